From an optimization exercise on the open Yosys and OpenROAD flow, aimed at small area; shortcuts taken in it are not production practice. RTL that was checked went through simulation tests only; none was proved equivalent to the original. Runs are listed by start time; runs that overlapped did not see each other's results, and the first one shown may already differ from the original design. Not every run is shown, and edits may drop behaviour that the tests do not exercise. The RTL of runs 1, 3, 4, 9, 10 and 12 was laid out without a check of its function. The clock port is modelled as an ideal driver; clocking choices that lean on that would not hold on a real chip.

==> design.v <==
module newpiece(input clk, input rst, output[2:0] piece, output[2:0] next);
logic[2:0] number, nextpiece;
always_ff @(posedge clk) begin
    if(~rst) begin
        number <= 0;
    end else begin
        if(number == 3'd6) begin
            number <= 0;
        end else begin
        number <= number + 1;
        end
    end
end
always_comb begin
    if(number == 3'd5) begin
        nextpiece = 3'd0;
    end else begin
        nextpiece = number + 2;
    end
end
assign piece = number;
assign next = nextpiece;
endmodule
module piece_rom(input[2:0] piece_id, input[1:0] rotation, input[1:0] row_index, output[0:3] piece_row, output[2:0] piece_rgb);
    logic[0:3] row;
    logic[2:0] piece_rgb_inner;
    always_comb begin
        case(piece_id)
            3'b000: begin
                piece_rgb_inner = 3'b011;
                if(rotation == 2'b01 || rotation == 2'b11) begin
                    case(row_index)
                        2'b00: row = 4'b0010;
                        2'b01: row = 4'b0010;
                        2'b10: row = 4'b0010;
                        2'b11: row = 4'b0010;
                    endcase
                end else begin
                    case(row_index)
                        2'b00: row = 4'b1111;
                        2'b01: row = 4'b0000;
                        2'b10: row = 4'b0000;
                        2'b11: row = 4'b0000;
                    endcase
                end
            end
            3'b001: begin
                piece_rgb_inner = 3'b001;
                case(rotation)
                    2'b00: begin
                        case(row_index)
                            2'b00: row = 4'b0100;
                            2'b01: row = 4'b0111;
                            2'b10: row = 4'b0000;
                            2'b11: row = 4'b0000;
                        endcase
                    end
                    2'b01: begin
                        case(row_index)
                            2'b00: row = 4'b0010;
                            2'b01: row = 4'b0010;
                            2'b10: row = 4'b0110;
                            2'b11: row = 4'b0000;
                        endcase
                    end
                    2'b10: begin
                        case(row_index)
                            2'b00: row = 4'b0000;
                            2'b01: row = 4'b0111;
                            2'b10: row = 4'b0001;
                            2'b11: row = 4'b0000;
                        endcase
                    end
                    2'b11: begin
                        case(row_index)
                            2'b00: row = 4'b0011;
                            2'b01: row = 4'b0010;
                            2'b10: row = 4'b0010;
                            2'b11: row = 4'b0000;
                        endcase
                    end
                endcase
            end
            3'b010: begin
                piece_rgb_inner = 3'b111;
                case(rotation)
                    2'b00: begin
                        case(row_index)
                            2'b00: row = 4'b0001;
                            2'b01: row = 4'b0111;
                            2'b10: row = 4'b0000;
                            2'b11: row = 4'b0000;
                        endcase
                    end
                    2'b01: begin
                        case(row_index)
                            2'b00: row = 4'b0110;
                            2'b01: row = 4'b0010;
                            2'b10: row = 4'b0010;
                            2'b11: row = 4'b0000;
                        endcase
                    end
                    2'b10: begin
                        case(row_index)
                            2'b00: row = 4'b0000;
                            2'b01: row = 4'b0111;
                            2'b10: row = 4'b0100;
                            2'b11: row = 4'b0000;
                        endcase
                    end
                    2'b11: begin
                        case(row_index)
                            2'b00: row = 4'b0010;
                            2'b01: row = 4'b0010;
                            2'b10: row = 4'b0011;
                            2'b11: row = 4'b0000;
                        endcase
                    end
                endcase
            end
            3'b011: begin
                piece_rgb_inner = 3'b110;
                case(row_index)
                    2'b00: row = 4'b0110;
                    2'b01: row = 4'b0110;
                    2'b10: row = 4'b0000;
                    2'b11: row = 4'b0000;
                endcase
            end
            3'b100: begin
                piece_rgb_inner = 3'b010;
                if(rotation == 2'b00 || rotation == 2'b10) begin
                    case(row_index)
                        2'b00: row = 4'b0011;
                        2'b01: row = 4'b0110;
                        2'b10: row = 4'b0000;
                        2'b11: row = 4'b0000;
                    endcase
                end else begin
                    case(row_index)
                        2'b00: row = 4'b0100;
                        2'b01: row = 4'b0110;
                        2'b10: row = 4'b0010;
                        2'b11: row = 4'b0000;
                    endcase
                end
            end
            3'b101: begin
                piece_rgb_inner = 3'b101;
                case(rotation)
                    2'b00: begin
                        case(row_index)
                            2'b00: row = 4'b0010;
                            2'b01: row = 4'b0111;
                            2'b10: row = 4'b0000;
                            2'b11: row = 4'b0000;
                        endcase
                    end
                    2'b01: begin
                        case(row_index)
                            2'b00: row = 4'b0010;
                            2'b01: row = 4'b0110;
                            2'b10: row = 4'b0010;
                            2'b11: row = 4'b0000;
                        endcase
                    end
                    2'b10: begin
                        case(row_index)
                            2'b00: row = 4'b0000;
                            2'b01: row = 4'b0111;
                            2'b10: row = 4'b0010;
                            2'b11: row = 4'b0000;
                        endcase
                    end
                    2'b11: begin
                        case(row_index)
                            2'b00: row = 4'b0010;
                            2'b01: row = 4'b0011;
                            2'b10: row = 4'b0010;
                            2'b11: row = 4'b0000;
                        endcase
                    end
                endcase
            end
            3'b110: begin
                piece_rgb_inner = 3'b100;
                if(rotation == 2'b00 || rotation == 2'b10) begin
                    case(row_index)
                        2'b00: row = 4'b0110;
                        2'b01: row = 4'b0011;
                        2'b10: row = 4'b0000;
                        2'b11: row = 4'b0000;
                    endcase
                end else begin
                    case(row_index)
                        2'b00: row = 4'b0001;
                        2'b01: row = 4'b0011;
                        2'b10: row = 4'b0010;
                        2'b11: row = 4'b0000;
                    endcase
                end
            end
            default: begin
                row = 4'b0000;
                piece_rgb_inner = 3'b000;
            end
        endcase
    end
    assign piece_row = row;
    assign piece_rgb = piece_rgb_inner;
endmodule
module tick_gen(input clk, input rst, input ticking, output vertical_flag, output horizontal_flag);
    logic[8:0] vertical_tick;    
    logic[6:0] horizontal_tick;  
    logic vertical_flag_inner;
    logic horizontal_flag_inner;
    always_ff @(posedge clk) begin
        if(~rst) begin
            vertical_tick <= '0;
            horizontal_tick <= '0;
            vertical_flag_inner <= 0;
            horizontal_flag_inner <= 0;
        end else if(ticking == 1)begin
            if(vertical_tick == 9'd358 && horizontal_tick != 7'd100) begin    
                vertical_tick <= '0;
                vertical_flag_inner <= 1;
            end else vertical_tick <= vertical_tick + 1;
            if(horizontal_tick == 7'd100 && vertical_tick != 9'd358) begin  
                horizontal_tick <= '0;
                horizontal_flag_inner <= 1;
            end else horizontal_tick <= horizontal_tick + 1;
            if(horizontal_tick == 7'd100 && vertical_tick == 9'd358) begin  
                vertical_tick <= '0;
                vertical_flag_inner <= 1;
                horizontal_tick <= '0;
                horizontal_flag_inner <= 1;
            end
            if(vertical_flag_inner == 1) vertical_flag_inner <= 0;
            if(horizontal_flag_inner == 1) horizontal_flag_inner <= 0;
        end
    end
    assign vertical_flag = vertical_flag_inner;
    assign horizontal_flag = horizontal_flag_inner;
endmodule
module board(input rst, input clk, input[3:0] board_x, input[4:0] board_y, input[3:0] vga_board_x, input[4:0] vga_board_y,
input[2:0] write_colour, input validate_start, output vga_occupied,
input write_done, input[5:0] x0, input[5:0] x1, input[5:0] x2, input[5:0] x3, input[5:0] y0, input[5:0] y1, 
input[5:0] y2, input[5:0] y3, input[5:0] future_x0, input[5:0] future_x1, input[5:0] future_x2, input[5:0] future_x3,
input[5:0] future_y0, input[5:0] future_y1, input[5:0] future_y2, input[5:0] future_y3,output occupied, output[1:0] lines_cleared, 
output[2:0] output_colour, output validate_done_flag, output left_allowed, output right_allowed, output crash, output board_rdy,
output rotation_allowed);
    logic[2:0] board[0:19][0:9];  
    logic[4:0] x, y;     
    logic board_rdy_inner, occupied_inner, validate_done_inner, crash_inner, left_allowed_inner, right_allowed_inner, vga_occupied_inner;
    logic rotation_allowed_inner;
    logic[2:0] colour_inner;
    logic[1:0] lines_cleared_inner;
    logic[2:0] count;
    logic signed[5:0] write_row, read_row;  
    logic[2:0] output_colour_inner;
    logic full;  
enum{RESET, WAIT, WRITE, CHECKLINE, FILLZERO, COPYLINE} state;
    always_ff @(posedge clk) begin
        if(~rst) begin
            validate_done_inner <= 0;
            x <= 5'd0;
            y <= 5'd0;
            board_rdy_inner <= 0;
            state <= RESET;
        end else begin
            case(state)
                RESET: begin
                    board[y][x] <= 24'd0;
                    x <= x + 1;
                    if(x == 5'd9) begin
                        x <= 5'd0;
                        y <= y + 1;
                        if(y == 5'd19) begin
                            state <= WAIT;
                            board_rdy_inner <= 1;
                        end
                    end
                end
                WAIT: begin
                    validate_done_inner <= 0;
                    if(validate_start) begin
                        state <= WRITE;
                        count <= 3'd0;
                    end
                    else state <= WAIT;
                end
                WRITE: begin
                    count <= count + 1;
                    if(count == 3'd4) begin
                        state <= CHECKLINE;
                        lines_cleared_inner <= 2'b00;
                        write_row <= 6'd19;
                        read_row <= 6'd19;
                        x <= 5'd0;
                        full <= 1;
                    end
                    if(count == 3'd0) board[y0][x0] <= write_colour;
                    if(count == 3'd1) board[y1][x1] <= write_colour;
                    if(count == 3'd2) board[y2][x2] <= write_colour;
                    if(count == 3'd3) board[y3][x3] <= write_colour;
                end
                CHECKLINE: begin
                    if(read_row == -6'd1) begin
                        state <= FILLZERO;
                        x <= 6'd0;
                    end else begin
                        x <= x + 1;
                        if(x == 6'd0) full <= 1;
                        if(board[read_row][x] == 0) begin
                            full <= 0;
                        end
                        if(x == 6'd10 && full == 1) begin
                            read_row <= read_row - 1;
                        end
                        if(x == 6'd10 && full == 0) begin
                            state <= COPYLINE;
                            x <= 6'd0;
                        end
                    end
                end
                COPYLINE: begin
                    if(x == 6'd10) begin
                        state <= CHECKLINE;
                        write_row <= write_row - 1;
                        read_row <= read_row - 1;
                        x <= 6'd0;
                        full <= 1;
                    end else begin
                        x <= x + 1;
                        board[write_row][x] <= board[read_row][x];
                    end
                end
                FILLZERO: begin
                    if(write_row == -6'd1) begin
                        state <= WAIT;
                        validate_done_inner <= 1;
                    end else begin
                        x <= x + 1;
                        if(x != 10) board[write_row][x] <= 24'd0;  
                        if(x == 10) begin
                            write_row <= write_row - 1;
                            x <= 6'd0;
                        end
                    end
                end
            endcase
        end
    end
    always_comb begin
        if(board[board_y][board_x] != 24'd0) begin
            occupied_inner = 1;
        end else begin
            occupied_inner = 0;
        end
        if(board[vga_board_y][vga_board_x] != 24'd0) begin
            vga_occupied_inner = 1;
            output_colour_inner = board[vga_board_y][vga_board_x];
        end else begin
            vga_occupied_inner = 0;
            output_colour_inner = 3'd0;
        end
    if ((board[y0+1][x0] != 24'd0) || (board[y1+1][x1] != 24'd0) || (board[y2+1][x2] != 24'd0) || (board[y3+1][x3] != 24'd0) ||
        (y0+1 == 6'd20) || (y1+1 == 6'd20) || (y2+1 == 6'd20) || (y3+1 == 6'd20)) begin
            crash_inner = 1;
        end else begin
            crash_inner = 0;
        end
        if((board[y0][x0+1] == 24'd0) && (board[y1][x1+1] == 24'd0) && (board[y2][x2+1] == 24'd0) && (board[y3][x3+1] == 24'd0) &&
            (x0+1 != 6'd10) && (x1+1 != 6'd10) && (x2+1 != 6'd10) && (x3+1 != 6'd10)) begin
                right_allowed_inner = 1;
            end else begin
                right_allowed_inner = 0;
            end
        if((board[y0][x0-1] == 24'd0) && (board[y1][x1-1] == 24'd0) && (board[y2][x2-1] == 24'd0) && (board[y3][x3-1] == 24'd0) &&
            (x0-1 <= 6'd9) && (x0-1 >= 6'd0) && (x1-1 <= 6'd9) && (x1-1 >= 6'd0) && (x2-1 <= 6'd9) && (x2-1 >= 6'd0) && 
            (x3-1 <= 6'd9) && (x3-1 >= 6'd0)) begin
                left_allowed_inner = 1;
            end else begin
                left_allowed_inner = 0;
            end
        if((board[future_y0][future_x0] == 24'd0) && (board[future_y1][future_x1] == 24'd0) && (board[future_y2][future_x2] == 24'd0) &&
           (board[future_y3][future_x3] == 24'd0) && (future_x0 <= 6'd9) && (future_x0 >= 6'd0) && (future_x1 <= 6'd9) && 
           (future_x1 >= 6'd0) && (future_x2 <= 6'd9) && (future_x2 >= 6'd0) && (future_x3 <= 6'd9) && (future_x3 >= 6'd0) && 
           (future_y0 >= 6'd0) && (future_y0 <= 6'd19) && (future_y1 >= 6'd0) && (future_y1 <= 6'd19) && 
           (future_y2 >= 6'd0) && (future_y2 <= 6'd19) && (future_y3 >= 6'd0) && (future_y3 <= 6'd19)) begin
            rotation_allowed_inner = 1;
           end else begin
            rotation_allowed_inner = 0;
           end
    end
    assign validate_done_flag = validate_done_inner;
    assign occupied = occupied_inner;
    assign output_colour = output_colour_inner;
    assign crash = crash_inner;
    assign left_allowed = left_allowed_inner;
    assign right_allowed = right_allowed_inner;
    assign rotation_allowed = rotation_allowed_inner;
    assign board_rdy = board_rdy_inner;
    assign vga_occupied = vga_occupied_inner;
endmodule
module game(input clk, input rst, input notstart, input pause, input notleft, input notright, input notrotate, input notfastdrop,
            input[3:0] vga_board_x, input[4:0] vga_board_y, output vga_occupied,
            output logic gameover, output logic[2:0] board_colour, output [2:0] current_colour, output[5:0] vga_x0, output[5:0] vga_x1,
            output[5:0] vga_x2, output[5:0] vga_x3, output[5:0] vga_y0, output[5:0] vga_y1, output[5:0] vga_y2, output[5:0] vga_y3);
    logic[2:0] piece, nextpiece;
    logic[23:0] score;
    logic vertical_flag, horizontal_flag;
    logic[2:0] current_piece_id, next_piece_id, count;
    logic[1:0] rotation, row_index;
    logic[3:0] piece_row, board_x, x_fetch, check_x;
    logic[4:0] board_y, y_fetch, check_y;
    logic[5:0] current_x[3:0], current_y[3:0];  
    logic signed[5:0] relative_x, relative_y;   
    logic[5:0] future_x[3:0], future_y[3:0];    
    logic board_rdy, validate_start, validate_done_flag, write_done, occupied, rotation_allowed, movement_allowed; 
    logic left_allowed, right_allowed, crash, fastdrop_allowed;
    logic[2:0] current_piece_rgb;
enum{WAIT, ACTIVE_PIECE, VALIDATE, GAMEOVER, PAUSE} state;
enum{AP_INIT, AP_FETCH, AP_SPAWN, AP_MOVE_ALLOWED, AP_MOVE_NOT_ALLOWED, AP_ROTATION, AP_ROTATE_FETCH, AP_FASTDROP} ap_state; 
    always_ff @(posedge clk) begin
        if(~rst) begin
            gameover <= 0;
            state <= WAIT;
            ap_state <= AP_INIT;
            validate_start <= 0;
            fastdrop_allowed <= 0;
            count <= 3'b000;
            x_fetch <= 4'b0000;
            y_fetch <= 5'b00000;
            current_piece_id <= 3'b000;
            rotation <= 2'b00;
            row_index <= 2'b00;
            relative_x <= 6'd0;
            relative_y <= 6'd0;
            for(int i = 0; i < 4; i++) begin
                current_x[i] <= 6'd0;
                current_y[i] <= 6'd0;
                future_x[i] <= 6'd0;
                future_y[i] <= 6'd0;
            end
        end else begin
            case(state)
                WAIT: begin
                    if(~notstart && board_rdy && notfastdrop) begin
                        state <= ACTIVE_PIECE;
                        ap_state <= AP_INIT;
                    end else state <= WAIT;
                end
                ACTIVE_PIECE: begin
                    if(notfastdrop) begin
                        fastdrop_allowed <= 1;
                    end
                    case(ap_state)
                        AP_INIT: begin
                                count <= 3'b000;
                                x_fetch <= 4'b000;
                                y_fetch <= 5'b000;
                                current_piece_id <= piece;
                                rotation <= 2'b00;
                                row_index <= 2'b00;
                                fastdrop_allowed <= 1;
                                relative_x <= 3;
                                relative_y <= 0;
                                ap_state <= AP_FETCH;
                        end
                        AP_FETCH: begin
                            if(count == 3'd4) begin
                                count <= 3'd0;
                                ap_state <= AP_MOVE_ALLOWED;
                            end else begin
                                if(x_fetch == 4'd4) begin
                                    row_index <= row_index + 1;
                                    x_fetch <= 4'd0;
                                end 
                                else begin 
                                    x_fetch <= x_fetch + 1;
                                    if(piece_row[x_fetch] == 1) begin
                                        current_x[count] <= x_fetch + 3;
                                        current_y[count] <= row_index + 0;
                                        count <= count + 1;
                                        if(occupied) begin
                                            state <= GAMEOVER;
                                            gameover <= 1;
                                        end
                                    end
                                end
                            end
                        end
                        AP_MOVE_ALLOWED: begin
                            if(vertical_flag) begin
                                if(crash) begin
                                    state <= VALIDATE;
                                    validate_start <= 1;
                                end 
                                else begin
                                    current_y[0] <= current_y[0] + 1;
                                    current_y[1] <= current_y[1] + 1;
                                    current_y[2] <= current_y[2] + 1;
                                    current_y[3] <= current_y[3] + 1;
                                    relative_y <= relative_y + 1;
                                end
                            end 
                            else begin
                                if(horizontal_flag) begin
                                    if(!notleft && left_allowed) begin
                                        current_x[0] <= current_x[0] - 1;
                                        current_x[1] <= current_x[1] - 1;
                                        current_x[2] <= current_x[2] - 1;
                                        current_x[3] <= current_x[3] - 1;
                                        relative_x <= relative_x - 1;
                                        ap_state <= AP_MOVE_NOT_ALLOWED;
                                    end
                                    if(!notright && right_allowed) begin
                                        current_x[0] <= current_x[0] + 1;
                                        current_x[1] <= current_x[1] + 1;
                                        current_x[2] <= current_x[2] + 1;
                                        current_x[3] <= current_x[3] + 1;
                                        relative_x <= relative_x + 1;
                                        ap_state <= AP_MOVE_NOT_ALLOWED;
                                    end
                                end
                                else begin
                                    if(!notrotate) begin
                                        rotation <= (rotation + 1) % 4;
                                        count <= 2'd0;
                                        x_fetch <= 4'b000;
                                        y_fetch <= 5'b000;
                                        ap_state <= AP_ROTATE_FETCH;
                                    end else begin
                                        if(!notfastdrop && !crash && fastdrop_allowed) begin
                                            fastdrop_allowed <= 0;
                                            ap_state <= AP_FASTDROP;
                                        end
                                    end
                                end
                            end     
                        end
                        AP_MOVE_NOT_ALLOWED: begin
                            if(vertical_flag) begin
                                if(crash) begin
                                    state <= VALIDATE;
                                    validate_start <= 1;
                                end 
                                else begin
                                    current_y[0] <= current_y[0] + 1;
                                    current_y[1] <= current_y[1] + 1;
                                    current_y[2] <= current_y[2] + 1;
                                    current_y[3] <= current_y[3] + 1;
                                    relative_y <= relative_y + 1;
                                end
                            end
                            if(notright && notleft && notrotate && notfastdrop) begin
                                ap_state <= AP_MOVE_ALLOWED;
                            end
                        end
                        AP_ROTATE_FETCH: begin
                            if(count == 3'd4) begin
                                count <= 3'd0;
                                ap_state <= AP_ROTATION;
                            end else begin
                                if(x_fetch == 4'd4) begin
                                    row_index <= row_index + 1;
                                    x_fetch <= 4'd0;
                                end 
                                else begin 
                                    x_fetch <= x_fetch + 1;
                                    if(piece_row[x_fetch] == 1) begin
                                        future_x[count] <= x_fetch + relative_x;
                                        future_y[count] <= row_index + relative_y;
                                        count <= count + 1; 
                                    end
                                end
                            end
                        end
                        AP_ROTATION: begin
                            ap_state <= AP_MOVE_NOT_ALLOWED;
                            if(rotation_allowed) begin
                                current_x[0] <= future_x[0];
                                current_x[1] <= future_x[1];
                                current_x[2] <= future_x[2];
                                current_x[3] <= future_x[3];
                                current_y[0] <= future_y[0];
                                current_y[1] <= future_y[1];
                                current_y[2] <= future_y[2];
                                current_y[3] <= future_y[3];
                            end else begin
                                rotation <= (rotation - 1) % 4;
                            end
                        end
                        AP_FASTDROP: begin
                            if(crash) begin
                                state <= VALIDATE;
                                validate_start <= 1;
                            end else begin
                                current_y[0] <= current_y[0] + 1;
                                current_y[1] <= current_y[1] + 1;
                                current_y[2] <= current_y[2] + 1;
                                current_y[3] <= current_y[3] + 1;
                            end
                        end
                    endcase
                end
                VALIDATE: begin
                    validate_start <= 0;
                    if(validate_done_flag) begin
                        state <= WAIT;
                    end          
                end
            endcase
        end
    end
    always_comb begin
        case(state)
            WAIT: begin
            end
            ACTIVE_PIECE: begin
            end
            VALIDATE: begin
            end
            GAMEOVER: begin
            end
            PAUSE: begin
            end
        endcase
    end
    assign check_x = 4'd0;
    assign check_y = 5'd0;
    assign board_x = (ap_state == AP_FETCH) ? (x_fetch + 3) : check_x;
    assign board_y = (ap_state == AP_FETCH) ? (row_index + 0) : check_y;
    assign current_colour = current_piece_rgb;
    assign vga_x0 = current_x[0];
    assign vga_x1 = current_x[1];
    assign vga_x2 = current_x[2];
    assign vga_x3 = current_x[3];
    assign vga_y0 = current_y[0];
    assign vga_y1 = current_y[1];
    assign vga_y2 = current_y[2];
    assign vga_y3 = current_y[3];
newpiece np(
    .clk(clk),
    .rst(rst),
    .piece(piece),
    .next(nextpiece)
);
piece_rom pr(
    .piece_id(current_piece_id),
    .rotation(rotation),
    .row_index(row_index),
    .piece_row(piece_row),
    .piece_rgb(current_piece_rgb)
);
tick_gen tg(
    .clk(clk),
    .rst(rst),
    .ticking(((state == ACTIVE_PIECE) && (ap_state != AP_ROTATE_FETCH) && (ap_state != AP_FASTDROP))),
    .vertical_flag(vertical_flag),
    .horizontal_flag(horizontal_flag)
);
board b(
    .clk(clk),
    .rst(rst),
    .board_rdy(board_rdy),
    .board_x(board_x),
    .board_y(board_y),
    .vga_board_x(vga_board_x),
    .vga_board_y(vga_board_y),
    .vga_occupied(vga_occupied),
    .x0(current_x[0]),
    .x1(current_x[1]),
    .x2(current_x[2]),
    .x3(current_x[3]),
    .y0(current_y[0]),
    .y1(current_y[1]),
    .y2(current_y[2]),
    .y3(current_y[3]),
    .future_x0(future_x[0]),
    .future_x1(future_x[1]),
    .future_x2(future_x[2]),
    .future_x3(future_x[3]),
    .future_y0(future_y[0]),
    .future_y1(future_y[1]),
    .future_y2(future_y[2]),
    .future_y3(future_y[3]),
    .left_allowed(left_allowed),
    .right_allowed(right_allowed),
    .rotation_allowed(rotation_allowed),
    .write_colour(current_piece_rgb),
    .validate_start(validate_start),
    .write_done(write_done),
    .validate_done_flag(validate_done_flag),
    .crash(crash),
    .occupied(occupied),
    .lines_cleared(),
    .output_colour(board_colour)
);
endmodule
module tetris(input logic CLOCK_50, input logic[3:0] KEY, input logic RESET_N, input logic START_N, output logic[6:0] HEX5,
              output logic [7:0] VGA_X, output logic [6:0] VGA_Y,
              output logic [2:0] VGA_COLOUR, output logic VGA_PLOT);
    logic[9:0] SW;
    assign SW = {RESET_N, START_N, 8'b1111_1111};
    logic[2:0] board_colour, current_colour;
    logic[7:0] x;
    logic[6:0] y;
    logic[4:0] vga_board_y;
    logic[3:0] vga_board_x;
    logic vga_occupied;
    logic[5:0] current_x0, current_x1, current_x2, current_x3, current_y0, current_y1, current_y2, current_y3;
    logic gameover;
    enum{RESET, WAITTOSTART, SCANDRAW, GAMEOVER} state;
    always_ff @(posedge CLOCK_50) begin
        if(~SW[9]) begin
            state <= RESET;
            x <= 8'd0;
            y <= 7'd0;
            HEX5 <= 7'b0001001;
            VGA_PLOT <= 1;
        end else begin
            case(state)
                RESET: begin
                    y <= y + 1;
                    if(y == 7'd119) begin
                        x <= x + 1;
                        y <= 7'd0;
                        if(x == 8'd159) begin
                            x <= 8'd3;
                            y <= 7'd0;
                            state <= WAITTOSTART;
                        end
                    end 
                end
                WAITTOSTART: begin
                    if(~SW[8]) begin
                        state <= SCANDRAW;
                    end
                end
                SCANDRAW: begin
                    if(gameover) begin
                        state <= GAMEOVER;
                    end else begin
                        x <= x + 1;
                        if(x == 8'd62) begin
                            x <= 8'd3;
                            y <= y + 1;
                            if(y == 7'd119) begin
                                y <= 7'd0;
                                x <= 8'd3;
                            end
                        end
                    end
                end
                GAMEOVER: begin 
                end
            endcase
        end
    end
    always_comb begin
        vga_board_x = (x - 3) / 6;
        vga_board_y = y / 6;
        VGA_COLOUR = 3'b000;
        case(state)
            RESET: begin
                if((x <= 8'd2) || (x >= 8'd63 && x <= 8'd65)) begin
                    VGA_COLOUR = 3'b111;
                end else begin
                    VGA_COLOUR = 3'b000;
                end
            end
            WAITTOSTART: begin
            end
            SCANDRAW: begin
                if(vga_occupied) begin
                    VGA_COLOUR = board_colour;
                end else if((vga_board_x == current_x0 && vga_board_y == current_y0) || 
                            (vga_board_x == current_x1 && vga_board_y == current_y1) ||
                            (vga_board_x == current_x2 && vga_board_y == current_y2) || 
                            (vga_board_x == current_x3 && vga_board_y == current_y3)) begin
                                VGA_COLOUR = current_colour;
                            end
                        else begin
                            VGA_COLOUR = 3'b000;
                        end
            end
            GAMEOVER: begin
            end
        endcase
    end
    assign VGA_X = x;
    assign VGA_Y = y;
    game g(
        .clk(CLOCK_50),
        .rst(SW[9]),
        .notstart(SW[8]),
        .pause(SW[7]),
        .notleft(KEY[3]),
        .notright(KEY[2]),
        .notrotate(KEY[1]),
        .notfastdrop(KEY[0]),
        .gameover(gameover),
        .vga_board_x(vga_board_x),
        .vga_board_y(vga_board_y),
        .vga_occupied(vga_occupied),
        .board_colour(board_colour),
        .current_colour(current_colour),
        .vga_x0(current_x0),
        .vga_x1(current_x1),
        .vga_x2(current_x2),
        .vga_x3(current_x3),
        .vga_y0(current_y0),
        .vga_y1(current_y1),
        .vga_y2(current_y2),
        .vga_y3(current_y3)
    );
endmodule
==> run.sh <==
#!/bin/bash
# synth_recipe.tcl (not shown) runs the flow's synth.tcl, then flattens the netlist and writes it again
# the make line also repeats each setting of config.mk as NAME=value (left out here)
make -C /OpenROAD-flow-scripts/flow DESIGN_CONFIG=/design/flow/config.mk WORK_HOME=/design/flow/orfs CLKGATE_MAP_FILE= SYNTH_SCRIPT=/design/flow/synth_recipe.tcl finish
==> config.mk <==
export PLATFORM = sky130hd
export DESIGN_NAME = tetris
export DESIGN_NICKNAME = tetris
export VERILOG_FILES = /design/flow/design.v
export SDC_FILE = /design/flow/constraint.sdc
export NUM_CORES = 8
export LEC_CHECK = 0
export CAP_MARGIN = 20
export CORE_MARGIN = 2
export CORE_UTILIZATION = 30
export SLEW_MARGIN = 20
==> constraint.sdc <==
create_clock -name core_clock -period 20.0 [get_ports {CLOCK_50}]
set_input_delay 4.0000 -clock core_clock [delete_from_list [all_inputs] [get_ports {CLOCK_50}]]
set_output_delay 4.0000 -clock core_clock [all_outputs]
set_load 0.01 [all_outputs]
==> out/results.tsv, run 1 <==
metric	value	unit
deepest clock path buffer count	3	
CP max stage delay	0.97	ns
CP max-delay cell	o31ai_2	
clock-pin transition on the worst setup and hold timing paths	0.06	ns
fraction of layout cells with a size suffix above 1	29.0	%
Mapped Cells	8067	
Placer Congestion	1.09	
area of the die	304000	um^2
mean post-synth cell area	11.1	um^2
CTS tree	built	
PortBufs	24	
setup tns final	0	ns
period utilization	76.4	%
die width	551	um
gr busiest metal	met2	
fin. max-slew vios	0	
top_reg_cell synth	edfxtp_1	
CP Class	flip-flop to primary output	
via/cell ratio	7.44	
Critical path buffers and inverters	7	
Die Span Y	551	um
FF+latch count, synth	799	
worst-margin pin slew	1.40	ns
Synth Area in XOR/XNOR	3.09	%
H-tree depth	3	
Clock Latency Late Sink	0.81	ns
Non-Filler Instances	12048	
EDFF count, synth	712	
adder and majority cell fraction of the synthesized area	5.42	%
Tmin final	15.29	ns
Top Ports	33	
CTS root buffer	clkbuf_16	
Hold Crit Class	flip-flop to flip-flop	
Syn-to-layout area delta	11.4	%
largest area contributor in the netlist	mux4_2	
ys async rst share	0	%
vias in the first global route	81581	
hpwl dp	412000	um
Worst setup EP type	primary output	
area share of the largest cell type after synthesis	33.2	%
GR Util met2	48.2	%
main combinational cell family by area after synthesis	multiplexers	
top cells by area, synth	mux4_2 33%, edfxtp_1 24%, ha_1 4.4%, nor2_1 3.8%, mux2i_1 3.5%	
Seq/Total Area, Yosys	25.7	%
core utilization of the finished layout	33.7	%
core area	298000	um^2
ANT nets after route	0	
1st-pass router iterations	10	
mux cell area share after synthesis	37.9	%
fmax	65.4	MHz
normalized max-slew margin	6.11	%
Final Hold Vio Count	0	
post-route DRC violation count	0	
met1 GRT Util	44.0	%
largest net degree at the start of global routing	101	
initial antenna violation count	83	
Critical Path RT	16.00	ns
clock skew	0.0803	ns
setup violators final	0	
Arr. time, crit path	11.29	ns
setup bufs post-CTS	0	
placed insts	11776	
Final Worst Setup Slack	4.71	ns
compound-cell area share of the yosys netlist	11.3	%
DR WL/cell	47.5	um
RSZ-0062 raised after global routing	no	
Synth Warn #	6	
simple-gate share of the synthesized area	12.1	%
Cell Rows	200	
first-pass GRT wire length	755000	um
Worst path top cell family by delay	compound AO/OA/AOI/OAI gates	
# hold bufs at CTS	0	
worst slack, placed	5.84	ns
status	timing/DRC/antenna clean	
DRT Wirelength	572000	um
Setup crit start kind	flip-flop	
Yosys cell types	102	
Tot GR Track Use	36.7	%
crit-path max FO	39	
Crit path top cell by count	buf_4	
nets	8305	
number of buffers created by CTS	95	
synthesized area	89900	um^2
Vias	89577	
initial DRC count	16085	
grt total ovfl	0	
Initial Util	30.2	%
CTS sink cnt	799	
Max Cap Viol	0	
quantity of gates resized following cts	0	
grt met3 use	20.9	%
[stage by stage]
stage / area, um^2 / hold slack (ns)
floorplan: 89900 / 0.416
finish: 100000 / 0.488
global route: 99900 / 0.510
detailed placement: 96800 / 0.485
global placement: 96700 / 0.445
CTS: 99800 / 0.493
[Yosys cell counts (188+ instances only)]
cell,instances
a21oi_1,427
clkbuf_1,504
edfxtp_1,712
ha_1,318
inv_1,188
mux2i_1,318
mux4_2,1325
nand2_1,466
nor2_1,898
nor3_1,448
o21ai_0,247
xnor2_1,189
[cell usage in the layout (no fill, tap or decap), types with 116 or more instances in the layout]
| cell | n |
|---|---|
| nand2_1 | 449 |
| xnor2_1 | 166 |
| inv_1 | 180 |
| mux4_2 | 1325 |
| edfxtp_1 | 712 |
| nor3_1 | 429 |
| o21ai_0 | 244 |
| a21oi_1 | 425 |
| a211oi_1 | 174 |
| nor2_1 | 888 |
| mux2i_1 | 318 |
| buf_4 | 510 |
| nand3_1 | 116 |
| ha_1 | 302 |
[tightest hold or removal path: stages (launching register included)]
cell and delay (ns):
dfxtp_1 0.33, nand2_1 0.06, a21oi_1 0.05
[kinds of logic after synthesis]
family | Yosys count
compound gates | 1520
xor+xnor | 317
fa+ha+maj | 363
buf+inv | 975
flops | 799
mux | 1727
other cells | 2
simple gates | 2364
[worst paths after layout]
path,slack [ns],start,depth (start not counted),end
worst max-delay path,4.71,x[0],27,VGA_COLOUR[0]
worst min-delay path,0.49,g.tg.horizontal_tick[1],2,g.tg.horizontal_tick[1]
worst max register to register,10.07,g.current_x[0][0],21,g.current_x[2][3]
worst min register to register,0.49,g.tg.horizontal_tick[1],2,g.tg.horizontal_tick[1]
[cell type report]
type,count,area [um^2]
clock buffers,108,2470
diodes,97,243
repair buffers,542,4230
flip-flops and latches,799,23100
clock inverters,65,594
fillers,29477,197000
multi-input cells,6299,63800
well taps,3939,4930
inverters,199,761
[state kept, by name, indices dropped and copies added, names as in the netlist, 5 cells and up]
signal / count
g.b.board: 600
g.b.read_row: 6
g.b.write_row: 6
g.b.x: 5
g.b.y: 5
g.current_x: 24
g.current_y: 24
g.future_x: 24
g.future_y: 24
g.relative_x: 6
g.relative_y: 6
g.tg.horizontal_tick: 7
g.tg.vertical_tick: 9
x: 8
y: 7
[metal layers]
metal  vias up  part of all wire (%)  wire length, um
met1     45238                    35           199000
met5         -                  0.25             1450
li1      32213                     -                -
met2      9631                    38           220000
met4        46                   9.0            51600
met3      2449                    17           100000
Power of run 1 is not shown: the default activity estimate is doubtful for this run.
==> inputs of run 2 (changes only) <==
==> design.v (replaced) <==
module piece_hit(input logic [3:0] vx, input logic [4:0] vy, input logic [15:0] M, input logic [15:0] MF,
                 input logic init, input logic fetching, input logic [2:0] count, input logic [1:0] ri,
                 input logic [2:0] xf, input logic [1:0] r0, input logic signed [4:0] rx,
                 input logic [4:0] ry, output logic hit);
    function automatic logic keep_old(input logic [15:0] m, input logic [1:0] q0, input logic [1:0] dr,
                                      input logic [1:0] dc, input logic [2:0] cnt);
        logic [2:0] rank;
        logic [1:0] pd, pq;
        rank = 3'd0;
        pd = dr - q0;
        for (int q = 0; q < 4; q++) begin
            pq = 2'(q) - q0;
            if (pq < pd)
                for (int c = 0; c < 4; c++) rank = rank + {2'b00, m[q * 4 + c]};
        end
        for (int c = 0; c < 4; c++)
            if (2'(c) < dc) rank = rank + {2'b00, m[{dr, 2'(c)}]};
        keep_old = rank >= cnt;
    endfunction
    always_comb begin
        logic signed [5:0] dr6, dc6;
        logic inbox, on_old, keep, on_new;
        logic [1:0] nc;
        keep = 1'b0;
        on_new = 1'b0;
        nc = 2'd0;
        dr6 = 6'({1'b0, vy}) - 6'({1'b0, ry});
        dc6 = 6'({2'b00, vx}) - 6'(signed'(rx));
        inbox = (dr6 >= 0) && (dr6 <= 3) && (dc6 >= 0) && (dc6 <= 3);
        on_old = init ? (vx == 4'd0 && vy == 5'd0) : (inbox && M[{dr6[1:0], dc6[1:0]}]);
        if (fetching) begin
            keep = init ? (count != 3'd4) : keep_old(M, r0, dr6[1:0], dc6[1:0], count);
            nc = 2'(vx - 4'd3);
            on_new = (vy < 5'd4) && (vx >= 4'd3) && (vx <= 4'd6) && MF[{vy[1:0], nc}] &&
                     ((vy[1:0] < ri) || (vy[1:0] == ri && {1'b0, nc} < xf));
            hit = (on_old && keep) || on_new;
        end else hit = on_old;
    end
endmodule
module tetris(input logic CLOCK_50, input logic[3:0] KEY, input logic RESET_N, input logic START_N,
              output logic[6:0] HEX5,
              output logic [7:0] VGA_X, output logic [6:0] VGA_Y,
              output logic [2:0] VGA_COLOUR, output logic VGA_PLOT);
    function automatic logic [15:0] shape(input logic [2:0] p, input logic [1:0] rot);
        logic [15:0] t, m;
        case ({p, rot})
            5'b000_00, 5'b000_10: t = 16'hf000;
            5'b000_01, 5'b000_11: t = 16'h2222;
            5'b001_00: t = 16'h4700;
            5'b001_01: t = 16'h2260;
            5'b001_10: t = 16'h0710;
            5'b001_11: t = 16'h3220;
            5'b010_00: t = 16'h1700;
            5'b010_01: t = 16'h6220;
            5'b010_10: t = 16'h0740;
            5'b010_11: t = 16'h2230;
            5'b011_00, 5'b011_01, 5'b011_10, 5'b011_11: t = 16'h6600;
            5'b100_00, 5'b100_10: t = 16'h3600;
            5'b100_01, 5'b100_11: t = 16'h4620;
            5'b101_00: t = 16'h2700;
            5'b101_01: t = 16'h2620;
            5'b101_10: t = 16'h0720;
            5'b101_11: t = 16'h2320;
            5'b110_00, 5'b110_10: t = 16'h6300;
            5'b110_01, 5'b110_11: t = 16'h1320;
            default: t = 16'h0000;
        endcase
        for (int r = 0; r < 4; r++)
            for (int c = 0; c < 4; c++)
                m[r * 4 + c] = t[12 - 4 * r + c];
        shape = m;
    endfunction
    function automatic logic [2:0] colour_of(input logic [2:0] p);
        case (p)
            3'd0: colour_of = 3'b011;
            3'd1: colour_of = 3'b001;
            3'd2: colour_of = 3'b111;
            3'd3: colour_of = 3'b110;
            3'd4: colour_of = 3'b010;
            3'd5: colour_of = 3'b101;
            3'd6: colour_of = 3'b100;
            default: colour_of = 3'b000;
        endcase
    endfunction
    assign HEX5 = 7'b0001001;
    assign VGA_PLOT = 1'b1;
    localparam logic [1:0] T_RESET = 2'd0, T_WAIT = 2'd1, T_SCAN = 2'd2, T_OVER = 2'd3;
    logic [1:0] tstate;
    logic [7:0] x;
    logic [6:0] y;
    logic gameover;
    always_ff @(posedge CLOCK_50) begin
        if (!RESET_N) begin
            tstate <= T_RESET;
            x <= 8'd0;
            y <= 7'd0;
        end else begin
            case (tstate)
                T_RESET: begin
                    y <= y + 7'd1;
                    if (y == 7'd119) begin
                        x <= x + 8'd1;
                        y <= 7'd0;
                        if (x == 8'd159) begin
                            x <= 8'd3;
                            tstate <= T_WAIT;
                        end
                    end
                end
                T_WAIT: if (!START_N) tstate <= T_SCAN;
                T_SCAN: begin
                    if (gameover) tstate <= T_OVER;
                    else begin
                        x <= x + 8'd1;
                        if (x == 8'd62) begin
                            x <= 8'd3;
                            y <= (y == 7'd119) ? 7'd0 : y + 7'd1;
                        end
                    end
                end
                default: ;
            endcase
        end
    end
    assign VGA_X = x;
    assign VGA_Y = y;
    logic [3:0] vx;
    logic [4:0] vy;
    always_comb begin
        logic [5:0] xm;
        xm = x[5:0] - 6'd3;
        vx = 4'(xm / 6'd6);
        vy = 5'(y / 7'd6);
    end
    logic board_rdy, board_clr;
    assign board_rdy = !(tstate == T_RESET && (x == 8'd0 || (x == 8'd1 && y < 7'd80)));
    assign board_clr = (tstate == T_RESET) && (x == 8'd0);
    logic [2:0] num;
    always_ff @(posedge CLOCK_50) begin
        if (!RESET_N) num <= 3'd0;
        else num <= (num == 3'd6) ? 3'd0 : num + 3'd1;
    end
    logic ticking;
    logic [8:0] vt;
    logic [6:0] ht;
    logic vflag, hflag;
    always_ff @(posedge CLOCK_50) begin
        if (!RESET_N) begin
            vt <= 9'd0;
            ht <= 7'd0;
            vflag <= 1'b0;
            hflag <= 1'b0;
        end else if (ticking) begin
            vt <= (vt == 9'd358) ? 9'd0 : vt + 9'd1;
            ht <= (ht == 7'd100) ? 7'd0 : ht + 7'd1;
            vflag <= !vflag && (vt == 9'd358);
            hflag <= !hflag && (ht == 7'd100);
        end
    end
    logic [2:0] brd [0:19][0:9];
    logic [4:0] ra;
    logic [2:0] rowc [0:9];
    logic [9:0] rowocc;
    always_comb begin
        logic [19:0] ra_oh;
        for (int r = 0; r < 20; r++) ra_oh[r] = (ra == 5'(r));
        for (int c = 0; c < 10; c++) begin
            rowc[c] = 3'd0;
            for (int r = 0; r < 20; r++) rowc[c] = rowc[c] | ({3{ra_oh[r]}} & brd[r][c]);
            rowocc[c] = (ra >= 5'd20) ? 1'b1 : (rowc[c] != 3'd0);
        end
    end
    logic [2:0] vcol;
    always_comb begin
        logic [19:0] vy_oh;
        logic [9:0] vx_oh;
        logic [2:0] rv;
        for (int r = 0; r < 20; r++) vy_oh[r] = (vy == 5'(r));
        for (int c = 0; c < 10; c++) vx_oh[c] = (vx == 4'(c));
        vcol = 3'd0;
        for (int r = 0; r < 20; r++) begin
            rv = 3'd0;
            for (int c = 0; c < 10; c++) rv = rv | ({3{vx_oh[c]}} & brd[r][c]);
            vcol = vcol | ({3{vy_oh[r]}} & rv);
        end
    end
    localparam logic [1:0] G_WAIT = 2'd0, G_ACTIVE = 2'd1, G_VALID = 2'd2, G_OVER = 2'd3;
    localparam logic [2:0] AP_INIT = 3'd0, AP_FETCH = 3'd1, AP_MA = 3'd2, AP_MNA = 3'd3,
                           AP_ROT = 3'd4, AP_RFETCH = 3'd5, AP_FD = 3'd6;
    localparam logic [2:0] B_IDLE = 3'd0, B_START = 3'd1, B_WRITE = 3'd2, B_CHECK = 3'd3,
                           B_COPY = 3'd4, B_FILL = 3'd5, B_DONE = 3'd6;
    logic [1:0] gstate;
    logic [2:0] ap;
    logic [2:0] count;         
    logic [2:0] xf;            
    logic [1:0] ri;            
    logic [2:0] cid;           
    logic [2:0] id;            
    logic [1:0] rot;           
    logic signed [4:0] rx;     
    logic [4:0] ry;            
    logic [1:0] r0;            
    logic init;                
    logic rok;                 
    logic [9:0] W [0:4];       
    logic [2:0] bstate;
    logic [4:0] bx;
    logic [4:0] wr, rr;        
    assign gameover = (gstate == G_OVER);
    assign ticking = (gstate == G_ACTIVE) && (ap != AP_RFETCH) && (ap != AP_FD);
    logic [15:0] M, MF;
    assign M = shape(id, rot);
    assign MF = (ap == AP_FETCH) ? shape(cid, 2'd0) : shape(id, rot + 2'd1);
    logic [9:0] P [0:3];
    always_comb begin
        for (int r = 0; r < 4; r++)
            for (int col = 0; col < 10; col++) begin
                P[r][col] = 1'b0;
                for (int c = 0; c < 4; c++)
                    if (M[r * 4 + c] && (6'(signed'(rx)) + 6'(c) == 6'(col))) P[r][col] = 1'b1;
            end
    end
    logic crash, left_ok, right_ok;
    always_comb begin
        crash = 1'b0;
        left_ok = 1'b1;
        right_ok = 1'b1;
        for (int r = 0; r < 4; r++) begin
            crash = crash | (|(P[r] & W[r + 1]));
            left_ok = left_ok & !P[r][0] & !(|(P[r][9:1] & W[r][8:0]));
            right_ok = right_ok & !P[r][9] & !(|(P[r][8:0] & W[r][9:1]));
        end
    end
    logic fbit;
    assign fbit = (xf[2] == 1'b0) && MF[{ri, xf[1:0]}];
    logic spawn_occ;
    always_comb begin
        spawn_occ = 1'b0;
        for (int r = 0; r < 4; r++)
            for (int c = 0; c < 4; c++)
                if (ri == 2'(r) && xf[1:0] == 2'(c)) spawn_occ = (brd[r][c + 3] != 3'd0);
    end
    logic rot_blocked;
    always_comb begin
        logic signed [5:0] col;
        col = 6'(signed'(rx)) + 6'(xf[1:0]);
        rot_blocked = 1'b1;
        for (int c = 0; c < 10; c++)
            if (col == 6'(c)) rot_blocked = W[ri][c];
    end
    logic vmove, wshift;
    assign vmove = (((ap == AP_MA) || (ap == AP_MNA)) && vflag && !crash) || ((ap == AP_FD) && !crash);
    assign wshift = (gstate == G_ACTIVE) &&
                    ((ap == AP_INIT) || ((ap == AP_FETCH) && (ri == 2'd0) && !xf[2]) || vmove);
    always_comb begin
        if (bstate == B_CHECK || bstate == B_COPY) ra = rr;
        else if (ap == AP_INIT) ra = 5'd0;
        else if (ap == AP_FETCH) ra = {2'b00, xf} + 5'd1;
        else ra = ry + 5'd5;
    end
    always_ff @(posedge CLOCK_50) begin
        if (wshift) begin
            for (int i = 0; i < 4; i++) W[i] <= W[i + 1];
            W[4] <= rowocc;
        end
    end
    always_ff @(posedge CLOCK_50) begin
        if (!RESET_N) begin
            gstate <= G_WAIT;
            ap <= AP_INIT;
            count <= 3'd0;
            xf <= 3'd0;
            ri <= 2'd0;
            cid <= 3'd0;
            id <= 3'd0;
            rot <= 2'd0;
            rx <= 5'sd0;
            ry <= 5'd0;
            r0 <= 2'd0;
            init <= 1'b1;
            rok <= 1'b0;
        end else begin
            case (gstate)
                G_WAIT: begin
                    if (!START_N && board_rdy && KEY[0]) begin
                        gstate <= G_ACTIVE;
                        ap <= AP_INIT;
                    end
                end
                G_ACTIVE: begin
                    case (ap)
                        AP_INIT: begin
                            count <= 3'd0;
                            xf <= 3'd0;
                            ri <= 2'd0;
                            cid <= num;
                            ap <= AP_FETCH;
                        end
                        AP_FETCH, AP_RFETCH: begin
                            if (count == 3'd4) begin
                                count <= 3'd0;
                                if (ap == AP_FETCH) begin
                                    ap <= AP_MA;
                                    id <= cid;
                                    rot <= 2'd0;
                                    rx <= 5'sd3;
                                    ry <= 5'd0;
                                    r0 <= ri + 2'd1;
                                    init <= 1'b0;
                                end else ap <= AP_ROT;
                            end else if (xf == 3'd4) begin
                                ri <= ri + 2'd1;
                                xf <= 3'd0;
                            end else begin
                                xf <= xf + 3'd1;
                                if (fbit) begin
                                    count <= count + 3'd1;
                                    if (ap == AP_FETCH) begin
                                        if (spawn_occ) gstate <= G_OVER;
                                    end else if (rot_blocked) rok <= 1'b0;
                                end
                            end
                        end
                        AP_MA: begin
                            if (vflag) begin
                                if (crash) gstate <= G_VALID;
                                else ry <= ry + 5'd1;
                            end else if (hflag) begin
                                if (!KEY[2] && right_ok) begin
                                    rx <= rx + 5'sd1;
                                    ap <= AP_MNA;
                                end else if (!KEY[3] && left_ok) begin
                                    rx <= rx - 5'sd1;
                                    ap <= AP_MNA;
                                end
                            end else if (!KEY[1]) begin
                                count <= 3'd0;
                                xf <= 3'd0;
                                rok <= 1'b1;
                                ap <= AP_RFETCH;
                            end else if (!KEY[0] && !crash) ap <= AP_FD;
                        end
                        AP_MNA: begin
                            if (vflag) begin
                                if (crash) gstate <= G_VALID;
                                else ry <= ry + 5'd1;
                            end
                            if (KEY == 4'b1111) ap <= AP_MA;
                        end
                        AP_ROT: begin
                            ap <= AP_MNA;
                            if (rok) begin
                                rot <= rot + 2'd1;
                                r0 <= ri + 2'd1;
                            end
                        end
                        AP_FD: begin
                            if (crash) gstate <= G_VALID;
                            else ry <= ry + 5'd1;
                        end
                        default: ;
                    endcase
                end
                G_VALID: if (bstate == B_DONE) gstate <= G_WAIT;
                default: ;
            endcase
        end
    end
    logic rowfull;
    assign rowfull = &rowocc;
    always_ff @(posedge CLOCK_50) begin
        if (!RESET_N) begin
            bstate <= B_IDLE;
            bx <= 5'd0;
            wr <= 5'd0;
            rr <= 5'd0;
        end else begin
            case (bstate)
                B_IDLE: if (gstate == G_ACTIVE && (ap == AP_MA || ap == AP_MNA || ap == AP_FD) &&
                            crash && (vflag || ap == AP_FD)) bstate <= B_START;
                B_START: begin
                    bstate <= B_WRITE;
                    bx <= 5'd0;
                end
                B_WRITE: begin
                    bx <= bx + 5'd1;
                    if (bx == 5'd4) begin
                        bstate <= B_CHECK;
                        wr <= 5'd19;
                        rr <= 5'd19;
                        bx <= 5'd0;
                    end
                end
                B_CHECK: begin
                    if (rr == 5'd31) begin
                        bstate <= B_FILL;
                        bx <= 5'd0;
                    end else begin
                        bx <= bx + 5'd1;
                        if (bx == 5'd10) begin
                            if (rowfull) rr <= rr - 5'd1;
                            else begin
                                bstate <= B_COPY;
                                bx <= 5'd0;
                            end
                        end
                    end
                end
                B_COPY: begin
                    if (bx == 5'd10) begin
                        bstate <= B_CHECK;
                        wr <= wr - 5'd1;
                        rr <= rr - 5'd1;
                        bx <= 5'd0;
                    end else bx <= bx + 5'd1;
                end
                B_FILL: begin
                    if (wr == 5'd31) bstate <= B_DONE;
                    else begin
                        bx <= bx + 5'd1;
                        if (bx == 5'd10) begin
                            wr <= wr - 5'd1;
                            bx <= 5'd0;
                        end
                    end
                end
                B_DONE: bstate <= B_IDLE;
                default: bstate <= B_IDLE;
            endcase
        end
    end
    logic [19:0] rowsel;
    logic [9:0] colsel;
    logic [2:0] wdata;
    always_comb begin
        logic [4:0] wrow;
        logic wen;
        logic [9:0] onehot;
        onehot = 10'd0;
        for (int c = 0; c < 10; c++) if (bx == 5'(c)) onehot[c] = 1'b1;
        wrow = (bstate == B_WRITE) ? (ry + {3'b000, bx[1:0]}) : wr;
        wen = ((bstate == B_WRITE) && !bx[2]) || (bstate == B_COPY) || ((bstate == B_FILL) && (wr != 5'd31));
        for (int r = 0; r < 20; r++) rowsel[r] = board_clr || (wen && wrow == 5'(r));
        if (board_clr) colsel = 10'h3ff;
        else if (bstate == B_WRITE) colsel = P[bx[1:0]];
        else colsel = onehot;
        if (board_clr) wdata = 3'd0;
        else if (bstate == B_WRITE) wdata = colour_of(cid);
        else if (bstate == B_COPY) wdata = rowc[bx[3:0]];
        else wdata = 3'd0;
    end
    always_ff @(posedge CLOCK_50) begin
        for (int r = 0; r < 20; r++)
            for (int c = 0; c < 10; c++)
                if (rowsel[r] && colsel[c]) brd[r][c] <= wdata;
    end
    logic hit;
    piece_hit ph(.vx(vx), .vy(vy), .M(M), .MF(MF), .init(init), .fetching(ap == AP_FETCH), .count(count),
                 .ri(ri), .xf(xf), .r0(r0), .rx(rx), .ry(ry), .hit(hit));
    always_comb begin
        VGA_COLOUR = 3'b000;
        case (tstate)
            T_RESET: if ((x <= 8'd2) || (x >= 8'd63 && x <= 8'd65)) VGA_COLOUR = 3'b111;
            T_SCAN: begin
                if (vcol != 3'd0) VGA_COLOUR = vcol;
                else if (hit) VGA_COLOUR = colour_of(cid);
            end
            default: ;
        endcase
    end
endmodule
==> out/results.tsv, run 2 <==
metric	value	unit	change
Placer Congestion	1.07		-1.4%
Top Ports	33		unchanged
core utilization of the finished layout	34.2	%	+0.59 points
worst-margin pin slew	1.24	ns	-0.163 ns
Crit path top cell by count	ha_1		
hold path endpoint	W[3][1]		
Syn-to-layout area delta	13.6	%	
PortBufs	24		unchanged
via/cell ratio	6.60		-11%
Top Registers	brd: 600 flops, W: 50 flops, vt: 9 flops		
normalized max-slew margin	17.2	%	+11 points
most common cell after layout, fill and taps aside	edfxtp_1		
DRT Wirelength	222000	um	-61%
Worst path top cell family by delay	adder cells		
synthesized area	41300	um^2	-54%
initial antenna violation count	21		-75%
Die Span Y	375	um	-32%
FF-to-FF path depth	17		-19%
CP max stage delay	0.77	ns	-0.20 ns
Mapped Cells	3925		-51%
Worst setup EP type	primary output		
initial DRC count	7503		-53%
most frequent cell after synthesis	edfxtp_1		
reg-to-reg startpoint	ap[0]		
DR WL/cell	38.5	um	-19%
hold_sp	W[4][1]		
crit-path max FO	11		-72%
deepest clock path buffer count	3		unchanged
Seq/Total Area, Yosys	51.7	%	+26 points
first-pass GRT wire length	301000	um	-60%
# hold bufs at CTS	0		unchanged
WP depth	47		+74%
Yosys cell types	107		+4.9%
period utilization	83.4	%	+7.0 points
hpwl dp	166000	um	-60%
number of buffers created by CTS	86		-9.5%
clock-pin transition on the worst setup and hold timing paths	0.06	ns	about the same
CTS sink cnt	741		-7.3%
Arr. time, crit path	12.68	ns	+1.39 ns
quantity of gates resized following cts	0		unchanged
post-route DRC violation count	0		unchanged
Clock Latency Late Sink	0.76	ns	-0.05 ns
worst slack, placed	3.77	ns	-2.07 ns
FF+latch count, synth	741		-7.3%
Final Hold Vio Count	0		unchanged
Largest register FFs	600		unchanged
Hold Slack	0.429	ns	-0.0591 ns
grt total ovfl	0		unchanged
setup violators final	0		unchanged
Cell Rows	136		-32%
H-tree depth	3		unchanged
setup tns final	0	ns	unchanged
Final Worst Setup Slack	3.32	ns	-1.40 ns
clock skew	0.0771	ns	-0.00328 ns
area share of the largest cell type after synthesis	47.3	%	+14 points
Vias	38039		-58%
vias in the first global route	35538		-56%
EDFF count, synth	650		-8.7%
mean post-synth cell area	10.5	um^2	-5.5%
Synth Warn #	6		unchanged
largest net degree at the start of global routing	201		+99%
status	timing/DRC/antenna clean		
Tmin final	16.68	ns	+1.40 ns
fraction of layout cells with a size suffix above 1	10.6	%	-18 points
Hold Crit Class	flip-flop to flip-flop		
area of the die	141000	um^2	-54%
Tot GR Track Use	30.6	%	-6.1 points
CP Class	flip-flop to primary output		
die width	375	um	-32%
reg2reg setup slack	11.64	ns	+1.57 ns
ys async rst share	0	%	unchanged
CTS tree	built		
core area	137000	um^2	-54%
top cells by area, synth	edfxtp_1 47%, dfxtp_1 4.4%, nor2_1 3.7%, a222oi_1 3.5%, a22oi_1 3.2%		
Commonest cells post-synth	650 x edfxtp_1, 402 x nor2_1, 291 x nand2_1		
ANT nets after route	0		unchanged
CTS root buffer	clkbuf_16		
top_reg_cell synth	edfxtp_1		
fin. max-slew vios	0		unchanged
Initial Util	30.2	%	-0.050 points
Setup crit start kind	flip-flop		
Biggest register	brd		
fmax	59.9	MHz	-8.4%
CP max-delay cell	fa_1		
largest area contributor in the netlist	edfxtp_1		
1st-pass router iterations	13		+3
Critical path buffers and inverters	5		-2
commonest non-fill, non-tap cells in the layout	650 x edfxtp_1, 400 x nor2_1, 291 x nand2_1		
setup bufs post-CTS	0		unchanged
hold depth	0		-2
Max Cap Viol	0		unchanged
Critical Path RT	16.00	ns	about the same
endpoint of the worst-slack reg-to-reg timing path	brd[52][2]		
RSZ-0062 raised after global routing	no		
nets	4005		-52%
-- run 2: changes by cell type in the layout (fill, tap and decap cells not counted), sizes merged, moves of 101 or more --
cell    before  now
a22oi       28  175
a211oi     175   52
a21oi      427  217
mux2i      318   79
buf        519  139
nor2       900  405
ha         318   94
nand2      469  292
xnor2      189   33
a222oi       1  144
xor2       128   27
nor3       448   65
mux4      1333    7
-- run 2: area by class of cell --
class	instances	area, um^2
Clock inverter	59	687
Timing Repair Buffer	163	1320
Antenna cell	4	10.0
Fill cell	13678	90100
Multi-Input combinational cell	2749	18500
Sequential cell	741	21300
Tap cell	1794	2240
Inverter	152	571
Clock buffer	100	2200
-- run 2: cell families after synthesis --
kind of cell               after synthesis  synth area share [%]
buffers and inverters                  441                  4.51
other                                    2                0.0182
xor gates and xnor gates                60                  1.27
and+or+nand+nor                       1231                  14.2
muxes                                  109                  2.93
adders and majority gates              105                  3.38
DFF                                    741                  51.7
AOI/OAI and AO/OA                     1236                  22.0
-- run 2: worst max-delay path by stage --
stage	startpoint	to	slack (ns)
final	y[6]	VGA_COLOUR[2]	3.32
after global routing	y[6]	VGA_COLOUR[2]	2.45
after CTS	y[6]	VGA_COLOUR[2]	3.01
after detailed placement	y[6]	VGA_COLOUR[2]	3.77
after global placement	y[6]	VGA_COLOUR[2]	3.93
after floorplan	y[6]	VGA_COLOUR[2]	5.87
-- run 2: worst register-to-register path: stages, from the launching register on --
cell and delay, ns:
dfxtp_1 0.64, nor3b_2 0.25, buf_4 0.24, nand4_2 0.34
a31oi_4 0.82, buf_4 0.45, buf_4 0.62, nand2_1 0.51
o22ai_1 0.40, a221o_1 0.30, a21oi_1 0.13, nand3_1 0.53
a222oi_1 0.23, a211oi_1 0.34, a211oi_1 0.14, o32ai_4 0.43
buf_4 0.75, buf_4 0.82
-- run 2: stage by stage --
stage          instances  cell area (um^2)
4_1_cts             5758             46900
2_1_floorplan       3931             41300
3_3_place_gp        5599             44000
6_report            5762             46900
5_1_grt             5758             46900
3_5_place_dp        5599             44000
-- run 2: metal layers --
| layer | track usage (%) | vias up | routed length (um) |
|---|---|---|---|
| met5 | 0 | - | 184 |
| met4 | 18.6 | 26 | 16800 |
| met3 | 9.73 | 697 | 28500 |
| met2 | 44.3 | 3182 | 91900 |
| met1 | 39.5 | 18758 | 84300 |
| li1 | - | 15376 | - |
Power of run 2 is not shown: the default activity estimate is doubtful for this run.
==> inputs of run 3 (changes only) <==
--- a/design.v
+++ b/design.v
@@ -1,26 +1,11 @@
 module piece_hit(input logic [3:0] vx, input logic [4:0] vy, input logic [15:0] M, input logic [15:0] MF,
                  input logic init, input logic fetching, input logic [2:0] count, input logic [1:0] ri,
-                 input logic [2:0] xf, input logic [1:0] r0, input logic signed [4:0] rx,
+                 input logic [2:0] xf, input logic [1:0] rofs, input logic signed [4:0] rx,
                  input logic [4:0] ry, output logic hit);
-    function automatic logic keep_old(input logic [15:0] m, input logic [1:0] q0, input logic [1:0] dr,
-                                      input logic [1:0] dc, input logic [2:0] cnt);
-        logic [2:0] rank;
-        logic [1:0] pd, pq;
-        rank = 3'd0;
-        pd = dr - q0;
-        for (int q = 0; q < 4; q++) begin
-            pq = 2'(q) - q0;
-            if (pq < pd)
-                for (int c = 0; c < 4; c++) rank = rank + {2'b00, m[q * 4 + c]};
-        end
-        for (int c = 0; c < 4; c++)
-            if (2'(c) < dc) rank = rank + {2'b00, m[{dr, 2'(c)}]};
-        keep_old = rank >= cnt;
-    endfunction
     always_comb begin
         logic signed [5:0] dr6, dc6;
         logic inbox, on_old, keep, on_new;
-        logic [1:0] nc;
+        logic [1:0] nc, rank0, rank;
         keep = 1'b0;
         on_new = 1'b0;
         nc = 2'd0;
@@ -28,8 +13,12 @@
         dc6 = 6'({2'b00, vx}) - 6'(signed'(rx));
         inbox = (dr6 >= 0) && (dr6 <= 3) && (dc6 >= 0) && (dc6 <= 3);
         on_old = init ? (vx == 4'd0 && vy == 5'd0) : (inbox && M[{dr6[1:0], dc6[1:0]}]);
+        rank0 = 2'd0;
+        for (int q = 0; q < 16; q++)
+            if (4'(q) < {dr6[1:0], dc6[1:0]}) rank0 = rank0 + {1'b0, M[q]};
+        rank = rank0 - rofs;
         if (fetching) begin
-            keep = init ? (count != 3'd4) : keep_old(M, r0, dr6[1:0], dc6[1:0], count);
+            keep = init ? (count != 3'd4) : ({1'b0, rank} >= count);
             nc = 2'(vx - 4'd3);
             on_new = (vy < 5'd4) && (vx >= 4'd3) && (vx <= 4'd6) && MF[{vy[1:0], nc}] &&
                      ((vy[1:0] < ri) || (vy[1:0] == ri && {1'b0, nc} < xf));
@@ -170,20 +159,6 @@
             rowocc[c] = (ra >= 5'd20) ? 1'b1 : (rowc[c] != 3'd0);
         end
     end
-    logic [2:0] vcol;
-    always_comb begin
-        logic [19:0] vy_oh;
-        logic [9:0] vx_oh;
-        logic [2:0] rv;
-        for (int r = 0; r < 20; r++) vy_oh[r] = (vy == 5'(r));
-        for (int c = 0; c < 10; c++) vx_oh[c] = (vx == 4'(c));
-        vcol = 3'd0;
-        for (int r = 0; r < 20; r++) begin
-            rv = 3'd0;
-            for (int c = 0; c < 10; c++) rv = rv | ({3{vx_oh[c]}} & brd[r][c]);
-            vcol = vcol | ({3{vy_oh[r]}} & rv);
-        end
-    end
     localparam logic [1:0] G_WAIT = 2'd0, G_ACTIVE = 2'd1, G_VALID = 2'd2, G_OVER = 2'd3;
     localparam logic [2:0] AP_INIT = 3'd0, AP_FETCH = 3'd1, AP_MA = 3'd2, AP_MNA = 3'd3,
                            AP_ROT = 3'd4, AP_RFETCH = 3'd5, AP_FD = 3'd6;
@@ -199,7 +174,7 @@
     logic [1:0] rot;           
     logic signed [4:0] rx;     
     logic [4:0] ry;            
-    logic [1:0] r0;            
+    logic [1:0] rofs;          
     logic init;                
     logic rok;                 
     logic [9:0] W [0:4];       
@@ -231,14 +206,20 @@
             right_ok = right_ok & !P[r][9] & !(|(P[r][8:0] & W[r][9:1]));
         end
     end
+    logic [1:0] pc_le;
+    always_comb begin
+        pc_le = 2'd0;
+        for (int q = 0; q < 4; q++)
+            if (2'(q) <= ri)
+                for (int c = 0; c < 4; c++) pc_le = pc_le + {1'b0, MF[q * 4 + c]};
+    end
     logic fbit;
     assign fbit = (xf[2] == 1'b0) && MF[{ri, xf[1:0]}];
     logic spawn_occ;
     always_comb begin
         spawn_occ = 1'b0;
-        for (int r = 0; r < 4; r++)
-            for (int c = 0; c < 4; c++)
-                if (ri == 2'(r) && xf[1:0] == 2'(c)) spawn_occ = (brd[r][c + 3] != 3'd0);
+        for (int c = 0; c < 4; c++)
+            if (xf[1:0] == 2'(c)) spawn_occ = (ri == 2'd0) ? W[4 - c][c + 3] : W[ri][c + 3];
     end
     logic rot_blocked;
     always_comb begin
@@ -252,8 +233,15 @@
     assign vmove = (((ap == AP_MA) || (ap == AP_MNA)) && vflag && !crash) || ((ap == AP_FD) && !crash);
     assign wshift = (gstate == G_ACTIVE) &&
                     ((ap == AP_INIT) || ((ap == AP_FETCH) && (ri == 2'd0) && !xf[2]) || vmove);
+    logic board_use, game_use;
+    logic [4:0] vb_row;
+    assign board_use = ((bstate == B_CHECK) && (bx == 5'd10)) || ((bstate == B_COPY) && (bx != 5'd10));
+    assign game_use = (gstate == G_ACTIVE) &&
+                      ((ap == AP_INIT) || ((ap == AP_FETCH) && (ri == 2'd0) && !xf[2]) ||
+                       (((ap == AP_MA) || (ap == AP_MNA)) && vflag) || (ap == AP_FD));
     always_comb begin
-        if (bstate == B_CHECK || bstate == B_COPY) ra = rr;
+        if (board_use) ra = rr;
+        else if (!game_use) ra = vb_row;
         else if (ap == AP_INIT) ra = 5'd0;
         else if (ap == AP_FETCH) ra = {2'b00, xf} + 5'd1;
         else ra = ry + 5'd5;
@@ -276,7 +264,7 @@
             rot <= 2'd0;
             rx <= 5'sd0;
             ry <= 5'd0;
-            r0 <= 2'd0;
+            rofs <= 2'd0;
             init <= 1'b1;
             rok <= 1'b0;
         end else begin
@@ -305,7 +293,7 @@
                                     rot <= 2'd0;
                                     rx <= 5'sd3;
                                     ry <= 5'd0;
-                                    r0 <= ri + 2'd1;
+                                    rofs <= 2'd0;
                                     init <= 1'b0;
                                 end else ap <= AP_ROT;
                             end else if (xf == 3'd4) begin
@@ -351,7 +339,7 @@
                             ap <= AP_MNA;
                             if (rok) begin
                                 rot <= rot + 2'd1;
-                                r0 <= ri + 2'd1;
+                                rofs <= pc_le;
                             end
                         end
                         AP_FD: begin
@@ -432,9 +420,9 @@
     logic [19:0] rowsel;
     logic [9:0] colsel;
     logic [2:0] wdata;
+    logic [4:0] wrow;
+    logic wen;
     always_comb begin
-        logic [4:0] wrow;
-        logic wen;
         logic [9:0] onehot;
         onehot = 10'd0;
         for (int c = 0; c < 10; c++) if (bx == 5'(c)) onehot[c] = 1'b1;
@@ -454,9 +442,31 @@
             for (int c = 0; c < 10; c++)
                 if (rowsel[r] && colsel[c]) brd[r][c] <= wdata;
     end
+    logic [2:0] VB [0:9];
+    logic [2:0] ymod;
+    logic lastrow;
+    logic [4:0] vyr, vyn;
+    assign ymod = 3'(y - 7'(vy) * 7'd6);
+    assign lastrow = (tstate == T_SCAN) && (ymod == 3'd5);
+    assign vyr = (tstate == T_SCAN || tstate == T_OVER) ? vy : 5'd0;
+    assign vyn = (vy == 5'd19) ? 5'd0 : vy + 5'd1;
+    assign vb_row = lastrow ? vyn : vyr;
+    always_ff @(posedge CLOCK_50) begin
+        for (int c = 0; c < 10; c++) begin
+            logic passed;
+            passed = lastrow && (4'(c) < vx);
+            if (colsel[c] && (board_clr || (wen && wrow == (passed ? vyn : vyr)))) VB[c] <= wdata;
+            else if (!board_use && !game_use && (!lastrow || passed)) VB[c] <= rowc[c];
+        end
+    end
+    logic [2:0] vcol;
+    always_comb begin
+        vcol = 3'd0;
+        for (int c = 0; c < 10; c++) if (vx == 4'(c)) vcol = VB[c];
+    end
     logic hit;
     piece_hit ph(.vx(vx), .vy(vy), .M(M), .MF(MF), .init(init), .fetching(ap == AP_FETCH), .count(count),
-                 .ri(ri), .xf(xf), .r0(r0), .rx(rx), .ry(ry), .hit(hit));
+                 .ri(ri), .xf(xf), .rofs(rofs), .rx(rx), .ry(ry), .hit(hit));
     always_comb begin
         VGA_COLOUR = 3'b000;
         case (tstate)
--- a/config.mk
+++ b/config.mk
@@ -7,5 +7,7 @@
 export LEC_CHECK = 0
 export CAP_MARGIN = 20
 export CORE_MARGIN = 2
-export CORE_UTILIZATION = 30
+export CORE_UTILIZATION = 50
+export CTS_BUF_LIST = sky130_fd_sc_hd__clkbuf_4
+export GPL_TIMING_DRIVEN = 0
 export SLEW_MARGIN = 20
==> out/results.tsv, run 3 <==
metric	value	unit	change
via/cell ratio	6.90		+4.6%
mean post-synth cell area	10.9	um^2	+3.3%
FF-to-FF path depth	27		+10
hold_sp	W[4][5]		
reg2reg setup slack	9.81	ns	-1.83 ns
synthesized area	40600	um^2	-1.6%
Clock Latency Late Sink	1.15	ns	+0.39 ns
fmax	52.6	MHz	-12%
area of the die	83600	um^2	-41%
Tot GR Track Use	40.7	%	+10 points
CTS sink cnt	771		+4.0%
area share of the largest cell type after synthesis	50.3	%	+3.0 points
Syn-to-layout area delta	13.4	%	
Largest register FFs	600		unchanged
1st-pass router iterations	10		-3
PortBufs	23		-4.2%
Die Span Y	289	um	-23%
Max Cap Viol	0		unchanged
Critical Path RT	16.00	ns	about the same
Arr. time, crit path	15.00	ns	+2.32 ns
post-route DRC violation count	0		unchanged
fin. max-slew vios	0		unchanged
CP max-delay cell	clkdlybuf4s50_1		
largest area contributor in the netlist	edfxtp_1		
DR WL/cell	32.9	um	-15%
commonest non-fill, non-tap cells in the layout	680 x edfxtp_1, 422 x nor2_1, 327 x nand2_1		
Crit path top cell by count	ha_1		
Tmin final	19.00	ns	+2.32 ns
clock-pin transition on the worst setup and hold timing paths	0.07	ns	about the same
reg-to-reg startpoint	y[6]		
fraction of layout cells with a size suffix above 1	14.0	%	+3.4 points
clock skew	0.0981	ns	+0.0210 ns
Initial Util	50.4	%	+20 points
RSZ-0062 raised after global routing	no		
Placer Congestion	1.05		-2.2%
register area	22200	um^2	+4.2%
EDFF count, synth	680		+4.6%
grt total ovfl	0		unchanged
endpoint of the worst-slack reg-to-reg timing path	brd[194][0]		
Mapped Cells	3739		-4.7%
CP Class	flip-flop to primary output		
design area	46100	um^2	-1.8%
most frequent cell after synthesis	edfxtp_1		
normalized max-slew margin	9.91	%	-7.3 points
H-tree depth	4		+1
Setup crit start kind	flip-flop		
Synth Warn #	7		+1
Vias	36150		-5.0%
setup violators final	0		unchanged
multi-input logic area	17500	um^2	-5.8%
first-pass GRT wire length	241000	um	-20%
top_reg_cell synth	edfxtp_1		
largest net degree at the start of global routing	114		-43%
initial antenna violation count	10		-52%
FF+latch count, synth	771		+4.0%
hold path endpoint	W[3][5]		
CTS tree	built		
Non-Filler Instances	5236		-9.1%
vias in the first global route	33594		-5.5%
CTS root buffer	clkbuf_4		
number of buffers created by CTS	199		+130%
Seq/Total Area, Yosys	54.7	%	+3.1 points
period utilization	95.0	%	+12 points
hold depth	0		unchanged
ys async rst share	0	%	unchanged
Final Hold Vio Count	0		unchanged
crit-path max FO	11		unchanged
CP max stage delay	0.59	ns	-0.18 ns
FILL cells	6990		-49%
Top Ports	33		unchanged
setup bufs post-CTS	0		unchanged
Top Registers	brd: 600 flops, W: 50 flops, VB: 30 flops		
Worst setup EP type	primary output		
Cell Rows	104		-24%
die width	289	um	-23%
Yosys cell types	103		-3.7%
status	timing/DRC/antenna clean		
Biggest register	brd		
deepest clock path buffer count	3		unchanged
worst-margin pin slew	1.34	ns	+0.104 ns
setup tns final	0	ns	unchanged
initial DRC count	6110		-19%
Commonest cells post-synth	680 x edfxtp_1, 430 x nor2_1, 327 x nand2_1		
top cells by area, synth	edfxtp_1 50%, dfxtp_1 4.5%, nor2_1 4.0%, nand2_1 3.0%, ha_1 2.9%		
ANT nets after route	0		unchanged
placed insts	4878		-13%
Hold Crit Class	flip-flop to flip-flop		
most common cell after layout, fill and taps aside	edfxtp_1		
core area	80500	um^2	-41%
hpwl dp	121000	um	-27%
Area after DPL	43600	um^2	-0.98%
nets	4128		+3.1%
DRT Wirelength	172000	um	-22%
-- run 3: worst max path at each step --
stage          cells after the start            end  from
3_3_place_gp                      52  VGA_COLOUR[2]  x[0]
5_1_grt                           52  VGA_COLOUR[2]  x[0]
4_1_cts                           52  VGA_COLOUR[2]  x[1]
6_report                          52  VGA_COLOUR[2]  x[1]
3_5_place_dp                      52  VGA_COLOUR[2]  x[0]
2_1_floorplan                     51  VGA_COLOUR[2]  x[0]
-- run 3: worst max-delay path, delay by kind of cell, from the launching register on --
family	cells	cell delay, ns
mux	11	2.91
flops	1	0.40
simple gates	5	1.32
fa+ha+maj	15	4.35
xor+xnor	6	1.40
buf+inv	6	2.04
compound gates	9	1.44
-- run 3: cells by family after synthesis --
| group | synth area share [%] |
|---|---|
| xor+xnor | 2.73 |
| flops | 54.7 |
| simple gates | 14.4 |
| other cells | 0.0185 |
| mux | 3.89 |
| compound gates | 17.3 |
| buf+inv | 3.58 |
| fa+ha+maj | 3.27 |
-- run 3: per-stage QoR --
| step | setup WS, ns | utilization [%] | hold WS, ns |
|---|---|---|---|
| after floorplan | 5.10 | - | 0.425 |
| after global placement | 1.97 | 52.4 | 0.433 |
| after detailed placement | 1.96 | 54.1 | 0.434 |
| after CTS | 0.738 | 57.1 | 0.428 |
| after global routing | 0.244 | 57.2 | 0.461 |
| final | 1.00 | 57.2 | 0.445 |
-- run 3: cell type report --
| type | instances | share of cell area (%) |
|---|---|---|
| flip-flops and latches | 771 | 48.3 |
| multi-input cells | 2623 | 37.9 |
| clock buffers | 280 | 4.56 |
| well taps | 1060 | 2.88 |
| repair buffers | 73 | 2.40 |
| plain buffers | 249 | 2.35 |
| inverters | 102 | 0.863 |
| clock inverters | 67 | 0.766 |
| diodes | 11 | 0.0597 |
-- run 3: metal layers --
metal | up-vias | global-route usage [%] | part of all wire (%)
met3 | 835 | 13.3 | 13
met4 | 6 | 32.2 | 9.6
met1 | 17265 | 49.2 | 35
met5 | - | 0.341 | 0.039
met2 | 2999 | 60.2 | 42
li1 | 15045 | - | -
-- run 3: timing repair --
item	in CTS	in global routing
endpoints found under the hold margin	0	0
setup endpoints to repair	0	1
gates resized for setup	0	2
hold buffers	0	0
Power of run 3 is not shown: the default activity estimate is doubtful for this run.
==> inputs of run 4 (changes only) <==
--- a/design.v
+++ b/design.v
@@ -1,29 +1,55 @@
-module piece_hit(input logic [3:0] vx, input logic [4:0] vy, input logic [15:0] M, input logic [15:0] MF,
-                 input logic init, input logic fetching, input logic [2:0] count, input logic [1:0] ri,
-                 input logic [2:0] xf, input logic [1:0] rofs, input logic signed [4:0] rx,
-                 input logic [4:0] ry, output logic hit);
+module piece_hit(input logic [3:0] vx, input logic [4:0] vy, input logic [2:0] id, input logic [1:0] rot,
+                 input logic [15:0] MF, input logic init, input logic fetching, input logic [2:0] count,
+                 input logic [1:0] ri, input logic [2:0] xf, input logic [1:0] rofs,
+                 input logic signed [4:0] rx, input logic [4:0] ry, output logic hit);
+    function automatic logic [15:0] cells_of(input logic [2:0] p, input logic [1:0] rot);
+        case ({p, rot})
+            5'b000_00, 5'b000_10: cells_of = 16'h3210;
+            5'b000_01, 5'b000_11: cells_of = 16'hd951;
+            5'b001_00: cells_of = 16'h6542;
+            5'b001_01: cells_of = 16'ha951;
+            5'b001_10: cells_of = 16'h8654;
+            5'b001_11: cells_of = 16'h9510;
+            5'b010_00: cells_of = 16'h6540;
+            5'b010_01: cells_of = 16'h9521;
+            5'b010_10: cells_of = 16'ha654;
+            5'b010_11: cells_of = 16'h9851;
+            5'b011_00, 5'b011_01, 5'b011_10, 5'b011_11: cells_of = 16'h6521;
+            5'b100_00, 5'b100_10: cells_of = 16'h6510;
+            5'b100_01, 5'b100_11: cells_of = 16'h9652;
+            5'b101_00: cells_of = 16'h6541;
+            5'b101_01: cells_of = 16'h9651;
+            5'b101_10: cells_of = 16'h9654;
+            5'b101_11: cells_of = 16'h9541;
+            5'b110_00, 5'b110_10: cells_of = 16'h5421;
+            5'b110_01, 5'b110_11: cells_of = 16'h9540;
+            default: cells_of = 16'h0000;
+        endcase
+    endfunction
     always_comb begin
         logic signed [5:0] dr6, dc6;
-        logic inbox, on_old, keep, on_new;
-        logic [1:0] nc, rank0, rank;
-        keep = 1'b0;
+        logic inbox, on_old, on_new;
+        logic [15:0] cl;
+        logic [1:0] nc;
         on_new = 1'b0;
         nc = 2'd0;
+        cl = cells_of(id, rot);
         dr6 = 6'({1'b0, vy}) - 6'({1'b0, ry});
         dc6 = 6'({2'b00, vx}) - 6'(signed'(rx));
         inbox = (dr6 >= 0) && (dr6 <= 3) && (dc6 >= 0) && (dc6 <= 3);
-        on_old = init ? (vx == 4'd0 && vy == 5'd0) : (inbox && M[{dr6[1:0], dc6[1:0]}]);
-        rank0 = 2'd0;
-        for (int q = 0; q < 16; q++)
-            if (4'(q) < {dr6[1:0], dc6[1:0]}) rank0 = rank0 + {1'b0, M[q]};
-        rank = rank0 - rofs;
+        on_old = 1'b0;
+        for (int j = 0; j < 4; j++) begin
+            logic [1:0] rk;
+            rk = 2'(j) - rofs;
+            if (cl[4 * j +: 4] == {dr6[1:0], dc6[1:0]} && (!fetching || {1'b0, rk} >= count)) on_old = inbox;
+        end
+        if (init) on_old = (vx == 4'd0) && (vy == 5'd0) && (!fetching || count != 3'd4);
         if (fetching) begin
-            keep = init ? (count != 3'd4) : ({1'b0, rank} >= count);
             nc = 2'(vx - 4'd3);
             on_new = (vy < 5'd4) && (vx >= 4'd3) && (vx <= 4'd6) && MF[{vy[1:0], nc}] &&
                      ((vy[1:0] < ri) || (vy[1:0] == ri && {1'b0, nc} < xf));
-            hit = (on_old && keep) || on_new;
-        end else hit = on_old;
+        end
+        hit = on_old || on_new;
     end
 endmodule
 module tetris(input logic CLOCK_50, input logic[3:0] KEY, input logic RESET_N, input logic START_N,
@@ -465,7 +491,7 @@
         for (int c = 0; c < 10; c++) if (vx == 4'(c)) vcol = VB[c];
     end
     logic hit;
-    piece_hit ph(.vx(vx), .vy(vy), .M(M), .MF(MF), .init(init), .fetching(ap == AP_FETCH), .count(count),
+    piece_hit ph(.vx(vx), .vy(vy), .id(id), .rot(rot), .MF(MF), .init(init), .fetching(ap == AP_FETCH), .count(count),
                  .ri(ri), .xf(xf), .rofs(rofs), .rx(rx), .ry(ry), .hit(hit));
     always_comb begin
         VGA_COLOUR = 3'b000;
==> flow/run.sh (new file) <==
#!/bin/bash
# Layout flow: the standard ORFS flow (standard.sh), with two changes:
#  - synthesis maps the logic with the ABC script in flow/abc_speed.script (area-oriented &nf mapping)
#    instead of ORFS's default; registers, their names and their cells are unchanged;
#  - clock tree synthesis runs with the settings in CTS_ARGS below.
# Every tool's output goes to ORFS's own logs under orfs/logs; standard.sh's output to standard.log.
set -euo pipefail
here=$(pwd)
rm -rf "$here/scripts_custom"
cp -r "$FLOW_HOME/scripts" "$here/scripts_custom"
cp "$here/flow/abc_speed.script" "$here/scripts_custom/abc_speed.script"
export SCRIPTS_DIR="$here/scripts_custom"
export CTS_ARGS="-sink_clustering_enable -repair_clock_nets -buf_list sky130_fd_sc_hd__clkbuf_4"
bash standard.sh > "$here/standard.log" 2>&1
==> flow/abc_speed.script (new file) <==
strash
&get -n
&fraig -x
&put
scorr
dc2
dretime
strash
&get -n
&dch -f
&nf -R 1000
&put
==> standard.sh (new file) <==
#!/bin/bash
# synth_recipe.tcl (not shown) runs the flow's synth.tcl, then flattens the netlist and writes it again
# the make line also repeats each setting of config.mk as NAME=value (left out here)
make -C /OpenROAD-flow-scripts/flow DESIGN_CONFIG=/design/flow/config.mk WORK_HOME=/design/flow/orfs CLKGATE_MAP_FILE= SYNTH_SCRIPT=/design/flow/synth_recipe.tcl "${@:-finish}"
--- a/config.mk
+++ b/config.mk
@@ -8,6 +8,5 @@
 export CAP_MARGIN = 20
 export CORE_MARGIN = 2
 export CORE_UTILIZATION = 50
-export CTS_BUF_LIST = sky130_fd_sc_hd__clkbuf_4
 export GPL_TIMING_DRIVEN = 0
 export SLEW_MARGIN = 20
removed: run.sh
==> out/results.tsv, run 4 <==
metric	value	unit	change
CTS root buffer	clkbuf_4		
Top Ports	33		unchanged
Mapped Cells	3084		-18%
fraction of layout cells with a size suffix above 1	12.5	%	-1.5 points
fmax	75.7	MHz	+44%
hpwl dp	86100	um	-29%
Clock Latency Late Sink	1.09	ns	-0.06 ns
core area	71700	um^2	-11%
CP Class	flip-flop to primary output		
via/cell ratio	6.64		-3.9%
main combinational cell family by area after synthesis	compound AO/OA/AOI/OAI gates		
Tmin final	13.21	ns	-5.79 ns
setup violators final	0		unchanged
Vias	29725		-18%
CTS tree	built		
Hold Crit Class	flip-flop to flip-flop		
CP max-delay cell	a21oi_1		
worst-margin pin slew	1.18	ns	-0.159 ns
EDFF count, synth	680		unchanged
top cells by area, synth	edfxtp_1 56%, dfxtp_1 5.0%, nor2_1 4.6%, a222oi_1 3.9%, ha_1 3.1%		
CP max stage delay	0.60	ns	about the same
simple-gate share of the synthesized area	13.3	%	-1.2 points
largest net degree at the start of global routing	88		-23%
register area	22200	um^2	about the same
gr busiest metal	met2		
1st-pass router iterations	7		-3
Placer Congestion	0.959		-8.6%
PortBufs	24		+4.3%
FILL cells	6009		-14%
multi-input logic area	14200	um^2	-18%
setup bufs post-CTS	0		unchanged
quantity of gates resized following cts	0		unchanged
area of the die	74800	um^2	-11%
vias in the first global route	29092		-13%
mux cell area share after synthesis	1.08	%	-2.8 points
fin. max-slew vios	0		unchanged
Syn-to-layout area delta	15.9	%	
ys async rst share	0	%	unchanged
Arr. time, crit path	9.21	ns	-5.79 ns
Final Hold Vio Count	0		unchanged
Tot GR Track Use	33.2	%	-7.5 points
Critical Path RT	16.00	ns	about the same
crit-path max FO	9		-2
area share of the largest cell type after synthesis	56.3	%	+6.0 points
FF+latch count, synth	771		unchanged
reg2reg setup slack	7.61	ns	-2.20 ns
H-tree depth	4		unchanged
initial antenna violation count	2		-8
first-pass GRT wire length	185000	um	-23%
adder and majority cell fraction of the synthesized area	3.49	%	+0.22 points
Synth Area in XOR/XNOR	2.53	%	-0.20 points
post-route DRC violation count	0		unchanged
period utilization	66.1	%	-29 points
Setup crit start kind	flip-flop		
top_reg_cell synth	edfxtp_1		
synthesized area	36300	um^2	-11%
commonest non-fill, non-tap cells in the layout	680 x edfxtp_1, 424 x nor2_1, 269 x clkbuf_4		
largest area contributor in the netlist	edfxtp_1		
Biggest register	brd		
die width	273	um	-5.4%
most frequent cell after synthesis	edfxtp_1		
grt met3 use	6.66	%	-6.6 points
GR Util met2	54.9	%	-5.3 points
Worst setup EP type	primary output		
nets	3474		-16%
Max Cap Viol	0		unchanged
clock skew	0.125	ns	+0.0272 ns
grt total ovfl	0		unchanged
Largest register FFs	600		unchanged
DRT Wirelength	125000	um	-27%
setup tns final	0	ns	unchanged
normalized max-slew margin	20.5	%	+11 points
compound-cell area share of the yosys netlist	17.3	%	-0.039 points
Critical path buffers and inverters	4		-2
Worst path top cell family by delay	simple AND/OR/NAND/NOR gates		
number of buffers created by CTS	192		-3.5%
initial DRC count	3998		-35%
Seq/Total Area, Yosys	61.3	%	+6.5 points
deepest clock path buffer count	3		unchanged
CTS sink cnt	771		unchanged
Cell Rows	98		-5.8%
# hold bufs at CTS	0		unchanged
Top Registers	brd: 600 flops, W: 50 flops, VB: 30 flops		
DR WL/cell	27.9	um	-15%
Initial Util	50.6	%	+0.15 points
status	timing/DRC/antenna clean		
Yosys cell types	64		-38%
clock-pin transition on the worst setup and hold timing paths	0.07	ns	about the same
ANT nets after route	0		unchanged
most common cell after layout, fill and taps aside	edfxtp_1		
Crit path top cell by count	nand2_1		
Commonest cells post-synth	680 x edfxtp_1, 446 x nor2_1, 260 x nand2_1		
Die Span Y	273	um	-5.4%
mean post-synth cell area	11.8	um^2	+8.3%
Synth Warn #	7		unchanged
RSZ-0062 raised after global routing	no		
met1 GRT Util	41.9	%	-7.3 points
==> run 4: final cells by class <==
class / count / area share [%]
Inverter: 85 / 0.794
Sequential cell: 771 / 52.9
Clock buffer: 269 / 4.80
Clock inverter: 80 / 1.16
Tap cell: 950 / 2.83
Antenna cell: 5 / 0.0298
Buffer: 8 / 0.143
Multi-Input combinational cell: 2226 / 33.8
Timing Repair Buffer: 86 / 3.51
==> run 4: kinds of logic after synthesis <==
group | after synthesis
adders and majority gates | 97
muxes | 37
AOI/OAI and AO/OA | 900
and+or+nand+nor | 1079
buffers and inverters | 93
xor gates and xnor gates | 105
DFF | 771
other | 2
==> run 4: path summary, 6_finish.rpt <==
kind / from / to / cells past startpoint
worst min-delay path: num[0] / num[0] / 1
worst max-delay path: y[4] / VGA_COLOUR[0] / 29
worst max register to register: y[4] / brd[89][1] / 36
worst min register to register: num[0] / num[0] / 1
==> run 4: metal layers <==
layer  share of wire [%]  routed length, um
met5                   0                  0
met4                 5.0               6240
met3                 9.0              11300
met2                  48              60100
met1                  38              47500
==> run 4: metrics by stage <==
step / util [%] / setup WS, ns / instance area [um^2] / instances / hold slack (ns)
3_3_place_gp: 52.6 / 1.39 / 37700 / 4064 / 0.428
3_5_place_dp: 55.1 / 7.88 / 39500 / 4126 / 0.444
4_1_cts: 58.6 / 6.73 / 42000 / 4475 / 0.461
6_report: 58.6 / 6.79 / 42100 / 4480 / 0.467
2_1_floorplan: - / 9.39 / 36300 / 3090 / 0.421
5_1_grt: 58.6 / 6.13 / 42100 / 4480 / 0.473
Power of run 4 is not shown: the default activity estimate is doubtful for this run.
==> inputs of run 5 (changes only) <==
--- a/design.v
+++ b/design.v
@@ -1,5 +1,5 @@
 module piece_hit(input logic [3:0] vx, input logic [4:0] vy, input logic [2:0] id, input logic [1:0] rot,
-                 input logic [15:0] MF, input logic init, input logic fetching, input logic [2:0] count,
+                 input logic [15:0] MF, input logic fetching, input logic [2:0] count,
                  input logic [1:0] ri, input logic [2:0] xf, input logic [1:0] rofs,
                  input logic signed [4:0] rx, input logic [4:0] ry, output logic hit);
     function automatic logic [15:0] cells_of(input logic [2:0] p, input logic [1:0] rot);
@@ -43,7 +43,6 @@
             rk = 2'(j) - rofs;
             if (cl[4 * j +: 4] == {dr6[1:0], dc6[1:0]} && (!fetching || {1'b0, rk} >= count)) on_old = inbox;
         end
-        if (init) on_old = (vx == 4'd0) && (vy == 5'd0) && (!fetching || count != 3'd4);
         if (fetching) begin
             nc = 2'(vx - 4'd3);
             on_new = (vy < 5'd4) && (vx >= 4'd3) && (vx <= 4'd6) && MF[{vy[1:0], nc}] &&
@@ -97,6 +96,14 @@
             default: colour_of = 3'b000;
         endcase
     endfunction
+    function automatic logic [8:0] lfsr9(input logic [8:0] s);
+        lfsr9 = {s[7:0], ~(s[8] ^ s[4])};
+    endfunction
+    function automatic logic [6:0] lfsr7(input logic [6:0] s);
+        lfsr7 = {s[5:0], ~(s[6] ^ s[5])};
+    endfunction
+    localparam logic [8:0] VT_END = 9'd275;    
+    localparam logic [6:0] HT_END = 7'd22;     
     assign HEX5 = 7'b0001001;
     assign VGA_PLOT = 1'b1;
     localparam logic [1:0] T_RESET = 2'd0, T_WAIT = 2'd1, T_SCAN = 2'd2, T_OVER = 2'd3;
@@ -166,10 +173,10 @@
             vflag <= 1'b0;
             hflag <= 1'b0;
         end else if (ticking) begin
-            vt <= (vt == 9'd358) ? 9'd0 : vt + 9'd1;
-            ht <= (ht == 7'd100) ? 7'd0 : ht + 7'd1;
-            vflag <= !vflag && (vt == 9'd358);
-            hflag <= !hflag && (ht == 7'd100);
+            vt <= (vt == VT_END) ? 9'd0 : lfsr9(vt);
+            ht <= (ht == HT_END) ? 7'd0 : lfsr7(ht);
+            vflag <= !vflag && (vt == VT_END);
+            hflag <= !hflag && (ht == HT_END);
         end
     end
     logic [2:0] brd [0:19][0:9];
@@ -192,8 +199,9 @@
                            B_COPY = 3'd4, B_FILL = 3'd5, B_DONE = 3'd6;
     logic [1:0] gstate;
     logic [2:0] ap;
-    logic [2:0] count;         
-    logic [2:0] xf;            
+    logic [5:0] k;             
+    logic [2:0] count, xf;
+    logic [4:0] bx;
     logic [1:0] ri;            
     logic [2:0] cid;           
     logic [2:0] id;            
@@ -201,12 +209,13 @@
     logic signed [4:0] rx;     
     logic [4:0] ry;            
     logic [1:0] rofs;          
-    logic init;                
     logic rok;                 
-    logic [9:0] W [0:4];       
+    logic [9:0] W [0:3];       
     logic [2:0] bstate;
-    logic [4:0] bx;
     logic [4:0] wr, rr;        
+    assign count = k[5:3];
+    assign xf = k[2:0];
+    assign bx = k[4:0];
     assign gameover = (gstate == G_OVER);
     assign ticking = (gstate == G_ACTIVE) && (ap != AP_RFETCH) && (ap != AP_FD);
     logic [15:0] M, MF;
@@ -223,13 +232,15 @@
     end
     logic crash, left_ok, right_ok;
     always_comb begin
+        logic [9:0] wrow;
         crash = 1'b0;
         left_ok = 1'b1;
         right_ok = 1'b1;
         for (int r = 0; r < 4; r++) begin
-            crash = crash | (|(P[r] & W[r + 1]));
-            left_ok = left_ok & !P[r][0] & !(|(P[r][9:1] & W[r][8:0]));
-            right_ok = right_ok & !P[r][9] & !(|(P[r][8:0] & W[r][9:1]));
+            wrow = (r == 0) ? rowocc : W[r - 1];
+            crash = crash | (|(P[r] & W[r]));
+            left_ok = left_ok & !P[r][0] & !(|(P[r][9:1] & wrow[8:0]));
+            right_ok = right_ok & !P[r][9] & !(|(P[r][8:0] & wrow[9:1]));
         end
     end
     logic [1:0] pc_le;
@@ -245,53 +256,57 @@
     always_comb begin
         spawn_occ = 1'b0;
         for (int c = 0; c < 4; c++)
-            if (xf[1:0] == 2'(c)) spawn_occ = (ri == 2'd0) ? W[4 - c][c + 3] : W[ri][c + 3];
+            if (xf[1:0] == 2'(c)) spawn_occ = (ri == 2'd0) ? (brd[0][c + 3] != 3'd0) : W[ri - 2'd1][c + 3];
     end
     logic rot_blocked;
     always_comb begin
         logic signed [5:0] col;
+        logic [9:0] wrow;
         col = 6'(signed'(rx)) + 6'(xf[1:0]);
+        wrow = (ri == 2'd0) ? rowocc : W[ri - 2'd1];
         rot_blocked = 1'b1;
         for (int c = 0; c < 10; c++)
-            if (col == 6'(c)) rot_blocked = W[ri][c];
+            if (col == 6'(c)) rot_blocked = wrow[c];
     end
-    logic vmove, wshift;
+    logic vmove, wload, wshift;
     assign vmove = (((ap == AP_MA) || (ap == AP_MNA)) && vflag && !crash) || ((ap == AP_FD) && !crash);
-    assign wshift = (gstate == G_ACTIVE) &&
-                    ((ap == AP_INIT) || ((ap == AP_FETCH) && (ri == 2'd0) && !xf[2]) || vmove);
-    logic board_use, game_use;
+    assign wload = (ap == AP_INIT) || ((ap == AP_FETCH) && (ri == 2'd0) && (xf < 3'd3));
+    assign wshift = (gstate == G_ACTIVE) && (wload || vmove);
+    logic board_use, game_use, game_top;
     logic [4:0] vb_row;
     assign board_use = ((bstate == B_CHECK) && (bx == 5'd10)) || ((bstate == B_COPY) && (bx != 5'd10));
+    assign game_top = (ap == AP_RFETCH) || ((ap == AP_MA) && hflag && !vflag);
     assign game_use = (gstate == G_ACTIVE) &&
-                      ((ap == AP_INIT) || ((ap == AP_FETCH) && (ri == 2'd0) && !xf[2]) ||
-                       (((ap == AP_MA) || (ap == AP_MNA)) && vflag) || (ap == AP_FD));
+                      (wload || game_top || (((ap == AP_MA) || (ap == AP_MNA)) && vflag) || (ap == AP_FD));
     always_comb begin
         if (board_use) ra = rr;
         else if (!game_use) ra = vb_row;
-        else if (ap == AP_INIT) ra = 5'd0;
-        else if (ap == AP_FETCH) ra = {2'b00, xf} + 5'd1;
+        else if (ap == AP_INIT) ra = 5'd1;
+        else if (ap == AP_FETCH) ra = {2'b00, xf} + 5'd2;
+        else if (game_top) ra = ry;
         else ra = ry + 5'd5;
     end
     always_ff @(posedge CLOCK_50) begin
         if (wshift) begin
-            for (int i = 0; i < 4; i++) W[i] <= W[i + 1];
-            W[4] <= rowocc;
+            for (int i = 0; i < 3; i++) W[i] <= W[i + 1];
+            W[3] <= rowocc;
         end
     end
+    logic bstart;
+    assign bstart = (gstate == G_ACTIVE) && (ap == AP_MA || ap == AP_MNA || ap == AP_FD) &&
+                    crash && (vflag || ap == AP_FD);
     always_ff @(posedge CLOCK_50) begin
         if (!RESET_N) begin
             gstate <= G_WAIT;
             ap <= AP_INIT;
-            count <= 3'd0;
-            xf <= 3'd0;
+            k <= 6'd0;
             ri <= 2'd0;
             cid <= 3'd0;
-            id <= 3'd0;
+            id <= 3'd7;
             rot <= 2'd0;
             rx <= 5'sd0;
             ry <= 5'd0;
             rofs <= 2'd0;
-            init <= 1'b1;
             rok <= 1'b0;
         end else begin
             case (gstate)
@@ -304,15 +319,14 @@
                 G_ACTIVE: begin
                     case (ap)
                         AP_INIT: begin
-                            count <= 3'd0;
-                            xf <= 3'd0;
+                            k <= 6'd0;
                             ri <= 2'd0;
                             cid <= num;
                             ap <= AP_FETCH;
                         end
                         AP_FETCH, AP_RFETCH: begin
                             if (count == 3'd4) begin
-                                count <= 3'd0;
+                                k[5:3] <= 3'd0;
                                 if (ap == AP_FETCH) begin
                                     ap <= AP_MA;
                                     id <= cid;
@@ -320,15 +334,14 @@
                                     rx <= 5'sd3;
                                     ry <= 5'd0;
                                     rofs <= 2'd0;
-                                    init <= 1'b0;
                                 end else ap <= AP_ROT;
                             end else if (xf == 3'd4) begin
                                 ri <= ri + 2'd1;
-                                xf <= 3'd0;
+                                k[2:0] <= 3'd0;
                             end else begin
-                                xf <= xf + 3'd1;
+                                k[2:0] <= xf + 3'd1;
                                 if (fbit) begin
-                                    count <= count + 3'd1;
+                                    k[5:3] <= count + 3'd1;
                                     if (ap == AP_FETCH) begin
                                         if (spawn_occ) gstate <= G_OVER;
                                     end else if (rot_blocked) rok <= 1'b0;
@@ -348,8 +361,7 @@
                                     ap <= AP_MNA;
                                 end
                             end else if (!KEY[1]) begin
-                                count <= 3'd0;
-                                xf <= 3'd0;
+                                k <= 6'd0;
                                 rok <= 1'b1;
                                 ap <= AP_RFETCH;
                             end else if (!KEY[0] && !crash) ap <= AP_FD;
@@ -375,7 +387,21 @@
                         default: ;
                     endcase
                 end
-                G_VALID: if (bstate == B_DONE) gstate <= G_WAIT;
+                G_VALID: begin
+                    if (bstate == B_DONE) gstate <= G_WAIT;
+                    case (bstate)
+                        B_START: k[4:0] <= 5'd0;
+                        B_WRITE: k[4:0] <= (bx == 5'd4) ? 5'd0 : bx + 5'd1;
+                        B_CHECK: begin
+                            if (rr == 5'd31) k[4:0] <= 5'd0;
+                            else if (bx == 5'd10 && !rowfull) k[4:0] <= 5'd0;
+                            else k[4:0] <= bx + 5'd1;
+                        end
+                        B_COPY: k[4:0] <= (bx == 5'd10) ? 5'd0 : bx + 5'd1;
+                        B_FILL: if (wr != 5'd31) k[4:0] <= (bx == 5'd10) ? 5'd0 : bx + 5'd1;
+                        default: ;
+                    endcase
+                end
                 default: ;
             endcase
         end
@@ -385,39 +411,24 @@
     always_ff @(posedge CLOCK_50) begin
         if (!RESET_N) begin
             bstate <= B_IDLE;
-            bx <= 5'd0;
             wr <= 5'd0;
             rr <= 5'd0;
         end else begin
             case (bstate)
-                B_IDLE: if (gstate == G_ACTIVE && (ap == AP_MA || ap == AP_MNA || ap == AP_FD) &&
-                            crash && (vflag || ap == AP_FD)) bstate <= B_START;
-                B_START: begin
-                    bstate <= B_WRITE;
-                    bx <= 5'd0;
-                end
+                B_IDLE: if (bstart) bstate <= B_START;
+                B_START: bstate <= B_WRITE;
                 B_WRITE: begin
-                    bx <= bx + 5'd1;
                     if (bx == 5'd4) begin
                         bstate <= B_CHECK;
                         wr <= 5'd19;
                         rr <= 5'd19;
-                        bx <= 5'd0;
                     end
                 end
                 B_CHECK: begin
-                    if (rr == 5'd31) begin
-                        bstate <= B_FILL;
-                        bx <= 5'd0;
-                    end else begin
-                        bx <= bx + 5'd1;
-                        if (bx == 5'd10) begin
-                            if (rowfull) rr <= rr - 5'd1;
-                            else begin
-                                bstate <= B_COPY;
-                                bx <= 5'd0;
-                            end
-                        end
+                    if (rr == 5'd31) bstate <= B_FILL;
+                    else if (bx == 5'd10) begin
+                        if (rowfull) rr <= rr - 5'd1;
+                        else bstate <= B_COPY;
                     end
                 end
                 B_COPY: begin
@@ -425,18 +436,11 @@
                         bstate <= B_CHECK;
                         wr <= wr - 5'd1;
                         rr <= rr - 5'd1;
-                        bx <= 5'd0;
-                    end else bx <= bx + 5'd1;
+                    end
                 end
                 B_FILL: begin
                     if (wr == 5'd31) bstate <= B_DONE;
-                    else begin
-                        bx <= bx + 5'd1;
-                        if (bx == 5'd10) begin
-                            wr <= wr - 5'd1;
-                            bx <= 5'd0;
-                        end
-                    end
+                    else if (bx == 5'd10) wr <= wr - 5'd1;
                 end
                 B_DONE: bstate <= B_IDLE;
                 default: bstate <= B_IDLE;
@@ -477,11 +481,14 @@
     assign vyr = (tstate == T_SCAN || tstate == T_OVER) ? vy : 5'd0;
     assign vyn = (vy == 5'd19) ? 5'd0 : vy + 5'd1;
     assign vb_row = lastrow ? vyn : vyr;
+    logic wr_vyn, wr_vyr;
+    assign wr_vyn = wen && (wrow == vyn);
+    assign wr_vyr = wen && (wrow == vyr);
     always_ff @(posedge CLOCK_50) begin
         for (int c = 0; c < 10; c++) begin
             logic passed;
             passed = lastrow && (4'(c) < vx);
-            if (colsel[c] && (board_clr || (wen && wrow == (passed ? vyn : vyr)))) VB[c] <= wdata;
+            if (colsel[c] && (board_clr || (passed ? wr_vyn : wr_vyr))) VB[c] <= wdata;
             else if (!board_use && !game_use && (!lastrow || passed)) VB[c] <= rowc[c];
         end
     end
@@ -491,7 +498,7 @@
         for (int c = 0; c < 10; c++) if (vx == 4'(c)) vcol = VB[c];
     end
     logic hit;
-    piece_hit ph(.vx(vx), .vy(vy), .id(id), .rot(rot), .MF(MF), .init(init), .fetching(ap == AP_FETCH), .count(count),
+    piece_hit ph(.vx(vx), .vy(vy), .id(id), .rot(rot), .MF(MF), .fetching(ap == AP_FETCH), .count(count),
                  .ri(ri), .xf(xf), .rofs(rofs), .rx(rx), .ry(ry), .hit(hit));
     always_comb begin
         VGA_COLOUR = 3'b000;
==> flow/run.sh (replaced) <==
#!/bin/bash
# Layout flow: the standard ORFS flow (standard.sh), with two changes:
#  - synthesis maps the logic with the ABC script in flow/abc_speed.script (area-oriented mapping)
#    instead of ORFS's default; registers, their names and their cells are unchanged;
#  - clock tree synthesis runs with the settings in CTS_ARGS below (no dummy loads, small clkbuf_4 clusters).
# Every tool's output goes to ORFS's own logs under orfs/logs; standard.sh's output to standard.log.
set -euo pipefail
here=$(pwd)
rm -rf "$here/scripts_custom"
cp -r "$FLOW_HOME/scripts" "$here/scripts_custom"
cp "$here/flow/abc_speed.script" "$here/scripts_custom/abc_speed.script"
export SCRIPTS_DIR="$here/scripts_custom"
export CTS_ARGS="-sink_clustering_enable -repair_clock_nets -dont_use_dummy_load -buf_list sky130_fd_sc_hd__clkbuf_4 -sink_clustering_size 8 -sink_clustering_max_diameter 30"
bash standard.sh > "$here/standard.log" 2>&1
==> flow/abc_speed.script (replaced) <==
strash
&get -n
&deepsyn -T 30
&put
strash
&get -n
&dch -f
&nf -R 1000
&put
==> out/results.tsv, run 5 <==
metric	value	unit	change
synthesized area	35000	um^2	-3.6%
PortBufs	24		unchanged
mean post-synth cell area	12.0	um^2	+1.6%
placed insts	3957		-4.1%
Critical Path RT	16.00	ns	about the same
worst slack, placed	8.50	ns	+0.622 ns
Final Worst Setup Slack	7.50	ns	+0.716 ns
largest area contributor in the netlist	edfxtp_1		
Cell Rows	96		-2.0%
ys async rst share	0	%	unchanged
initial antenna violation count	2		unchanged
largest net degree at the start of global routing	108		+23%
FILL cells	5846		-2.7%
Top Ports	33		unchanged
fmax	80.0	MHz	+5.7%
hpwl dp	83900	um	-2.6%
worst setup path start	x[0]		
Placer Congestion	0.963		+0.34%
Tot GR Track Use	33.3	%	+0.084 points
vias in the first global route	26921		-7.5%
normalized max-slew margin	19.4	%	-1.1 points
Top Registers	brd: 600 flops, W: 40 flops, VB: 30 flops		
post-route DRC violation count	0		unchanged
hold_sp	num[0]		
RSZ-0062 raised after global routing	no		
FF+latch count, synth	755		-2.1%
reg2reg setup slack	9.03	ns	+1.42 ns
Seq/Total Area, Yosys	62.4	%	+1.1 points
Setup crit start kind	flip-flop		
Biggest register	brd		
Hold Crit Class	flip-flop to flip-flop		
Mapped Cells	2927		-5.1%
deepest clock path buffer count	3		unchanged
setup tns final	0	ns	unchanged
die width	269	um	-1.8%
EDFF count, synth	670		-1.5%
grt total ovfl	0		unchanged
DRT Wirelength	120000	um	-4.2%
DR WL/cell	29.2	um	+4.5%
fraction of layout cells with a size suffix above 1	9.02	%	-3.5 points
Clock Latency Late Sink	1.06	ns	-0.03 ns
number of buffers created by CTS	146		-24%
Die Span Y	269	um	-1.8%
Tmin final	12.50	ns	-0.716 ns
Initial Util	50.7	%	+0.15 points
quantity of gates resized following cts	0		unchanged
# hold bufs at CTS	0		unchanged
top_reg_cell synth	edfxtp_1		
setup violators final	0		unchanged
Largest register FFs	600		unchanged
setup bufs post-CTS	0		unchanged
1st-pass router iterations	9		+2
Non-Filler Instances	4107		-8.3%
most common cell after layout, fill and taps aside	edfxtp_1		
via/cell ratio	6.78		+2.2%
nets	3277		-5.7%
Yosys cell types	67		+4.7%
initial DRC count	4075		+1.9%
Hold Slack	0.471	ns	+0.00415 ns
worst-margin pin slew	1.20	ns	+0.0141 ns
Worst setup EP type	primary output		
CTS tree	built		
core area	68900	um^2	-3.9%
first-pass GRT wire length	176000	um	-5.0%
fin. max-slew vios	0		unchanged
crit-path max FO	11		+2
top cells by area, synth	edfxtp_1 58%, dfxtp_1 4.9%, nor2_1 4.5%, a22oi_1 3.9%, ha_1 3.2%		
area share of the largest cell type after synthesis	57.5	%	+1.2 points
Max Cap Viol	0		unchanged
reg-to-reg startpoint	y[3]		
CP Class	flip-flop to primary output		
status	timing/DRC/antenna clean		
H-tree depth	4		unchanged
area of the die	72100	um^2	-3.5%
Vias	27856		-6.3%
most frequent cell after synthesis	edfxtp_1		
Syn-to-layout area delta	12.1	%	
clock-pin transition on the worst setup and hold timing paths	0.07	ns	about the same
ANT nets after route	0		unchanged
Arr. time, crit path	8.50	ns	-0.71 ns
Commonest cells post-synth	670 x edfxtp_1, 422 x nor2_1, 256 x nand2_1		
clock skew	0.181	ns	+0.0553 ns
CTS root buffer	clkbuf_4		
period utilization	62.5	%	-3.6 points
CTS sink cnt	755		-2.1%
commonest non-fill, non-tap cells in the layout	670 x edfxtp_1, 401 x nor2_1, 256 x nand2_1		
Synth Warn #	7		unchanged
Final Hold Vio Count	0		unchanged
run 5: per-layer routing:
metal  vias up  track usage, %  share of wire, %
met3       351            6.37               9.0
met2      1576            52.8                46
met1     13791            44.2                39
met4         0            16.5               5.3
li1      12138               -                 -
met5         -               0                 0
run 5: layout make-up:
| class | instances | area [um^2] | area share (%) |
|---|---|---|---|
| Buffer | 8 | 60.1 | 0.153 |
| Timing Repair Buffer | 93 | 1470 | 3.75 |
| Tap cell | 931 | 1160 | 2.97 |
| Clock buffer | 146 | 1100 | 2.79 |
| Sequential cell | 755 | 21800 | 55.6 |
| Antenna cell | 4 | 10.0 | 0.0255 |
| Multi-Input combinational cell | 2078 | 13200 | 33.8 |
| Inverter | 92 | 355 | 0.906 |
run 5: critical path, stage by stage, from the launching register on:
cell	delay, ns
dfxtp_1	0.53
ha_1	0.37
nor3_1	0.13
nor2_1	0.16
nor3b_1	0.09
a221o_1	0.59
nor2_1	0.77
xor2_1	0.27
nand2b_1	0.15
and2_0	0.55
clkinv_1	0.42
ha_1	0.32
fa_1	0.45
a22o_1	0.24
nor3_1	0.16
nand2_1	0.07
or4_1	0.54
a21oi_1	0.26
a31oi_1	0.11
nor3_1	0.29
nand2_1	0.09
nor2_1	0.10
o21ai_0	0.08
nand2b_1	0.19
clkdlybuf4s50_1	0.57
run 5: final timing paths:
check,to,cells after the start
worst max-delay path,VGA_COLOUR[1],24
worst min-delay path,num[0],1
worst max register to register,rx[2],33
worst min register to register,num[0],1
run 5: metrics by stage:
stage / area, um^2 / util (%)
floorplan: 35000 / -
global placement: 36400 / 52.8
detailed placement: 38100 / 55.2
CTS: 39200 / 56.8
global route: 39200 / 56.9
finish: 39200 / 56.9
run 5: kinds of logic after synthesis:
family | Yosys count | synth area share [%]
AND/OR/NAND/NOR | 1072 | 13.8
AO/OA/AOI/OAI | 832 | 17.1
flip-flops | 755 | 62.4
buffers and inverters | 100 | 1.16
adder cells (fa/ha/maj) | 96 | 3.58
XOR/XNOR | 50 | 1.25
multiplexers | 20 | 0.662
other | 2 | 0.0215
Power of run 5 is not shown: the default activity estimate is doubtful for this run.
==> inputs of run 6 (changes only) <==
--- a/flow/run.sh
+++ b/flow/run.sh
@@ -10,5 +10,5 @@
 cp -r "$FLOW_HOME/scripts" "$here/scripts_custom"
 cp "$here/flow/abc_speed.script" "$here/scripts_custom/abc_speed.script"
 export SCRIPTS_DIR="$here/scripts_custom"
-export CTS_ARGS="-sink_clustering_enable -repair_clock_nets -dont_use_dummy_load -buf_list sky130_fd_sc_hd__clkbuf_4 -sink_clustering_size 8 -sink_clustering_max_diameter 30"
+export CTS_ARGS="-sink_clustering_enable -repair_clock_nets -dont_use_dummy_load -buf_list sky130_fd_sc_hd__clkbuf_4 -sink_clustering_size 10 -sink_clustering_max_diameter 40"
 bash standard.sh > "$here/standard.log" 2>&1
==> out/results.tsv, run 6 <==
metric	value	unit	change
clock-pin transition on the worst setup and hold timing paths	0.08	ns	about the same
Arr. time, crit path	8.51	ns	about the same
via/cell ratio	6.77		-0.23%
Yosys cell types	67		unchanged
commonest non-fill, non-tap cells in the layout	670 x edfxtp_1, 401 x nor2_1, 256 x nand2_1		
Final Hold Vio Count	0		unchanged
Die Span Y	269	um	unchanged
Seq/Total Area, Yosys	62.4	%	unchanged
most common cell after layout, fill and taps aside	edfxtp_1		
worst-margin pin slew	1.22	ns	+0.0190 ns
top_reg_cell synth	edfxtp_1		
H-tree depth	3		-1
1st-pass router iterations	7		-2
fraction of layout cells with a size suffix above 1	7.88	%	-1.1 points
Max Cap Viol	0		unchanged
Hold Crit Class	flip-flop to flip-flop		
fmax	79.9	MHz	-0.11%
core area	68900	um^2	unchanged
PortBufs	24		unchanged
Vias	27529		-1.2%
CTS sink cnt	755		unchanged
clock skew	0.165	ns	-0.0155 ns
Biggest register	brd		
CTS root buffer	clkbuf_4		
Commonest cells post-synth	670 x edfxtp_1, 422 x nor2_1, 256 x nand2_1		
quantity of gates resized following cts	0		unchanged
deepest clock path buffer count	3		unchanged
Critical Path RT	16.00	ns	about the same
Area after DPL	38100	um^2	unchanged
EDFF count, synth	670		unchanged
grt total ovfl	0		unchanged
area of the die	72100	um^2	unchanged
top cells by area, synth	edfxtp_1 58%, dfxtp_1 4.9%, nor2_1 4.5%, a22oi_1 3.9%, ha_1 3.2%		
register area	21800	um^2	unchanged
ys async rst share	0	%	unchanged
setup bufs post-CTS	0		unchanged
Mapped Cells	2927		unchanged
mean post-synth cell area	12.0	um^2	unchanged
Clock Latency Late Sink	0.98	ns	-0.08 ns
ANT nets after route	0		unchanged
number of buffers created by CTS	107		-27%
initial antenna violation count	4		+2
normalized max-slew margin	18.4	%	-1.0 points
crit-path max FO	11		unchanged
vias in the first global route	26614		-1.1%
period utilization	62.6	%	+0.070 points
die width	269	um	unchanged
largest net degree at the start of global routing	108		unchanged
setup tns final	0	ns	unchanged
RSZ-0062 raised after global routing	no		
Syn-to-layout area delta	11.3	%	
Initial Util	50.7	%	unchanged
synthesized area	35000	um^2	unchanged
design area	38900	um^2	-0.75%
# hold bufs at CTS	0		unchanged
status	timing/DRC/antenna clean		
FF+latch count, synth	755		unchanged
CTS tree	built		
most frequent cell after synthesis	edfxtp_1		
post-route DRC violation count	0		unchanged
core utilization of the finished layout	56.5	%	-0.42 points
largest area contributor in the netlist	edfxtp_1		
Largest register FFs	600		unchanged
Top Registers	brd: 600 flops, W: 40 flops, VB: 30 flops		
FILL cells	5867		+0.36%
DRT Wirelength	120000	um	-0.33%
fin. max-slew vios	0		unchanged
multi-input logic area	13200	um^2	unchanged
CP Class	flip-flop to primary output		
Cell Rows	96		unchanged
Top Ports	33		unchanged
hpwl dp	83900	um	unchanged
initial DRC count	4016		-1.4%
first-pass GRT wire length	175000	um	-0.44%
Setup crit start kind	flip-flop		
Placer Congestion	0.963		unchanged
Tmin final	12.51	ns	+0.0139 ns
nets	3238		-1.2%
area share of the largest cell type after synthesis	57.5	%	unchanged
Tot GR Track Use	33.0	%	-0.29 points
Synth Warn #	7		unchanged
setup violators final	0		unchanged
Worst setup EP type	primary output		
DR WL/cell	29.4	um	+0.63%
-- run 6: cell counts after synthesis --
Identical to the previous run, type by type.
-- run 6: cells by family (layout without fill, tap and decap cells) --
| logic type | count (synthesis) | count (layout) | synth area share (%) |
|---|---|---|---|
| muxes | 20 | 20 | 0.662 |
| adders and majority gates | 96 | 96 | 3.58 |
| AOI/OAI and AO/OA | 832 | 832 | 17.1 |
| and+or+nand+nor | 1072 | 1072 | 13.8 |
| DFF | 755 | 755 | 62.4 |
| other | 2 | 12 | 0.0215 |
| xor gates and xnor gates | 50 | 50 | 1.25 |
| buffers and inverters | 100 | 300 | 1.16 |
-- run 6: final timing paths --
check,startpoint,to,slack (ns),cells past startpoint
setup reg to reg,y[3],rx[2],9.01,33
hold reg to reg,num[0],num[0],0.47,1
hold / removal,num[0],num[0],0.47,1
setup / recovery,x[0],VGA_COLOUR[1],7.49,24
-- run 6: critical path: stages (launching register included) --
cell and delay (ns):
dfxtp_1 0.53, ha_1 0.37, nor3_1 0.13, nor2_1 0.16, nor3b_1 0.09, a221o_1 0.59, nor2_1 0.78, xor2_1 0.27
nand2b_1 0.15, and2_0 0.57, clkinv_1 0.43, ha_1 0.33, fa_1 0.45, a22o_1 0.24, nor3_1 0.17, nand2_1 0.07
or4_1 0.54, a21oi_1 0.27, a31oi_1 0.11, nor3_1 0.29, nand2_1 0.09, nor2_1 0.11, o21ai_0 0.08, nand2b_1 0.20
clkdlybuf4s50_1 0.57
-- run 6: per-layer routing --
layer  GRT usage (%)  vias up  share of wire, %
met5               0        -                 0
met2            52.1     1485                46
met3            6.37      354               9.1
li1                -    12058                 -
met4            16.4        0               5.7
met1            43.9    13632                39
-- run 6: layout make-up --
type / count / share of cell area, %
diodes: 4 / 0.0257
repair buffers: 93 / 3.78
clock buffers: 107 / 2.06
flip-flops and latches: 755 / 56.1
multi-input cells: 2078 / 34.0
inverters: 92 / 0.913
plain buffers: 8 / 0.154
well taps: 931 / 2.99
-- run 6: through the flow --
stage                     hold WS [ns]  instances  worst slack [ns]
after floorplan                  0.433       2933              7.82
after global placement           0.451       3888             -3.66
after detailed placement         0.459       3957              8.50
after CTS                        0.478       4064              7.49
after global routing             0.502       4068              7.12
final                            0.472       4068              7.49
Power of run 6 is not shown: the default activity estimate is doubtful for this run.
==> inputs of run 7 (changes only) <==
==> flow/run.sh (replaced) <==
#!/bin/bash
# Layout flow: the standard ORFS flow (standard.sh), with these changes:
#  - synthesis maps the logic with the ABC script in flow/abc_speed.script (area-oriented mapping)
#    instead of ORFS's default, and leaves adders to ABC (no ADDER_MAP_FILE); registers, their names
#    and their cells are unchanged;
#  - the larger buffers (buf_6/8/12/16, bufbuf_8/16) are added to the platform's don't-use list, so repair_design
#    fixes slew with smaller ones;
#  - clock tree synthesis runs with the settings in CTS_ARGS below (no dummy loads, clkbuf_8
#    clusters).
# Every tool's output goes to ORFS's own logs under orfs/logs; standard.sh's output to standard.log.
set -euo pipefail
here=$(pwd)
rm -rf "$here/scripts_custom"
cp -r "$FLOW_HOME/scripts" "$here/scripts_custom"
cp "$here/flow/abc_speed.script" "$here/scripts_custom/abc_speed.script"
export SCRIPTS_DIR="$here/scripts_custom"
export CTS_ARGS="-sink_clustering_enable -repair_clock_nets -dont_use_dummy_load -buf_list sky130_fd_sc_hd__clkbuf_8 -sink_clustering_size 15 -sink_clustering_max_diameter 50"
platform_du=$(make -s -C "$FLOW_HOME" DESIGN_CONFIG="$FLOW_CONFIG" WORK_HOME="$here/orfs" print-DONT_USE_CELLS 2> "$here/print_dont_use.log" | sed -n 's/^DONT_USE_CELLS: //p')
du="$platform_du sky130_fd_sc_hd__buf_6 sky130_fd_sc_hd__buf_8 sky130_fd_sc_hd__buf_12 sky130_fd_sc_hd__buf_16 sky130_fd_sc_hd__bufbuf_8 sky130_fd_sc_hd__bufbuf_16"
echo "$du" > "$here/dont_use_cells.log"
bash standard.sh "DONT_USE_CELLS=$du" "ADDER_MAP_FILE=" finish > "$here/standard.log" 2>&1
==> flow/abc_speed.script (replaced) <==
strash
&get -n
&deepsyn -T 300
&put
strash
&get -n
&dch -f
&nf -R 1000
&put
--- a/config.mk
+++ b/config.mk
@@ -7,6 +7,6 @@
 export LEC_CHECK = 0
 export CAP_MARGIN = 20
 export CORE_MARGIN = 2
-export CORE_UTILIZATION = 50
+export CORE_UTILIZATION = 70
 export GPL_TIMING_DRIVEN = 0
 export SLEW_MARGIN = 20
==> out/results.tsv, run 7 <==
metric	value	unit	change
ys async rst share	0	%	unchanged
Hold Crit Class	flip-flop to flip-flop		
Top Registers	brd: 600 flops, W: 40 flops, VB: 30 flops		
setup violators final	0		unchanged
DR WL/cell	31.5	um	+7.4%
deepest clock path buffer count	3		unchanged
initial DRC count	5256		+31%
Arr. time, crit path	6.79	ns	-1.72 ns
FF+latch count, synth	755		unchanged
Die Span Y	220	um	-18%
quantity of gates resized following cts	0		unchanged
FF-to-FF path depth	23		-30%
ANT nets after route	0		unchanged
via/cell ratio	7.76		+15%
H-tree depth	3		unchanged
CTS tree	built		
core area	46400	um^2	-33%
Biggest register	brd		
most common cell after layout, fill and taps aside	edfxtp_1		
EDFF count, synth	670		unchanged
RSZ-0062 raised after global routing	no		
fmax	92.7	MHz	+16%
clock skew	0.103	ns	-0.0621 ns
Critical Path RT	16.00	ns	about the same
top cells by area, synth	edfxtp_1 61%, dfxtp_1 5.2%, nor2_1 4.8%, a22oi_1 4.4%, nand2_1 2.6%		
Tot GR Track Use	44.8	%	+12 points
worst-margin pin slew	1.24	ns	+0.0229 ns
CTS root buffer	clkbuf_8		
synthesized area	32700	um^2	-6.4%
Mapped Cells	2654		-9.3%
top_reg_cell synth	edfxtp_1		
clock-pin transition on the worst setup and hold timing paths	0.09	ns	about the same
Final Hold Vio Count	0		unchanged
Setup crit start kind	flip-flop		
mean post-synth cell area	12.3	um^2	+3.2%
PortBufs	24		unchanged
CTS sink cnt	755		unchanged
Seq/Total Area, Yosys	66.6	%	+4.3 points
status	timing/DRC/antenna clean		
crit-path max FO	16		+5
number of buffers created by CTS	66		-38%
normalized max-slew margin	16.7	%	-1.7 points
first-pass GRT wire length	158000	um	-9.9%
most frequent cell after synthesis	edfxtp_1		
Cell Rows	79		-18%
area share of the largest cell type after synthesis	61.4	%	+3.9 points
setup bufs post-CTS	0		unchanged
# hold bufs at CTS	0		unchanged
setup tns final	0	ns	unchanged
fraction of layout cells with a size suffix above 1	6.90	%	-0.98 points
commonest non-fill, non-tap cells in the layout	670 x edfxtp_1, 398 x nor2_1, 230 x nand2_1		
die width	220	um	-18%
DRT Wirelength	108000	um	-9.8%
Largest register FFs	600		unchanged
Placer Congestion	1.02		+5.9%
fin. max-slew vios	0		unchanged
CP Class	flip-flop to primary output		
Top Ports	33		unchanged
1st-pass router iterations	11		+4
Worst setup EP type	primary output		
Syn-to-layout area delta	8.09	%	
Yosys cell types	62		-7.5%
Initial Util	70.6	%	+20 points
hold depth	0		-1
period utilization	54.0	%	-8.6 points
Vias	26521		-3.7%
vias in the first global route	25194		-5.3%
Clock Latency Late Sink	0.74	ns	-0.24 ns
nets	2820		-13%
post-route DRC violation count	0		unchanged
grt total ovfl	0		unchanged
Max Cap Viol	0		unchanged
Tmin final	10.79	ns	-1.72 ns
largest area contributor in the netlist	edfxtp_1		
initial antenna violation count	3		-1
Synth Warn #	7		unchanged
area of the die	48500	um^2	-33%
hpwl dp	72600	um	-13%
Commonest cells post-synth	670 x edfxtp_1, 418 x nor2_1, 230 x nand2_1		
largest net degree at the start of global routing	119		+10%
-- run 7: cell count changes after synthesis, moves of 24 or more --
cell	previous run	this run
ha_1	89	0
clkinv_1	92	29
nand3_1	102	55
o21ai_0	125	93
a221oi_1	46	19
a22o_1	60	33
nand2_1	256	230
nor3_1	63	87
-- run 7: cell type report --
class / count / area [um^2]
Fill cell: 2716 / 11000
Buffer: 8 / 60.1
Timing Repair Buffer: 85 / 512
Multi-Input combinational cell: 1868 / 11200
Sequential cell: 755 / 21800
Antenna cell: 1 / 2.50
Inverter: 29 / 124
Clock buffer: 66 / 908
Tap cell: 607 / 759
-- run 7: kinds of logic (layout without fill, tap and decap cells) --
family          count (synthesis)  in the layout  synth area share [%]
compound gates                763            763                  16.7
xor+xnor                       42             42                  1.12
buf+inv                        37            188                 0.516
flops                         755            755                  66.6
mux                            17             17                 0.523
other cells                     2              9                0.0229
simple gates                 1038           1038                  14.5
-- run 7: worst max-delay path, stage by stage, from the launching register on --
cell and delay, ns:
dfxtp_1 0.53, and3_1 0.36, nor2_1 0.10, o21ai_0 0.23, a32oi_1 0.49, nand2b_1 0.31, nor2_1 0.44, nand2_1 0.31
and2_0 0.36, nor2b_1 0.52, nor3_1 0.32, and2_0 0.35, a221oi_1 0.34, o21ai_0 0.18, a221o_1 0.31, nor4_1 0.36
a211oi_1 0.13, nor2_1 0.29, buf_1 0.19
-- run 7: path summary, 6_finish.rpt --
check	to	slack, ns	from
max	VGA_COLOUR[0]	9.21	x[5]
min	W[2][6]	0.46	W[3][6]
max reg2reg	brd[166][1]	9.27	k[1]
min reg2reg	W[2][6]	0.46	W[3][6]
-- run 7: stage by stage --
step	worst slack, ns	instances	util, %	hold slack [ns]	instance area [um^2]
finish	9.21	3419	76.4	0.455	35400
global route	9.01	3419	76.4	0.469	35400
CTS	9.58	3418	76.3	0.456	35400
detailed placement	9.64	3352	74.4	0.434	34500
global placement	5.37	3291	72.5	0.432	33600
floorplan	11.23	2660	-	0.426	32800
-- run 7: metal layers --
layer  part of all wire (%)  global-route usage, %  vias to the layer above
met5                  0.031                      0                        -
met4                    8.5                   32.2                        2
met3                     15                   12.8                      614
met2                     45                   68.1                     2621
met1                     32                   55.6                    12377
li1                       -                      -                    10907
Power of run 7 is not shown: the default activity estimate is doubtful for this run.
==> inputs of run 8 (changes only) <==
--- a/config.mk
+++ b/config.mk
@@ -7,6 +7,6 @@
 export LEC_CHECK = 0
 export CAP_MARGIN = 20
 export CORE_MARGIN = 2
-export CORE_UTILIZATION = 70
+export CORE_UTILIZATION = 60
 export GPL_TIMING_DRIVEN = 0
 export SLEW_MARGIN = 20
==> out/results.tsv, run 8 <==
metric	value	unit	change
1st-pass router iterations	10		-1
top_reg_cell synth	edfxtp_1		
area of the die	56500	um^2	+16%
Max Cap Viol	0		unchanged
fin. max-slew vios	0		unchanged
reg2reg setup slack	9.77	ns	+0.50 ns
Die Span Y	238	um	+7.9%
design area	35600	um^2	+0.56%
Top Ports	33		unchanged
core area	53900	um^2	+16%
commonest non-fill, non-tap cells in the layout	670 x edfxtp_1, 398 x nor2_1, 230 x nand2_1		
largest net degree at the start of global routing	102		-14%
number of buffers created by CTS	71		+7.6%
Largest register FFs	600		unchanged
PortBufs	24		unchanged
grt total ovfl	0		unchanged
crit-path max FO	16		unchanged
endpoint of the worst-slack reg-to-reg timing path	ap[0]		
Critical Path RT	16.00	ns	about the same
Synth Warn #	7		unchanged
Arr. time, crit path	6.74	ns	-0.05 ns
Cell Rows	85		+7.6%
worst-margin pin slew	1.15	ns	-0.0926 ns
setup tns final	0	ns	unchanged
Worst setup EP type	primary output		
deepest clock path buffer count	3		unchanged
clock-pin transition on the worst setup and hold timing paths	0.09	ns	about the same
Cell Chain, Critical Path	and3_1 > nor2_1 > o21ai_0 > a32oi_1 > nand2b_1 > nor2_1 > nand2_1 > and2_0 > nor2b_1 > nor3_2 > and2_0 > a221oi_1 > o21ai_0 > a221o_1 > nor4_1 > a211oi_1 > nor2_1 > buf_1		
ys async rst share	0	%	unchanged
largest area contributor in the netlist	edfxtp_1		
Area after DPL	34600	um^2	+0.38%
normalized max-slew margin	23.3	%	+6.5 points
first-pass GRT wire length	156000	um	-1.2%
mean post-synth cell area	12.3	um^2	unchanged
CTS root buffer	clkbuf_8		
nets	2822		+0.071%
initial antenna violation count	2		-1
DRT Wirelength	106000	um	-1.5%
Placer Congestion	1.04		+2.3%
reg-to-reg startpoint	k[1]		
Top Registers	brd: 600 flops, W: 40 flops, VB: 30 flops		
quantity of gates resized following cts	0		unchanged
status	timing/DRC/antenna clean		
Commonest cells post-synth	670 x edfxtp_1, 418 x nor2_1, 230 x nand2_1		
setup bufs post-CTS	0		unchanged
critical path endpoint	VGA_COLOUR[1]		
most frequent cell after synthesis	edfxtp_1		
Tmin final	10.74	ns	-0.0524 ns
Crit path top cell by count	nor2_1		
setup violators final	0		unchanged
CTS sink cnt	755		unchanged
Final Hold Vio Count	0		unchanged
period utilization	53.7	%	-0.26 points
post-route DRC violation count	0		unchanged
top cells by area, synth	edfxtp_1 61%, dfxtp_1 5.2%, nor2_1 4.8%, a22oi_1 4.4%, nand2_1 2.6%		
via/cell ratio	7.28		-6.1%
area share of the largest cell type after synthesis	61.4	%	unchanged
Setup crit start kind	flip-flop		
Initial Util	60.7	%	-9.9 points
fmax	93.1	MHz	+0.49%
most common cell after layout, fill and taps aside	edfxtp_1		
CP Class	flip-flop to primary output		
Vias	25555		-3.6%
H-tree depth	3		unchanged
synthesized area	32700	um^2	unchanged
initial DRC count	4025		-23%
ANT nets after route	0		unchanged
DR WL/cell	30.3	um	-4.1%
worst setup path start	x[5]		
Non-Filler Instances	3510		+2.7%
hpwl dp	72800	um	+0.34%
RSZ-0062 raised after global routing	no		
Syn-to-layout area delta	8.70	%	
CP max-delay cell	dfxtp_1		
die width	238	um	+7.9%
clock skew	0.0884	ns	-0.0145 ns
Hold Crit Class	flip-flop to flip-flop		
FF+latch count, synth	755		unchanged
vias in the first global route	24395		-3.2%
Yosys cell types	62		unchanged
placed insts	3438		+2.6%
Biggest register	brd		
fraction of layout cells with a size suffix above 1	7.04	%	+0.14 points
Mapped Cells	2654		unchanged
EDFF count, synth	670		unchanged
Tot GR Track Use	37.5	%	-7.2 points
CTS tree	built		
Seq/Total Area, Yosys	66.6	%	unchanged
# hold bufs at CTS	0		unchanged
FF-to-FF path depth	24		+4.3%
CP max stage delay	0.57	ns	+0.04 ns
Clock Latency Late Sink	0.71	ns	-0.03 ns
[run 8: area by class of cell]
class | count | area (um^2)
Sequential cell | 755 | 21800
Fill cell | 4052 | 18300
Multi-Input combinational cell | 1868 | 11300
Clock buffer | 71 | 977
Tap cell | 696 | 871
Timing Repair Buffer | 82 | 478
Inverter | 29 | 124
Buffer | 8 | 60.1
Antenna cell | 1 | 2.50
[run 8: critical path, delay by kind of cell (launching register included)]
family	cells	cell delay, ns
simple gates	11	3.65
buf+inv	1	0.19
compound gates	6	1.63
flops	1	0.57
[run 8: how the worst min path moves through the flow]
stage,slack (ns),endpoint,start,depth (start not counted)
floorplan,0.43,W[2][1],W[3][1],0
global placement,0.43,W[2][2],W[3][2],0
detailed placement,0.44,W[2][4],W[3][4],0
CTS,0.43,W[2][6],W[3][6],0
global route,0.44,W[2][6],W[3][6],0
finish,0.43,W[2][6],W[3][6],0
[run 8: logic make-up (layout without fill, tap and decap cells)]
logic type	count (synthesis)	after routing	share of synthesized area [%]
AND/OR/NAND/NOR	1038	1038	14.5
flip-flops	755	755	66.6
AO/OA/AOI/OAI	763	763	16.7
multiplexers	17	17	0.523
XOR/XNOR	42	42	1.12
buffers and inverters	37	190	0.516
other	2	9	0.0229
[run 8: routing by layer]
| metal | global-route usage (%) | vias up | part of all wire [%] |
|---|---|---|---|
| met2 | 58.3 | 1917 | 45 |
| met1 | 48.9 | 12327 | 36 |
| met3 | 9.21 | 395 | 12 |
| met4 | 21.1 | 2 | 6.6 |
| li1 | - | 10914 | - |
| met5 | 0 | - | 0.0066 |
[run 8: stage by stage]
stage	worst slack, ns	hold slack [ns]	util [%]
2_1_floorplan	11.23	0.426	-
3_3_place_gp	4.86	0.431	62.6
3_5_place_dp	10.16	0.436	64.2
4_1_cts	9.42	0.433	66.0
5_1_grt	9.01	0.444	66.0
6_report	9.26	0.433	66.0
Power of run 8 is not shown: the default activity estimate is doubtful for this run.
==> inputs of run 9 (changes only) <==
--- a/design.v
+++ b/design.v
@@ -192,13 +192,12 @@
             rowocc[c] = (ra >= 5'd20) ? 1'b1 : (rowc[c] != 3'd0);
         end
     end
-    localparam logic [1:0] G_WAIT = 2'd0, G_ACTIVE = 2'd1, G_VALID = 2'd2, G_OVER = 2'd3;
-    localparam logic [2:0] AP_INIT = 3'd0, AP_FETCH = 3'd1, AP_MA = 3'd2, AP_MNA = 3'd3,
-                           AP_ROT = 3'd4, AP_RFETCH = 3'd5, AP_FD = 3'd6;
-    localparam logic [2:0] B_IDLE = 3'd0, B_START = 3'd1, B_WRITE = 3'd2, B_CHECK = 3'd3,
-                           B_COPY = 3'd4, B_FILL = 3'd5, B_DONE = 3'd6;
-    logic [1:0] gstate;
-    logic [2:0] ap;
+    localparam logic [3:0] S_WAIT = 4'd0, S_INIT = 4'd1, S_FETCH = 4'd2, S_MA = 4'd3, S_MNA = 4'd4,
+                           S_ROT = 4'd5, S_RFETCH = 4'd6, S_FD = 4'd7, S_START = 4'd8, S_WRITE = 4'd9,
+                           S_CHECK = 4'd10, S_COPY = 4'd11, S_FILL = 4'd12, S_DONE = 4'd13,
+                           S_OVER = 4'd14;
+    logic [3:0] st;
+    logic active, fetching;
     logic [5:0] k;             
     logic [2:0] count, xf;
     logic [4:0] bx;
@@ -211,16 +210,17 @@
     logic [1:0] rofs;          
     logic rok;                 
     logic [9:0] W [0:3];       
-    logic [2:0] bstate;
     logic [4:0] wr, rr;        
     assign count = k[5:3];
     assign xf = k[2:0];
     assign bx = k[4:0];
-    assign gameover = (gstate == G_OVER);
-    assign ticking = (gstate == G_ACTIVE) && (ap != AP_RFETCH) && (ap != AP_FD);
+    assign gameover = (st == S_OVER);
+    assign active = (st >= S_INIT) && (st <= S_FD);
+    assign fetching = (st == S_FETCH) || (st == S_OVER);
+    assign ticking = active && (st != S_RFETCH) && (st != S_FD);
     logic [15:0] M, MF;
     assign M = shape(id, rot);
-    assign MF = (ap == AP_FETCH) ? shape(cid, 2'd0) : shape(id, rot + 2'd1);
+    assign MF = fetching ? shape(cid, 2'd0) : shape(id, rot + 2'd1);
     logic [9:0] P [0:3];
     always_comb begin
         for (int r = 0; r < 4; r++)
@@ -269,20 +269,19 @@
             if (col == 6'(c)) rot_blocked = wrow[c];
     end
     logic vmove, wload, wshift;
-    assign vmove = (((ap == AP_MA) || (ap == AP_MNA)) && vflag && !crash) || ((ap == AP_FD) && !crash);
-    assign wload = (ap == AP_INIT) || ((ap == AP_FETCH) && (ri == 2'd0) && (xf < 3'd3));
-    assign wshift = (gstate == G_ACTIVE) && (wload || vmove);
+    assign vmove = (((st == S_MA) || (st == S_MNA)) && vflag && !crash) || ((st == S_FD) && !crash);
+    assign wload = (st == S_INIT) || ((st == S_FETCH) && (ri == 2'd0) && (xf < 3'd3));
+    assign wshift = wload || vmove;
     logic board_use, game_use, game_top;
     logic [4:0] vb_row;
-    assign board_use = ((bstate == B_CHECK) && (bx == 5'd10)) || ((bstate == B_COPY) && (bx != 5'd10));
-    assign game_top = (ap == AP_RFETCH) || ((ap == AP_MA) && hflag && !vflag);
-    assign game_use = (gstate == G_ACTIVE) &&
-                      (wload || game_top || (((ap == AP_MA) || (ap == AP_MNA)) && vflag) || (ap == AP_FD));
+    assign board_use = ((st == S_CHECK) && (bx == 5'd10)) || ((st == S_COPY) && (bx != 5'd10));
+    assign game_top = (st == S_RFETCH) || ((st == S_MA) && hflag && !vflag);
+    assign game_use = wload || game_top || (((st == S_MA) || (st == S_MNA)) && vflag) || (st == S_FD);
     always_comb begin
         if (board_use) ra = rr;
         else if (!game_use) ra = vb_row;
-        else if (ap == AP_INIT) ra = 5'd1;
-        else if (ap == AP_FETCH) ra = {2'b00, xf} + 5'd2;
+        else if (st == S_INIT) ra = 5'd1;
+        else if (st == S_FETCH) ra = {2'b00, xf} + 5'd2;
         else if (game_top) ra = ry;
         else ra = ry + 5'd5;
     end
@@ -292,158 +291,133 @@
             W[3] <= rowocc;
         end
     end
-    logic bstart;
-    assign bstart = (gstate == G_ACTIVE) && (ap == AP_MA || ap == AP_MNA || ap == AP_FD) &&
-                    crash && (vflag || ap == AP_FD);
+    logic rowfull;
+    assign rowfull = &rowocc;
     always_ff @(posedge CLOCK_50) begin
         if (!RESET_N) begin
-            gstate <= G_WAIT;
-            ap <= AP_INIT;
-            k <= 6'd0;
-            ri <= 2'd0;
+            st <= S_WAIT;
             cid <= 3'd0;
             id <= 3'd7;
-            rot <= 2'd0;
             rx <= 5'sd0;
             ry <= 5'd0;
-            rofs <= 2'd0;
-            rok <= 1'b0;
         end else begin
-            case (gstate)
-                G_WAIT: begin
-                    if (!START_N && board_rdy && KEY[0]) begin
-                        gstate <= G_ACTIVE;
-                        ap <= AP_INIT;
-                    end
+            case (st)
+                S_WAIT: if (!START_N && board_rdy && KEY[0]) st <= S_INIT;
+                S_INIT: begin
+                    k <= 6'd0;
+                    ri <= 2'd0;
+                    cid <= num;
+                    st <= S_FETCH;
                 end
-                G_ACTIVE: begin
-                    case (ap)
-                        AP_INIT: begin
-                            k <= 6'd0;
-                            ri <= 2'd0;
-                            cid <= num;
-                            ap <= AP_FETCH;
-                        end
-                        AP_FETCH, AP_RFETCH: begin
-                            if (count == 3'd4) begin
-                                k[5:3] <= 3'd0;
-                                if (ap == AP_FETCH) begin
-                                    ap <= AP_MA;
-                                    id <= cid;
-                                    rot <= 2'd0;
-                                    rx <= 5'sd3;
-                                    ry <= 5'd0;
-                                    rofs <= 2'd0;
-                                end else ap <= AP_ROT;
-                            end else if (xf == 3'd4) begin
-                                ri <= ri + 2'd1;
-                                k[2:0] <= 3'd0;
-                            end else begin
-                                k[2:0] <= xf + 3'd1;
-                                if (fbit) begin
-                                    k[5:3] <= count + 3'd1;
-                                    if (ap == AP_FETCH) begin
-                                        if (spawn_occ) gstate <= G_OVER;
-                                    end else if (rot_blocked) rok <= 1'b0;
-                                end
-                            end
-                        end
-                        AP_MA: begin
-                            if (vflag) begin
-                                if (crash) gstate <= G_VALID;
-                                else ry <= ry + 5'd1;
-                            end else if (hflag) begin
-                                if (!KEY[2] && right_ok) begin
-                                    rx <= rx + 5'sd1;
-                                    ap <= AP_MNA;
-                                end else if (!KEY[3] && left_ok) begin
-                                    rx <= rx - 5'sd1;
-                                    ap <= AP_MNA;
-                                end
-                            end else if (!KEY[1]) begin
-                                k <= 6'd0;
-                                rok <= 1'b1;
-                                ap <= AP_RFETCH;
-                            end else if (!KEY[0] && !crash) ap <= AP_FD;
-                        end
-                        AP_MNA: begin
-                            if (vflag) begin
-                                if (crash) gstate <= G_VALID;
-                                else ry <= ry + 5'd1;
-                            end
-                            if (KEY == 4'b1111) ap <= AP_MA;
+                S_FETCH, S_RFETCH: begin
+                    if (count == 3'd4) begin
+                        k[5:3] <= 3'd0;
+                        if (st == S_FETCH) begin
+                            st <= S_MA;
+                            id <= cid;
+                            rot <= 2'd0;
+                            rx <= 5'sd3;
+                            ry <= 5'd0;
+                            rofs <= 2'd0;
+                        end else st <= S_ROT;
+                    end else if (xf == 3'd4) begin
+                        ri <= ri + 2'd1;
+                        k[2:0] <= 3'd0;
+                    end else begin
+                        k[2:0] <= xf + 3'd1;
+                        if (fbit) begin
+                            k[5:3] <= count + 3'd1;
+                            if (st == S_FETCH) begin
+                                if (spawn_occ) st <= S_OVER;
+                            end else if (rot_blocked) rok <= 1'b0;
                         end
-                        AP_ROT: begin
-                            ap <= AP_MNA;
-                            if (rok) begin
-                                rot <= rot + 2'd1;
-                                rofs <= pc_le;
-                            end
-                        end
-                        AP_FD: begin
-                            if (crash) gstate <= G_VALID;
-                            else ry <= ry + 5'd1;
-                        end
-                        default: ;
-                    endcase
+                    end
                 end
-                G_VALID: begin
-                    if (bstate == B_DONE) gstate <= G_WAIT;
-                    case (bstate)
-                        B_START: k[4:0] <= 5'd0;
-                        B_WRITE: k[4:0] <= (bx == 5'd4) ? 5'd0 : bx + 5'd1;
-                        B_CHECK: begin
-                            if (rr == 5'd31) k[4:0] <= 5'd0;
-                            else if (bx == 5'd10 && !rowfull) k[4:0] <= 5'd0;
-                            else k[4:0] <= bx + 5'd1;
+                S_MA: begin
+                    if (vflag) begin
+                        if (crash) st <= S_START;
+                        else ry <= ry + 5'd1;
+                    end else if (hflag) begin
+                        if (!KEY[2] && right_ok) begin
+                            rx <= rx + 5'sd1;
+                            st <= S_MNA;
+                        end else if (!KEY[3] && left_ok) begin
+                            rx <= rx - 5'sd1;
+                            st <= S_MNA;
                         end
-                        B_COPY: k[4:0] <= (bx == 5'd10) ? 5'd0 : bx + 5'd1;
-                        B_FILL: if (wr != 5'd31) k[4:0] <= (bx == 5'd10) ? 5'd0 : bx + 5'd1;
-                        default: ;
-                    endcase
+                    end else if (!KEY[1]) begin
+                        k <= 6'd0;
+                        rok <= 1'b1;
+                        st <= S_RFETCH;
+                    end else if (!KEY[0] && !crash) st <= S_FD;
                 end
-                default: ;
-            endcase
-        end
-    end
-    logic rowfull;
-    assign rowfull = &rowocc;
-    always_ff @(posedge CLOCK_50) begin
-        if (!RESET_N) begin
-            bstate <= B_IDLE;
-            wr <= 5'd0;
-            rr <= 5'd0;
-        end else begin
-            case (bstate)
-                B_IDLE: if (bstart) bstate <= B_START;
-                B_START: bstate <= B_WRITE;
-                B_WRITE: begin
+                S_MNA: begin
+                    if (vflag && crash) st <= S_START;
+                    else begin
+                        if (vflag) ry <= ry + 5'd1;
+                        if (KEY == 4'b1111) st <= S_MA;
+                    end
+                end
+                S_ROT: begin
+                    st <= S_MNA;
+                    if (rok) begin
+                        rot <= rot + 2'd1;
+                        rofs <= pc_le;
+                    end
+                end
+                S_FD: begin
+                    if (crash) st <= S_START;
+                    else ry <= ry + 5'd1;
+                end
+                S_START: begin
+                    st <= S_WRITE;
+                    k[4:0] <= 5'd0;
+                end
+                S_WRITE: begin
+                    k[4:0] <= bx + 5'd1;
                     if (bx == 5'd4) begin
-                        bstate <= B_CHECK;
+                        st <= S_CHECK;
                         wr <= 5'd19;
                         rr <= 5'd19;
+                        k[4:0] <= 5'd0;
                     end
                 end
-                B_CHECK: begin
-                    if (rr == 5'd31) bstate <= B_FILL;
-                    else if (bx == 5'd10) begin
-                        if (rowfull) rr <= rr - 5'd1;
-                        else bstate <= B_COPY;
+                S_CHECK: begin
+                    if (rr == 5'd31) begin
+                        st <= S_FILL;
+                        k[4:0] <= 5'd0;
+                    end else begin
+                        k[4:0] <= bx + 5'd1;
+                        if (bx == 5'd10) begin
+                            if (rowfull) rr <= rr - 5'd1;
+                            else begin
+                                st <= S_COPY;
+                                k[4:0] <= 5'd0;
+                            end
+                        end
                     end
                 end
-                B_COPY: begin
+                S_COPY: begin
+                    k[4:0] <= bx + 5'd1;
                     if (bx == 5'd10) begin
-                        bstate <= B_CHECK;
+                        st <= S_CHECK;
                         wr <= wr - 5'd1;
                         rr <= rr - 5'd1;
+                        k[4:0] <= 5'd0;
                     end
                 end
-                B_FILL: begin
-                    if (wr == 5'd31) bstate <= B_DONE;
-                    else if (bx == 5'd10) wr <= wr - 5'd1;
+                S_FILL: begin
+                    if (wr == 5'd31) st <= S_DONE;
+                    else begin
+                        k[4:0] <= bx + 5'd1;
+                        if (bx == 5'd10) begin
+                            wr <= wr - 5'd1;
+                            k[4:0] <= 5'd0;
+                        end
+                    end
                 end
-                B_DONE: bstate <= B_IDLE;
-                default: bstate <= B_IDLE;
+                S_DONE: st <= S_WAIT;
+                default: ;
             endcase
         end
     end
@@ -456,15 +430,15 @@
         logic [9:0] onehot;
         onehot = 10'd0;
         for (int c = 0; c < 10; c++) if (bx == 5'(c)) onehot[c] = 1'b1;
-        wrow = (bstate == B_WRITE) ? (ry + {3'b000, bx[1:0]}) : wr;
-        wen = ((bstate == B_WRITE) && !bx[2]) || (bstate == B_COPY) || ((bstate == B_FILL) && (wr != 5'd31));
+        wrow = (st == S_WRITE) ? (ry + {3'b000, bx[1:0]}) : wr;
+        wen = ((st == S_WRITE) && !bx[2]) || (st == S_COPY) || ((st == S_FILL) && (wr != 5'd31));
         for (int r = 0; r < 20; r++) rowsel[r] = board_clr || (wen && wrow == 5'(r));
         if (board_clr) colsel = 10'h3ff;
-        else if (bstate == B_WRITE) colsel = P[bx[1:0]];
+        else if (st == S_WRITE) colsel = P[bx[1:0]];
         else colsel = onehot;
         if (board_clr) wdata = 3'd0;
-        else if (bstate == B_WRITE) wdata = colour_of(cid);
-        else if (bstate == B_COPY) wdata = rowc[bx[3:0]];
+        else if (st == S_WRITE) wdata = colour_of(cid);
+        else if (st == S_COPY) wdata = rowc[bx[3:0]];
         else wdata = 3'd0;
     end
     always_ff @(posedge CLOCK_50) begin
@@ -488,7 +462,7 @@
         for (int c = 0; c < 10; c++) begin
             logic passed;
             passed = lastrow && (4'(c) < vx);
-            if (colsel[c] && (board_clr || (passed ? wr_vyn : wr_vyr))) VB[c] <= wdata;
+            if (colsel[c] && (passed ? wr_vyn : wr_vyr)) VB[c] <= wdata;
             else if (!board_use && !game_use && (!lastrow || passed)) VB[c] <= rowc[c];
         end
     end
@@ -498,7 +472,7 @@
         for (int c = 0; c < 10; c++) if (vx == 4'(c)) vcol = VB[c];
     end
     logic hit;
-    piece_hit ph(.vx(vx), .vy(vy), .id(id), .rot(rot), .MF(MF), .fetching(ap == AP_FETCH), .count(count),
+    piece_hit ph(.vx(vx), .vy(vy), .id(id), .rot(rot), .MF(MF), .fetching(fetching), .count(count),
                  .ri(ri), .xf(xf), .rofs(rofs), .rx(rx), .ry(ry), .hit(hit));
     always_comb begin
         VGA_COLOUR = 3'b000;
--- a/flow/run.sh
+++ b/flow/run.sh
@@ -14,7 +14,7 @@
 cp -r "$FLOW_HOME/scripts" "$here/scripts_custom"
 cp "$here/flow/abc_speed.script" "$here/scripts_custom/abc_speed.script"
 export SCRIPTS_DIR="$here/scripts_custom"
-export CTS_ARGS="-sink_clustering_enable -repair_clock_nets -dont_use_dummy_load -buf_list sky130_fd_sc_hd__clkbuf_8 -sink_clustering_size 15 -sink_clustering_max_diameter 50"
+export CTS_ARGS="-sink_clustering_enable -repair_clock_nets -dont_use_dummy_load -buf_list sky130_fd_sc_hd__clkbuf_8 -sink_clustering_size 16 -sink_clustering_max_diameter 55"
 platform_du=$(make -s -C "$FLOW_HOME" DESIGN_CONFIG="$FLOW_CONFIG" WORK_HOME="$here/orfs" print-DONT_USE_CELLS 2> "$here/print_dont_use.log" | sed -n 's/^DONT_USE_CELLS: //p')
 du="$platform_du sky130_fd_sc_hd__buf_6 sky130_fd_sc_hd__buf_8 sky130_fd_sc_hd__buf_12 sky130_fd_sc_hd__buf_16 sky130_fd_sc_hd__bufbuf_8 sky130_fd_sc_hd__bufbuf_16"
 echo "$du" > "$here/dont_use_cells.log"
==> flow/abc_speed.script (replaced) <==
strash
&get -n
&deepsyn -T 900
&put
strash
&get -n
&dch -f
&nf -R 1000 -p -a -A 4 -F 8 -C 32
&put
--- a/config.mk
+++ b/config.mk
@@ -7,6 +7,6 @@
 export LEC_CHECK = 0
 export CAP_MARGIN = 20
 export CORE_MARGIN = 2
-export CORE_UTILIZATION = 60
+export CORE_UTILIZATION = 70
 export GPL_TIMING_DRIVEN = 0
 export SLEW_MARGIN = 20
==> out/results.tsv, run 9 <==
metric	value	unit	change
status	timing/DRC/antenna clean		
H-tree depth	2		-1
ANT nets after route	0		unchanged
Worst setup EP type	flip-flop		
# hold bufs at CTS	0		unchanged
die width	220	um	-7.6%
1st-pass router iterations	10		unchanged
Critical Path RT	20.57	ns	+4.57 ns
number of buffers created by CTS	59		-17%
CP Class	flip-flop to flip-flop		
DR WL/cell	31.9	um	+5.3%
Biggest register	brd		
Cell Rows	79		-7.1%
Commonest cells post-synth	693 x edfxtp_1, 376 x nor2_1, 221 x nand2_1		
top cells by area, synth	edfxtp_1 64%, nor2_1 4.3%, dfxtp_1 3.6%, a222oi_1 2.9%, a22oi_1 2.8%		
FF-to-FF path depth	25		+4.2%
area of the die	48200	um^2	-15%
synthesized area	32500	um^2	-0.61%
nets	2739		-2.9%
PortBufs	24		unchanged
Clock Latency Late Sink	0.73	ns	+0.02 ns
DRT Wirelength	106000	um	+0.18%
Area after DPL	34500	um^2	-0.27%
quantity of gates resized following cts	0		unchanged
fmax	88.3	MHz	-5.1%
CTS sink cnt	751		-0.53%
Tot GR Track Use	44.4	%	+6.8 points
grt total ovfl	0		unchanged
Final Hold Vio Count	0		unchanged
setup bufs post-CTS	0		unchanged
reg-to-reg startpoint	k[1]		
core utilization of the finished layout	76.4	%	+10 points
area share of the largest cell type after synthesis	63.9	%	+2.5 points
FF+latch count, synth	751		-0.53%
post-route DRC violation count	0		unchanged
first-pass GRT wire length	156000	um	+0.13%
hold depth	0		unchanged
initial DRC count	5420		+35%
Die Span Y	220	um	-7.6%
setup violators final	0		unchanged
initial antenna violation count	1		-1
Seq/Total Area, Yosys	67.5	%	+0.87 points
EDFF count, synth	693		+3.4%
largest area contributor in the netlist	edfxtp_1		
reg2reg setup slack	8.68	ns	-1.09 ns
fin. max-slew vios	0		unchanged
clock skew	0.103	ns	+0.0145 ns
deepest clock path buffer count	3		unchanged
vias in the first global route	25014		+2.5%
Syn-to-layout area delta	8.61	%	about the same
hpwl dp	73700	um	+1.2%
RSZ-0062 raised after global routing	no		
multi-input logic area	10900	um^2	-3.3%
Hold Slack	0.466	ns	+0.0325 ns
core area	46300	um^2	-14%
Synth Warn #	7		unchanged
top_reg_cell synth	edfxtp_1		
normalized max-slew margin	17.1	%	-6.1 points
Mapped Cells	2542		-4.2%
crit-path max FO	21		+5
Top Ports	33		unchanged
CTS root buffer	clkbuf_8		
Arr. time, crit path	11.89	ns	+5.15 ns
largest net degree at the start of global routing	76		-25%
commonest non-fill, non-tap cells in the layout	693 x edfxtp_1, 359 x nor2_1, 220 x nand2_1		
register area	22000	um^2	+0.68%
most frequent cell after synthesis	edfxtp_1		
Initial Util	70.4	%	+9.6 points
Vias	25941		+1.5%
most common cell after layout, fill and taps aside	edfxtp_1		
CTS tree	built		
Max Cap Viol	0		unchanged
Top Registers	brd: 600 flops, W: 40 flops, VB: 30 flops		
Yosys cell types	67		+8.1%
period utilization	56.6	%	+2.9 points
via/cell ratio	7.77		+6.7%
worst setup path start	k[1]		
clock-pin transition on the worst setup and hold timing paths	0.10	ns	about the same
mean post-synth cell area	12.8	um^2	+3.8%
ys async rst share	0	%	unchanged
critical path endpoint	st[0]		
Hold Crit Class	flip-flop to flip-flop		
Largest register FFs	600		unchanged
worst-margin pin slew	1.23	ns	+0.0836 ns
fraction of layout cells with a size suffix above 1	8.46	%	+1.4 points
FILL cells	2747		-32%
design area	35400	um^2	-0.69%
Setup crit start kind	flip-flop		
Placer Congestion	1.02		-2.2%
endpoint of the worst-slack reg-to-reg timing path	st[0]		
Tmin final	11.32	ns	+0.582 ns
-- run 9: cell types whose count changed in the layout (fill, tap and decap cells not counted), moves of 23 or more --
cell,delta
nor2_1,-39
nand4_1,-28
nor3_1,-38
dfxtp_1,-25
buf_2,+34
a22oi_1,-74
a221oi_1,+29
a22o_1,+32
edfxtp_1,+23
-- run 9: cells by family after synthesis --
family | after synthesis | synth area share (%)
muxes | 22 | 0.734
xor gates and xnor gates | 37 | 0.996
DFF | 751 | 67.5
and+or+nand+nor | 923 | 13.0
AOI/OAI and AO/OA | 758 | 17.0
other | 2 | 0.0231
adders and majority gates | 1 | 0.0308
buffers and inverters | 48 | 0.646
-- run 9: cell type report --
class                   instances  area share (%)
diodes                          2          0.0142
plain buffers                   8           0.170
clock buffers                  59            2.30
inverters                      40           0.425
multi-input cells            1749            30.8
flip-flops and latches        751            62.2
well taps                     607            2.15
repair buffers                123            1.99
-- run 9: metal layers --
metal  vias up  GRT usage (%)  share of wire [%]
met5         -              0              0.012
met4         2           29.0                7.9
met3       573           11.9                 15
met2      2567           67.6                 44
met1     12157           56.6                 33
li1      10642              -                  -
-- run 9: worst max-delay path: stages (launching register included) --
cell	delay, ns
edfxtp_1	0.94
nor2b_1	0.95
nand3_1	0.50
xor2_1	0.28
nor2_1	0.39
nor3b_2	0.11
and2_0	0.25
a221oi_1	0.87
nand2b_1	0.43
nor3_2	0.11
buf_2	0.23
buf_2	0.25
a22oi_1	0.27
nand2_1	0.10
a211oi_1	0.39
nand4_1	0.49
nor4_1	1.08
clkinv_1	0.26
a222oi_1	0.29
o21ai_0	0.16
nor4_1	0.66
nor3b_1	0.27
a2111oi_1	0.83
o21ai_0	0.37
or4_1	0.54
and3_1	0.17
-- run 9: worst min-delay path by stage --
stage / startpoint / endpoint / slack (ns)
detailed placement: W[3][9] / W[2][9] / 0.44
floorplan: W[3][5] / W[2][5] / 0.42
global placement: W[3][1] / W[2][1] / 0.44
CTS: W[3][9] / W[2][9] / 0.47
global route: W[3][9] / W[2][9] / 0.49
finish: W[3][9] / W[2][9] / 0.47
-- run 9: metrics by stage --
stage	instances	worst slack, ns	TNS [ns]
3_5_place_dp	3278	8.67	0
5_1_grt	3337	8.02	0
2_1_floorplan	2548	0.415	0
4_1_cts	3337	8.66	0
3_3_place_gp	3179	-18.03	-3471.85
6_report	3339	8.68	0
Power of run 9 is not shown: the default activity estimate is doubtful for this run.
==> inputs of run 10 (changes only) <==
==> flow/abc_speed.script (replaced) <==
strash
&get -n
&deepsyn -T 300
&put
strash
&get -n
&dch -f
&nf -R 1000 -p -a -A 4 -F 8 -C 32
&put
==> config.mk (replaced) <==
export PLATFORM = sky130hd
export DESIGN_NAME = tetris
export DESIGN_NICKNAME = tetris
export VERILOG_FILES = /design/flow/design.v
export SDC_FILE = /design/flow/constraint.sdc
export NUM_CORES = 8
export LEC_CHECK = 0
export CAP_MARGIN = 10
export CORE_MARGIN = 2
export CORE_UTILIZATION = 75
export GPL_TIMING_DRIVEN = 0
export SLEW_MARGIN = 10
==> out/results.tsv, run 10 <==
metric	value	unit	change
Worst setup EP type	flip-flop		
initial DRC count	8833		+63%
area of the die	45000	um^2	-6.7%
fin. max-slew vios	0		unchanged
via/cell ratio	8.69		+12%
PortBufs	24		unchanged
fmax	95.4	MHz	+8.0%
Clock Latency Late Sink	0.78	ns	+0.05 ns
DR WL/cell	38.0	um	+19%
Non-Filler Instances	3314		-0.75%
Final Hold Vio Count	0		unchanged
clock-pin transition on the worst setup and hold timing paths	0.11	ns	about the same
RSZ-0062 raised after global routing	no		
Largest register FFs	600		unchanged
number of buffers created by CTS	57		-3.4%
ANT nets after route	0		unchanged
FF-to-FF path depth	20		-20%
Arr. time, crit path	10.81	ns	-1.08 ns
top_reg_cell synth	edfxtp_1		
top cells by area, synth	edfxtp_1 64%, nor2_1 4.4%, a222oi_1 4.3%, dfxtp_1 3.6%, nand2_1 2.9%		
most frequent cell after synthesis	edfxtp_1		
CTS tree	built		
Tmin final	10.48	ns	-0.840 ns
setup bufs post-CTS	0		unchanged
Cell Rows	76		-3.8%
largest net degree at the start of global routing	130		+71%
status	timing/DRC/antenna clean		
CTS root buffer	clkbuf_8		
period utilization	52.4	%	-4.2 points
FF+latch count, synth	751		unchanged
Vias	28807		+11%
Die Span Y	212	um	-3.4%
hpwl dp	76500	um	+3.8%
H-tree depth	2		unchanged
Initial Util	75.7	%	+5.4 points
crit-path max FO	112		+430%
Setup crit start kind	flip-flop		
commonest non-fill, non-tap cells in the layout	693 x edfxtp_1, 363 x nor2_1, 251 x nand2_1		
initial antenna violation count	7		+6
Tot GR Track Use	57.0	%	+13 points
DRT Wirelength	126000	um	+18%
nets	2729		-0.37%
area share of the largest cell type after synthesis	64.1	%	+0.14 points
placed insts	3247		-0.95%
Critical Path RT	20.33	ns	-0.24 ns
Max Cap Viol	0		unchanged
first-pass GRT wire length	182000	um	+17%
# hold bufs at CTS	0		unchanged
grt total ovfl	0		unchanged
Top Ports	33		unchanged
Commonest cells post-synth	693 x edfxtp_1, 382 x nor2_1, 251 x nand2_1		
worst setup path start	k[1]		
EDFF count, synth	693		unchanged
fraction of layout cells with a size suffix above 1	7.17	%	-1.3 points
endpoint of the worst-slack reg-to-reg timing path	brd[67][2]		
Yosys cell types	63		-6.0%
deepest clock path buffer count	3		unchanged
core area	42900	um^2	-7.3%
clock skew	0.0878	ns	-0.0152 ns
reg2reg setup slack	9.52	ns	+0.84 ns
vias in the first global route	27456		+9.8%
post-route DRC violation count	0		unchanged
most common cell after layout, fill and taps aside	edfxtp_1		
critical path endpoint	brd[67][2]		
reg-to-reg startpoint	k[1]		
Seq/Total Area, Yosys	67.7	%	+0.15 points
CP Class	flip-flop to flip-flop		
largest area contributor in the netlist	edfxtp_1		
normalized max-slew margin	13.9	%	-3.2 points
Mapped Cells	2564		+0.87%
ys async rst share	0	%	unchanged
synthesized area	32500	um^2	-0.22%
worst-margin pin slew	1.28	ns	+0.0488 ns
FILL cells	1932		-30%
die width	212	um	-3.4%
Syn-to-layout area delta	7.64	%	
setup violators final	0		unchanged
CTS sink cnt	751		unchanged
Biggest register	brd		
Hold Crit Class	flip-flop to flip-flop		
Top Registers	brd: 600 flops, W: 40 flops, VB: 30 flops		
setup tns final	0	ns	unchanged
Synth Warn #	7		unchanged
Final Worst Setup Slack	9.52	ns	+0.840 ns
mean post-synth cell area	12.7	um^2	-1.1%
quantity of gates resized following cts	0		unchanged
worst slack, placed	10.71	ns	+2.05 ns
1st-pass router iterations	22		+12
Placer Congestion	1.04		+2.3%
==> run 10: layout make-up <==
cell class	instances	area (um^2)	area share, %
diodes	9	22.5	0.0644
plain buffers	8	60.1	0.172
clock buffers	57	785	2.24
inverters	30	128	0.365
multi-input cells	1781	10700	30.6
flip-flops and latches	751	22000	62.8
well taps	585	732	2.09
repair buffers	93	562	1.61
==> run 10: how the worst min path moves through the flow <==
stage	cells after the start	slack [ns]	end	start
after floorplan	0	0.42	W[2][5]	W[3][5]
after global placement	0	0.44	W[2][0]	W[3][0]
after detailed placement	0	0.44	W[2][0]	W[3][0]
after CTS	0	0.45	W[2][8]	W[3][8]
after global routing	0	0.46	W[2][8]	W[3][8]
final	0	0.45	W[2][8]	W[3][8]
==> run 10: cell families (layout without fill, tap and decap cells) <==
kind of cell	Yosys count	after routing	share of synthesized area, %
compound gates	694	694	15.6
mux	37	37	1.14
xor+xnor	40	40	1.08
simple gates	1002	1002	14.0
buf+inv	38	188	0.532
other cells	2	17	0.0231
flops	751	751	67.7
==> run 10: stage by stage <==
step / instance area, um^2 / utilization, % / hold slack [ns]
after floorplan: 32500 / - / 0.421
after global placement: 33300 / 77.7 / 0.438
after detailed placement: 34100 / 79.6 / 0.439
after CTS: 34900 / 81.4 / 0.450
after global routing: 34900 / 81.5 / 0.461
final: 35000 / 81.5 / 0.452
==> run 10: routing by layer <==
| metal | share of wire [%] | vias to the layer above | track usage, % | wire length (um) |
|---|---|---|---|---|
| met2 | 41 | 4036 | 79.6 | 51600 |
| met5 | 0.076 | - | 1.78 | 96 |
| met4 | 12 | 6 | 47.0 | 14800 |
| met1 | 28 | 12787 | 64.1 | 34800 |
| li1 | - | 10652 | - | - |
| met3 | 20 | 1326 | 31.2 | 24700 |
==> run 10: worst max-delay path: stages, from the launching register on <==
cell	delay (ns)
edfxtp_1	0.87
nand2_1	0.57
or4_1	0.76
a21oi_1	0.22
a21oi_1	0.12
nor2_1	0.93
a21oi_1	0.36
nand2_1	0.50
or2_0	0.50
nor3b_2	0.20
buf_4	0.26
a222oi_1	0.39
nand2_1	0.13
nor3_1	0.96
o32ai_1	0.61
nor4_1	0.41
a21oi_1	0.12
o21ai_0	0.09
a21o_1	0.50
clkinv_4	0.71
buf_4	0.71
Power of run 10 is not shown: the default activity estimate is doubtful for this run.
==> inputs of run 11 (changes only) <==
--- a/design.v
+++ b/design.v
@@ -192,12 +192,13 @@
             rowocc[c] = (ra >= 5'd20) ? 1'b1 : (rowc[c] != 3'd0);
         end
     end
-    localparam logic [3:0] S_WAIT = 4'd0, S_INIT = 4'd1, S_FETCH = 4'd2, S_MA = 4'd3, S_MNA = 4'd4,
-                           S_ROT = 4'd5, S_RFETCH = 4'd6, S_FD = 4'd7, S_START = 4'd8, S_WRITE = 4'd9,
-                           S_CHECK = 4'd10, S_COPY = 4'd11, S_FILL = 4'd12, S_DONE = 4'd13,
-                           S_OVER = 4'd14;
-    logic [3:0] st;
-    logic active, fetching;
+    localparam logic [1:0] G_WAIT = 2'd0, G_ACTIVE = 2'd1, G_VALID = 2'd2, G_OVER = 2'd3;
+    localparam logic [2:0] AP_INIT = 3'd0, AP_FETCH = 3'd1, AP_MA = 3'd2, AP_MNA = 3'd3,
+                           AP_ROT = 3'd4, AP_RFETCH = 3'd5, AP_FD = 3'd6;
+    localparam logic [2:0] B_IDLE = 3'd0, B_START = 3'd1, B_WRITE = 3'd2, B_CHECK = 3'd3,
+                           B_COPY = 3'd4, B_FILL = 3'd5, B_DONE = 3'd6;
+    logic [1:0] gstate;
+    logic [2:0] ap;
     logic [5:0] k;             
     logic [2:0] count, xf;
     logic [4:0] bx;
@@ -210,17 +211,16 @@
     logic [1:0] rofs;          
     logic rok;                 
     logic [9:0] W [0:3];       
+    logic [2:0] bstate;
     logic [4:0] wr, rr;        
     assign count = k[5:3];
     assign xf = k[2:0];
     assign bx = k[4:0];
-    assign gameover = (st == S_OVER);
-    assign active = (st >= S_INIT) && (st <= S_FD);
-    assign fetching = (st == S_FETCH) || (st == S_OVER);
-    assign ticking = active && (st != S_RFETCH) && (st != S_FD);
+    assign gameover = (gstate == G_OVER);
+    assign ticking = (gstate == G_ACTIVE) && (ap != AP_RFETCH) && (ap != AP_FD);
     logic [15:0] M, MF;
     assign M = shape(id, rot);
-    assign MF = fetching ? shape(cid, 2'd0) : shape(id, rot + 2'd1);
+    assign MF = (ap == AP_FETCH) ? shape(cid, 2'd0) : shape(id, rot + 2'd1);
     logic [9:0] P [0:3];
     always_comb begin
         for (int r = 0; r < 4; r++)
@@ -269,19 +269,20 @@
             if (col == 6'(c)) rot_blocked = wrow[c];
     end
     logic vmove, wload, wshift;
-    assign vmove = (((st == S_MA) || (st == S_MNA)) && vflag && !crash) || ((st == S_FD) && !crash);
-    assign wload = (st == S_INIT) || ((st == S_FETCH) && (ri == 2'd0) && (xf < 3'd3));
-    assign wshift = wload || vmove;
+    assign vmove = (((ap == AP_MA) || (ap == AP_MNA)) && vflag && !crash) || ((ap == AP_FD) && !crash);
+    assign wload = (ap == AP_INIT) || ((ap == AP_FETCH) && (ri == 2'd0) && (xf < 3'd3));
+    assign wshift = (gstate == G_ACTIVE) && (wload || vmove);
     logic board_use, game_use, game_top;
     logic [4:0] vb_row;
-    assign board_use = ((st == S_CHECK) && (bx == 5'd10)) || ((st == S_COPY) && (bx != 5'd10));
-    assign game_top = (st == S_RFETCH) || ((st == S_MA) && hflag && !vflag);
-    assign game_use = wload || game_top || (((st == S_MA) || (st == S_MNA)) && vflag) || (st == S_FD);
+    assign board_use = ((bstate == B_CHECK) && (bx == 5'd10)) || ((bstate == B_COPY) && (bx != 5'd10));
+    assign game_top = (ap == AP_RFETCH) || ((ap == AP_MA) && hflag && !vflag);
+    assign game_use = (gstate == G_ACTIVE) &&
+                      (wload || game_top || (((ap == AP_MA) || (ap == AP_MNA)) && vflag) || (ap == AP_FD));
     always_comb begin
         if (board_use) ra = rr;
         else if (!game_use) ra = vb_row;
-        else if (st == S_INIT) ra = 5'd1;
-        else if (st == S_FETCH) ra = {2'b00, xf} + 5'd2;
+        else if (ap == AP_INIT) ra = 5'd1;
+        else if (ap == AP_FETCH) ra = {2'b00, xf} + 5'd2;
         else if (game_top) ra = ry;
         else ra = ry + 5'd5;
     end
@@ -291,133 +292,151 @@
             W[3] <= rowocc;
         end
     end
-    logic rowfull;
-    assign rowfull = &rowocc;
+    logic bstart;
+    assign bstart = (gstate == G_ACTIVE) && (ap == AP_MA || ap == AP_MNA || ap == AP_FD) &&
+                    crash && (vflag || ap == AP_FD);
     always_ff @(posedge CLOCK_50) begin
         if (!RESET_N) begin
-            st <= S_WAIT;
+            gstate <= G_WAIT;
+            ap <= AP_INIT;
             cid <= 3'd0;
             id <= 3'd7;
             rx <= 5'sd0;
             ry <= 5'd0;
         end else begin
-            case (st)
-                S_WAIT: if (!START_N && board_rdy && KEY[0]) st <= S_INIT;
-                S_INIT: begin
-                    k <= 6'd0;
-                    ri <= 2'd0;
-                    cid <= num;
-                    st <= S_FETCH;
-                end
-                S_FETCH, S_RFETCH: begin
-                    if (count == 3'd4) begin
-                        k[5:3] <= 3'd0;
-                        if (st == S_FETCH) begin
-                            st <= S_MA;
-                            id <= cid;
-                            rot <= 2'd0;
-                            rx <= 5'sd3;
-                            ry <= 5'd0;
-                            rofs <= 2'd0;
-                        end else st <= S_ROT;
-                    end else if (xf == 3'd4) begin
-                        ri <= ri + 2'd1;
-                        k[2:0] <= 3'd0;
-                    end else begin
-                        k[2:0] <= xf + 3'd1;
-                        if (fbit) begin
-                            k[5:3] <= count + 3'd1;
-                            if (st == S_FETCH) begin
-                                if (spawn_occ) st <= S_OVER;
-                            end else if (rot_blocked) rok <= 1'b0;
-                        end
+            case (gstate)
+                G_WAIT: begin
+                    if (!START_N && board_rdy && KEY[0]) begin
+                        gstate <= G_ACTIVE;
+                        ap <= AP_INIT;
                     end
                 end
-                S_MA: begin
-                    if (vflag) begin
-                        if (crash) st <= S_START;
-                        else ry <= ry + 5'd1;
-                    end else if (hflag) begin
-                        if (!KEY[2] && right_ok) begin
-                            rx <= rx + 5'sd1;
-                            st <= S_MNA;
-                        end else if (!KEY[3] && left_ok) begin
-                            rx <= rx - 5'sd1;
-                            st <= S_MNA;
+                G_ACTIVE: begin
+                    case (ap)
+                        AP_INIT: begin
+                            k <= 6'd0;
+                            ri <= 2'd0;
+                            cid <= num;
+                            ap <= AP_FETCH;
                         end
-                    end else if (!KEY[1]) begin
-                        k <= 6'd0;
-                        rok <= 1'b1;
-                        st <= S_RFETCH;
-                    end else if (!KEY[0] && !crash) st <= S_FD;
-                end
-                S_MNA: begin
-                    if (vflag && crash) st <= S_START;
-                    else begin
-                        if (vflag) ry <= ry + 5'd1;
-                        if (KEY == 4'b1111) st <= S_MA;
-                    end
-                end
-                S_ROT: begin
-                    st <= S_MNA;
-                    if (rok) begin
-                        rot <= rot + 2'd1;
-                        rofs <= pc_le;
-                    end
-                end
-                S_FD: begin
-                    if (crash) st <= S_START;
-                    else ry <= ry + 5'd1;
+                        AP_FETCH, AP_RFETCH: begin
+                            if (count == 3'd4) begin
+                                k[5:3] <= 3'd0;
+                                if (ap == AP_FETCH) begin
+                                    ap <= AP_MA;
+                                    id <= cid;
+                                    rot <= 2'd0;
+                                    rx <= 5'sd3;
+                                    ry <= 5'd0;
+                                    rofs <= 2'd0;
+                                end else ap <= AP_ROT;
+                            end else if (xf == 3'd4) begin
+                                ri <= ri + 2'd1;
+                                k[2:0] <= 3'd0;
+                            end else begin
+                                k[2:0] <= xf + 3'd1;
+                                if (fbit) begin
+                                    k[5:3] <= count + 3'd1;
+                                    if (ap == AP_FETCH) begin
+                                        if (spawn_occ) gstate <= G_OVER;
+                                    end else if (rot_blocked) rok <= 1'b0;
+                                end
+                            end
+                        end
+                        AP_MA: begin
+                            if (vflag) begin
+                                if (crash) gstate <= G_VALID;
+                                else ry <= ry + 5'd1;
+                            end else if (hflag) begin
+                                if (!KEY[2] && right_ok) begin
+                                    rx <= rx + 5'sd1;
+                                    ap <= AP_MNA;
+                                end else if (!KEY[3] && left_ok) begin
+                                    rx <= rx - 5'sd1;
+                                    ap <= AP_MNA;
+                                end
+                            end else if (!KEY[1]) begin
+                                k <= 6'd0;
+                                rok <= 1'b1;
+                                ap <= AP_RFETCH;
+                            end else if (!KEY[0] && !crash) ap <= AP_FD;
+                        end
+                        AP_MNA: begin
+                            if (vflag) begin
+                                if (crash) gstate <= G_VALID;
+                                else ry <= ry + 5'd1;
+                            end
+                            if (KEY == 4'b1111) ap <= AP_MA;
+                        end
+                        AP_ROT: begin
+                            ap <= AP_MNA;
+                            if (rok) begin
+                                rot <= rot + 2'd1;
+                                rofs <= pc_le;
+                            end
+                        end
+                        AP_FD: begin
+                            if (crash) gstate <= G_VALID;
+                            else ry <= ry + 5'd1;
+                        end
+                        default: ;
+                    endcase
                 end
-                S_START: begin
-                    st <= S_WRITE;
-                    k[4:0] <= 5'd0;
+                G_VALID: begin
+                    if (bstate == B_DONE) gstate <= G_WAIT;
+                    case (bstate)
+                        B_START: k[4:0] <= 5'd0;
+                        B_WRITE: k[4:0] <= (bx == 5'd4) ? 5'd0 : bx + 5'd1;
+                        B_CHECK: begin
+                            if (rr == 5'd31) k[4:0] <= 5'd0;
+                            else if (bx == 5'd10 && !rowfull) k[4:0] <= 5'd0;
+                            else k[4:0] <= bx + 5'd1;
+                        end
+                        B_COPY: k[4:0] <= (bx == 5'd10) ? 5'd0 : bx + 5'd1;
+                        B_FILL: if (wr != 5'd31) k[4:0] <= (bx == 5'd10) ? 5'd0 : bx + 5'd1;
+                        default: ;
+                    endcase
                 end
-                S_WRITE: begin
-                    k[4:0] <= bx + 5'd1;
+                default: ;
+            endcase
+        end
+    end
+    logic rowfull;
+    assign rowfull = &rowocc;
+    always_ff @(posedge CLOCK_50) begin
+        if (!RESET_N) begin
+            bstate <= B_IDLE;
+        end else begin
+            case (bstate)
+                B_IDLE: if (bstart) bstate <= B_START;
+                B_START: bstate <= B_WRITE;
+                B_WRITE: begin
                     if (bx == 5'd4) begin
-                        st <= S_CHECK;
+                        bstate <= B_CHECK;
                         wr <= 5'd19;
                         rr <= 5'd19;
-                        k[4:0] <= 5'd0;
                     end
                 end
-                S_CHECK: begin
-                    if (rr == 5'd31) begin
-                        st <= S_FILL;
-                        k[4:0] <= 5'd0;
-                    end else begin
-                        k[4:0] <= bx + 5'd1;
-                        if (bx == 5'd10) begin
-                            if (rowfull) rr <= rr - 5'd1;
-                            else begin
-                                st <= S_COPY;
-                                k[4:0] <= 5'd0;
-                            end
-                        end
+                B_CHECK: begin
+                    if (rr == 5'd31) bstate <= B_FILL;
+                    else if (bx == 5'd10) begin
+                        if (rowfull) rr <= rr - 5'd1;
+                        else bstate <= B_COPY;
                     end
                 end
-                S_COPY: begin
-                    k[4:0] <= bx + 5'd1;
+                B_COPY: begin
                     if (bx == 5'd10) begin
-                        st <= S_CHECK;
+                        bstate <= B_CHECK;
                         wr <= wr - 5'd1;
                         rr <= rr - 5'd1;
-                        k[4:0] <= 5'd0;
                     end
                 end
-                S_FILL: begin
-                    if (wr == 5'd31) st <= S_DONE;
-                    else begin
-                        k[4:0] <= bx + 5'd1;
-                        if (bx == 5'd10) begin
-                            wr <= wr - 5'd1;
-                            k[4:0] <= 5'd0;
-                        end
-                    end
+                B_FILL: begin
+                    if (wr == 5'd31) bstate <= B_DONE;
+                    else if (bx == 5'd10) wr <= wr - 5'd1;
                 end
-                S_DONE: st <= S_WAIT;
-                default: ;
+                B_DONE: bstate <= B_IDLE;
+                default: bstate <= B_IDLE;
             endcase
         end
     end
@@ -430,15 +449,15 @@
         logic [9:0] onehot;
         onehot = 10'd0;
         for (int c = 0; c < 10; c++) if (bx == 5'(c)) onehot[c] = 1'b1;
-        wrow = (st == S_WRITE) ? (ry + {3'b000, bx[1:0]}) : wr;
-        wen = ((st == S_WRITE) && !bx[2]) || (st == S_COPY) || ((st == S_FILL) && (wr != 5'd31));
+        wrow = (bstate == B_WRITE) ? (ry + {3'b000, bx[1:0]}) : wr;
+        wen = ((bstate == B_WRITE) && !bx[2]) || (bstate == B_COPY) || ((bstate == B_FILL) && (wr != 5'd31));
         for (int r = 0; r < 20; r++) rowsel[r] = board_clr || (wen && wrow == 5'(r));
         if (board_clr) colsel = 10'h3ff;
-        else if (st == S_WRITE) colsel = P[bx[1:0]];
+        else if (bstate == B_WRITE) colsel = P[bx[1:0]];
         else colsel = onehot;
         if (board_clr) wdata = 3'd0;
-        else if (st == S_WRITE) wdata = colour_of(cid);
-        else if (st == S_COPY) wdata = rowc[bx[3:0]];
+        else if (bstate == B_WRITE) wdata = colour_of(cid);
+        else if (bstate == B_COPY) wdata = rowc[bx[3:0]];
         else wdata = 3'd0;
     end
     always_ff @(posedge CLOCK_50) begin
@@ -472,7 +491,7 @@
         for (int c = 0; c < 10; c++) if (vx == 4'(c)) vcol = VB[c];
     end
     logic hit;
-    piece_hit ph(.vx(vx), .vy(vy), .id(id), .rot(rot), .MF(MF), .fetching(fetching), .count(count),
+    piece_hit ph(.vx(vx), .vy(vy), .id(id), .rot(rot), .MF(MF), .fetching(ap == AP_FETCH), .count(count),
                  .ri(ri), .xf(xf), .rofs(rofs), .rx(rx), .ry(ry), .hit(hit));
     always_comb begin
         VGA_COLOUR = 3'b000;
==> flow/abc_speed.script (replaced) <==
strash
&get -n
&deepsyn -T 900
&put
strash
&get -n
&dch -f
&nf -R 1000 -p -a -A 4 -F 8 -C 32
&put
==> config.mk (replaced) <==
export PLATFORM = sky130hd
export DESIGN_NAME = tetris
export DESIGN_NICKNAME = tetris
export VERILOG_FILES = /design/flow/design.v
export SDC_FILE = /design/flow/constraint.sdc
export NUM_CORES = 8
export LEC_CHECK = 0
export CAP_MARGIN = 20
export CORE_MARGIN = 2
export CORE_UTILIZATION = 70
export GPL_TIMING_DRIVEN = 0
export SLEW_MARGIN = 20
==> out/results.tsv, run 11 <==
metric	value	unit	change
Clock Latency Late Sink	0.76	ns	-0.02 ns
grt total ovfl	0		unchanged
quantity of gates resized following cts	0		unchanged
crit-path max FO	20		-82%
vias in the first global route	24671		-10%
Seq/Total Area, Yosys	67.6	%	about the same
placed insts	3282		+1.1%
nets	2743		+0.51%
Critical Path RT	20.55	ns	+0.22 ns
clock skew	0.125	ns	+0.0375 ns
FILL cells	2802		+45%
top cells by area, synth	edfxtp_1 64%, nor2_1 4.6%, a222oi_1 3.8%, dfxtp_1 3.8%, nand2_1 2.7%		
Syn-to-layout area delta	8.28	%	
Max Cap Viol	0		unchanged
hold depth	0		unchanged
FF-to-FF path depth	30		+50%
Worst setup EP type	flip-flop		
H-tree depth	2		unchanged
fraction of layout cells with a size suffix above 1	7.75	%	+0.59 points
synthesized area	32600	um^2	+0.45%
status	timing/DRC/antenna clean		
Die Span Y	220	um	+3.7%
CTS root buffer	clkbuf_8		
first-pass GRT wire length	155000	um	-15%
post-route DRC violation count	0		unchanged
Top Registers	brd: 600 flops, W: 40 flops, VB: 30 flops		
deepest clock path buffer count	3		unchanged
number of buffers created by CTS	59		+3.5%
Placer Congestion	1.01		-3.4%
area of the die	48300	um^2	+7.5%
DR WL/cell	31.9	um	-16%
setup bufs post-CTS	0		unchanged
Commonest cells post-synth	693 x edfxtp_1, 397 x nor2_1, 235 x nand2_1		
CP Class	flip-flop to flip-flop		
setup violators final	0		unchanged
top_reg_cell synth	edfxtp_1		
CTS tree	built		
hold_sp	W[3][3]		
Non-Filler Instances	3343		+0.88%
reg2reg setup slack	9.43	ns	-0.09 ns
PortBufs	24		unchanged
fin. max-slew vios	0		unchanged
FF+latch count, synth	755		+0.53%
core area	46300	um^2	+7.9%
RSZ-0062 raised after global routing	no		
Yosys cell types	63		unchanged
CTS sink cnt	755		+0.53%
hold path endpoint	W[2][3]		
Tot GR Track Use	44.3	%	-13 points
worst-margin pin slew	1.22	ns	-0.0616 ns
DRT Wirelength	107000	um	-15%
# hold bufs at CTS	0		unchanged
CP max-delay cell	a2111oi_0		
largest net degree at the start of global routing	105		-19%
normalized max-slew margin	17.7	%	+3.7 points
period utilization	52.8	%	+0.44 points
fmax	94.6	MHz	-0.82%
Initial Util	70.5	%	-5.2 points
Setup crit start kind	flip-flop		
area share of the largest cell type after synthesis	63.8	%	-0.29 points
commonest non-fill, non-tap cells in the layout	693 x edfxtp_1, 378 x nor2_1, 235 x nand2_1		
endpoint of the worst-slack reg-to-reg timing path	rx[4]		
Largest register FFs	600		unchanged
Top Ports	33		unchanged
via/cell ratio	7.75		-11%
Synth Warn #	7		unchanged
most common cell after layout, fill and taps aside	edfxtp_1		
reg-to-reg startpoint	y[6]		
hpwl dp	73300	um	-4.1%
initial DRC count	5290		-40%
mean post-synth cell area	12.7	um^2	+0.45%
die width	220	um	+3.7%
Hold Crit Class	flip-flop to flip-flop		
ys async rst share	0	%	unchanged
Final Hold Vio Count	0		unchanged
CP max stage delay	1.03	ns	+0.07 ns
initial antenna violation count	4		-3
clock-pin transition on the worst setup and hold timing paths	0.10	ns	about the same
ANT nets after route	0		unchanged
Mapped Cells	2564		unchanged
EDFF count, synth	693		unchanged
1st-pass router iterations	10		-55%
largest area contributor in the netlist	edfxtp_1		
Cell Rows	79		+3.9%
Biggest register	brd		
Arr. time, crit path	11.12	ns	+0.31 ns
Vias	25915		-10%
most frequent cell after synthesis	edfxtp_1		
Tmin final	10.57	ns	+0.0870 ns
[run 11: cell count changes after synthesis, sizes merged, moves of 19 or more]
cell | before | now
nor3 | 79 | 51
a22o | 23 | 52
a22oi | 120 | 92
nand3 | 71 | 39
mux2i | 37 | 3
nand4 | 75 | 56
a221oi | 11 | 37
[run 11: logic make-up after synthesis]
logic type             count (synthesis)  synth area share [%]
AO/OA/AOI/OAI                        734                  16.4
XOR/XNOR                              44                  1.18
buffers and inverters                 52                 0.690
flip-flops                           755                  67.6
multiplexers                          22                 0.782
other                                  2                0.0230
AND/OR/NAND/NOR                      955                  13.3
[run 11: through the flow]
stage	setup TNS, ns	util, %	worst slack (ns)	instance area [um^2]	hold WS [ns]
2_1_floorplan	0	-	3.90	32600	0.421
3_3_place_gp	-2410.79	72.4	-11.38	33500	0.434
3_5_place_dp	0	74.6	9.71	34500	0.438
4_1_cts	0	76.3	9.70	35300	0.451
5_1_grt	0	76.4	8.96	35300	0.470
6_report	0	76.4	9.43	35300	0.449
[run 11: layout make-up]
cell class / instances / area [um^2] / area share (%)
timing repair buffer: 105 / 622 / 1.76
inverter: 44 / 170 / 0.482
buffer: 8 / 60.1 / 0.170
antenna: 2 / 5.00 / 0.0142
multi-input combinational: 1763 / 10800 / 30.7
clock buffer: 59 / 812 / 2.30
sequential: 755 / 22100 / 62.4
tap: 607 / 759 / 2.15
[run 11: metal layers]
| layer | routed length [um] | track usage (%) |
|---|---|---|
| met4 | 8650 | 31.5 |
| met3 | 16200 | 12.2 |
| met5 | 0 | 0 |
| met1 | 34300 | 56.3 |
| met2 | 47600 | 66.4 |
[run 11: worst max-delay path by stage]
| stage | cells after the start | from | endpoint |
|---|---|---|---|
| after floorplan | 25 | y[6] | VB[1][1] |
| after global placement | 20 | k[1] | VB[6][1] |
| after detailed placement | 31 | y[6] | rx[4] |
| after CTS | 31 | y[6] | rx[4] |
| after global routing | 30 | y[6] | rx[4] |
| final | 30 | y[6] | rx[4] |
[run 11: critical path: cells and delay by family (launching register included)]
family	cells	cell delay [ns]
buffers and inverters	4	1.17
multiplexers	1	0.30
AND/OR/NAND/NOR	13	4.07
AO/OA/AOI/OAI	11	4.15
XOR/XNOR	1	0.20
flip-flops	1	0.51
Power of run 11 is not shown: the default activity estimate is doubtful for this run.
==> inputs of run 12 (changes only) <==
--- a/design.v
+++ b/design.v
@@ -192,13 +192,12 @@
             rowocc[c] = (ra >= 5'd20) ? 1'b1 : (rowc[c] != 3'd0);
         end
     end
-    localparam logic [1:0] G_WAIT = 2'd0, G_ACTIVE = 2'd1, G_VALID = 2'd2, G_OVER = 2'd3;
-    localparam logic [2:0] AP_INIT = 3'd0, AP_FETCH = 3'd1, AP_MA = 3'd2, AP_MNA = 3'd3,
-                           AP_ROT = 3'd4, AP_RFETCH = 3'd5, AP_FD = 3'd6;
-    localparam logic [2:0] B_IDLE = 3'd0, B_START = 3'd1, B_WRITE = 3'd2, B_CHECK = 3'd3,
-                           B_COPY = 3'd4, B_FILL = 3'd5, B_DONE = 3'd6;
-    logic [1:0] gstate;
-    logic [2:0] ap;
+    localparam logic [3:0] S_WAIT = 4'd0, S_INIT = 4'd1, S_FETCH = 4'd2, S_MA = 4'd3, S_MNA = 4'd4,
+                           S_ROT = 4'd5, S_RFETCH = 4'd6, S_FD = 4'd7, S_START = 4'd8, S_WRITE = 4'd9,
+                           S_CHECK = 4'd10, S_COPY = 4'd11, S_FILL = 4'd12, S_DONE = 4'd13,
+                           S_OVER = 4'd14;
+    logic [3:0] st;
+    logic active, fetching;
     logic [5:0] k;             
     logic [2:0] count, xf;
     logic [4:0] bx;
@@ -211,16 +210,17 @@
     logic [1:0] rofs;          
     logic rok;                 
     logic [9:0] W [0:3];       
-    logic [2:0] bstate;
     logic [4:0] wr, rr;        
     assign count = k[5:3];
     assign xf = k[2:0];
     assign bx = k[4:0];
-    assign gameover = (gstate == G_OVER);
-    assign ticking = (gstate == G_ACTIVE) && (ap != AP_RFETCH) && (ap != AP_FD);
+    assign gameover = (st == S_OVER);
+    assign active = (st >= S_INIT) && (st <= S_FD);
+    assign fetching = (st == S_FETCH) || (st == S_OVER);
+    assign ticking = active && (st != S_RFETCH) && (st != S_FD);
     logic [15:0] M, MF;
     assign M = shape(id, rot);
-    assign MF = (ap == AP_FETCH) ? shape(cid, 2'd0) : shape(id, rot + 2'd1);
+    assign MF = fetching ? shape(cid, 2'd0) : shape(id, rot + 2'd1);
     logic [9:0] P [0:3];
     always_comb begin
         for (int r = 0; r < 4; r++)
@@ -269,20 +269,19 @@
             if (col == 6'(c)) rot_blocked = wrow[c];
     end
     logic vmove, wload, wshift;
-    assign vmove = (((ap == AP_MA) || (ap == AP_MNA)) && vflag && !crash) || ((ap == AP_FD) && !crash);
-    assign wload = (ap == AP_INIT) || ((ap == AP_FETCH) && (ri == 2'd0) && (xf < 3'd3));
-    assign wshift = (gstate == G_ACTIVE) && (wload || vmove);
+    assign vmove = (((st == S_MA) || (st == S_MNA)) && vflag && !crash) || ((st == S_FD) && !crash);
+    assign wload = (st == S_INIT) || ((st == S_FETCH) && (ri == 2'd0) && (xf < 3'd3));
+    assign wshift = wload || vmove;
     logic board_use, game_use, game_top;
     logic [4:0] vb_row;
-    assign board_use = ((bstate == B_CHECK) && (bx == 5'd10)) || ((bstate == B_COPY) && (bx != 5'd10));
-    assign game_top = (ap == AP_RFETCH) || ((ap == AP_MA) && hflag && !vflag);
-    assign game_use = (gstate == G_ACTIVE) &&
-                      (wload || game_top || (((ap == AP_MA) || (ap == AP_MNA)) && vflag) || (ap == AP_FD));
+    assign board_use = ((st == S_CHECK) && (bx == 5'd10)) || (st == S_COPY) || ((st == S_WRITE) && !bx[2]);
+    assign game_top = (st == S_RFETCH) || ((st == S_MA) && hflag && !vflag);
+    assign game_use = wload || game_top || (((st == S_MA) || (st == S_MNA)) && vflag) || (st == S_FD);
     always_comb begin
-        if (board_use) ra = rr;
+        if (board_use) ra = (st == S_WRITE) ? wrow : rr;
         else if (!game_use) ra = vb_row;
-        else if (ap == AP_INIT) ra = 5'd1;
-        else if (ap == AP_FETCH) ra = {2'b00, xf} + 5'd2;
+        else if (st == S_INIT) ra = 5'd1;
+        else if (st == S_FETCH) ra = {2'b00, xf} + 5'd2;
         else if (game_top) ra = ry;
         else ra = ry + 5'd5;
     end
@@ -292,178 +291,158 @@
             W[3] <= rowocc;
         end
     end
-    logic bstart;
-    assign bstart = (gstate == G_ACTIVE) && (ap == AP_MA || ap == AP_MNA || ap == AP_FD) &&
-                    crash && (vflag || ap == AP_FD);
+    logic rowfull;
+    assign rowfull = &rowocc;
     always_ff @(posedge CLOCK_50) begin
         if (!RESET_N) begin
-            gstate <= G_WAIT;
-            ap <= AP_INIT;
+            st <= S_WAIT;
             cid <= 3'd0;
             id <= 3'd7;
             rx <= 5'sd0;
             ry <= 5'd0;
         end else begin
-            case (gstate)
-                G_WAIT: begin
-                    if (!START_N && board_rdy && KEY[0]) begin
-                        gstate <= G_ACTIVE;
-                        ap <= AP_INIT;
-                    end
+            case (st)
+                S_WAIT: if (!START_N && board_rdy && KEY[0]) st <= S_INIT;
+                S_INIT: begin
+                    k <= 6'd0;
+                    ri <= 2'd0;
+                    cid <= num;
+                    st <= S_FETCH;
                 end
-                G_ACTIVE: begin
-                    case (ap)
-                        AP_INIT: begin
-                            k <= 6'd0;
-                            ri <= 2'd0;
-                            cid <= num;
-                            ap <= AP_FETCH;
-                        end
-                        AP_FETCH, AP_RFETCH: begin
-                            if (count == 3'd4) begin
-                                k[5:3] <= 3'd0;
-                                if (ap == AP_FETCH) begin
-                                    ap <= AP_MA;
-                                    id <= cid;
-                                    rot <= 2'd0;
-                                    rx <= 5'sd3;
-                                    ry <= 5'd0;
-                                    rofs <= 2'd0;
-                                end else ap <= AP_ROT;
-                            end else if (xf == 3'd4) begin
-                                ri <= ri + 2'd1;
-                                k[2:0] <= 3'd0;
-                            end else begin
-                                k[2:0] <= xf + 3'd1;
-                                if (fbit) begin
-                                    k[5:3] <= count + 3'd1;
-                                    if (ap == AP_FETCH) begin
-                                        if (spawn_occ) gstate <= G_OVER;
-                                    end else if (rot_blocked) rok <= 1'b0;
-                                end
-                            end
+                S_FETCH, S_RFETCH: begin
+                    if (count == 3'd4) begin
+                        k[5:3] <= 3'd0;
+                        if (st == S_FETCH) begin
+                            st <= S_MA;
+                            id <= cid;
+                            rot <= 2'd0;
+                            rx <= 5'sd3;
+                            ry <= 5'd0;
+                            rofs <= 2'd0;
+                        end else st <= S_ROT;
+                    end else if (xf == 3'd4) begin
+                        ri <= ri + 2'd1;
+                        k[2:0] <= 3'd0;
+                    end else begin
+                        k[2:0] <= xf + 3'd1;
+                        if (fbit) begin
+                            k[5:3] <= count + 3'd1;
+                            if (st == S_FETCH) begin
+                                if (spawn_occ) st <= S_OVER;
+                            end else if (rot_blocked) rok <= 1'b0;
                         end
-                        AP_MA: begin
-                            if (vflag) begin
-                                if (crash) gstate <= G_VALID;
-                                else ry <= ry + 5'd1;
-                            end else if (hflag) begin
-                                if (!KEY[2] && right_ok) begin
-                                    rx <= rx + 5'sd1;
-                                    ap <= AP_MNA;
-                                end else if (!KEY[3] && left_ok) begin
-                                    rx <= rx - 5'sd1;
-                                    ap <= AP_MNA;
-                                end
-                            end else if (!KEY[1]) begin
-                                k <= 6'd0;
-                                rok <= 1'b1;
-                                ap <= AP_RFETCH;
-                            end else if (!KEY[0] && !crash) ap <= AP_FD;
-                        end
-                        AP_MNA: begin
-                            if (vflag) begin
-                                if (crash) gstate <= G_VALID;
-                                else ry <= ry + 5'd1;
-                            end
-                            if (KEY == 4'b1111) ap <= AP_MA;
-                        end
-                        AP_ROT: begin
-                            ap <= AP_MNA;
-                            if (rok) begin
-                                rot <= rot + 2'd1;
-                                rofs <= pc_le;
-                            end
-                        end
-                        AP_FD: begin
-                            if (crash) gstate <= G_VALID;
-                            else ry <= ry + 5'd1;
-                        end
-                        default: ;
-                    endcase
+                    end
                 end
-                G_VALID: begin
-                    if (bstate == B_DONE) gstate <= G_WAIT;
-                    case (bstate)
-                        B_START: k[4:0] <= 5'd0;
-                        B_WRITE: k[4:0] <= (bx == 5'd4) ? 5'd0 : bx + 5'd1;
-                        B_CHECK: begin
-                            if (rr == 5'd31) k[4:0] <= 5'd0;
-                            else if (bx == 5'd10 && !rowfull) k[4:0] <= 5'd0;
-                            else k[4:0] <= bx + 5'd1;
+                S_MA: begin
+                    if (vflag) begin
+                        if (crash) st <= S_START;
+                        else ry <= ry + 5'd1;
+                    end else if (hflag) begin
+                        if (!KEY[2] && right_ok) begin
+                            rx <= rx + 5'sd1;
+                            st <= S_MNA;
+                        end else if (!KEY[3] && left_ok) begin
+                            rx <= rx - 5'sd1;
+                            st <= S_MNA;
                         end
-                        B_COPY: k[4:0] <= (bx == 5'd10) ? 5'd0 : bx + 5'd1;
-                        B_FILL: if (wr != 5'd31) k[4:0] <= (bx == 5'd10) ? 5'd0 : bx + 5'd1;
-                        default: ;
-                    endcase
+                    end else if (!KEY[1]) begin
+                        k <= 6'd0;
+                        rok <= 1'b1;
+                        st <= S_RFETCH;
+                    end else if (!KEY[0] && !crash) st <= S_FD;
                 end
-                default: ;
-            endcase
-        end
-    end
-    logic rowfull;
-    assign rowfull = &rowocc;
-    always_ff @(posedge CLOCK_50) begin
-        if (!RESET_N) begin
-            bstate <= B_IDLE;
-        end else begin
-            case (bstate)
-                B_IDLE: if (bstart) bstate <= B_START;
-                B_START: bstate <= B_WRITE;
-                B_WRITE: begin
+                S_MNA: begin
+                    if (vflag && crash) st <= S_START;
+                    else begin
+                        if (vflag) ry <= ry + 5'd1;
+                        if (KEY == 4'b1111) st <= S_MA;
+                    end
+                end
+                S_ROT: begin
+                    st <= S_MNA;
+                    if (rok) begin
+                        rot <= rot + 2'd1;
+                        rofs <= pc_le;
+                    end
+                end
+                S_FD: begin
+                    if (crash) st <= S_START;
+                    else ry <= ry + 5'd1;
+                end
+                S_START: begin
+                    st <= S_WRITE;
+                    k[4:0] <= 5'd0;
+                end
+                S_WRITE: begin
+                    k[4:0] <= bx + 5'd1;
                     if (bx == 5'd4) begin
-                        bstate <= B_CHECK;
+                        st <= S_CHECK;
                         wr <= 5'd19;
                         rr <= 5'd19;
+                        k[4:0] <= 5'd0;
                     end
                 end
-                B_CHECK: begin
-                    if (rr == 5'd31) bstate <= B_FILL;
-                    else if (bx == 5'd10) begin
-                        if (rowfull) rr <= rr - 5'd1;
-                        else bstate <= B_COPY;
+                S_CHECK: begin
+                    if (rr == 5'd31) begin
+                        st <= S_FILL;
+                        k[4:0] <= 5'd0;
+                    end else begin
+                        k[4:0] <= bx + 5'd1;
+                        if (bx == 5'd10) begin
+                            if (rowfull) rr <= rr - 5'd1;
+                            else begin
+                                st <= S_COPY;
+                                k[4:0] <= 5'd0;
+                            end
+                        end
                     end
                 end
-                B_COPY: begin
+                S_COPY: begin
+                    k[4:0] <= bx + 5'd1;
                     if (bx == 5'd10) begin
-                        bstate <= B_CHECK;
+                        st <= S_CHECK;
                         wr <= wr - 5'd1;
                         rr <= rr - 5'd1;
+                        k[4:0] <= 5'd0;
                     end
                 end
-                B_FILL: begin
-                    if (wr == 5'd31) bstate <= B_DONE;
-                    else if (bx == 5'd10) wr <= wr - 5'd1;
+                S_FILL: begin
+                    if (wr == 5'd31) st <= S_DONE;
+                    else begin
+                        k[4:0] <= bx + 5'd1;
+                        if (bx == 5'd10) begin
+                            wr <= wr - 5'd1;
+                            k[4:0] <= 5'd0;
+                        end
+                    end
                 end
-                B_DONE: bstate <= B_IDLE;
-                default: bstate <= B_IDLE;
+                S_DONE: st <= S_WAIT;
+                default: ;
             endcase
         end
     end
-    logic [19:0] rowsel;
-    logic [9:0] colsel;
-    logic [2:0] wdata;
     logic [4:0] wrow;
     logic wen;
+    logic [9:0] onehot;
+    logic [19:0] rowen;
+    logic [2:0] mdata [0:9];
+    logic zb;
     always_comb begin
-        logic [9:0] onehot;
+        logic ben;
         onehot = 10'd0;
         for (int c = 0; c < 10; c++) if (bx == 5'(c)) onehot[c] = 1'b1;
-        wrow = (bstate == B_WRITE) ? (ry + {3'b000, bx[1:0]}) : wr;
-        wen = ((bstate == B_WRITE) && !bx[2]) || (bstate == B_COPY) || ((bstate == B_FILL) && (wr != 5'd31));
-        for (int r = 0; r < 20; r++) rowsel[r] = board_clr || (wen && wrow == 5'(r));
-        if (board_clr) colsel = 10'h3ff;
-        else if (bstate == B_WRITE) colsel = P[bx[1:0]];
-        else colsel = onehot;
-        if (board_clr) wdata = 3'd0;
-        else if (bstate == B_WRITE) wdata = colour_of(cid);
-        else if (bstate == B_COPY) wdata = rowc[bx[3:0]];
-        else wdata = 3'd0;
+        wrow = (st == S_WRITE) ? (ry + {3'b000, bx[1:0]}) : wr;
+        wen = ((st == S_WRITE) && !bx[2]) || (st == S_COPY) || ((st == S_FILL) && (wr != 5'd31));
+        ben = ((st == S_WRITE) && !bx[2]) || (((st == S_COPY) || ((st == S_FILL) && (wr != 5'd31))) && (bx == 5'd10));
+        for (int r = 0; r < 20; r++) rowen[r] = board_clr || (ben && wrow == 5'(r));
+        for (int c = 0; c < 10; c++)
+            mdata[c] = ((st == S_WRITE) && !bx[2] && P[bx[1:0]][c]) ? colour_of(cid) : rowc[c];
+        zb = board_clr || (st == S_FILL);
     end
     always_ff @(posedge CLOCK_50) begin
         for (int r = 0; r < 20; r++)
-            for (int c = 0; c < 10; c++)
-                if (rowsel[r] && colsel[c]) brd[r][c] <= wdata;
+            if (rowen[r])
+                for (int c = 0; c < 10; c++) brd[r][c] <= zb ? 3'd0 : mdata[c];
     end
     logic [2:0] VB [0:9];
     logic [2:0] ymod;
@@ -479,10 +458,12 @@
     assign wr_vyr = wen && (wrow == vyr);
     always_ff @(posedge CLOCK_50) begin
         for (int c = 0; c < 10; c++) begin
-            logic passed;
+            logic passed, wt;
             passed = lastrow && (4'(c) < vx);
-            if (colsel[c] && (passed ? wr_vyn : wr_vyr)) VB[c] <= wdata;
-            else if (!board_use && !game_use && (!lastrow || passed)) VB[c] <= rowc[c];
+            wt = ((st == S_WRITE) || onehot[c]) && (passed ? wr_vyn : wr_vyr);
+            if (wt) VB[c] <= (st == S_FILL) ? 3'd0 : mdata[c];
+            else if (!board_use && !game_use && !(st == S_FILL && vb_row == wr) && (!lastrow || passed))
+                VB[c] <= mdata[c];
         end
     end
     logic [2:0] vcol;
@@ -491,7 +472,7 @@
         for (int c = 0; c < 10; c++) if (vx == 4'(c)) vcol = VB[c];
     end
     logic hit;
-    piece_hit ph(.vx(vx), .vy(vy), .id(id), .rot(rot), .MF(MF), .fetching(ap == AP_FETCH), .count(count),
+    piece_hit ph(.vx(vx), .vy(vy), .id(id), .rot(rot), .MF(MF), .fetching(fetching), .count(count),
                  .ri(ri), .xf(xf), .rofs(rofs), .rx(rx), .ry(ry), .hit(hit));
     always_comb begin
         VGA_COLOUR = 3'b000;
==> flow/run.sh (replaced) <==
#!/bin/bash
# Layout flow: the standard ORFS flow (standard.sh), with these changes:
#  - synthesis maps the logic with the ABC script in flow/abc_speed.script (area-oriented mapping)
#    instead of ORFS's default, and leaves adders to ABC (no ADDER_MAP_FILE); registers, their names
#    and their cells are unchanged;
#  - the larger buffers (buf_6/8/12/16, bufbuf_8/16) are added to the platform's don't-use list, so
#    repair_design fixes slew with smaller ones;
set -euo pipefail
here=$(pwd)
rm -rf "$here/scripts_custom"
cp -r "$FLOW_HOME/scripts" "$here/scripts_custom"
cp "$here/flow/abc_speed.script" "$here/scripts_custom/abc_speed.script"
export SCRIPTS_DIR="$here/scripts_custom"
platform_du=$(make -s -C "$FLOW_HOME" DESIGN_CONFIG="$FLOW_CONFIG" WORK_HOME="$here/orfs" print-DONT_USE_CELLS 2> "$here/print_dont_use.log" | sed -n 's/^DONT_USE_CELLS: //p')
du="$platform_du sky130_fd_sc_hd__buf_6 sky130_fd_sc_hd__buf_8 sky130_fd_sc_hd__buf_12 sky130_fd_sc_hd__buf_16 sky130_fd_sc_hd__bufbuf_8 sky130_fd_sc_hd__bufbuf_16"
echo "$du" > "$here/dont_use_cells.log"
res="$here/orfs/results/$FLOW_PLATFORM/tetris/base"
cts_base="-sink_clustering_enable -repair_clock_nets -dont_use_dummy_load -buf_list sky130_fd_sc_hd__clkbuf_8"
: > "$here/clk_check.log"
for clusters in "15 50" "12 40" "10 30"; do
  set -- $clusters
  export CTS_ARGS="$cts_base -sink_clustering_size $1 -sink_clustering_max_diameter $2"
  rm -f "$res"/4_* "$here/orfs/logs/$FLOW_PLATFORM/tetris/base"/4_*
  bash standard.sh "DONT_USE_CELLS=$du" "ADDER_MAP_FILE=" cts >> "$here/standard.log" 2>&1
  CLK_CHECK_ODB="$res/4_cts.odb" CLK_CHECK_SDC="$res/4_cts.sdc" CLK_CHECK_OUT="$here/clk_slew.txt" \
    openroad -no_init -threads "$NUM_CORES" -exit "$here/flow/clk_check.tcl" >> "$here/clk_check.log" 2>&1
  slew=$(cat "$here/clk_slew.txt")
  echo "clusters $1 $2: estimated clock-pin slew $slew ns" >> "$here/clk_check.log"
  if awk -v s="$slew" 'BEGIN { exit !(s <= 0.112) }'; then break; fi
done
bash standard.sh "DONT_USE_CELLS=$du" "ADDER_MAP_FILE=" finish >> "$here/standard.log" 2>&1
==> flow/abc_speed.script (replaced) <==
strash
&get -n
&deepsyn -T 300
&put
strash
&get -n
&dch -f
&nf -R 1000 -p -a -A 4 -F 8 -C 32
&put
==> flow/clk_check.tcl (new file) <==
# Estimates, from a global route of the design after clock tree synthesis, the largest slew at a
# flip-flop clock pin, and writes it (in ns) to the file named by CLK_CHECK_OUT.
set P $::env(FLOW_HOME)/platforms/sky130hd
read_liberty $P/lib/sky130_fd_sc_hd__tt_025C_1v80.lib
read_db $::env(CLK_CHECK_ODB)
read_sdc $::env(CLK_CHECK_SDC)
source $P/setRC.tcl
set ::env(MIN_ROUTING_LAYER) met1
set ::env(MAX_ROUTING_LAYER) met5
set ::env(MIN_CLK_ROUTING_LAYER) met3
source $P/fastroute.tcl
global_route -allow_congestion
estimate_parasitics -global_routing
set_propagated_clock [all_clocks]
set worst 0
foreach pin [get_pins -of_objects [all_registers] -filter "is_clock==1"] {
  set s [get_property $pin slew_max]
  if {$s > $worst} { set worst $s }
}
set f [open $::env(CLK_CHECK_OUT) w]
puts $f $worst
close $f
puts "largest flip-flop clock pin slew (global route estimate): $worst ns"
==> out/results.tsv, run 12 <==
metric	value	unit	change
status	timing/DRC/antenna clean		
nets	2546		-7.2%
hold_sp	W[3][6]		
mux cell area share after synthesis	0.691	%	-0.091 points
setup bufs post-CTS	0		unchanged
setup tns final	0	ns	unchanged
Crit path top cell by count	nand2_1		
synthesized area	31900	um^2	-2.3%
ys async rst share	0	%	unchanged
largest area contributor in the netlist	edfxtp_1		
FF+latch count, synth	751		-0.53%
Die Span Y	217	um	-1.1%
H-tree depth	3		+1
fraction of layout cells with a size suffix above 1	8.75	%	+1.0 points
Max Cap Viol	0		unchanged
RSZ-0062 raised after global routing	no		
CP Class	flip-flop to primary output		
Final Hold Vio Count	0		unchanged
Placer Congestion	0.964		-4.3%
main combinational cell family by area after synthesis	compound AO/OA/AOI/OAI gates		
largest net degree at the start of global routing	34		-68%
core area	45200	um^2	-2.3%
Biggest register	brd		
Cell Chain, Critical Path	xor2_1 > a21boi_0 > nand2_1 > mux2i_1 > xnor2_1 > a21oi_1 > a21oi_1 > xnor2_1 > o221ai_1 > nor2_1 > a21oi_1 > nor3_1 > o221ai_1 > o32ai_1 > and3_1 > nand2_1 > o21ai_0 > nand2_1 > nand2_1 > buf_1		
commonest non-fill, non-tap cells in the layout	693 x edfxtp_1, 236 x nand2_1, 181 x nor2_1		
Hold Crit Class	flip-flop to flip-flop		
Tmin final	10.09	ns	-0.479 ns
via/cell ratio	8.05		+3.8%
CTS sink cnt	751		-0.53%
Yosys cell types	65		+3.2%
Arr. time, crit path	6.09	ns	-5.03 ns
Top Ports	33		unchanged
fin. max-slew vios	0		unchanged
worst-margin pin slew	1.29	ns	+0.0725 ns
number of buffers created by CTS	66		+12%
initial antenna violation count	3		-1
CTS root buffer	clkbuf_8		
deepest clock path buffer count	3		unchanged
FILL cells	2564		-8.5%
worst slack, placed	10.78	ns	+1.07 ns
Syn-to-layout area delta	8.70	%	
ANT nets after route	0		unchanged
Initial Util	70.5	%	about the same
grt total ovfl	0		unchanged
most common cell after layout, fill and taps aside	edfxtp_1		
mean post-synth cell area	13.5	um^2	+5.9%
Synth Warn #	8		+1
Mapped Cells	2366		-7.7%
Cell Rows	78		-1.3%
Tot GR Track Use	45.8	%	+1.5 points
Largest register FFs	600		unchanged
Seq/Total Area, Yosys	68.9	%	+1.4 points
Critical Path RT	16.00	ns	-4.55 ns
EDFF count, synth	693		unchanged
# diodes	0		-2
top_reg_cell synth	edfxtp_1		
clock skew	0.115	ns	-0.0102 ns
adder and majority cell fraction of the synthesized area	0.0314	%	+0.031 points
# hold bufs at CTS	0		unchanged
top cells by area, synth	edfxtp_1 65%, a222oi_1 3.9%, dfxtp_1 3.6%, nand2_1 2.8%, a22oi_1 2.5%		
CP max-delay cell	a21oi_1		
Worst setup EP type	primary output		
normalized max-slew margin	13.7	%	-4.0 points
reg-to-reg startpoint	y[5]		
Setup crit start kind	flip-flop		
die width	217	um	-1.1%
compound-cell area share of the yosys netlist	17.0	%	+0.54 points
CP max stage delay	0.87	ns	-0.16 ns
Final Worst Setup Slack	9.91	ns	+0.479 ns
Critical path buffers and inverters	1		-3
vias in the first global route	24118		-2.2%
Top Registers	brd: 600 flops, W: 40 flops, VB: 30 flops		
CTS tree	built		
first-pass GRT wire length	156000	um	+0.44%
area of the die	47200	um^2	-2.3%
simple-gate share of the synthesized area	11.6	%	-1.7 points
post-route DRC violation count	0		unchanged
period utilization	50.5	%	-2.4 points
hpwl dp	71200	um	-2.9%
quantity of gates resized following cts	0		unchanged
PortBufs	24		unchanged
clock-pin transition on the worst setup and hold timing paths	0.08	ns	-0.02 ns
Synth Area in XOR/XNOR	1.26	%	+0.083 points
1st-pass router iterations	9		-1
most frequent cell after synthesis	edfxtp_1		
area share of the largest cell type after synthesis	65.3	%	+1.5 points
DRT Wirelength	109000	um	+2.1%
fmax	99.1	MHz	+4.7%
setup violators final	0		unchanged
Clock Latency Late Sink	0.73	ns	-0.03 ns
initial DRC count	5546		+4.8%
worst setup path start	y[5]		
crit-path max FO	17		-15%
Commonest cells post-synth	693 x edfxtp_1, 237 x nand2_1, 208 x nor2_1		
Worst path top cell family by delay	compound AO/OA/AOI/OAI gates		
Vias	25246		-2.6%
DR WL/cell	34.8	um	+8.8%
## run 12: cell types whose count changed in the layout (fill, tap and decap cells not counted), sizes merged, moves of 11 or more
cell    before  now
a21oi      138   97
a221oi      37   24
a22oi       92  107
a31oi       14   27
and2        17   41
clkinv      44   25
nor2       397  208
nor3        51   38
nor4        18    4
o21ai      119  130
## run 12: final cells by class
class / count / area (um^2) / area share (%)
plain buffers: 8 / 60.1 / 0.173
inverters: 25 / 93.8 / 0.271
clock buffers: 66 / 908 / 2.62
multi-input cells: 1588 / 10200 / 29.5
repair buffers: 99 / 624 / 1.80
flip-flops and latches: 751 / 22000 / 63.4
well taps: 600 / 751 / 2.17
## run 12: cells by family (layout without fill, tap and decap cells)
kind of cell,Yosys count,in the layout
fa+ha+maj,1,1
flops,751,751
simple gates,779,779
mux,21,21
buf+inv,33,198
other cells,2,8
compound gates,733,733
xor+xnor,46,46
## run 12: per-stage QoR
| step | instances | hold slack [ns] | utilization (%) | area [um^2] |
|---|---|---|---|---|
| after floorplan | 2372 | 0.425 | - | 31900 |
| after global placement | 2996 | 0.435 | 72.4 | 32700 |
| after detailed placement | 3067 | 0.439 | 74.5 | 33600 |
| after CTS | 3133 | 0.467 | 76.5 | 34500 |
| after global routing | 3137 | 0.480 | 76.7 | 34600 |
| final | 3137 | 0.471 | 76.7 | 34600 |
## run 12: worst paths after layout
path                   endpoint  slack (ns)  cells past startpoint
hold / removal          W[2][6]        0.47                      0
hold reg to reg         W[2][6]        0.47                      0
setup / recovery  VGA_COLOUR[1]        9.91                     20
setup reg to reg          rx[4]       10.39                     26
## run 12: layer usage
| layer | up-vias | share of wire [%] | GRT usage, % | wire (um) |
|---|---|---|---|---|
| li1 | 10048 | - | - | - |
| met1 | 11832 | 31 | 57.7 | 34300 |
| met2 | 2700 | 44 | 68.9 | 48000 |
| met3 | 662 | 16 | 13.3 | 17600 |
| met4 | 4 | 8.4 | 32.3 | 9170 |
| met5 | - | 0.040 | 0 | 44 |
Power of run 12 is not shown: the default activity estimate is doubtful for this run.
==> inputs of run 13 (changes only) <==
--- a/design.v
+++ b/design.v
@@ -274,11 +274,13 @@
     assign wshift = wload || vmove;
     logic board_use, game_use, game_top;
     logic [4:0] vb_row;
-    assign board_use = ((st == S_CHECK) && (bx == 5'd10)) || (st == S_COPY) || ((st == S_WRITE) && !bx[2]);
+    assign board_use = ((st == S_CHECK) && (bx == 5'd10)) || (st == S_COPY) || ((st == S_WRITE) && !bx[2]) ||
+                       (st == S_FILL) || board_clr;
     assign game_top = (st == S_RFETCH) || ((st == S_MA) && hflag && !vflag);
     assign game_use = wload || game_top || (((st == S_MA) || (st == S_MNA)) && vflag) || (st == S_FD);
     always_comb begin
-        if (board_use) ra = (st == S_WRITE) ? wrow : rr;
+        if (board_clr || (st == S_FILL)) ra = 5'd31;
+        else if (board_use) ra = (st == S_WRITE) ? wrow : rr;
         else if (!game_use) ra = vb_row;
         else if (st == S_INIT) ra = 5'd1;
         else if (st == S_FETCH) ra = {2'b00, xf} + 5'd2;
@@ -426,7 +428,6 @@
     logic [9:0] onehot;
     logic [19:0] rowen;
     logic [2:0] mdata [0:9];
-    logic zb;
     always_comb begin
         logic ben;
         onehot = 10'd0;
@@ -436,13 +437,12 @@
         ben = ((st == S_WRITE) && !bx[2]) || (((st == S_COPY) || ((st == S_FILL) && (wr != 5'd31))) && (bx == 5'd10));
         for (int r = 0; r < 20; r++) rowen[r] = board_clr || (ben && wrow == 5'(r));
         for (int c = 0; c < 10; c++)
-            mdata[c] = ((st == S_WRITE) && !bx[2] && P[bx[1:0]][c]) ? colour_of(cid) : rowc[c];
-        zb = board_clr || (st == S_FILL);
+            mdata[c] = rowc[c] | ({3{(st == S_WRITE) && !bx[2] && P[bx[1:0]][c]}} & colour_of(cid));
     end
     always_ff @(posedge CLOCK_50) begin
         for (int r = 0; r < 20; r++)
             if (rowen[r])
-                for (int c = 0; c < 10; c++) brd[r][c] <= zb ? 3'd0 : mdata[c];
+                for (int c = 0; c < 10; c++) brd[r][c] <= mdata[c];
     end
     logic [2:0] VB [0:9];
     logic [2:0] ymod;
@@ -461,9 +461,7 @@
             logic passed, wt;
             passed = lastrow && (4'(c) < vx);
             wt = ((st == S_WRITE) || onehot[c]) && (passed ? wr_vyn : wr_vyr);
-            if (wt) VB[c] <= (st == S_FILL) ? 3'd0 : mdata[c];
-            else if (!board_use && !game_use && !(st == S_FILL && vb_row == wr) && (!lastrow || passed))
-                VB[c] <= mdata[c];
+            if (wt || (!board_use && !game_use && (!lastrow || passed))) VB[c] <= mdata[c];
         end
     end
     logic [2:0] vcol;
==> out/results.tsv, run 13 <==
metric	value	unit	change
status	timing/DRC/antenna clean		
RSZ-0062 raised after global routing	no		
Setup crit start kind	flip-flop		
multi-input logic area	9730	um^2	-4.9%
Top Registers	brd: 600 flops, W: 40 flops, VB: 30 flops		
top_reg_cell synth	edfxtp_1		
CP max-delay cell	nor4b_2		
FILL cells	2451		-4.4%
Initial Util	71.0	%	+0.45 points
ys async rst share	0	%	unchanged
Clock Latency Late Sink	0.72	ns	about the same
period utilization	64.4	%	+14 points
synthesized area	31400	um^2	-1.5%
Tot GR Track Use	45.9	%	+0.12 points
Cell Rows	77		-1.3%
Max Cap Viol	0		unchanged
most common cell after layout, fill and taps aside	edfxtp_1		
clock-pin transition on the worst setup and hold timing paths	0.09	ns	about the same
via/cell ratio	8.05		about the same
H-tree depth	3		unchanged
CTS root buffer	clkbuf_8		
Worst setup EP type	flip-flop		
largest net degree at the start of global routing	36		+5.9%
endpoint of the worst-slack reg-to-reg timing path	rx[4]		
nets	2476		-2.7%
Arr. time, crit path	13.50	ns	+7.41 ns
clock skew	0.113	ns	-0.00254 ns
vias in the first global route	23824		-1.2%
Placer Congestion	0.983		+1.9%
FF+latch count, synth	751		unchanged
core area	44200	um^2	-2.1%
normalized max-slew margin	12.7	%	-1.0 points
worst-margin pin slew	1.31	ns	+0.0198 ns
Hold Slack	0.478	ns	+0.00663 ns
initial antenna violation count	0		-3
hold depth	0		unchanged
largest area contributor in the netlist	edfxtp_1		
Mapped Cells	2287		-3.3%
most frequent cell after synthesis	edfxtp_1		
CP Class	flip-flop to flip-flop		
EDFF count, synth	693		unchanged
reg-to-reg startpoint	x[5]		
# hold bufs at CTS	0		unchanged
Critical path buffers and inverters	3		+2
number of buffers created by CTS	66		unchanged
Commonest cells post-synth	693 x edfxtp_1, 229 x nand2_1, 157 x nor2_1		
DR WL/cell	34.8	um	about the same
Biggest register	brd		
Seq/Total Area, Yosys	70.0	%	+1.1 points
quantity of gates resized following cts	0		unchanged
FF-to-FF path depth	34		+31%
Vias	24645		-2.4%
deepest clock path buffer count	3		unchanged
CTS tree	built		
Synth Warn #	8		unchanged
Tmin final	12.87	ns	+2.78 ns
post-route DRC violation count	0		unchanged
Hold Crit Class	flip-flop to flip-flop		
top cells by area, synth	edfxtp_1 66%, a222oi_1 4.6%, dfxtp_1 3.7%, nand2_1 2.7%, a22oi_1 2.2%		
register area	22000	um^2	about the same
fin. max-slew vios	0		unchanged
Top Ports	33		unchanged
first-pass GRT wire length	154000	um	-1.1%
setup tns final	0	ns	unchanged
Largest register FFs	600		unchanged
reg2reg setup slack	7.13	ns	-3.26 ns
area of the die	46500	um^2	-1.5%
Critical Path RT	20.62	ns	+4.62 ns
hold path endpoint	W[2][4]		
CP max stage delay	0.87	ns	about the same
mean post-synth cell area	13.7	um^2	+1.9%
hold_sp	W[3][4]		
Final Hold Vio Count	0		unchanged
Syn-to-layout area delta	9.01	%	
fmax	77.7	MHz	-22%
Die Span Y	216	um	-0.75%
DRT Wirelength	106000	um	-2.4%
fraction of layout cells with a size suffix above 1	9.36	%	+0.61 points
setup violators final	0		unchanged
Non-Filler Instances	3061		-2.4%
CTS sink cnt	751		unchanged
Yosys cell types	58		-11%
grt total ovfl	0		unchanged
commonest non-fill, non-tap cells in the layout	693 x edfxtp_1, 228 x nand2_1, 145 x a222oi_1		
PortBufs	24		unchanged
crit-path max FO	22		+5
1st-pass router iterations	9		unchanged
initial DRC count	5599		+0.96%
ANT nets after route	0		unchanged
Worst path top cell family by delay	simple AND/OR/NAND/NOR gates		
placed insts	2992		-2.4%
die width	216	um	-0.75%
hpwl dp	68600	um	-3.6%
setup bufs post-CTS	0		unchanged
Crit path top cell by count	nor3_1		
area share of the largest cell type after synthesis	66.3	%	+1.0 points
[run 13: cell types whose count changed after synthesis, sizes merged, moves of 13 or more]
cell / change
o21bai: +13
a22o: -15
clkinv: +14
a222oi: +22
nor3: +16
nand3: +13
o21ai: -22
nor2: -51
and2: -19
a22oi: -15
[run 13: logic make-up (layout without fill, tap and decap cells)]
family,count (synthesis),after routing,share of synthesized area [%]
AO/OA/AOI/OAI,691,691,16.3
multiplexers,6,6,0.199
XOR/XNOR,55,55,1.53
buffers and inverters,47,221,0.658
flip-flops,751,751,70.0
other,2,10,0.0239
AND/OR/NAND/NOR,735,735,11.3
[run 13: worst max-delay path by stage]
stage	start	endpoint	depth (start not counted)
floorplan	x[5]	rr[0]	22
detailed placement	x[5]	rx[4]	34
global placement	x[5]	rr[0]	22
finish	x[5]	rx[4]	34
CTS	x[5]	rx[4]	34
global route	x[5]	rx[4]	34
[run 13: area by class of cell]
| type | instances | share of cell area [%] |
|---|---|---|
| Antenna cell | 2 | 0.0146 |
| Buffer | 8 | 0.176 |
| Clock buffer | 66 | 2.65 |
| Inverter | 39 | 0.428 |
| Multi-Input combinational cell | 1495 | 28.4 |
| Sequential cell | 751 | 64.2 |
| Tap cell | 592 | 2.16 |
| Timing Repair Buffer | 108 | 1.90 |
[run 13: through the flow]
step | utilization, % | setup slack [ns] | cell area (um^2)
floorplan | - | 10.87 | 31400
global placement | 72.9 | 4.46 | 32200
detailed placement | 75.2 | 7.80 | 33300
CTS | 77.3 | 7.66 | 34200
global route | 77.4 | 6.42 | 34200
finish | 77.4 | 7.13 | 34200
[run 13: metal layers]
layer | up-vias | track usage (%) | part of all wire [%]
met2 | 2763 | 68.3 | 43
met1 | 11414 | 57.3 | 30
met3 | 687 | 16.9 | 18
li1 | 9781 | - | -
met5 | - | 0 | 0
met4 | 0 | 29.7 | 8.5
Power of run 13 is not shown: the default activity estimate is doubtful for this run.
==> inputs of run 14 (changes only) <==
--- a/config.mk
+++ b/config.mk
@@ -7,6 +7,6 @@
 export LEC_CHECK = 0
 export CAP_MARGIN = 20
 export CORE_MARGIN = 2
-export CORE_UTILIZATION = 70
+export CORE_UTILIZATION = 73
 export GPL_TIMING_DRIVEN = 0
 export SLEW_MARGIN = 20
==> out/results.tsv, run 14 <==
metric	value	unit	change
Largest register FFs	600		unchanged
DR WL/cell	36.6	um	+5.3%
Setup crit start kind	flip-flop		
clock skew	0.113	ns	+0.000259 ns
Critical Path RT	20.61	ns	about the same
Synth Warn #	8		unchanged
most common cell after layout, fill and taps aside	edfxtp_1		
Tot GR Track Use	50.0	%	+4.1 points
FF+latch count, synth	751		unchanged
Final Hold Vio Count	0		unchanged
fin. max-slew vios	0		unchanged
Seq/Total Area, Yosys	70.0	%	unchanged
DRT Wirelength	110000	um	+3.6%
Clock Latency Late Sink	0.72	ns	about the same
grt total ovfl	0		unchanged
normalized max-slew margin	16.2	%	+3.6 points
Initial Util	74.3	%	+3.3 points
Top Ports	33		unchanged
Commonest cells post-synth	693 x edfxtp_1, 229 x nand2_1, 157 x nor2_1		
area share of the largest cell type after synthesis	66.3	%	unchanged
initial DRC count	6550		+17%
most frequent cell after synthesis	edfxtp_1		
worst-margin pin slew	1.26	ns	-0.0548 ns
multi-input logic area	9740	um^2	about the same
Top Registers	brd: 600 flops, W: 40 flops, VB: 30 flops		
1st-pass router iterations	12		+3
Tmin final	13.62	ns	+0.742 ns
Worst setup EP type	flip-flop		
EDFF count, synth	693		unchanged
Arr. time, crit path	14.23	ns	+0.73 ns
Cell Rows	75		-2.6%
die width	211	um	-2.0%
first-pass GRT wire length	159000	um	+3.2%
nets	2481		+0.20%
largest net degree at the start of global routing	36		unchanged
crit-path max FO	22		unchanged
status	timing/DRC/antenna clean		
top_reg_cell synth	edfxtp_1		
quantity of gates resized following cts	0		unchanged
ys async rst share	0	%	unchanged
setup tns final	0	ns	unchanged
Mapped Cells	2287		unchanged
PortBufs	24		unchanged
commonest non-fill, non-tap cells in the layout	693 x edfxtp_1, 228 x nand2_1, 145 x a222oi_1		
deepest clock path buffer count	3		unchanged
RSZ-0062 raised after global routing	no		
Yosys cell types	58		unchanged
# hold bufs at CTS	0		unchanged
Placer Congestion	1.01		+2.8%
fmax	73.4	MHz	-5.4%
mean post-synth cell area	13.7	um^2	unchanged
Max Cap Viol	0		unchanged
CP max-delay cell	dfxtp_1		
clock-pin transition on the worst setup and hold timing paths	0.10	ns	about the same
H-tree depth	3		unchanged
top cells by area, synth	edfxtp_1 66%, a222oi_1 4.6%, dfxtp_1 3.7%, nand2_1 2.7%, a22oi_1 2.2%		
period utilization	68.1	%	+3.7 points
number of buffers created by CTS	66		unchanged
via/cell ratio	8.41		+4.5%
vias in the first global route	24443		+2.6%
core area	42200	um^2	-4.5%
largest area contributor in the netlist	edfxtp_1		
synthesized area	31400	um^2	unchanged
hpwl dp	67200	um	-2.1%
register area	22000	um^2	unchanged
Biggest register	brd		
CP Class	flip-flop to flip-flop		
CTS tree	built		
Die Span Y	211	um	-2.0%
Syn-to-layout area delta	8.94	%	about the same
CTS root buffer	clkbuf_8		
CTS sink cnt	751		unchanged
post-route DRC violation count	0		unchanged
Vias	25350		+2.9%
CP max stage delay	0.87	ns	about the same
FILL cells	2118		-14%
setup violators final	0		unchanged
fraction of layout cells with a size suffix above 1	9.59	%	+0.22 points
ANT nets after route	0		unchanged
Hold Crit Class	flip-flop to flip-flop		
setup bufs post-CTS	0		unchanged
area of the die	44700	um^2	-4.0%
initial antenna violation count	2		+2
run 14: critical path, delay by kind of cell, from the launching register on:
family | cells | cell delay, ns
xor+xnor | 1 | 0.33
buf+inv | 5 | 1.20
compound gates | 10 | 3.17
simple gates | 22 | 7.97
flops | 1 | 0.87
run 14: metrics by stage:
step / worst slack [ns] / area (um^2) / hold WS, ns / utilization [%] / instances
6_report: 6.38 / 34200 / 0.463 / 81.0 / 3013
5_1_grt: 6.15 / 34200 / 0.473 / 81.0 / 3011
4_1_cts: 7.09 / 34200 / 0.454 / 80.9 / 3009
3_5_place_dp: 7.50 / 33200 / 0.445 / 78.7 / 2943
3_3_place_gp: 4.56 / 32200 / 0.431 / 76.2 / 2856
2_1_floorplan: 10.87 / 31400 / 0.425 / - / 2293
run 14: final cells by class:
cell class	instances	share of cell area, %
multi-input combinational	1495	28.5
tap	539	1.97
timing repair buffer	113	2.01
inverter	39	0.428
sequential	751	64.3
antenna	2	0.0146
clock buffer	66	2.66
buffer	8	0.176
run 14: path summary, 6_finish.rpt:
path	start	endpoint	slack, ns	cells after the start
worst min-delay path	W[3][2]	W[2][2]	0.46	0
worst min register to register	W[3][2]	W[2][2]	0.46	0
worst max-delay path	x[5]	rx[4]	6.38	38
worst max register to register	x[5]	rx[4]	6.38	38
run 14: logic make-up (layout without fill, tap and decap cells):
group | count (synthesis) | after routing | synth area share, %
DFF | 751 | 751 | 70.0
and+or+nand+nor | 735 | 735 | 11.3
AOI/OAI and AO/OA | 691 | 691 | 16.3
xor gates and xnor gates | 55 | 55 | 1.53
buffers and inverters | 47 | 226 | 0.658
muxes | 6 | 6 | 0.199
other | 2 | 10 | 0.0239
run 14: layer usage:
metal  part of all wire (%)  up-vias  wire [um]  global-route usage, %
met5                      0        -          0                      0
met4                    8.5        0       9400                   32.3
met3                     19      845      21200                   21.9
met2                     43     3083      47600                   73.3
met1                     29    11627      32000                   61.0
li1                       -     9795          -                      -
Power of run 14 is not shown: the default activity estimate is doubtful for this run.
==> inputs of run 15 (changes only) <==
--- a/flow/run.sh
+++ b/flow/run.sh
@@ -17,7 +17,7 @@
 res="$here/orfs/results/$FLOW_PLATFORM/tetris/base"
 cts_base="-sink_clustering_enable -repair_clock_nets -dont_use_dummy_load -buf_list sky130_fd_sc_hd__clkbuf_8"
 : > "$here/clk_check.log"
-for clusters in "15 50" "12 40" "10 30"; do
+for clusters in "16 55" "15 50" "12 40" "10 30"; do
   set -- $clusters
   export CTS_ARGS="$cts_base -sink_clustering_size $1 -sink_clustering_max_diameter $2"
   rm -f "$res"/4_* "$here/orfs/logs/$FLOW_PLATFORM/tetris/base"/4_*
@@ -26,6 +26,6 @@
     openroad -no_init -threads "$NUM_CORES" -exit "$here/flow/clk_check.tcl" >> "$here/clk_check.log" 2>&1
   slew=$(cat "$here/clk_slew.txt")
   echo "clusters $1 $2: estimated clock-pin slew $slew ns" >> "$here/clk_check.log"
-  if awk -v s="$slew" 'BEGIN { exit !(s <= 0.112) }'; then break; fi
+  if awk -v s="$slew" 'BEGIN { exit !(s <= 0.117) }'; then break; fi
 done
 bash standard.sh "DONT_USE_CELLS=$du" "ADDER_MAP_FILE=" finish >> "$here/standard.log" 2>&1
--- a/config.mk
+++ b/config.mk
@@ -7,6 +7,6 @@
 export LEC_CHECK = 0
 export CAP_MARGIN = 20
 export CORE_MARGIN = 2
-export CORE_UTILIZATION = 73
+export CORE_UTILIZATION = 70
 export GPL_TIMING_DRIVEN = 0
 export SLEW_MARGIN = 20
==> out/results.tsv, run 15 <==
metric	value	unit	change
Commonest cells post-synth	693 x edfxtp_1, 229 x nand2_1, 157 x nor2_1		
initial antenna violation count	3		+1
via/cell ratio	8.08		-3.9%
Die Span Y	216	um	+2.1%
crit-path max FO	22		unchanged
fmax	76.3	MHz	+3.8%
reg-to-reg startpoint	x[5]		
period utilization	65.6	%	-2.5 points
1st-pass router iterations	10		-2
FF-to-FF path depth	34		-11%
area of the die	46500	um^2	+4.2%
Vias	24681		-2.6%
CP max stage delay	1.00	ns	+0.13 ns
Synth Warn #	8		unchanged
vias in the first global route	23744		-2.9%
reg2reg setup slack	6.89	ns	+0.50 ns
placed insts	2992		+1.7%
Syn-to-layout area delta	8.70	%	
Yosys cell types	58		unchanged
worst-margin pin slew	1.26	ns	+0.00902 ns
largest net degree at the start of global routing	36		unchanged
nets	2469		-0.48%
Biggest register	brd		
status	timing/DRC/antenna clean		
Final Hold Vio Count	0		unchanged
first-pass GRT wire length	155000	um	-2.8%
area share of the largest cell type after synthesis	66.3	%	unchanged
# hold bufs at CTS	0		unchanged
endpoint of the worst-slack reg-to-reg timing path	rx[4]		
Worst setup EP type	flip-flop		
hold_sp	W[3][4]		
Cell Rows	77		+2.7%
Top Ports	33		unchanged
most frequent cell after synthesis	edfxtp_1		
hpwl dp	68600	um	+2.2%
quantity of gates resized following cts	0		unchanged
CTS sink cnt	751		unchanged
CTS tree	built		
CTS root buffer	clkbuf_8		
Largest register FFs	600		unchanged
FF+latch count, synth	751		unchanged
H-tree depth	2		-1
ys async rst share	0	%	unchanged
number of buffers created by CTS	59		-11%
DRT Wirelength	106000	um	-3.5%
DR WL/cell	34.8	um	-4.8%
FILL cells	2471		+17%
hold depth	0		unchanged
Arr. time, crit path	13.73	ns	-0.50 ns
setup tns final	0	ns	unchanged
RSZ-0062 raised after global routing	no		
Non-Filler Instances	3053		+1.3%
hold path endpoint	W[2][4]		
post-route DRC violation count	0		unchanged
largest area contributor in the netlist	edfxtp_1		
Hold Crit Class	flip-flop to flip-flop		
deepest clock path buffer count	3		unchanged
Setup crit start kind	flip-flop		
fraction of layout cells with a size suffix above 1	9.11	%	-0.48 points
ANT nets after route	0		unchanged
Max Cap Viol	0		unchanged
Initial Util	71.0	%	-3.3 points
mean post-synth cell area	13.7	um^2	unchanged
normalized max-slew margin	15.7	%	-0.51 points
core area	44200	um^2	+4.7%
Critical Path RT	20.61	ns	about the same
Tot GR Track Use	45.8	%	-4.2 points
grt total ovfl	0		unchanged
Placer Congestion	0.983		-2.7%
die width	216	um	+2.1%
fin. max-slew vios	0		unchanged
EDFF count, synth	693		unchanged
clock-pin transition on the worst setup and hold timing paths	0.09	ns	about the same
PortBufs	24		unchanged
setup violators final	0		unchanged
CP Class	flip-flop to flip-flop		
top cells by area, synth	edfxtp_1 66%, a222oi_1 4.6%, dfxtp_1 3.7%, nand2_1 2.7%, a22oi_1 2.2%		
Seq/Total Area, Yosys	70.0	%	unchanged
Tmin final	13.11	ns	-0.502 ns
Mapped Cells	2287		unchanged
clock skew	0.173	ns	+0.0604 ns
Clock Latency Late Sink	0.77	ns	+0.05 ns
most common cell after layout, fill and taps aside	edfxtp_1		
synthesized area	31400	um^2	unchanged
Crit path top cell by count	nor3_1		
Top Registers	brd: 600 flops, W: 40 flops, VB: 30 flops		
top_reg_cell synth	edfxtp_1		
setup bufs post-CTS	0		unchanged
CP max-delay cell	nor4b_2		
initial DRC count	5697		-13%
commonest non-fill, non-tap cells in the layout	693 x edfxtp_1, 228 x nand2_1, 145 x a222oi_1		
[run 15: cell counts after synthesis]
Identical to the previous run, type by type.
[run 15: cell type report]
type,count,area (um^2),area share (%)
multi-input combinational,1495,9730,28.5
sequential,751,22000,64.4
antenna,1,2.50,0.00734
buffer,8,60.1,0.176
tap,592,741,2.17
clock buffer,59,812,2.38
inverter,39,146,0.429
timing repair buffer,108,651,1.91
[run 15: worst max-delay path by stage]
stage | from | endpoint | slack (ns) | cells past startpoint
finish | x[5] | rx[4] | 6.89 | 34
global route | x[5] | rx[4] | 6.33 | 34
CTS | x[5] | rx[4] | 7.65 | 34
detailed placement | x[5] | rx[4] | 7.80 | 34
global placement | x[5] | rr[0] | 4.46 | 22
floorplan | x[5] | rr[0] | 10.87 | 22
[run 15: per-layer routing]
metal / global-route usage (%) / vias to the layer above / part of all wire [%] / wire, um
met1: 57.8 / 11504 / 31 / 32700
met4: 29.6 / 2 / 8.2 / 8720
met2: 68.8 / 2714 / 44 / 46300
met5: 0.313 / - / 0.011 / 12
met3: 15.2 / 692 / 17 / 18600
li1: - / 9769 / - / -
[run 15: logic make-up after synthesis]
group / count (synthesis) / share of synthesized area (%)
other: 2 / 0.0239
AO/OA/AOI/OAI: 691 / 16.3
flip-flops: 751 / 70.0
XOR/XNOR: 55 / 1.53
buffers and inverters: 47 / 0.658
AND/OR/NAND/NOR: 735 / 11.3
multiplexers: 6 / 0.199
[run 15: worst max-delay path, delay by kind of cell (launching register included)]
kind / cells / cell delay [ns]
AOI/OAI and AO/OA: 9 / 3.17
xor gates and xnor gates: 1 / 0.32
buffers and inverters: 2 / 0.64
DFF: 1 / 0.77
and+or+nand+nor: 22 / 8.14
[run 15: through the flow]
step / hold slack [ns] / util (%) / cell area [um^2] / setup WS (ns)
6_report: 0.460 / 77.1 / 34100 / 6.89
5_1_grt: 0.488 / 77.1 / 34100 / 6.33
4_1_cts: 0.461 / 77.1 / 34100 / 7.65
3_5_place_dp: 0.438 / 75.2 / 33300 / 7.80
3_3_place_gp: 0.438 / 72.9 / 32200 / 4.46
2_1_floorplan: 0.425 / - / 31400 / 10.87
Power of run 15 is not shown: the default activity estimate is doubtful for this run.

==> separate check: timing with driven ports <==
Ports are ideal in the flow. The routed layouts listed here were re-timed in OpenROAD. Step 1 sets driving cells, clkbuf_16 on the clock port and buf_2 on the other inputs (assumed; they add their load-dependent delay and slew). Step 2, shift: input delay + t, output delay - t, t = (earliest + latest rising clock arrival at the registers) / 2. This alone moves slack from input paths to output paths. Slacks: ideal ports / drivers / drivers and shift; pairs: ideal ports / drivers.
run	t, ns	setup WS [ns]	worst hold slack (ns)	worst setup path after step 2	worst slew at a driven data input, ns
run 1	0.867	4.713 / 4.609 / 5.476	0.488 / 0.488 / 0.488	register to output	0.03
run 2	0.791	3.317 / 3.243 / 4.035	0.429 / 0.429 / 0.429	register to output	0.04
run 3	1.163	1.001 / 0.938 / 2.101	0.445 / 0.445 / 0.445	register to output	0.04
run 4	1.093	6.788 / 6.723 / 7.608	0.467 / 0.467 / 0.467	register to register	0.05
run 5	1.038	7.503 / 7.438 / 8.476	0.471 / 0.471 / 0.471	register to output	0.03
run 6	0.956	7.489 / 7.426 / 8.382	0.472 / 0.472 / 0.472	register to output	0.03
run 7	0.748	9.207 / 9.145 / 9.272	0.455 / 0.455 / 0.455	register to register	0.05
run 8	0.725	9.260 / 9.199 / 9.768	0.433 / 0.433 / 0.433	register to register	0.04
run 9	0.740	8.678 / 8.678 / 8.678	0.466 / 0.466 / 0.466	register to register	0.03
run 10	0.790	9.518 / 9.518 / 9.518	0.452 / 0.452 / 0.452	register to register	0.04
run 11	0.750	9.431 / 9.431 / 9.431	0.449 / 0.449 / 0.449	register to register	0.04
run 12	0.729	9.910 / 9.853 / 10.390	0.471 / 0.471 / 0.471	register to register	0.04
run 13	0.725	7.126 / 7.126 / 7.126	0.478 / 0.478 / 0.478	register to register	0.03
run 14	0.718	6.384 / 6.384 / 6.384	0.463 / 0.463 / 0.463	register to register	0.05
run 15	0.740	6.886 / 6.886 / 6.886	0.460 / 0.460 / 0.460	register to register	0.03
After both steps setup and hold are still met in every run listed.
